Source: an optimization exercise on an open RTL-to-GDS flow (aim: small area and a short achievable clock period). Production flows keep margins and buffers that such runs may drop. RTL that was checked went through simulation tests only; none was proved equivalent to the original. Order is by start time. A run may have started before the one above it ended, and the first run may already hold edits. The series may have gaps, and a smaller design here may also do less where the tests do not look. The RTL of runs 2 to 8, 16 to 20, 23 and 28 was laid out without a check of its function. The clock cells of runs 9 and 11 to 28 come from the design's own scripts or RTL, not from TritonCTS. The flow treats the clock pin as an ideal source. Dropping or thinning the clock tree relies on that and would not hold on a real chip. Power figures rest on the tool's default switching activity, not on a simulated workload.

<file path="design/flow/design.v">
`timescale 1ns/1ps
module fifo_sync #(
     parameter Depth = 64,
     parameter  Width = 8)
    (input clk,
     input  resetn,  
     input [Width-1:0] data_in,
     input wr_en, rd_en,
     output [Width-1:0] data_out,    
     output empty, full);
     reg [Width-1:0] memory [0: Depth-1];
     wire do_write = wr_en && !full;
     wire do_read = rd_en && !empty;
     localparam addr_width = $clog2(Depth);
     reg [addr_width:0] count; 
     reg [addr_width-1:0] rd_ptr,wr_ptr;
     always@(posedge clk)
        begin
            if(do_write) 
                    memory[wr_ptr] <= data_in;
        end            
      assign data_out = memory[rd_ptr];
      always@(posedge clk or negedge resetn)
        begin
            if(!resetn)
                begin
                    count <= 0;
                    rd_ptr <= 0;
                    wr_ptr <= 0;
                end  
            else if(do_read && do_write)
                begin
                    rd_ptr <= rd_ptr +1;
                    wr_ptr <= wr_ptr +1;
                end
             else if (do_write)
                begin
                    wr_ptr <= wr_ptr +1;
                    count <= count +1;
                end        
             else if(do_read)
                begin
                    rd_ptr <= rd_ptr +1;
                    count <= count -1;
                end
          end
       assign empty = (count == 0);
       assign full = (count == Depth);
     endmodule
</file>
<file path="design/flow/run.sh">
#!/bin/bash
# synth_recipe.tcl (not shown) runs the flow's synth.tcl, then flattens the netlist and writes it again
# the make line also repeats each setting of config.mk as NAME=value (left out here)
make -C /OpenROAD-flow-scripts/flow DESIGN_CONFIG=/design/flow/config.mk WORK_HOME=/design/flow/orfs CLKGATE_MAP_FILE= SYNTH_SCRIPT=/design/flow/synth_recipe.tcl finish
</file>
<file path="design/flow/config.mk">
export PLATFORM = sky130hd
export DESIGN_NAME = fifo_sync
export DESIGN_NICKNAME = fifo_sync
export VERILOG_FILES = /design/flow/design.v
export SDC_FILE = /design/flow/constraint.sdc
export NUM_CORES = 4
export LEC_CHECK = 0
export CAP_MARGIN = 20
export CORE_MARGIN = 2
export CORE_UTILIZATION = 40
export SLEW_MARGIN = 20
</file>
<file path="design/flow/constraint.sdc">
create_clock -name core_clock -period 4.0 [get_ports {clk}]
set_input_delay 0.8000 -clock core_clock [delete_from_list [all_inputs] [get_ports {clk}]]
set_output_delay 0.8000 -clock core_clock [all_outputs]
set_load 0.01 [all_outputs]
</file>
==> impl_results.md, run 1 <==
* Ports at 22
* Slew Viols, Final at 0
* Hpwl dp at 30.2 mm
* Layout area overhead at 18.9%
* # fillers at 4284
* CP Class: flop to primary output
* Largest stage delay, worst path at 0.54 ns
* FMAX at 254 MHz
* Skew final at 0.0147 ns
* Final setup violation count at 0
* Syn. warnings at 1
* Leakage Power at 8.37 nW
* Largest net degree at the start of global routing at 65
* CP max FO at 15
* First-pass GRT wire length at 73.7 mm
* VDD IR max at 0.000345 V
* Actual slew at the worst max-slew pin at 1.08 ns
* # H-tree levels at 2
* Placed Area at 22600 sq um
* Cell family with most CP delay: multiplexers
* Placer Congestion at 0.795
* CP Data Arrival Time at 3.14 ns
* Synth Flop Type: edfxtp_1
* Die Span X at 234 um
* Hold violation count in the final report at 0
* Vias/cell at 5.52
* Final core occ at 0.480
* Post-CTS Hold Fix Bufs at 0
* CTS tree: done
* Final period util at 0.985
* Clock transition at path regs at 0.06 ns
* Finished Cell Area at 25100 sq um
* # DRC at 0
* Row cnt at 84
* Clock root buffer: clkbuf_16
* Most frequent cells in the layout: edfxtp_1 (512), buf_4 (111), mux4_2 (91)
* Port Buffer Count at 21
* CP required at 3.20 ns
* Via total after detailed routing at 10700
* Drt wl/cell at 25.7 um
* Most common cell after layout, fill and taps aside: edfxtp_1
* Grt total ovfl at 0
* Drt pass-1 iters at 6
* Initial antenna violation count at 0
* Hold_ws at 0.166 ns
* Startpoint Class: flop
* Flops & latches, synth at 531
* Die H at 234 um
* GRT Util Overall at 0.187
* Num CTS Buffers at 55
* Layout Nets at 1224
* Synth Instances at 1059
* Sequential share of the synthesized area at 0.750
* Clock latency on the worst-skew pair at 0.59 ns
* Critical Path Sink Type: primary output
* Max-cap violations at 0
* Async SR Flop Fraction at 0.0358
* Min-Delay Path Class: primary input to async pin
* Avg Inst Size Synth at 20.0 sq um
* RSZ-0062 raised after global routing: no
* Outcome: timing/DRC/antenna clean
* Vias in the first global route at 11000
* Synth unique cells at 53
* EDFF count, synth at 512
* WL final at 49.8 mm
* Layout cells sized above 1 at 0.292
* Post-DRT Antenna Nets at 0
* Clock Sinks at 531
* WP buf/inv at 3
* Rel. slew slack at 0.282
* Starting Density at 0.404
* CORE AREA at 52300 sq um
* Tmin final at 3.94 ns
* Synthesized area at 21100 sq um
* PD cells at 709 nW/um^2
* Setup TNS Final at 0 ns
* Crit-path slowest cell: mux4_2
* Die ar. at 54700 sq um
* Worst-path cell chain: buf_4, bufbuf_16, mux4_2, mux2i_1, a22oi_2, o2111a_2, dlygate4sd2_1
* Drt first-iter violations at 1012
* Clk buf depth at 3
-- cell type report --
cell class	count	area (sq um)	share of cell area
Tap cell	688	861	0.0343
Sequential cell	531	15900	0.631
Multi-Input combinational cell	460	5090	0.203
Antenna cell	1	2.50	0.0000996
Inverter	9	33.8	0.00134
Timing Repair Buffer	145	1370	0.0544
Clock buffer	68	1510	0.0600
Clock inverter	34	410	0.0163
-- path summary, 6_finish.rpt --
path / slack (ns) / depth (start not counted) / start / end
max: 0.06 / 7 / rd_ptr[0]$_DFFE_PN0P_ / data_out[1]
min: 0.17 / 1 / resetn / count[4]$_DFFE_PN0P_
max reg2reg: 1.20 / 11 / count[5]$_DFFE_PN0P_ / count[6]$_DFFE_PN0P_
min reg2reg: 0.52 / 1 / count[6]$_DFFE_PN0P_ / count[6]$_DFFE_PN0P_
max in group asynchronous: 3.44 / 1 / resetn / rd_ptr[1]$_DFFE_PN0P_
min in group core_clock: 0.52 / 1 / count[6]$_DFFE_PN0P_ / count[6]$_DFFE_PN0P_
-- registers in the layout, indices dropped and copies added, names as in the netlist --
signal  flops
memory    512
count       7
rd_ptr      6
wr_ptr      6
-- cells in the mapped netlist, drive strengths merged (3+ instances only) --
cell type | instances | share of area
nand2 | 17 | 0.0030
nand3b | 7 | 0.0028
ha | 9 | 0.0053
xor2 | 5 | 0.0021
o22ai | 29 | 0.0086
mux2i | 89 | 0.042
xnor2 | 10 | 0.0041
edfxtp | 512 | 0.73
o2111a | 6 | 0.0032
or3b | 3 | 0.0012
a211oi | 32 | 0.012
nand3 | 5 | 0.0018
o21ai | 15 | 0.0036
clkbuf | 21 | 0.0038
buf | 38 | 0.015
nor2 | 79 | 0.014
nand2b | 5 | 0.0018
inv | 9 | 0.0016
dfrtp | 19 | 0.023
mux4 | 98 | 0.11
nor2b | 5 | 0.0015
a21oi | 7 | 0.0017
and3 | 3 | 0.00089
a22oi | 14 | 0.0050
-- layer usage --
metal / up-vias / routed length, um / global-route usage
li1: 4633 / - / -
met1: 5616 / 21700 / 0.261
met2: 351 / 23700 / 0.297
met3: 78 / 3040 / 0.0364
met4: 0 / 1430 / 0.0639
met5: - / 0 / 0
-- power by group --
group	switching, W	internal (W)	leakage [nW]
registers	0.000207	0.00638	4.83
clock network	0.00209	0.00330	0.939
logic	0.00316	0.00267	2.60
-- repair_timing --
item                                    4_1_cts  5_1_grt
pin swaps                                     8        1
setup buffers                                15        1
cloned                                        4        1
endpoints found under the setup margin        8        2
resized for setup                            58        8
-- per-stage QoR --
stage               instances  setup WS, ns  power (W)
finish                   1936        0.0587     0.0178
global route             1935       0.00749     0.0185
CTS                      1933      0.000554     0.0179
detailed placement       1812         0.153     0.0119
global placement         1812         0.119     0.0118
floorplan                1059          1.37     0.0100
-- cell families (layout without fill, tap and decap cells) --
kind of cell    count (synthesis)  in the layout  share of synthesized area
flops                         531            531                      0.750
simple gates                  134            134                     0.0303
buf+inv                        68            256                     0.0205
other cells                     0              1                          0
fa+ha+maj                      10             10                    0.00628
compound gates                113            113                     0.0380
mux                           188            188                      0.149
xor+xnor                       15             15                    0.00622
==> run 2: changes to the inputs <==
==> design/flow/design.v (replaced) <==
`timescale 1ns/1ps
module fifo_sync #(
     parameter Depth = 64,
     parameter Width = 8)
    (input clk,
     input  resetn,
     input [Width-1:0] data_in,
     input wr_en, rd_en,
     output [Width-1:0] data_out,
     output empty, full);
     localparam AW = $clog2(Depth);
     reg [AW:0] count;        
     reg        empty_r;      
     wire do_read  = rd_en & ~empty_r;
     wire do_write = wr_en & ~count[AW];
     always @(posedge clk or negedge resetn)
        if (!resetn) begin
           count   <= 0;
           empty_r <= 1'b1;
        end else if (do_write != do_read) begin
           count   <= do_write ? count + 1'b1 : count - 1'b1;
           empty_r <= do_read & (count == 1);
        end
     assign empty = empty_r;
     assign full  = count[AW];
     wire [Depth:0] valid;
     genvar i;
     generate
        for (i = 0; i < Depth; i = i + 1) begin : dec
           assign valid[i] = (count > i);
        end
     endgenerate
     assign valid[Depth] = 1'b0;
     reg  [Width-1:0] mem [0:Depth-1];
     generate
        for (i = 0; i < Depth; i = i + 1) begin : ent
           wire hold  = ~do_read & valid[i];
           wire shift =  do_read & valid[i+1];
           wire [Width-1:0] next = (i + 1 < Depth) ? mem[(i + 1) % Depth] : {Width{1'b0}};
           wire load  = ~(hold | shift);
           always @(posedge clk)
              mem[i] <= ({Width{hold}}  & mem[i])
                      | ({Width{shift}} & next)
                      | ({Width{load}}  & data_in);
        end
     endgenerate
     assign data_out = mem[0];
endmodule
==> run 2 against run 1 <==
Wire length up 35%. Via count up 71%. Critical path depth shrank 3. Die area up 5.4%. Hold slack improved by 0.31 ns. Sequential power rose by 48%. Final cell count increased by 48%. Non-clock buffer count decreased by 55. Critical path type is now flop to flop. Largest power group is now combinational cells. Highest routed layer is now met5.
==> impl_results.md, run 2 <==
* Avg Inst Size Synth at 10.6 sq um
* Final setup violation count at 0
* Hold_sp: mem[4][2]$_DFF_P_
* Final period util at 0.840
* Worst Setup SP: count[3]$_DFFE_PN0P_
* Synth Instances at 2109
* CTS resizes at 0
* Via total after detailed routing at 18200
* Finished Cell Area at 25000 sq um
* Critical Path Sink Type: flop
* # fillers at 5196
* GRT Util Overall at 0.231
* Clock Sinks at 520
* WP buf/inv at 0
* Most common cell in the synthesized netlist: dfxtp_1
* Largest register FFs at 504
* Vias/cell at 6.37
* Area of the multi-input gates at 10700 sq um
* Synthesized area at 22300 sq um
* Dpl ws at 0.185 ns
* Die H at 240 um
* Vias in the first global route at 17300
* Clock root buffer: clkbuf_16
* Drt first-iter violations at 1749
* # DRC at 0
* First-pass GRT wire length at 105 mm
* Biggest regs: mem x504, count x7, empty_r x1
* Hpwl dp at 41.3 mm
* Worst setup margin at 0.639 ns
* Min-Delay Path Class: flop to flop
* Drt pass-1 iters at 5
* Reg with most FFs: mem
* Most frequent cells in the layout: dfxtp_1 (504), a221o_1 (424), and3_1 (295)
* Hold violation count in the final report at 0
* Rel. slew slack at 0.258
* FMAX at 298 MHz
* Starting Density at 0.405
* Slew Viols, Final at 0
* Ports at 22
* CORE AREA at 55100 sq um
* # H-tree levels at 2
* Cell family with most CP delay: compound AO/OA/AOI/OAI gates
* Synth top area cells: dfxtp_1 (45%), a221o_1 (19%), and3_1 (8.3%)
* Clock latency on the worst-skew pair at 0.62 ns
* CP max FO at 21
* Startpoint Class: flop
* Async SR Flop Fraction at 0.0154
* Row cnt at 86
* Placed Area at 23000 sq um
* Post-synth top area cell: dfxtp_1
* CP Class: flop to flop
* CTS tree: done
* Synth Flop Type: dfxtp_1
* Final core occ at 0.453
* Drt wl/cell at 23.6 um
* Tmin final at 3.36 ns
* Grt total ovfl at 0
* Flops & latches, synth at 520
* Clk buf depth at 3
* Placer Congestion at 0.843
* Setup TNS Final at 0 ns
* Actual slew at the worst max-slew pin at 1.11 ns
* Sequential share of the synthesized area at 0.472
* CP Data Arrival Time at 3.86 ns
* VDD IR max at 0.000371 V
* Initial antenna violation count at 1
* Largest net degree at the start of global routing at 61
* Top-area cell type share of the netlist area at 0.453
* Register-to-register setup slack at 0.64 ns
* WL final at 67.3 mm
* Layout area overhead at 12.0%
* Register Area at 10500 sq um
* Crit-path slowest cell: dfrtp_1
* Layout cells sized above 1 at 0.132
* Outcome: timing/DRC/antenna clean
* EDFF count, synth at 8
* Die ar. at 57600 sq um
* Most common cell after layout, fill and taps aside: dfxtp_1
* Worst-path cell chain: nand2_1, o21ai_1, a211oi_2, a221o_1
* Post-CTS Setup Inserts at 0
* Synth unique cells at 97
* Die Span X at 240 um
* Largest stage delay, worst path at 1.02 ns
* PD cells at 1030 nW/um^2
* Port Buffer Count at 21
* Post-DRT Antenna Nets at 0
* Post-synth top cells: dfxtp_1 (504), a221o_1 (424), and3_1 (295)
* RR Startpoint: count[3]$_DFFE_PN0P_
* Max-cap violations at 0
* RSZ-0062 raised after global routing: no
* Syn. warnings at 2
* Clock transition at path regs at 0.06 ns
* Post-CTS Hold Fix Bufs at 0
* Num CTS Buffers at 55
* CP required at 4.50 ns
* Layout Nets at 2078
* Skew final at 0.0194 ns
* Leakage Power at 10.2 nW
* Hold_ws at 0.471 ns
==> run 2: cell count changes after synthesis, sizes merged, moves of 55 or more <==
cell	delta
and3	+292
mux2i	-88
dfxtp	+504
clkbuf	+79
mux4	-98
edfxtp	-504
and2	+57
buf	+57
a21oi	+55
a221o	+424
==> run 2: metrics by stage <==
stage | cells | total power (W)
final | 2857 | 0.0257
after global routing | 2856 | 0.0273
after CTS | 2856 | 0.0256
after detailed placement | 2752 | 0.0201
after global placement | 2752 | 0.0198
after floorplan | 2109 | 0.0173
==> run 2: final timing paths <==
path / endpoint / cells after the start
max in group asynchronous: count[6]$_DFFE_PN0P_ / 1
hold reg to reg: mem[3][2]$_DFF_P_ / 1
setup reg to reg: mem[26][4]$_DFF_P_ / 4
setup / recovery: mem[26][4]$_DFF_P_ / 4
min in group asynchronous: count[6]$_DFFE_PN0P_ / 1
hold / removal: mem[3][2]$_DFF_P_ / 1
==> run 2: final cells by class <==
class,instances,share of cell area
multi-input combinational,1363,0.430
sequential,520,0.422
clock buffer,68,0.0612
tap,748,0.0375
timing repair buffer,90,0.0281
clock inverter,36,0.0163
inverter,31,0.00466
antenna,1,0.000100
==> run 2: report_power, final <==
| part | internal, W | total [W] | switching (W) |
|---|---|---|---|
| Combinational | 0.00464 | 0.0106 | 0.00592 |
| Sequential | 0.00805 | 0.00975 | 0.00169 |
| Clock | 0.00323 | 0.00542 | 0.00218 |
| Total | 0.0159 | 0.0257 | 0.00980 |
==> run 2: cells by family (layout without fill, tap and decap cells) <==
family,after synthesis,count (layout),synth area share
buffers and inverters,226,225,0.0461
and+or+nand+nor,622,622,0.173
other,0,1,0
xor gates and xnor gates,5,5,0.00196
adders and majority gates,5,5,0.00281
AOI/OAI and AO/OA,730,730,0.304
muxes,1,1,0.000449
DFF,520,520,0.472
==> run 2: routing by layer <==
layer  global-route usage  up-vias  part of all wire
met1                0.337     8964              0.48
met3               0.0472      128             0.078
li1                     -     8465                 -
met5                    0        -           0.00019
met4               0.0809        2             0.029
met2                0.335      652              0.42
==> run 2: worst reg2reg max path: stages (launching register included) <==
cell and delay, ns:
dfrtp_1 1.02, nand2_1 0.60, o21ai_1 0.95, a211oi_2 0.33, a221o_1 0.36
==> run 3: changes to the inputs <==
==> design/flow/design.v (replaced) <==
`timescale 1ns/1ps
module fifo_sync #(
     parameter Depth = 64,
     parameter Width = 8)
    (input clk,
     input  resetn,
     input [Width-1:0] data_in,
     input wr_en, rd_en,
     output [Width-1:0] data_out,
     output empty, full);
     reg  [Depth-1:0] vld;
     wire [Depth:0]   valid = {1'b0, vld};
     wire do_read  = rd_en & vld[0];
     wire do_write = wr_en & ~vld[Depth-1];
     always @(posedge clk or negedge resetn)
        if (!resetn)
           vld <= 0;
        else if (do_write & ~do_read)
           vld <= {vld[Depth-2:0], 1'b1};
        else if (do_read & ~do_write)
           vld <= {1'b0, vld[Depth-1:1]};
     assign empty = ~vld[0];
     assign full  = vld[Depth-1];
     genvar i;
     reg  [Width-1:0] mem [0:Depth-1];
     generate
        for (i = 0; i < Depth; i = i + 1) begin : ent
           wire hold  = ~do_read & valid[i];
           wire shift =  do_read & valid[i+1];
           wire [Width-1:0] next = (i + 1 < Depth) ? mem[(i + 1) % Depth] : {Width{1'b0}};
           wire load  = ~(hold | shift);
           always @(posedge clk)
              mem[i] <= ({Width{hold}}  & mem[i])
                      | ({Width{shift}} & next)
                      | ({Width{load}}  & data_in);
        end
     endgenerate
     assign data_out = mem[0];
endmodule
==> run 3 against run 2 <==
Highest routed layer is now met4. Non-clock buffer count down 47. Combinational power decreased by 34%. Wire length decreased by 16%.
==> impl_results.md, run 3 <==
* GRT Util Overall at 0.180
* WP buf/inv at 2
* Tmin final at 2.73 ns
* FMAX at 367 MHz
* Final setup violation count at 0
* Flops & latches, synth at 576
* Setup TNS Final at 0 ns
* Num CTS Buffers at 60
* Leakage Power at 9.68 nW
* Outcome: timing/DRC/antenna clean
* First-pass GRT wire length at 94.1 mm
* Most frequent cells in the layout: dfxtp_1 (504), o221a_2 (423), nand2b_1 (243)
* Clock Sinks at 576
* Final Total Pwr at 0.0224 W
* Largest net degree at the start of global routing at 96
* Initial antenna violation count at 0
* CP Data Arrival Time at 1.93 ns
* Post-CTS Hold Fix Bufs at 0
* EDFF count, synth at 8
* Clock root buffer: clkbuf_16
* Biggest regs: mem x504, vld x64
* Via total after detailed routing at 16700
* Vias in the first global route at 16800
* CTS resizes at 0
* Placed Area at 24700 sq um
* Ports at 22
* Most common cell after layout, fill and taps aside: dfxtp_1
* Placer Congestion at 0.746
* Hpwl dp at 34.6 mm
* Post-CTS Setup Inserts at 0
* Slew Viols, Final at 0
* CORE AREA at 60400 sq um
* Post-synth top cells: dfxtp_1 (504), o221a_2 (423), nand2b_1 (243)
* Final core occ at 0.441
* CP required at 3.20 ns
* Vias/cell at 5.75
* CP max FO at 15
* Sequential share of the synthesized area at 0.489
* Die ar. at 62900 sq um
* Antenna Cells at 0
* Clock latency on the worst-skew pair at 0.63 ns
* Rel. slew slack at 0.387
* Most common cell in the synthesized netlist: dfxtp_1
* Starting Density at 0.404
* Worst Setup SP: vld[0]$_DFFE_PN0P_
* Drt pass-1 iters at 5
* # H-tree levels at 2
* Synthesized area at 24400 sq um
* Largest register FFs at 504
* Cell family with most CP delay: buffers and inverters
* Hold_ws at 0.310 ns
* Top-area cell type share of the netlist area at 0.414
* Hold violation count in the final report at 0
* Clock transition at path regs at 0.06 ns
* Max-cap violations at 0
* Post-DRT Antenna Nets at 0
* Finished Cell Area at 26600 sq um
* Layout area overhead at 9.25%
* CTS tree: done
* Row cnt at 90
* Final period util at 0.681
* Syn. warnings at 2
* Grt total ovfl at 0
* Actual slew at the worst max-slew pin at 0.919 ns
* Reg with most FFs: mem
* Die Span X at 251 um
* Worst-path cell chain: inv_1, clkdlybuf4s50_1
* Drt first-iter violations at 1111
* # DRC at 0
* Layout cells sized above 1 at 0.282
* VDD IR max at 0.000424 V
* Layout Nets at 2079
* Avg Inst Size Synth at 11.4 sq um
* CP Class: flop to primary output
* Async SR Flop Fraction at 0.111
* Post-synth top area cell: dfxtp_1
* Startpoint Class: flop
* Min-Delay Path Class: primary input to async pin
* RSZ-0062 raised after global routing: no
* Crit-path slowest cell: dfrtp_4
* Synth Instances at 2137
* Clk buf depth at 3
* PD cells at 840 nW/um^2
* Synth Flop Type: dfxtp_1
* Drt wl/cell at 19.6 um
* Largest stage delay, worst path at 0.58 ns
* Critical Path Sink Type: primary output
* Skew final at 0.0392 ns
* Synth unique cells at 43
* WL final at 56.8 mm
* Synth top area cells: dfxtp_1 (41%), o221a_2 (20%), or2b_1 (7.0%)
* Die H at 251 um
* RR Startpoint: vld[0]$_DFFE_PN0P_
* Port Buffer Count at 21
==> run 3: routing by layer <==
metal / part of all wire / GRT usage
met1: 0.50 / 0.255
met5: 0 / 0
met4: 0.021 / 0.0514
met2: 0.45 / 0.285
met3: 0.037 / 0.0250
==> run 3: kinds of logic after synthesis <==
| group | synth area share |
|---|---|
| muxes | 0.0214 |
| buffers and inverters | 0.0529 |
| DFF | 0.489 |
| xor gates and xnor gates | 0.00108 |
| AOI/OAI and AO/OA | 0.279 |
| and+or+nand+nor | 0.156 |
==> run 3: worst register-to-register path: stages (launching register included) <==
cell and delay [ns]:
dfrtp_4 0.58, buf_12 0.25, a21boi_1 0.71, nand2b_1 0.36, o221a_2 0.24
==> run 3: final timing paths <==
kind / to / slack, ns / cells past startpoint
worst max-delay path: empty / 1.27 / 2
worst min register to register: mem[62][5]$_DFF_P_ / 0.49 / 2
worst min-delay path: vld[55]$_DFFE_PN0P_ / 0.31 / 1
min in group core_clock: mem[62][5]$_DFF_P_ / 0.49 / 2
max in group asynchronous: vld[0]$_DFFE_PN0P_ / 3.02 / 1
worst max register to register: mem[46][3]$_DFF_P_ / 1.79 / 4
==> run 3: where the power goes <==
group | total (W) | switching, W | internal (W)
sequential | 0.00983 | 0.00161 | 0.00822
combinational | 0.00702 | 0.00337 | 0.00365
clock | 0.00553 | 0.00233 | 0.00319
total | 0.0224 | 0.00731 | 0.0151
==> run 3: final cells by class <==
type | instances | area, sq um
clock buffer | 94 | 1790
multi-input combinational | 1324 | 11200
timing repair buffer | 43 | 372
fill | 5581 | 33700
sequential | 576 | 11900
clock inverter | 15 | 160
tap | 782 | 978
inverter | 62 | 233
==> run 3: metrics by stage <==
step           setup WS (ns)  instances
3_3_place_gp            1.25       2787
5_1_grt                 1.20       2896
3_5_place_dp            1.19       2787
6_report                1.27       2896
4_1_cts                 1.23       2896
2_1_floorplan           2.02       2137
==> run 4: changes to the inputs <==
==> design/flow/design.v (replaced) <==
`timescale 1ns/1ps
module fifo_sync #(
     parameter Depth = 64,
     parameter Width = 8)
    (input clk,
     input  resetn,
     input [Width-1:0] data_in,
     input wr_en, rd_en,
     output [Width-1:0] data_out,
     output empty, full);
     reg  [7:0] ta;
     reg  [6:0] tb;
     reg        empty_r;
     wire do_read  = rd_en & ~empty_r;
     wire do_write = wr_en & ~ta[7];
     wire up   = do_write & ~do_read;
     wire down = do_read & ~do_write;
     always @(posedge clk or negedge resetn)
        if (!resetn) begin
           ta      <= 8'b0;
           tb      <= 7'b0;
           empty_r <= 1'b1;
        end else if (up) begin
           if (tb[6]) begin                  
              tb <= 7'b0;
              ta <= {ta[6:0], 1'b1};
           end else
              tb <= {tb[5:0], 1'b1};
           empty_r <= 1'b0;
        end else if (down) begin
           if (!tb[0]) begin                 
              tb <= 7'b1111111;
              ta <= {1'b0, ta[7:1]};
           end else
              tb <= {1'b0, tb[6:1]};
           empty_r <= ~ta[0] & ~tb[1];       
        end
     assign empty = empty_r;
     assign full  = ta[7];
     wire [Depth:0] valid;
     genvar i;
     generate
        for (i = 0; i < Depth; i = i + 1) begin : dec
           wire a_gt  = ta[i / 8];
           wire a_ge  = (i / 8 == 0) ? 1'b1 : ta[(i / 8 + 7) % 8];
           wire b_gt  = (i % 8 == 7) ? 1'b0 : tb[i % 8 % 7];
           assign valid[i] = a_gt | (a_ge & b_gt);
        end
     endgenerate
     assign valid[Depth] = 1'b0;
     reg  [Width-1:0] mem [0:Depth-1];
     generate
        for (i = 0; i < Depth; i = i + 1) begin : ent
           wire hold  = ~do_read & valid[i];
           wire shift =  do_read & valid[i+1];
           wire load  = ~(hold | shift);
           wire [Width-1:0] next = (i + 1 < Depth) ? mem[(i + 1) % Depth] : {Width{1'b0}};
           wire [Width-1:0] d;
           fifo_sel #(.Width(Width)) sel (
              .hold(hold), .shift(shift), .load(load),
              .cur(mem[i]), .nxt(next), .din(data_in), .d(d));
           always @(posedge clk)
              mem[i] <= d;
        end
     endgenerate
     assign data_out = mem[0];
endmodule
module fifo_sel #(
     parameter Width = 8)
    (input hold, shift, load,
     input [Width-1:0] cur, nxt, din,
     output [Width-1:0] d);
     assign d = ({Width{hold}}  & cur)
              | ({Width{shift}} & nxt)
              | ({Width{load}}  & din);
endmodule
--- a/design/flow/config.mk
+++ b/design/flow/config.mk
@@ -8,4 +8,7 @@
 export CAP_MARGIN = 20
 export CORE_MARGIN = 2
 export CORE_UTILIZATION = 40
+export SETUP_SLACK_MARGIN = 1.8
 export SLEW_MARGIN = 20
+export SYNTH_HIERARCHICAL = 1
+export SYNTH_MINIMUM_KEEP_SIZE = 0
==> run 4 against run 3 <==
Sequential share of layout area up 0.063 points. Non-clock buffer count increased by 47. Register-to-register slack gained 0.07 ns. Still clean on timing, DRC and antenna. Largest power group unchanged. Combinational power grew 26%.
==> impl_results.md, run 4 <==
* Most frequent cells in the layout: inv_1 (514), a222oi_1 (512), dfxtp_1 (512)
* Complex-gate fraction of the synthesized area at 0.290
* CP Data Arrival Time at 2.67 ns
* Worst setup margin at 1.82 ns
* Starting Density at 0.404
* Clock transition at path regs at 0.06 ns
* GRT Util Overall at 0.218
* Sequential share of the synthesized area at 0.527
* Reg with most FFs: mem
* Die Span X at 229 um
* FF-to-FF End: ta[7]$_DFFE_PN0P_
* Clock share of power at 0.213
* Clock latency on the worst-skew pair at 0.60 ns
* Avg Inst Size Synth at 9.78 sq um
* Clk buf depth at 3
* Sw frac at 0.378
* Post-synth top area cell: dfxtp_1
* Rel. slew slack at 0.334
* Skew final at 0.0195 ns
* CP required at 4.49 ns
* Register-to-register setup slack at 1.86 ns
* Xor/xnor share of the synthesized area at 0
* Final setup violation count at 0
* Synth top area cells: dfxtp_1 (51%), a222oi_1 (25%), inv_1 (9.6%)
* Largest stage delay, worst path at 0.57 ns
* Hold_sp: mem[44][6]$_DFF_P_
* FMAX at 458 MHz
* Syn. warnings at 9
* WL final at 59.2 mm
* Synth Area in Simple Gates at 0.0367
* Row cnt at 82
* Dpl ws at 0.527 ns
* VDD IR max at 0.000369 V
* Antenna Cells at 0
* Num CTS Buffers at 54
* Final Non-Filler Cells at 2747
* # DRC at 0
* PD cells at 998 nW/um^2
* Actual slew at the worst max-slew pin at 0.999 ns
* First-pass GRT wire length at 93.4 mm
* EDFF count, synth at 0
* Largest net degree at the start of global routing at 65
* Hold violation count in the final report at 0
* FF-to-FF path depth at 9
* Comb pwr share at 0.372
* CP Class: primary input to flop
* Synth unique cells at 33
* Layout cells sized above 1 at 0.137
* Synthesized area at 20200 sq um
* Min-Delay Path Class: flop to flop
* Hpwl dp at 35.1 mm
* Vias/cell at 6.26
* Via total after detailed routing at 17200
* Placer Congestion at 0.803
* RR Startpoint: empty_r$_DFFE_PN1P_
* Initial antenna violation count at 0
* Synth Flop Type: dfxtp_1
* RSZ-0062 raised after global routing: no
* Critical Path Sink Type: flop
* Tmin final at 2.18 ns
* Clock Sinks at 528
* Synth Instances at 2068
* Startpoint Class: primary input
* Clock root buffer: clkbuf_16
* Drt wl/cell at 21.6 um
* Layout area overhead at 17.5%
* Cell depth of the worst hold path at 2
* Max-cap violations at 0
* Hold path endpoint: mem[43][6]$_DFF_P_
* CORE AREA at 50100 sq um
* Die ar. at 52400 sq um
* Most common cell in the synthesized netlist: inv_1
* P_int at 0.0148 W
* # H-tree levels at 2
* Flop pwr share at 0.416
* P_sw at 0.00897 W
* Post-Synth Adder-Cell Area at 0.000619
* Post-DRT Antenna Nets at 0
* Setup TNS Final at 0 ns
* Outcome: timing/DRC/antenna clean
* Layout Nets at 2046
* Flops & latches, synth at 528
* Die H at 229 um
* Final period util at 0.546
* Drt first-iter violations at 3572
* Slew Viols, Final at 0
* Worst-path cell chain: clkdlybuf4s50_1, nand2b_4, clkinvlp_4, ha_4, clkinv_8, and3_4, mux2_4
* Drt pass-1 iters at 13
* Biggest regs: mem x512, ta x8, tb x7
* CTS tree: done
* Post-synth top cells: inv_1 (516), a222oi_1 (512), dfxtp_1 (512)
* Port Buffer Count at 21
* CP max FO at 13
* Async SR Flop Fraction at 0.0303
* Most common cell after layout, fill and taps aside: inv_1
* Crit-path slowest cell: clkdlybuf4s50_1
* Ports at 22
* Grt total ovfl at 0
* Final Total Pwr at 0.0237 W
* Placed Instances at 2606
* Leakage Power at 11.4 nW
* Largest family of logic cells by synthesized area: compound AO/OA/AOI/OAI gates
* Top-area cell type share of the netlist area at 0.507
* Mux share of post-synthesis cell area at 0.00408
* Vias in the first global route at 16400
* Largest register FFs at 512
==> run 4: metal layers <==
layer	vias up	GRT usage	share of wire
met5	-	0	0
met4	0	0.0694	0.023
met3	107	0.0373	0.087
met2	793	0.358	0.47
met1	8493	0.293	0.42
li1	7790	-	-
==> run 4: how the worst max path moves through the flow <==
stage	startpoint	slack, ns	to	cells after the start
final	wr_en	1.82	ta[7]$_DFFE_PN0P_	7
after global routing	empty_r$_DFFE_PN1P_	1.79	mem[35][5]$_DFF_P_	8
after CTS	rd_en	1.75	ta[7]$_DFFE_PN0P_	9
after detailed placement	rd_en	0.53	mem[22][6]$_DFF_P_	7
after global placement	rd_en	0.55	mem[62][6]$_DFF_P_	7
after floorplan	rd_en	1.54	ta[7]$_DFFE_PN0P_	11
==> run 4: worst max-delay path, delay by kind of cell <==
kind                       cells  cell delay [ns]
buffers and inverters          3             0.81
and+or+nand+nor                2             0.42
adders and majority gates      1             0.35
muxes                          1             0.29
==> run 4: stage by stage <==
stage / instance area [sq um] / hold WS, ns / utilization
after global routing: 23800 / 0.490 / 0.475
after CTS: 23300 / 0.469 / 0.465
final: 23800 / 0.467 / 0.475
after floorplan: 20300 / 0.435 / -
after global placement: 20600 / 0.444 / 0.412
after detailed placement: 20600 / 0.455 / 0.412
==> run 4: what timing repair did <==
item / 4_1_cts / 5_1_grt
pin swaps: 5 / 20
resized for setup: 143 / 63
endpoints found under the setup margin: 537 / 464
setup buffers: 21 / 15
endpoints found under the hold margin: 0 / 0
hold buffers: 0 / 0
cloned: 5 / 2
==> run 4: power groups by stage <==
stage / Combinational (W) / Sequential [W] / Clock (W)
floorplan: 0.00641 / 0.00897 / 0
global placement: 0.00722 / 0.00975 / 0
detailed placement: 0.00756 / 0.00980 / 0
CTS: 0.00827 / 0.00977 / 0.00514
global route: 0.00974 / 0.0101 / 0.00536
finish: 0.00882 / 0.00986 / 0.00504
==> run 4: cells by family (layout without fill, tap and decap cells) <==
| group | count (synthesis) | in the layout |
|---|---|---|
| simple gates | 170 | 170 |
| mux | 7 | 7 |
| fa+ha+maj | 1 | 1 |
| other cells | 1 | 9 |
| flops | 528 | 528 |
| buf+inv | 708 | 707 |
| compound gates | 653 | 653 |
==> run 4: area by class of cell <==
type                    count  area [sq um]
repair inverters            2          17.5
inverters                 517          1980
multi-input cells         840          7430
fillers                  4579         26300
clock buffers              89          1730
clock inverters             9          76.3
repair buffers             90          1030
flip-flops and latches    528         10700
well taps                 672           841
==> run 5: changes to the inputs <==
--- a/design/flow/config.mk
+++ b/design/flow/config.mk
@@ -8,7 +8,7 @@
 export CAP_MARGIN = 20
 export CORE_MARGIN = 2
 export CORE_UTILIZATION = 40
-export SETUP_SLACK_MARGIN = 1.8
+export SETUP_SLACK_MARGIN = 2.2
 export SLEW_MARGIN = 20
 export SYNTH_HIERARCHICAL = 1
 export SYNTH_MINIMUM_KEEP_SIZE = 0
==> run 5 against run 4 <==
Sequential power about the same. Worst setup slack worse by 0.028 ns. Critical path depth up 2. Largest cell class unchanged. Critical path type is now flop to flop. Largest power group unchanged. Highest routed layer unchanged. Final cell count up 2.4%.
==> impl_results.md, run 5 <==
* Leakage Power at 12.0 nW
* Clock Sinks at 528
* Met1 WL at 26.1 mm
* Die H at 229 um
* Synth unique cells at 33
* Vias/cell at 6.39
* Most common cell in the synthesized netlist: inv_1
* Clock root buffer: clkbuf_16
* Ports at 22
* Critical Path Sink Type: flop
* Antenna Cells at 0
* CP required at 4.47 ns
* WL final at 65.0 mm
* Routed wire length on met2 at 30.4 mm
* Most frequent cells in the layout: inv_1 (513), a222oi_1 (512), dfxtp_1 (504)
* CP Data Arrival Time at 2.69 ns
* Drt wl/cell at 23.1 um
* Clock transition at path regs at 0.07 ns
* Drt first-iter violations at 3966
* Actual slew at the worst max-slew pin at 1.14 ns
* Comb pwr share at 0.396
* Synthesized area at 20200 sq um
* Final setup violation count at 0
* RSZ-0062 raised after global routing: yes
* Sw frac at 0.386
* PD cells at 986 nW/um^2
* CTS tree: done
* Setup TNS Final at 0 ns
* Top Metal Used: met4
* # DRC at 0
* Startpoint Class: flop
* Flop pwr share at 0.398
* Synth Instances at 2068
* Drt pass-1 iters at 14
* EDFF count, synth at 0
* Post-DRT Antenna Nets at 0
* Die Span X at 229 um
* Largest register FFs at 512
* P_sw at 0.00977 W
* CP max FO at 8
* P_int at 0.0156 W
* Largest net degree at the start of global routing at 65
* Clock share of power at 0.206
* # H-tree levels at 2
* Vias in the first global route at 16700
* Outcome: timing/DRC/antenna clean
* Most common cell after layout, fill and taps aside: inv_1
* Placer Congestion at 0.782
* Hold violation count in the final report at 0
* Tmin final at 2.21 ns
* Port Buffer Count at 21
* Skew final at 0.0225 ns
* Sequential share of the synthesized area at 0.527
* Row cnt at 82
* Layout area overhead at 27.0%
* GRT Util Overall at 0.228
* Post-synth top area cell: dfxtp_1
* # fillers at 4334
* FMAX at 452 MHz
* Syn. warnings at 9
* Rel. slew slack at 0.241
* Clk buf depth at 3
* Layout cells sized above 1 at 0.231
* Min-Delay Path Class: flop to flop
* Synth top area cells: dfxtp_1 (51%), a222oi_1 (25%), inv_1 (9.6%)
* Final period util at 0.553
* WL met3 at 6.03 mm
* Avg Inst Size Synth at 9.78 sq um
* Die ar. at 52400 sq um
* Flops & latches, synth at 528
* Top-area cell type share of the netlist area at 0.507
* VDD IR max at 0.000440 V
* Hold_ws at 0.464 ns
* Grt total ovfl at 0
* Synth Flop Type: dfxtp_1
* Starting Density at 0.404
* Reg with most FFs: mem
* CP Class: flop to flop
* Slew Viols, Final at 0
* Max-cap violations at 0
* Async SR Flop Fraction at 0.0303
* Num CTS Buffers at 54
* Clock latency on the worst-skew pair at 0.61 ns
* First-pass GRT wire length at 96.3 mm
* Layout Nets at 2111
* Initial antenna violation count at 0
* Via total after detailed routing at 18000
* Biggest regs: mem x512, ta x8, tb x7
* CORE AREA at 50100 sq um
* Hpwl dp at 34.8 mm
* Post-synth top cells: inv_1 (516), a222oi_1 (512), dfxtp_1 (512)
==> run 5: cell counts after synthesis <==
Identical to the previous run, type by type.
==> run 5: cell type report <==
type                       instances  area (sq um)  area share
sequential                       528         10700       0.416
multi-input combinational        844          8230       0.321
timing repair buffer             148          2020      0.0786
inverter                         517          1980      0.0772
clock buffer                      80          1640      0.0640
tap                              672           841      0.0327
clock inverter                    20           213     0.00828
timing repair inverter             5          61.3     0.00239
==> run 5: cell families after synthesis <==
kind of cell               count (synthesis)  share of synthesized area
AOI/OAI and AO/OA                        653                      0.290
adders and majority gates                  1                   0.000619
buffers and inverters                    708                      0.142
DFF                                      528                      0.527
muxes                                      7                    0.00408
other                                      1                   0.000185
and+or+nand+nor                          170                     0.0367
==> run 5: worst max-delay path, cell delays in order, from the launching register on <==
cell and delay (ns):
dfstp_2 0.56, buf_6 0.13, nor2b_4 0.04, buf_12 0.16, buf_12 0.15, mux2_4 0.28, buf_12 0.16, a21oi_4 0.09
a222oi_1 0.38, inv_1 0.10
==> run 5: what timing repair did <==
action                                 4_1_cts  5_1_grt
resized for setup                          368      149
pin swaps                                  342      204
hold buffers                                 0        0
endpoints found under the hold margin        0        0
setup endpoints to repair                  538      538
buffers inserted                            60       31
gates cloned                                15        6
==> run 5: path summary, 6_finish.rpt <==
path                                     start                  to  slack [ns]  cells after the start
max                        empty_r$_DFFE_PN1P_  mem[32][4]$_DFF_P_        1.79                      9
min                         mem[42][6]$_DFF_P_  mem[41][6]$_DFF_P_        0.46                      2
min in group asynchronous               resetn   ta[0]$_DFFE_PN0P_        0.67                      1
min reg2reg                 mem[42][6]$_DFF_P_  mem[41][6]$_DFF_P_        0.46                      2
max in group asynchronous               resetn   ta[4]$_DFFE_PN0P_        2.70                      1
max reg2reg                empty_r$_DFFE_PN1P_  mem[32][4]$_DFF_P_        1.79                      9
==> run 5: per-stage QoR <==
step | power [W] | setup WS (ns) | instances | util | area, sq um
floorplan | 0.0154 | 1.54 | 2076 | - | 20300
global placement | 0.0170 | 0.602 | 2602 | 0.412 | 20600
detailed placement | 0.0173 | 0.569 | 2602 | 0.412 | 20600
CTS | 0.0244 | 1.87 | 2777 | 0.494 | 24700
global route | 0.0267 | 1.79 | 2814 | 0.513 | 25700
finish | 0.0253 | 1.79 | 2814 | 0.513 | 25700
==> run 5: layer usage <==
layer  track usage  vias to the layer above
li1              -                     7959
met1         0.304                     8858
met2         0.374                      987
met3        0.0362                      165
met4        0.0864                        0
met5             0                        -
==> run 5: power groups by stage <==
stage          combinational (W)  clock, W  sequential, W
3_5_place_dp             0.00742         0        0.00990
6_report                  0.0100   0.00522         0.0101
2_1_floorplan            0.00643         0        0.00897
4_1_cts                  0.00910   0.00528        0.00997
5_1_grt                   0.0109   0.00552         0.0103
3_3_place_gp             0.00713         0        0.00983
==> run 6: changes to the inputs <==
--- a/design/flow/design.v
+++ b/design/flow/design.v
@@ -10,8 +10,10 @@
      output empty, full);
      reg  [7:0] ta;
      reg  [6:0] tb;
-     reg        empty_r;
-     wire do_read  = rd_en & ~empty_r;
+     reg        nempty;       
+     reg        empty_r;      
+     reg        full_r;       
+     wire do_read  = rd_en & nempty;
      wire do_write = wr_en & ~ta[7];
      wire up   = do_write & ~do_read;
      wire down = do_read & ~do_write;
@@ -19,24 +21,30 @@
         if (!resetn) begin
            ta      <= 8'b0;
            tb      <= 7'b0;
+           nempty  <= 1'b0;
            empty_r <= 1'b1;
+           full_r  <= 1'b0;
         end else if (up) begin
            if (tb[6]) begin                  
               tb <= 7'b0;
               ta <= {ta[6:0], 1'b1};
            end else
               tb <= {tb[5:0], 1'b1};
+           nempty  <= 1'b1;
            empty_r <= 1'b0;
+           full_r  <= ta[6] & tb[6];         
         end else if (down) begin
            if (!tb[0]) begin                 
               tb <= 7'b1111111;
               ta <= {1'b0, ta[7:1]};
            end else
               tb <= {1'b0, tb[6:1]};
-           empty_r <= ~ta[0] & ~tb[1];       
+           nempty  <= ta[0] | tb[1];         
+           empty_r <= ~(ta[0] | tb[1]);
+           full_r  <= 1'b0;
         end
      assign empty = empty_r;
-     assign full  = ta[7];
+     assign full  = full_r;
      wire [Depth:0] valid;
      genvar i;
      generate
--- a/design/flow/config.mk
+++ b/design/flow/config.mk
@@ -8,6 +8,8 @@
 export CAP_MARGIN = 20
 export CORE_MARGIN = 2
 export CORE_UTILIZATION = 40
+export CTS_CLUSTER_DIAMETER = 100
+export CTS_CLUSTER_SIZE = 30
 export SETUP_SLACK_MARGIN = 2.2
 export SLEW_MARGIN = 20
 export SYNTH_HIERARCHICAL = 1
==> run 6 against run 5 <==
Still clean. Worst setup slack better by 0.12 ns. Fmax up 5.7%. Synthesized cell count up 0.19%. Power down 12%. Sequential power down 4%. Largest power group is now combinational cells.
==> impl_results.md, run 6 <==
* Clock latency on the worst-skew pair at 0.59 ns
* Layout area overhead at 17.9%
* Hold_sp: mem[26][6]$_DFF_P_
* Rel. slew slack at 0.329
* Synth Flop Type: dfxtp_1
* CP Class: flop to primary output
* Cell depth of the worst hold path at 2
* WL final at 58.9 mm
* Num CTS Buffers at 21
* Grt total ovfl at 0
* # fillers at 4421
* Avg Inst Size Synth at 9.80 sq um
* FF-to-FF path depth at 7
* Syn. warnings at 9
* Skew final at 0.0453 ns
* Outcome: timing/DRC/antenna clean
* RSZ-0062 raised after global routing: yes
* Synth unique cells at 35
* Startpoint Class: flop
* FMAX at 478 MHz
* Synth top area cells: dfxtp_1 (50%), a222oi_1 (25%), inv_1 (9.6%)
* Met1 WL at 24.8 mm
* Placed Instances at 2614
* Largest register FFs at 512
* Post-synth top cells: inv_1 (517), a222oi_1 (512), dfxtp_1 (512)
* Biggest regs: mem x512, ta x8, tb x7
* Post-synth top area cell: dfxtp_1
* Drt pass-1 iters at 11
* Setup TNS Final at 0 ns
* Actual slew at the worst max-slew pin at 1.01 ns
* Hold path endpoint: mem[25][6]$_DFF_P_
* Die ar. at 52600 sq um
* CP required at 3.20 ns
* Post-DRT Antenna Nets at 0
* Die Span X at 229 um
* Most common cell after layout, fill and taps aside: inv_1
* Vias in the first global route at 16000
* Die H at 229 um
* Tmin final at 2.09 ns
* Largest stage delay, worst path at 0.58 ns
* Top-area cell type share of the netlist area at 0.505
* Synth Instances at 2072
* EDFF count, synth at 0
* WL met3 at 4.52 mm
* Crit-path slowest cell: dfstp_2
* Slew Viols, Final at 0
* Critical Path Sink Type: primary output
* CORE AREA at 50200 sq um
* Final period util at 0.523
* Ports at 22
* Final Non-Filler Cells at 2741
* Placed Area at 20700 sq um
* Initial antenna violation count at 1
* First-pass GRT wire length at 89.2 mm
* FF-to-FF End: mem[20][6]$_DFF_P_
* Final setup violation count at 0
* CP max FO at 2
* Hold violation count in the final report at 0
* # H-tree levels at 1
* Via total after detailed routing at 17300
* Final Total Pwr at 0.0222 W
* Reg with most FFs: mem
* Row cnt at 82
* WP buf/inv at 1
* Starting Density at 0.405
* Max-cap violations at 0
* Drt wl/cell at 21.5 um
* Clock transition at path regs at 0.11 ns
* Clk buf depth at 3
* Flops & latches, synth at 530
* Clock Sinks at 530
* Register-to-register setup slack at 2.06 ns
* Placer Congestion at 0.780
* RR Startpoint: nempty$_DFFE_PN0P_
* Routed wire length on met2 at 27.9 mm
* Largest net degree at the start of global routing at 65
* Layout cells sized above 1 at 0.202
* Cell family with most CP delay: flip-flops
* VDD IR max at 0.000389 V
* # DRC at 0
* Antenna Cells at 0
* Synthesized area at 20300 sq um
* Most common cell in the synthesized netlist: inv_1
* Top Metal Used: met5
* Hpwl dp at 36.0 mm
* CP Data Arrival Time at 1.29 ns
* Vias/cell at 6.30
* Leakage Power at 11.2 nW
* Min-Delay Path Class: flop to flop
* Most frequent cells in the layout: inv_1 (516), a222oi_1 (512), dfxtp_1 (504)
* CTS tree: done
* Async SR Flop Fraction at 0.0340
* Sequential share of the synthesized area at 0.527
* GRT Util Overall at 0.205
* Port Buffer Count at 21
* Finished Cell Area at 23900 sq um
* Clock root buffer: clkbuf_16
* Layout Nets at 2076
* PD cells at 926 nW/um^2
* Drt first-iter violations at 3409
* Post-CTS Hold Fix Bufs at 0
* Worst-path cell chain: buf_6
## run 6: what timing repair did
| action | CTS | global route |
|---|---|---|
| setup buffers | 37 | 49 |
| pin swaps | 78 | 281 |
| endpoints found under the setup margin | 540 | 506 |
| resized for setup | 321 | 137 |
| cloned | 3 | 9 |
## run 6: area by class of cell
class                      count  area, sq um  share of cell area
tap                          672          841              0.0351
multi-input combinational    844         8090               0.338
inverter                     519         1970              0.0821
sequential                   530        10700               0.449
timing repair buffer         147         1720              0.0718
clock buffer                  26          544              0.0227
clock inverter                 3         46.3             0.00193
## run 6: how the worst max path moves through the flow
stage,from,endpoint,slack (ns),cells after the start
final,empty_r$_DFFE_PN1P_,empty,1.91,1
after global routing,empty_r$_DFFE_PN1P_,empty,1.89,1
after CTS,empty_r$_DFFE_PN1P_,empty,1.89,1
after detailed placement,rd_en,mem[7][6]$_DFF_P_,0.59,7
after global placement,rd_en,mem[7][6]$_DFF_P_,0.62,7
after floorplan,rd_en,ta[7]$_DFFE_PN0P_,1.45,12
## run 6: routing by layer
metal | vias up | track usage
li1 | 7847 | -
met1 | 8518 | 0.274
met2 | 781 | 0.344
met3 | 111 | 0.0300
met4 | 2 | 0.0578
met5 | - | 0
## run 6: report_power, final
| group | leakage [nW] | switching [W] | internal, W |
|---|---|---|---|
| sequential | 4.49 | 0.00176 | 0.00797 |
| combinational | 6.44 | 0.00553 | 0.00425 |
| clock | 0.284 | 0.00161 | 0.00105 |
## run 6: per-stage QoR
step	util	hold WS, ns	setup slack (ns)
global placement	0.413	0.446	0.617
floorplan	-	0.435	1.45
global route	0.477	0.482	1.89
finish	0.477	0.454	1.91
CTS	0.452	0.452	1.89
detailed placement	0.413	0.455	0.593
## run 6: cell families after synthesis
group,count (synthesis),share of synthesized area
compound gates,654,0.291
fa+ha+maj,1,0.000616
buf+inv,707,0.140
flops,530,0.527
mux,7,0.00456
other cells,1,0.000185
simple gates,172,0.0362
==> run 7: changes to the inputs <==
--- a/design/flow/config.mk
+++ b/design/flow/config.mk
@@ -7,7 +7,7 @@
 export LEC_CHECK = 0
 export CAP_MARGIN = 20
 export CORE_MARGIN = 2
-export CORE_UTILIZATION = 40
+export CORE_UTILIZATION = 55
 export CTS_CLUSTER_DIAMETER = 100
 export CTS_CLUSTER_SIZE = 30
 export SETUP_SLACK_MARGIN = 2.2
==> run 7 against run 6 <==
Die area is 27% lower. Sequential share of layout area increased by 1.8 points. Flip-flop and latch count did not move. Clock skew down 0.018 ns. First-iteration DRC count down 9.7%. Non-clock buffer count decreased by 37. Core utilization up 15 points. Largest cell class unchanged. Largest power group is now registers. Highest routed layer is now met4.
==> impl_results.md, run 7 <==
* Biggest regs: mem x512, ta x8, tb x7
* Reg with most FFs: mem
* Largest stage delay, worst path at 0.61 ns
* Port Buffer Count at 21
* Critical Path Sink Type: primary output
* # DRC at 0
* Drt pass-1 iters at 13
* Layout cells sized above 1 at 0.179
* Post-synth top cells: inv_1 (517), a222oi_1 (512), dfxtp_1 (512)
* Post-CTS Hold Fix Bufs at 0
* Skew final at 0.0268 ns
* Sequential share of the synthesized area at 0.527
* Die Span X at 196 um
* Clock transition at path regs at 0.12 ns
* Clock root buffer: clkbuf_16
* GR peak layer: met2
* Most common cell after layout, fill and taps aside: inv_1
* Syn. warnings at 9
* Ports at 22
* WP buf/inv at 1
* Setup TNS Final at 0 ns
* CTS tree: done
* Clk buf depth at 3
* CP Class: flop to primary output
* Async SR Flop Fraction at 0.0340
* Startpoint Class: flop
* Min-Delay Path Class: flop to flop
* Hpwl dp at 35.4 mm
* CORE AREA at 36500 sq um
* Tmin final at 2.09 ns
* Placed Area at 20500 sq um
* Largest net degree at the start of global routing at 42
* Antenna Cells at 0
* Sw frac at 0.400
* Comb pwr share at 0.436
* Layout area overhead at 13.2%
* P_sw at 0.00863 W
* Clock Sinks at 530
* Most common cell in the synthesized netlist: inv_1
* Placer Congestion at 0.804
* Synth unique cells at 35
* Drt wl/cell at 22.6 um
* Initial antenna violation count at 0
* GRT Util Overall at 0.281
* CP max FO at 2
* Leakage Power at 10.9 nW
* Flops & latches, synth at 530
* Grt total ovfl at 0
* WL final at 56.6 mm
* RSZ-0062 raised after global routing: yes
* P_int at 0.0129 W
* Rel. slew slack at 0.276
* Vias/cell at 6.78
* # fillers at 3016
* Row cnt at 70
* Final Total Pwr at 0.0216 W
* Actual slew at the worst max-slew pin at 1.09 ns
* Hold violation count in the final report at 0
* Clock share of power at 0.119
* Vias in the first global route at 15800
* Synth Instances at 2072
* Crit-path slowest cell: dfstp_2
* Avg Inst Size Synth at 9.80 sq um
* Outcome: timing/DRC/antenna clean
* PD cells at 938 nW/um^2
* Post-synth top area cell: dfxtp_1
* Die H at 196 um
* Worst-path cell chain: buf_6
* Most frequent cells in the layout: inv_1 (515), a222oi_1 (512), dfxtp_1 (504)
* EDFF count, synth at 0
* Slew Viols, Final at 0
* Clock latency on the worst-skew pair at 0.57 ns
* Largest register FFs at 512
* CP Data Arrival Time at 1.29 ns
* CP required at 3.20 ns
* Met3 Resource Use GR at 0.0296
* Grt met2 use at 0.470
* Via total after detailed routing at 16900
* # H-tree levels at 1
* Final setup violation count at 0
* Synth Flop Type: dfxtp_1
* Post-DRT Antenna Nets at 0
* FMAX at 478 MHz
* Finished Cell Area at 23000 sq um
* Layout Nets at 2043
* Synthesized area at 20300 sq um
* Worst setup margin at 1.91 ns
* First-pass GRT wire length at 88.5 mm
* Drt first-iter violations at 3080
* Final core occ at 0.630
* Synth top area cells: dfxtp_1 (50%), a222oi_1 (25%), inv_1 (9.6%)
* Grt met1 use at 0.389
* Max-cap violations at 0
* Cell family with most CP delay: flip-flops
* VDD IR max at 0.000539 V
* Flop pwr share at 0.445
* Num CTS Buffers at 21
* Starting Density at 0.556
* Final period util at 0.523
* Dpl ws at 0.384 ns
* Top-area cell type share of the netlist area at 0.505
* Die ar. at 38500 sq um
## run 7: cell types whose count changed in the layout (fill, tap and decap cells not counted), sizes merged
| cell | change |
|---|---|
| inv | +1 |
| clkbuf | -4 |
| bufinv | -1 |
| and2 | +2 |
| dlygate4sd2 | +1 |
| buf | -35 |
| clkdlybuf4s15 | -1 |
## run 7: logic make-up after synthesis
logic type / after synthesis / synth area share
muxes: 7 / 0.00456
adders and majority gates: 1 / 0.000616
AOI/OAI and AO/OA: 654 / 0.291
DFF: 530 / 0.527
and+or+nand+nor: 172 / 0.0362
buffers and inverters: 707 / 0.140
other: 1 / 0.000185
## run 7: final cells by class
| class | instances | area [sq um] | share of cell area |
|---|---|---|---|
| clock buffers | 24 | 537 | 0.0233 |
| clock inverters | 1 | 11.3 | 0.000490 |
| inverters | 519 | 1970 | 0.0857 |
| multi-input cells | 846 | 7890 | 0.343 |
| flip-flops and latches | 530 | 10700 | 0.467 |
| well taps | 468 | 586 | 0.0255 |
| repair buffers | 110 | 1250 | 0.0545 |
| repair inverters | 2 | 17.5 | 0.000762 |
## run 7: what timing repair did
action,4_1_cts,5_1_grt
endpoints found under the setup margin,540,508
gates cloned,4,6
gates resized for setup,252,138
buffers inserted,29,26
pin swaps,16,177
## run 7: power groups by stage
stage	Combinational, W	Clock, W	Sequential, W
after floorplan	0.00651	0	0.00898
after global placement	0.00729	0	0.00966
after detailed placement	0.00755	0	0.00970
after CTS	0.00863	0.00265	0.00957
after global routing	0.0103	0.00282	0.00985
final	0.00941	0.00256	0.00960
## run 7: final timing paths
| kind | startpoint | slack [ns] | depth (start not counted) | endpoint |
|---|---|---|---|---|
| max | empty_r$_DFFE_PN1P_ | 1.91 | 1 | empty |
| max in group asynchronous | resetn | 2.60 | 1 | tb[1]$_DFFE_PN0P_ |
| min | mem[43][6]$_DFF_P_ | 0.47 | 2 | mem[42][6]$_DFF_P_ |
| min reg2reg | mem[43][6]$_DFF_P_ | 0.47 | 2 | mem[42][6]$_DFF_P_ |
| min in group asynchronous | resetn | 0.73 | 1 | ta[7]$_DFFE_PN0P_ |
| max reg2reg | nempty$_DFFE_PN0P_ | 2.10 | 7 | mem[57][6]$_DFF_P_ |
## run 7: layer usage
metal	share of wire	vias up
li1	-	7786
met1	0.43	8291
met2	0.47	756
met3	0.074	107
met4	0.026	0
met5	0	-
## run 7: through the flow
stage	hold slack (ns)	instances
after floorplan	0.435	2080
after global placement	0.443	2410
after detailed placement	0.451	2410
after CTS	0.478	2468
after global routing	0.499	2500
final	0.467	2500
==> run 8: changes to the inputs <==
--- a/design/flow/design.v
+++ b/design/flow/design.v
@@ -11,7 +11,6 @@
      reg  [7:0] ta;
      reg  [6:0] tb;
      reg        nempty;       
-     reg        empty_r;      
      reg        full_r;       
      wire do_read  = rd_en & nempty;
      wire do_write = wr_en & ~ta[7];
@@ -22,7 +21,6 @@
            ta      <= 8'b0;
            tb      <= 7'b0;
            nempty  <= 1'b0;
-           empty_r <= 1'b1;
            full_r  <= 1'b0;
         end else if (up) begin
            if (tb[6]) begin                  
@@ -31,7 +29,6 @@
            end else
               tb <= {tb[5:0], 1'b1};
            nempty  <= 1'b1;
-           empty_r <= 1'b0;
            full_r  <= ta[6] & tb[6];         
         end else if (down) begin
            if (!tb[0]) begin                 
@@ -40,10 +37,9 @@
            end else
               tb <= {1'b0, tb[6:1]};
            nempty  <= ta[0] | tb[1];         
-           empty_r <= ~(ta[0] | tb[1]);
            full_r  <= 1'b0;
         end
-     assign empty = empty_r;
+     assign empty = ~nempty;
      assign full  = full_r;
      wire [Depth:0] valid;
      genvar i;
@@ -59,9 +55,9 @@
      reg  [Width-1:0] mem [0:Depth-1];
      generate
         for (i = 0; i < Depth; i = i + 1) begin : ent
-           wire hold  = ~do_read & valid[i];
-           wire shift =  do_read & valid[i+1];
-           wire load  = ~(hold | shift);
+           wire hold  = ~rd_en & valid[i];
+           wire shift =  rd_en & valid[i+1];
+           wire load  =  rd_en ? ~valid[i+1] : ~valid[i];
            wire [Width-1:0] next = (i + 1 < Depth) ? mem[(i + 1) % Depth] : {Width{1'b0}};
            wire [Width-1:0] d;
            fifo_sel #(.Width(Width)) sel (
--- a/design/flow/config.mk
+++ b/design/flow/config.mk
@@ -7,7 +7,7 @@
 export LEC_CHECK = 0
 export CAP_MARGIN = 20
 export CORE_MARGIN = 2
-export CORE_UTILIZATION = 55
+export CORE_UTILIZATION = 40
 export CTS_CLUSTER_DIAMETER = 100
 export CTS_CLUSTER_SIZE = 30
 export SETUP_SLACK_MARGIN = 2.2
==> run 8 against run 7 <==
Global-route usage is 9.3 points lower. Register-to-register slack gained 0.09 ns. Sequential power up 2%. Via count down 4.1%. Largest cell class unchanged. Still clean. Non-clock buffer count down 6. Combinational power shrank 23%.
==> impl_results.md, run 8 <==
* Largest stage delay, worst path at 0.41 ns
* Worst-path cell chain: inv_2, buf_6
* Port Buffer Count at 21
* Top-area cell type share of the netlist area at 0.509
* Post-DRT Antenna Nets at 0
* Synth unique cells at 29
* Min-Delay Path Class: flop to flop
* Synth top area cells: dfxtp_1 (51%), a222oi_1 (25%), inv_1 (9.6%)
* Clk buf depth at 3
* Starting Density at 0.404
* VDD IR max at 0.000344 V
* Slew Viols, Final at 0
* Clock share of power at 0.138
* Post-CTS Hold Fix Bufs at 0
* WL final at 52.3 mm
* Most common cell after layout, fill and taps aside: inv_1
* Clock transition at path regs at 0.12 ns
* Die Span X at 228 um
* Drt first-iter violations at 2933
* Grt total ovfl at 0
* Clock Sinks at 529
* Post-synth top area cell: dfxtp_1
* Reg with most FFs: mem
* CP Data Arrival Time at 1.15 ns
* Via total after detailed routing at 16200
* Comb pwr share at 0.366
* Placer Congestion at 0.781
* Largest net degree at the start of global routing at 65
* Num CTS Buffers at 21
* FMAX at 512 MHz
* Flops & latches, synth at 529
* Sequential share of the synthesized area at 0.530
* Avg Inst Size Synth at 9.92 sq um
* Synth Instances at 2029
* Register Area at 10700 sq um
* Final setup violation count at 0
* EDFF count, synth at 0
* Layout cells sized above 1 at 0.203
* # fillers at 4645
* Clock root buffer: clkbuf_16
* Leakage Power at 11.2 nW
* Layout area overhead at 15.9%
* Cell count along the critical path at 2
* Initial antenna violation count at 0
* Cell family with most CP delay: flip-flops
* Hpwl dp at 32.8 mm
* Area of the multi-input gates at 8190 sq um
* Die H at 228 um
* PD cells at 844 nW/um^2
* Layout Nets at 2013
* First-pass GRT wire length at 82.4 mm
* Sw frac at 0.386
* Actual slew at the worst max-slew pin at 1.04 ns
* Synth Flop Type: dfxtp_1
* Final Total Pwr at 0.0197 W
* FF-to-FF path depth at 7
* Row cnt at 82
* Crit-path slowest cell: dfrtp_1
* Setup TNS Final at 0 ns
* P_sw at 0.00760 W
* Startpoint Class: flop
* Most common cell in the synthesized netlist: inv_1
* Synthesized area at 20100 sq um
* CTS tree: done
* Tmin final at 1.95 ns
* Final period util at 0.488
* Cell depth of the worst hold path at 2
* P_int at 0.0121 W
* CORE AREA at 49900 sq um
* # DRC at 0
* Flop pwr share at 0.496
* Antenna Cells at 0
* Post-synth top cells: inv_1 (516), a222oi_1 (512), dfxtp_1 (512)
* CP max FO at 2
* Rel. slew slack at 0.308
* Clock latency on the worst-skew pair at 0.58 ns
* Outcome: timing/DRC/antenna clean
* Ports at 22
* Syn. warnings at 9
* Critical Path Sink Type: primary output
* Max-cap violations at 0
* Vias/cell at 6.07
* Largest register FFs at 512
* WP buf/inv at 2
* # H-tree levels at 1
* Vias in the first global route at 15200
* CP required at 3.20 ns
* RSZ-0062 raised after global routing: yes
* Async SR Flop Fraction at 0.0321
* Drt pass-1 iters at 14
* GRT Util Overall at 0.188
* Biggest regs: mem x512, ta x8, tb x7
* Drt wl/cell at 19.6 um
* Hold violation count in the final report at 0
* Die ar. at 52100 sq um
* CP Class: flop to primary output
* Skew final at 0.0284 ns
* Most frequent cells in the layout: inv_1 (515), a222oi_1 (512), dfxtp_1 (504)
run 8: layout make-up:
type,instances,share of cell area
Sequential cell,529,0.461
Multi-Input combinational cell,827,0.351
Inverter,516,0.0831
Timing Repair Buffer,104,0.0428
Tap cell,672,0.0361
Clock buffer,24,0.0230
Clock inverter,4,0.00317
run 8: final timing paths:
path                                    start                  to  slack [ns]
setup / recovery           nempty$_DFFE_PN0P_               empty        2.05
hold / removal             mem[15][6]$_DFF_P_  mem[14][6]$_DFF_P_        0.48
setup reg to reg            ta[2]$_DFFE_PN0P_  mem[15][2]$_DFF_P_        2.19
hold reg to reg            mem[15][6]$_DFF_P_  mem[14][6]$_DFF_P_        0.48
max in group asynchronous              resetn   tb[0]$_DFFE_PN0P_        2.79
min in group asynchronous              resetn  full_r$_DFFE_PN0P_        0.65
run 8: worst min-delay path, cell delays in order (launching register included):
cell,delay [ns]
dfxtp_1,0.35
a222oi_1,0.07
inv_1,0.05
run 8: per-stage QoR:
step | setup WS, ns | hold WS (ns) | std cells | instance area (sq um) | util
final | 2.05 | 0.476 | 2676 | 23300 | 0.468
after detailed placement | 0.935 | 0.455 | 2583 | 21000 | 0.422
after global routing | 2.00 | 0.503 | 2676 | 23300 | 0.468
after global placement | 0.982 | 0.447 | 2583 | 21000 | 0.422
after CTS | 2.02 | 0.483 | 2625 | 22300 | 0.447
after floorplan | 1.81 | 0.435 | 2037 | 21100 | -
run 8: cell families (layout without fill, tap and decap cells):
family | after synthesis | after routing | synth area share
flip-flops | 529 | 529 | 0.530
AND/OR/NAND/NOR | 222 | 225 | 0.0520
other | 1 | 9 | 0.000186
adder cells (fa/ha/maj) | 2 | 2 | 0.00124
AO/OA/AOI/OAI | 579 | 579 | 0.273
multiplexers | 12 | 12 | 0.00665
buffers and inverters | 684 | 648 | 0.136
run 8: metal layers:
metal,part of all wire,wire [um],track usage,vias up
met5,0,0,0,-
met4,0.015,771,0.0419,0
met3,0.061,3190,0.0216,45
met2,0.47,24800,0.314,550
met1,0.45,23500,0.261,8057
li1,-,-,-,7585
run 8: what timing repair did:
item,CTS,global route
setup endpoints to repair,539,461
cloned,1,3
pin swaps,0,7
buffers inserted,13,48
resized for setup,226,137
run 8: power by group through the flow:
stage               logic [W]  registers (W)  clock network (W)
finish                0.00720        0.00977            0.00271
detailed placement    0.00586        0.00978                  0
global placement      0.00559        0.00972                  0
CTS                   0.00628        0.00973            0.00280
global route          0.00801         0.0100            0.00297
floorplan             0.00549        0.00877                  0
==> run 9: changes to the inputs <==
--- a/design/flow/design.v
+++ b/design/flow/design.v
@@ -41,24 +41,33 @@
         end
      assign empty = ~nempty;
      assign full  = full_r;
-     wire [Depth:0] valid;
+     wire [Depth:0] vn;
      genvar i;
      generate
         for (i = 0; i < Depth; i = i + 1) begin : dec
            wire a_gt  = ta[i / 8];
            wire a_ge  = (i / 8 == 0) ? 1'b1 : ta[(i / 8 + 7) % 8];
            wire b_gt  = (i % 8 == 7) ? 1'b0 : tb[i % 8 % 7];
-           assign valid[i] = a_gt | (a_ge & b_gt);
+           assign vn[i] = ~(a_gt | (a_ge & b_gt));
         end
      endgenerate
-     assign valid[Depth] = 1'b0;
+     assign vn[Depth] = 1'b1;
+     wire rd_n = ~rd_en;
      reg  [Width-1:0] mem [0:Depth-1];
      generate
         for (i = 0; i < Depth; i = i + 1) begin : ent
-           wire hold  = ~rd_en & valid[i];
-           wire shift =  rd_en & valid[i+1];
-           wire load  =  rd_en ? ~valid[i+1] : ~valid[i];
-           wire [Width-1:0] next = (i + 1 < Depth) ? mem[(i + 1) % Depth] : {Width{1'b0}};
+           wire hold, shift, load;
+           wire [Width-1:0] next;
+           fifo_nor2 h (.a(rd_en), .b(vn[i]), .y(hold));
+           if (i + 1 < Depth) begin : mid
+              fifo_nor2 s (.a(rd_n), .b(vn[i+1]), .y(shift));
+              fifo_mux  l (.s(rd_en), .a(vn[i]), .b(vn[i+1]), .y(load));
+              assign next = mem[(i + 1) % Depth];
+           end else begin : last
+              assign shift = 1'b0;
+              assign load  = rd_en | vn[i];
+              assign next  = {Width{1'b0}};
+           end
            wire [Width-1:0] d;
            fifo_sel #(.Width(Width)) sel (
               .hold(hold), .shift(shift), .load(load),
@@ -78,3 +87,9 @@
               | ({Width{shift}} & nxt)
               | ({Width{load}}  & din);
 endmodule
+module fifo_nor2 (input a, b, output y);
+     assign y = ~(a | b);
+endmodule
+module fifo_mux (input s, a, b, output y);
+     assign y = s ? b : a;
+endmodule
==> design/flow/flow/run.sh (new file) <==
#!/bin/bash
# The standard ORFS flow (standard.sh), except that the clock tree is built by
# flow/cts_hook.tcl: a two-level tree of root buffers (up to 4 on the clock
# port) feeding leaf buffers at the centres of balanced groups of flip-flops.
set -euo pipefail
here=$(pwd)
export PRE_CTS_TCL=$here/flow/cts_hook.tcl
export MYCTS_LEAVES=${MYCTS_LEAVES:-21}
export MYCTS_ROOTS=${MYCTS_ROOTS:-4}
bash standard.sh finish > "$here/orfs_make.log" 2>&1 || { tail -n 50 "$here/orfs_make.log"; exit 1; }
tail -n 5 "$here/orfs_make.log"
==> design/flow/flow/cts_hook.tcl (new file) <==
# PRE_CTS_TCL hook: build the clock tree by hand (see mycts.tcl) and make
# the clock_tree_synthesis call that cts.tcl makes next do nothing, so the
# rest of cts.tcl (legalisation, timing repair) runs on this tree.
source [file join [file dirname [info script]] mycts.tcl]
mycts_build $::env(MYCTS_LEAVES) $::env(MYCTS_ROOTS) \
  sky130_fd_sc_hd__clkbuf_16 sky130_fd_sc_hd__clkbuf_16
rename clock_tree_synthesis orfs_clock_tree_synthesis
proc clock_tree_synthesis { args } {
  puts "clock tree built by flow/cts_hook.tcl; TritonCTS not run"
  set_propagated_clock [all_clocks]
}
==> design/flow/flow/mycts.tcl (new file) <==
# Two-level clock tree built by hand: root buffer(s) at the middle of the
# sinks, each driving leaf buffers placed at the centres of balanced groups of
# flip-flops (groups made by recursive bisection, so the leaves carry nearly
# equal loads and the registers' clock arrivals stay balanced).
proc mycts_split {pts k} {
  # pts: list of {x y item}; returns a list of k groups
  if {$k <= 1} { return [list $pts] }
  set xs {}; set ys {}
  foreach p $pts { lappend xs [lindex $p 0]; lappend ys [lindex $p 1] }
  set xs [lsort -integer $xs]; set ys [lsort -integer $ys]
  set w [expr {[lindex $xs end] - [lindex $xs 0]}]
  set h [expr {[lindex $ys end] - [lindex $ys 0]}]
  set axis [expr {$w >= $h ? 0 : 1}]
  set sorted [lsort -integer -index $axis $pts]
  set k1 [expr {$k / 2}]
  set n1 [expr {int(round(double([llength $pts]) * $k1 / $k))}]
  return [concat [mycts_split [lrange $sorted 0 [expr {$n1 - 1}]] $k1] \
                 [mycts_split [lrange $sorted $n1 end] [expr {$k - $k1}]]]
}
proc mycts_centre {pts} {
  set sx 0; set sy 0
  foreach p $pts { set sx [expr {$sx + [lindex $p 0]}]; set sy [expr {$sy + [lindex $p 1]}] }
  set n [llength $pts]
  return [list [expr {$sx / $n}] [expr {$sy / $n}]]
}
proc mycts_build {nleaf nroot leafcell rootcell} {
  set block [ord::get_db_block]
  set db [ord::get_db]
  set clknet [$block findNet clk]
  set leaf_m [$db findMaster $leafcell]
  set root_m [$db findMaster $rootcell]
  set pts {}
  foreach it [$clknet getITerms] {
    set bb [[$it getInst] getBBox]
    lappend pts [list [expr {([$bb xMin] + [$bb xMax]) / 2}] [expr {([$bb yMin] + [$bb yMax]) / 2}] $it]
  }
  puts "mycts: [llength $pts] sinks, $nleaf leaves, $nroot roots"
  set groups [mycts_split $pts $nleaf]
  set leaves {}
  set li 0
  foreach g $groups {
    lassign [mycts_centre $g] cx cy
    set inst [odb::dbInst_create $block $leaf_m "clkbuf_leaf_$li"]
    $inst setLocation [expr {$cx - [$leaf_m getWidth] / 2}] [expr {$cy - [$leaf_m getHeight] / 2}]
    $inst setPlacementStatus PLACED
    set net [odb::dbNet_create $block "clknet_leaf_$li"]
    $net setSigType CLOCK
    [$inst findITerm X] connect $net
    foreach p $g {
      set it [lindex $p 2]
      $it disconnect
      $it connect $net
    }
    lappend leaves [list $cx $cy $inst]
    incr li
  }
  set rgroups [mycts_split $leaves $nroot]
  set ri 0
  foreach g $rgroups {
    lassign [mycts_centre $g] cx cy
    set inst [odb::dbInst_create $block $root_m "clkbuf_root_$ri"]
    $inst setLocation [expr {$cx - [$root_m getWidth] / 2}] [expr {$cy - [$root_m getHeight] / 2}]
    $inst setPlacementStatus PLACED
    [$inst findITerm A] connect $clknet
    set net [odb::dbNet_create $block "clknet_root_$ri"]
    $net setSigType CLOCK
    [$inst findITerm X] connect $net
    foreach p $g { [[lindex $p 2] findITerm A] connect $net }
    incr ri
  }
  $clknet setSigType CLOCK
}
==> design/flow/standard.sh (new file) <==
#!/bin/bash
# synth_recipe.tcl (not shown) runs the flow's synth.tcl, then flattens the netlist and writes it again
# the make line also repeats each setting of config.mk as NAME=value (left out here)
make -C /OpenROAD-flow-scripts/flow DESIGN_CONFIG=/design/flow/config.mk WORK_HOME=/design/flow/orfs CLKGATE_MAP_FILE= SYNTH_SCRIPT=/design/flow/synth_recipe.tcl "${@:-finish}"
==> design/flow/config.mk (replaced) <==
export PLATFORM = sky130hd
export DESIGN_NAME = fifo_sync
export DESIGN_NICKNAME = fifo_sync
export VERILOG_FILES = /design/flow/design.v
export SDC_FILE = /design/flow/constraint.sdc
export NUM_CORES = 4
export LEC_CHECK = 0
export CAP_MARGIN = 20
export CORE_MARGIN = 2
export CORE_UTILIZATION = 55
export SETUP_SLACK_MARGIN = 2.4
export SLEW_MARGIN = 20
export SYNTH_HIERARCHICAL = 1
export SYNTH_MINIMUM_KEEP_SIZE = 0
removed: design/flow/run.sh
==> run 9 against run 8 <==
Combinational power rose by 44%. Via count increased by 7.0%. Synthesized cell count fell by 0.39%. Critical path type unchanged. Die area decreased by 25%. Register-to-register slack improved by 0.05 ns. Critical path depth is the same. Hold slack lost 0.0012 ns. Core utilization rose by 22 points. Critical endpoint unchanged. Power increased by 16%. Clock skew rose by 0.0025 ns. Sequential power barely moved. Sequential share of layout area fell by 3.9 points.
==> impl_results.md, run 9 <==
* WL final at 60.6 mm
* Ports at 22
* Drt pass-1 iters at 14
* EDFF count, synth at 0
* CP required at 3.20 ns
* Leakage Power at 12.2 nW
* Drt wl/cell at 23.5 um
* Final Total Pwr at 0.0228 W
* Drt first-iter violations at 3203
* Avg Inst Size Synth at 10.2 sq um
* Tmin final at 1.77 ns
* Max-cap violations at 0
* Vias in the first global route at 16300
* Outcome: timing/DRC/antenna clean
* Dpl ws at 1.37 ns
* Die Span X at 198 um
* GRT Util Overall at 0.299
* # fillers at 2741
* Via total after detailed routing at 17400
* Placer Congestion at 0.767
* Syn. warnings at 9
* Async SR Flop Fraction at 0.0321
* First-pass GRT wire length at 93.4 mm
* Reg with most FFs: mem
* Slew Viols, Final at 0
* Synth Flop Type: dfxtp_1
* Placed Area at 20800 sq um
* Crit-path slowest cell: dfrtp_1
* Placed Instances at 2380
* Post-DRT Antenna Nets at 0
* CP Class: flop to primary output
* Synth top area cells: dfxtp_1 (50%), a222oi_1 (25%), inv_1 (9.5%)
* Row cnt at 70
* Layout area overhead at 23.5%
* Finished Cell Area at 25400 sq um
* Critical Path Sink Type: primary output
* Synth Instances at 2021
* Worst setup margin at 2.23 ns
* Final Non-Filler Cells at 2579
* Hold violation count in the final report at 0
* Layout cells sized above 1 at 0.247
* Final setup violation count at 0
* Startpoint Class: flop
* Most common cell after layout, fill and taps aside: inv_1
* CP Data Arrival Time at 0.97 ns
* Clock latency on the worst-skew pair at 0.37 ns
* Biggest regs: mem x512, ta x8, tb x7
* Most frequent cells in the layout: inv_1 (516), a222oi_1 (512), dfxtp_1 (504)
* VDD IR max at 0.000556 V
* Synthesized area at 20600 sq um
* Antenna Cells at 0
* Largest register FFs at 512
* Skew final at 0.0309 ns
* Cell depth of the worst hold path at 2
* Rel. slew slack at 0.413
* Vias/cell at 6.74
* Hpwl dp at 33.3 mm
* # DRC at 0
* Min-Delay Path Class: flop to flop
* CP max FO at 2
* Flops & latches, synth at 529
* Grt total ovfl at 0
* Hold path endpoint: mem[35][6]$_DFF_P_
* Largest stage delay, worst path at 0.41 ns
* RR Startpoint: ta[2]$_DFFE_PN0P_
* Worst-path cell chain: inv_2, buf_6
* Clock transition at path regs at 0.10 ns
* Sequential share of the synthesized area at 0.518
* FF-to-FF End: mem[27][4]$_DFF_P_
* Hold_sp: mem[36][6]$_DFF_P_
* PD cells at 896 nW/um^2
* CORE AREA at 36800 sq um
* Register Area at 10700 sq um
* Most common cell in the synthesized netlist: inv_1
* Actual slew at the worst max-slew pin at 0.879 ns
* Starting Density at 0.560
* Post-synth top cells: inv_1 (523), a222oi_1 (512), dfxtp_1 (512)
* Final period util at 0.444
* Top-area cell type share of the netlist area at 0.498
* Area of the multi-input gates at 8790 sq um
* FMAX at 563 MHz
* FF-to-FF path depth at 6
* RSZ-0062 raised after global routing: yes
* Largest net degree at the start of global routing at 65
* Setup TNS Final at 0 ns
* Synth unique cells at 25
* Die ar. at 39000 sq um
* Port Buffer Count at 21
* Layout Nets at 2127
* Register-to-register setup slack at 2.24 ns
* Die H at 198 um
* Post-synth top area cell: dfxtp_1
* Initial antenna violation count at 1
==> run 9: repair_timing <==
action,in CTS,in global routing
hold buffers,0,0
buffers inserted,124,31
endpoints found under the setup margin,539,543
cloned,15,4
pin swaps,132,167
gates resized for setup,469,98
endpoints found under the hold margin,0,0
==> run 9: per-module statistics from Yosys (local to each module, per instance), excerpt <==
module | flops+latches | cells
fifo_sync | 529 | 679
fifo_mux | 0 | 1
fifo_nor2 | 0 | 1
==> run 9: final cells by class <==
cell class              instances  share of cell area
plain buffers                  25              0.0246
inverters                     523              0.0781
multi-input cells             824               0.345
flip-flops and latches        529               0.422
well taps                     468              0.0230
repair buffers                210               0.107
==> run 9: critical path, delay by kind of cell, from the launching register on <==
kind	cells	cell delay, ns
buf+inv	2	0.20
flops	1	0.41
==> run 9: worst max path at each step <==
stage	startpoint	to	slack, ns	cells after the start
global placement	rd_en	mem[26][6]$_DFF_P_	1.40	5
floorplan	rd_en	mem[63][6]$_DFF_P_	2.00	5
detailed placement	rd_en	mem[25][6]$_DFF_P_	1.37	5
CTS	nempty$_DFFE_PN0P_	empty	2.23	2
global route	rd_en	mem[34][0]$_DFF_P_	2.17	8
finish	nempty$_DFFE_PN0P_	empty	2.23	2
==> run 9: per-layer routing <==
metal / routed length (um) / GRT usage / part of all wire / up-vias
li1: - / - / - / 7882
met4: 1380 / 0.0724 / 0.023 / 2
met5: 7 / 0 / 0.00012 / -
met1: 25400 / 0.411 / 0.42 / 8655
met3: 5420 / 0.0463 / 0.090 / 87
met2: 28400 / 0.495 / 0.47 / 752
==> run 9: metrics by stage <==
stage	hold WS [ns]	util
after floorplan	0.435	-
after detailed placement	0.458	0.567
final	0.475	0.692
after global routing	0.499	0.692
after global placement	0.448	0.566
after CTS	0.464	0.669
==> run 9: cell families (layout without fill, tap and decap cells) <==
logic type / Yosys count / in the layout / share of synthesized area
simple gates: 159 / 159 / 0.0305
buf+inv: 676 / 758 / 0.131
other cells: 1 / 9 / 0.000182
fa+ha+maj: 2 / 2 / 0.00121
flops: 529 / 529 / 0.518
mux: 77 / 77 / 0.0527
compound gates: 577 / 577 / 0.266
==> run 9: report_power, final <==
group / internal (W) / switching [W] / leakage (nW)
clock network: 0.00113 / 0.00157 / 0.308
registers: 0.00794 / 0.00181 / 4.50
logic: 0.00484 / 0.00551 / 7.42
==> run 10: changes to the inputs <==
==> design/flow/run.sh (new file) <==
#!/bin/bash
# synth_recipe.tcl (not shown) runs the flow's synth.tcl, then flattens the netlist and writes it again
# the make line also repeats each setting of config.mk as NAME=value (left out here)
make -C /OpenROAD-flow-scripts/flow DESIGN_CONFIG=/design/flow/config.mk WORK_HOME=/design/flow/orfs CLKGATE_MAP_FILE= SYNTH_SCRIPT=/design/flow/synth_recipe.tcl finish
--- a/design/flow/config.mk
+++ b/design/flow/config.mk
@@ -8,7 +8,9 @@
 export CAP_MARGIN = 20
 export CORE_MARGIN = 2
 export CORE_UTILIZATION = 55
-export SETUP_SLACK_MARGIN = 2.4
+export CTS_CLUSTER_DIAMETER = 100
+export CTS_CLUSTER_SIZE = 25
+export SETUP_SLACK_MARGIN = 2.3
 export SLEW_MARGIN = 20
 export SYNTH_HIERARCHICAL = 1
 export SYNTH_MINIMUM_KEEP_SIZE = 0
removed: design/flow/flow/run.sh
removed: design/flow/flow/cts_hook.tcl
removed: design/flow/flow/mycts.tcl
removed: design/flow/standard.sh
==> run 10 against run 9 <==
Wire length fell by 8.0%. Power decreased by 5.5%. Still clean on timing, DRC and antenna. Global-route usage is 3.6 points lower. Critical path depth stayed put. Fmax is 9.8% lower. Largest power group is now registers. Worst setup slack got worse by 0.19 ns.
==> impl_results.md, run 10 <==
* Synth top area cells: dfxtp_1 (50%), a222oi_1 (25%), inv_1 (9.5%)
* Crit-path slowest cell: dfrtp_1
* VDD IR max at 0.000474 V
* Post-synth top cells: inv_1 (523), a222oi_1 (512), dfxtp_1 (512)
* Clock share of power at 0.130
* Sequential share of the synthesized area at 0.518
* RSZ-0062 raised after global routing: yes
* Synth Area in Simple Gates at 0.0305
* Largest stage delay, worst path at 0.40 ns
* Vias/cell at 6.70
* CP max FO at 2
* Comb pwr share at 0.423
* Leakage Power at 11.5 nW
* FF-to-FF path depth at 5
* FF-to-FF End: mem[40][4]$_DFF_P_
* CORE AREA at 36800 sq um
* Hold violation count in the final report at 0
* Layout cells sized above 1 at 0.204
* Placer Congestion at 0.768
* Slew Viols, Final at 0
* Port Buffer Count at 21
* Row cnt at 70
* PD cells at 917 nW/um^2
* Async SR Flop Fraction at 0.0321
* Syn. warnings at 9
* Drt first-iter violations at 2965
* Clock Sinks at 529
* Die Span X at 198 um
* Initial antenna violation count at 0
* CP Class: flop to primary output
* Mux share of post-synthesis cell area at 0.0527
* Hold_ws at 0.467 ns
* Synth unique cells at 25
* Largest register FFs at 512
* Most common cell after layout, fill and taps aside: inv_1
* EDFF count, synth at 0
* Post-DRT Antenna Nets at 0
* Die H at 198 um
* Clock root buffer: clkbuf_16
* Worst-path cell chain: inv_2, buf_6
* Most frequent cells in the layout: inv_1 (518), a222oi_1 (512), dfxtp_1 (504)
* Drt wl/cell at 22.3 um
* CTS tree: done
* WL final at 55.7 mm
* Flop pwr share at 0.447
* Die ar. at 39000 sq um
* Reg with most FFs: mem
* Layout Nets at 2038
* Most common cell in the synthesized netlist: inv_1
* Complex-gate fraction of the synthesized area at 0.266
* Hold_sp: mem[51][6]$_DFF_P_
* First-pass GRT wire length at 83.9 mm
* Synthesized area at 20600 sq um
* Largest family of logic cells by synthesized area: compound AO/OA/AOI/OAI gates
* Xor/xnor share of the synthesized area at 0
* Post-Synth Adder-Cell Area at 0.00121
* Starting Density at 0.560
* Skew final at 0.0270 ns
* FMAX at 508 MHz
* Grt total ovfl at 0
* Biggest regs: mem x512, ta x8, tb x7
* CP required at 3.20 ns
* Cell depth of the worst hold path at 2
* Ports at 22
* Hpwl dp at 33.8 mm
* Avg Inst Size Synth at 10.2 sq um
* Clock transition at path regs at 0.10 ns
* GRT Util Overall at 0.263
* Antenna Cells at 0
* Max-cap violations at 0
* Actual slew at the worst max-slew pin at 0.968 ns
* Synth Flop Type: dfxtp_1
* Post-CTS Hold Fix Bufs at 0
* Tmin final at 1.97 ns
* # H-tree levels at 1
* Flops & latches, synth at 529
* Worst Setup SP: nempty$_DFFE_PN0P_
* Synth Instances at 2021
* Via total after detailed routing at 16700
* Outcome: timing/DRC/antenna clean
* Register-to-register setup slack at 2.29 ns
* Vias in the first global route at 15400
* Clock latency on the worst-skew pair at 0.58 ns
* Startpoint Class: flop
* P_sw at 0.00836 W
* Final period util at 0.492
* RR Startpoint: ta[5]$_DFFE_PN0P_
* Drt pass-1 iters at 14
* Rel. slew slack at 0.355
* Largest net degree at the start of global routing at 65
* Critical Path Sink Type: primary output
* Hold path endpoint: mem[50][6]$_DFF_P_
* CP Data Arrival Time at 1.17 ns
* Layout area overhead at 14.0%
* Sw frac at 0.388
* P_int at 0.0132 W
* Min-Delay Path Class: flop to flop
* # DRC at 0
* Setup TNS Final at 0 ns
* Clk buf depth at 3
* Num CTS Buffers at 25
* Top-area cell type share of the netlist area at 0.498
* Post-synth top area cell: dfxtp_1
* Final setup violation count at 0
* Final Total Pwr at 0.0215 W
run 10: cell families after synthesis:
kind of cell,Yosys count
mux,77
fa+ha+maj,2
simple gates,159
buf+inv,676
flops,529
compound gates,577
other cells,1
run 10: modules after synthesis (local to each module, per instance), a selection:
module     flops+latches  cells inside
fifo_sync            529           679
fifo_mux               0             1
fifo_nor2              0             1
run 10: worst max-delay path by stage:
| stage | cells after the start | endpoint | slack (ns) |
|---|---|---|---|
| after floorplan | 5 | mem[63][6]$_DFF_P_ | 2.00 |
| after global placement | 6 | mem[5][2]$_DFF_P_ | 1.44 |
| after detailed placement | 6 | mem[50][5]$_DFF_P_ | 1.38 |
| after CTS | 2 | empty | 2.00 |
| after global routing | 2 | empty | 1.98 |
| final | 2 | empty | 2.03 |
run 10: repair_timing:
action	in CTS	in global routing
cloned	1	3
endpoints found under the setup margin	535	490
buffers inserted	9	71
resized for setup	171	168
pin swaps	2	51
run 10: power by group through the flow:
stage / clock [W] / sequential [W] / combinational [W]
6_report: 0.00279 / 0.00963 / 0.00912
5_1_grt: 0.00306 / 0.00988 / 0.0100
4_1_cts: 0.00287 / 0.0100 / 0.00710
3_5_place_dp: 0 / 0.00996 / 0.00680
3_3_place_gp: 0 / 0.00995 / 0.00654
2_1_floorplan: 0 / 0.00892 / 0.00614
run 10: per-layer routing:
metal	GRT usage	up-vias	routed length [um]
li1	-	7698	-
met1	0.365	8252	24300
met2	0.441	681	26200
met3	0.0307	71	4040
met4	0.0602	0	1140
met5	0	-	0
run 10: final cells by class:
| cell class | count | area [sq um] |
|---|---|---|
| fillers | 2967 | 13300 |
| flip-flops and latches | 529 | 10700 |
| multi-input cells | 824 | 8160 |
| inverters | 523 | 1980 |
| repair buffers | 121 | 1360 |
| clock buffers | 28 | 637 |
| well taps | 468 | 586 |
| clock inverters | 1 | 30.0 |
run 10: critical path, delay by kind of cell (launching register included):
family                 cells  cell delay, ns
flip-flops                 1            0.40
buffers and inverters      2            0.19
run 10: per-stage QoR:
stage | utilization | worst slack (ns) | cells | instance area (sq um)
after detailed placement | 0.567 | 1.38 | 2381 | 20900
after global placement | 0.567 | 1.44 | 2381 | 20900
final | 0.639 | 2.03 | 2494 | 23500
after floorplan | - | 2.00 | 2029 | 20700
after CTS | 0.598 | 2.00 | 2420 | 22000
after global routing | 0.639 | 1.98 | 2494 | 23500
==> run 11: changes to the inputs <==
==> design/flow/flow/run.sh (new file) <==
#!/bin/bash
# The standard ORFS flow (standard.sh), except that the clock tree is built by
# flow/cts_hook.tcl: a two-level tree of root buffers (up to 4 on the clock
# port) feeding leaf buffers at the centres of balanced groups of flip-flops.
set -euo pipefail
here=$(pwd)
export PRE_CTS_TCL=$here/flow/cts_hook.tcl
export MYCTS_LEAVES=${MYCTS_LEAVES:-21}
export MYCTS_ROOTS=${MYCTS_ROOTS:-4}
bash standard.sh finish > "$here/orfs_make.log" 2>&1 || { tail -n 50 "$here/orfs_make.log"; exit 1; }
tail -n 5 "$here/orfs_make.log"
==> design/flow/flow/cts_hook.tcl (new file) <==
# PRE_CTS_TCL hook: build the clock tree by hand (see mycts.tcl) and make
# the clock_tree_synthesis call that cts.tcl makes next do nothing, so the
# rest of cts.tcl (legalisation, timing repair) runs on this tree.
source [file join [file dirname [info script]] mycts.tcl]
mycts_build $::env(MYCTS_LEAVES) $::env(MYCTS_ROOTS) \
  sky130_fd_sc_hd__clkbuf_16 sky130_fd_sc_hd__clkbuf_16
rename clock_tree_synthesis orfs_clock_tree_synthesis
proc clock_tree_synthesis { args } {
  puts "clock tree built by flow/cts_hook.tcl; TritonCTS not run"
  set_propagated_clock [all_clocks]
}
==> design/flow/flow/mycts.tcl: back to that of run 9 <==
==> design/flow/standard.sh (new file) <==
#!/bin/bash
# synth_recipe.tcl (not shown) runs the flow's synth.tcl, then flattens the netlist and writes it again
# the make line also repeats each setting of config.mk as NAME=value (left out here)
make -C /OpenROAD-flow-scripts/flow DESIGN_CONFIG=/design/flow/config.mk WORK_HOME=/design/flow/orfs CLKGATE_MAP_FILE= SYNTH_SCRIPT=/design/flow/synth_recipe.tcl "${@:-finish}"
--- a/design/flow/config.mk
+++ b/design/flow/config.mk
@@ -8,9 +8,8 @@
 export CAP_MARGIN = 20
 export CORE_MARGIN = 2
 export CORE_UTILIZATION = 55
-export CTS_CLUSTER_DIAMETER = 100
-export CTS_CLUSTER_SIZE = 25
-export SETUP_SLACK_MARGIN = 2.3
+export SETUP_SLACK_MARGIN = 2.25
 export SLEW_MARGIN = 20
 export SYNTH_HIERARCHICAL = 1
 export SYNTH_MINIMUM_KEEP_SIZE = 0
+export TNS_END_PERCENT = 10
removed: design/flow/run.sh
==> run 11 against run 10 <==
Clock power decreased by 4%. Worst setup slack improved by 0.15 ns. Hold slack improved by 0.0051 ns. Clock skew increased by 0.0061 ns. Power decreased by 6.7%. Critical path depth increased by 3. Area after synthesis unchanged. Fmax increased by 8.4%. Sequential share of layout area increased by 2.3 points. Register-to-register slack got worse by 0.11 ns. Cell area decreased by 4.9%. Critical path type is now flop to flop.
==> impl_results.md, run 11 <==
* Leakage Power at 11.1 nW
* Vias/cell at 6.67
* # DRC at 0
* CP Data Arrival Time at 2.07 ns
* Max-cap violations at 0
* Vias in the first global route at 15000
* First-pass GRT wire length at 84.2 mm
* Worst setup margin at 2.18 ns
* Most frequent cells in the layout: inv_1 (521), a222oi_1 (512), dfxtp_1 (512)
* Layout area overhead at 8.47%
* Largest net degree at the start of global routing at 65
* Async SR Flop Fraction at 0.0321
* Post-synth top area cell: dfxtp_1
* Skew final at 0.0331 ns
* Crit-path slowest cell: dfrtp_4
* Die ar. at 39000 sq um
* Synth unique cells at 25
* Drt pass-1 iters at 11
* CP max FO at 8
* Post-synth top cells: inv_1 (523), a222oi_1 (512), dfxtp_1 (512)
* WL final at 54.3 mm
* CP required at 4.25 ns
* Clock latency on the worst-skew pair at 0.36 ns
* Syn. warnings at 9
* Min-Delay Path Class: flop to flop
* Hold violation count in the final report at 0
* Ports at 22
* Synth Area in Simple Gates at 0.0305
* Die Span X at 198 um
* Worst-path cell chain: buf_2, a21oi_1, nor2_1, a222oi_1, inv_1
* Top-area cell type share of the netlist area at 0.498
* EDFF count, synth at 0
* Outcome: timing/DRC/antenna clean
* Layout cells sized above 1 at 0.131
* Die H at 198 um
* Drt first-iter violations at 3042
* VDD IR max at 0.000474 V
* Final setup violation count at 0
* Post-CTS Hold Fix Bufs at 0
* RSZ-0062 raised after global routing: yes
* Starting Density at 0.560
* Tmin final at 1.82 ns
* Complex-gate fraction of the synthesized area at 0.266
* Actual slew at the worst max-slew pin at 0.972 ns
* Register-to-register setup slack at 2.18 ns
* Synthesized area at 20600 sq um
* Clock transition at path regs at 0.10 ns
* FMAX at 551 MHz
* Dpl ws at 1.05 ns
* Final period util at 0.454
* Grt total ovfl at 0
* Hpwl dp at 33.5 mm
* Startpoint Class: flop
* Most common cell in the synthesized netlist: inv_1
* Antenna Cells at 0
* Post-DRT Antenna Nets at 0
* Row cnt at 70
* Most common cell after layout, fill and taps aside: inv_1
* CORE AREA at 36800 sq um
* Initial antenna violation count at 0
* Xor/xnor share of the synthesized area at 0
* Via total after detailed routing at 16200
* Avg Inst Size Synth at 10.2 sq um
* Critical Path Sink Type: flop
* Biggest regs: mem x512, ta x8, tb x7
* CP Class: flop to flop
* Synth top area cells: dfxtp_1 (50%), a222oi_1 (25%), inv_1 (9.5%)
* Slew Viols, Final at 0
* Drt wl/cell at 22.3 um
* Layout Nets at 1985
* Largest family of logic cells by synthesized area: compound AO/OA/AOI/OAI gates
* Post-Synth Adder-Cell Area at 0.00121
* Port Buffer Count at 21
* Rel. slew slack at 0.352
* Synth Instances at 2021
* Sequential share of the synthesized area at 0.518
* Placer Congestion at 0.748
* Largest register FFs at 512
* Synth Flop Type: dfxtp_1
* Largest stage delay, worst path at 0.54 ns
* Setup TNS Final at 0 ns
* Flops & latches, synth at 529
* PD cells at 900 nW/um^2
* GRT Util Overall at 0.266
* Reg with most FFs: mem
* Mux share of post-synthesis cell area at 0.0527
[run 11: cell counts after synthesis]
No cell type changed its count.
[run 11: worst paths after layout]
kind	startpoint	end	cells past startpoint
min reg2reg	mem[28][6]$_DFF_P_	mem[27][6]$_DFF_P_	2
max	ta[6]$_DFFE_PN0P_	mem[50][2]$_DFF_P_	5
max in group asynchronous	resetn	tb[1]$_DFFE_PN0P_	1
max reg2reg	ta[6]$_DFFE_PN0P_	mem[50][2]$_DFF_P_	5
min	mem[28][6]$_DFF_P_	mem[27][6]$_DFF_P_	2
min in group asynchronous	resetn	full_r$_DFFE_PN0P_	1
[run 11: kinds of logic after synthesis]
logic type | Yosys count
buf+inv | 676
compound gates | 577
flops | 529
simple gates | 159
mux | 77
fa+ha+maj | 2
other cells | 1
[run 11: critical path: cells and delay by family, from the launching register on]
family,cells,cell delay [ns]
compound gates,2,0.67
flops,1,0.54
simple gates,1,0.23
buf+inv,2,0.26
[run 11: Yosys stat by module, one instance, submodules excluded, a selection]
module	times used	cells	flops+latches	area [sq um]
fifo_mux	63	1	0	15.0
fifo_nor2	127	1	0	3.75
fifo_sync	1	679	529	11500
[run 11: timing repair]
item / 4_1_cts / 5_1_grt
cloned: 4 / 2
hold endpoints to repair: 0 / 0
gates resized for setup: 95 / 79
setup buffers: 9 / 20
pin swaps: 3 / 5
endpoints found under the setup margin: 539 / 510
[run 11: where the power goes]
part           switching [W]  leakage, nW  internal [W]
registers            0.00203         4.50       0.00792
clock network        0.00154        0.308       0.00113
logic                0.00413         6.32       0.00334
[run 11: stage by stage]
stage               cells  instance area [sq um]  utilization  total power (W)  hold WS [ns]
finish               2437                  22300        0.608           0.0201         0.472
global route         2437                  22300        0.608           0.0215         0.496
CTS                  2415                  21800        0.593           0.0196         0.474
detailed placement   2377                  20800        0.565           0.0168         0.455
global placement     2377                  20800        0.565           0.0165         0.448
floorplan            2029                  20600            -           0.0150         0.435
[run 11: area by class of cell]
type,instances,area [sq um]
repair buffers,68,835
multi-input cells,824,7610
flip-flops and latches,529,10700
plain buffers,25,626
well taps,468,586
fillers,3167,14400
inverters,523,1970
[run 11: layer usage]
layer / up-vias / track usage / wire length (um)
li1: 7588 / - / -
met1: 7954 / 0.388 / 24300
met2: 658 / 0.433 / 25100
met3: 49 / 0.0208 / 4010
met4: 0 / 0.0551 / 931
met5: - / 0 / 0
==> run 12: changes to the inputs <==
--- a/design/flow/design.v
+++ b/design/flow/design.v
@@ -61,7 +61,7 @@
            fifo_nor2 h (.a(rd_en), .b(vn[i]), .y(hold));
            if (i + 1 < Depth) begin : mid
               fifo_nor2 s (.a(rd_n), .b(vn[i+1]), .y(shift));
-              fifo_mux  l (.s(rd_en), .a(vn[i]), .b(vn[i+1]), .y(load));
+              fifo_ao21 l (.a(rd_en), .b(vn[i+1]), .c(vn[i]), .y(load));
               assign next = mem[(i + 1) % Depth];
            end else begin : last
               assign shift = 1'b0;
@@ -90,6 +90,6 @@
 module fifo_nor2 (input a, b, output y);
      assign y = ~(a | b);
 endmodule
-module fifo_mux (input s, a, b, output y);
-     assign y = s ? b : a;
+module fifo_ao21 (input a, b, c, output y);
+     assign y = (a & b) | c;
 endmodule
--- a/design/flow/config.mk
+++ b/design/flow/config.mk
@@ -8,7 +8,7 @@
 export CAP_MARGIN = 20
 export CORE_MARGIN = 2
 export CORE_UTILIZATION = 55
-export SETUP_SLACK_MARGIN = 2.25
+export SETUP_SLACK_MARGIN = 2.2
 export SLEW_MARGIN = 20
 export SYNTH_HIERARCHICAL = 1
 export SYNTH_MINIMUM_KEEP_SIZE = 0
==> run 12 against run 11 <==
Final cell count fell by 0.62%. Die area fell by 2.3%. Sequential power fell by 3.5%. Area after synthesis fell by 2.3%. Highest routed layer unchanged.
==> impl_results.md, run 12 <==
* Synth Flop Type: dfxtp_1
* Vias in the first global route at 15100
* Actual slew at the worst max-slew pin at 0.903 ns
* Max-cap violations at 0
* Grt total ovfl at 0
* Leakage Power at 10.6 nW
* Tmin final at 2.02 ns
* Synthesized area at 20100 sq um
* Synth Instances at 2021
* Row cnt at 70
* Cell family with most CP delay: buffers and inverters
* Reg with most FFs: mem
* Hold violation count in the final report at 0
* Via total after detailed routing at 16000
* Largest family of logic cells by synthesized area: compound AO/OA/AOI/OAI gates
* Dpl ws at 1.20 ns
* Worst-path cell chain: clkdlybuf4s50_1
* FMAX at 495 MHz
* RSZ-0062 raised after global routing: yes
* Synth top area cells: dfxtp_1 (51%), a222oi_1 (25%), inv_1 (9.8%)
* Register Area at 10700 sq um
* Largest register FFs at 512
* Die ar. at 38100 sq um
* Hpwl dp at 32.5 mm
* Sequential share of the synthesized area at 0.530
* Startpoint Class: flop
* Synth Area in Simple Gates at 0.0313
* Skew final at 0.0303 ns
* WP buf/inv at 1
* Drt pass-1 iters at 13
* PD cells at 863 nW/um^2
* # DRC at 0
* Async SR Flop Fraction at 0.0321
* Final setup violation count at 0
* Post-DRT Antenna Nets at 0
* Min-Delay Path Class: flop to flop
* Die H at 195 um
* Rel. slew slack at 0.398
* Drt wl/cell at 20.9 um
* EDFF count, synth at 0
* Worst setup margin at 1.98 ns
* Mux share of post-synthesis cell area at 0.00696
* Most common cell in the synthesized netlist: inv_1
* CP Data Arrival Time at 1.22 ns
* Flops & latches, synth at 529
* CP max FO at 2
* Layout Nets at 1970
* GRT Util Overall at 0.251
* CP Class: flop to primary output
* Drt first-iter violations at 2928
* VDD IR max at 0.000517 V
* WL final at 50.7 mm
* Syn. warnings at 9
* Avg Inst Size Synth at 9.96 sq um
* CP required at 3.20 ns
* Post-CTS Hold Fix Bufs at 0
* Critical Path Sink Type: primary output
* Biggest regs: mem x512, ta x8, tb x7
* Initial antenna violation count at 0
* Vias/cell at 6.59
* Setup TNS Final at 0 ns
* Top-area cell type share of the netlist area at 0.509
* Clock latency on the worst-skew pair at 0.36 ns
* Clock transition at path regs at 0.09 ns
* Final period util at 0.505
* CORE AREA at 36300 sq um
* Post-Synth Adder-Cell Area at 0.00124
* Most common cell after layout, fill and taps aside: inv_1
* Complex-gate fraction of the synthesized area at 0.296
* Synth unique cells at 25
* Largest stage delay, worst path at 0.55 ns
* Xor/xnor share of the synthesized area at 0
* Placer Congestion at 0.794
* Port Buffer Count at 21
* Ports at 22
* Antenna Cells at 0
* Outcome: timing/DRC/antenna clean
* Layout cells sized above 1 at 0.0809
* Slew Viols, Final at 0
* Starting Density at 0.554
* Layout area overhead at 6.89%
* Post-synth top cells: inv_1 (523), a222oi_1 (512), dfxtp_1 (512)
* Largest net degree at the start of global routing at 65
* Crit-path slowest cell: clkdlybuf4s50_1
* Post-synth top area cell: dfxtp_1
* Area of the multi-input gates at 7080 sq um
* Most frequent cells in the layout: inv_1 (521), a222oi_1 (512), dfxtp_1 (512)
* Die Span X at 195 um
* First-pass GRT wire length at 80.2 mm
* # fillers at 3172
-- run 12: path summary, 6_finish.rpt --
path                               startpoint                 end  slack [ns]  cells past startpoint
setup / recovery            mem[0][5]$_DFF_P_         data_out[5]        1.98                      1
hold / removal             mem[11][6]$_DFF_P_  mem[10][6]$_DFF_P_        0.47                      2
setup reg to reg            tb[5]$_DFFE_PN0P_  mem[37][6]$_DFF_P_        2.16                      4
hold reg to reg            mem[11][6]$_DFF_P_  mem[10][6]$_DFF_P_        0.47                      2
max in group asynchronous              resetn   ta[6]$_DFFE_PN0P_        2.50                      1
min in group asynchronous              resetn   tb[1]$_DFFE_PN0P_        0.92                      1
-- run 12: report_power, final --
part,switching [W],leakage [nW],total [W],internal (W)
Combinational,0.00364,5.79,0.00631,0.00267
Sequential,0.00188,4.51,0.00961,0.00773
Clock,0.00152,0.308,0.00265,0.00113
-- run 12: cells by family after synthesis --
group | after synthesis
AOI/OAI and AO/OA | 640
muxes | 14
DFF | 529
adders and majority gates | 2
and+or+nand+nor | 159
other | 1
buffers and inverters | 676
-- run 12: tightest hold or removal path: stages, from the launching register on --
cell and delay, ns:
dfxtp_1 0.34, a222oi_1 0.06, inv_1 0.05
-- run 12: through the flow --
stage | utilization | power [W] | cells | hold slack [ns] | instance area [sq um]
6_report | 0.592 | 0.0186 | 2422 | 0.471 | 21500
5_1_grt | 0.592 | 0.0200 | 2422 | 0.498 | 21500
4_1_cts | 0.584 | 0.0185 | 2414 | 0.474 | 21200
3_5_place_dp | 0.558 | 0.0156 | 2380 | 0.453 | 20300
3_3_place_gp | 0.558 | 0.0154 | 2380 | 0.442 | 20300
2_1_floorplan | - | 0.0141 | 2029 | 0.435 | 20200
-- run 12: what timing repair did --
action / CTS / global route
gates cloned: 0 / 4
pin swaps: 3 / 7
resized for setup: 90 / 52
setup buffers: 9 / 4
endpoints found under the setup margin: 539 / 535
-- run 12: area by class of cell --
class | count | area share
Inverter | 523 | 0.0914
Multi-Input combinational cell | 824 | 0.329
Buffer | 25 | 0.0291
Tap cell | 468 | 0.0272
Sequential cell | 529 | 0.497
Timing Repair Buffer | 53 | 0.0258
-- run 12: metal layers --
metal,wire [um],global-route usage,vias to the layer above
met3,3350,0.0159,42
met5,0,0,-
met4,681,0.0362,0
met1,22400,0.352,7797
li1,-,-,7553
met2,24200,0.438,558
-- run 12: Yosys stat by module (local to each module, per instance), a selection --
| module | cells inside | flip-flops and latches |
|---|---|---|
| fifo_sync | 679 | 529 |
| fifo_ao21 | 1 | 0 |
| fifo_nor2 | 1 | 0 |
==> run 13: changes to the inputs <==
--- a/design/flow/flow/run.sh
+++ b/design/flow/flow/run.sh
@@ -7,5 +7,7 @@
 export PRE_CTS_TCL=$here/flow/cts_hook.tcl
 export MYCTS_LEAVES=${MYCTS_LEAVES:-21}
 export MYCTS_ROOTS=${MYCTS_ROOTS:-4}
+# port buffers: a plain buffer rather than the delay cell ORFS picks by area
+export BUFFER_PORTS_ARGS="-buffer_cell sky130_fd_sc_hd__buf_4"
 bash standard.sh finish > "$here/orfs_make.log" 2>&1 || { tail -n 50 "$here/orfs_make.log"; exit 1; }
 tail -n 5 "$here/orfs_make.log"
--- a/design/flow/config.mk
+++ b/design/flow/config.mk
@@ -8,8 +8,7 @@
 export CAP_MARGIN = 20
 export CORE_MARGIN = 2
 export CORE_UTILIZATION = 55
-export SETUP_SLACK_MARGIN = 2.2
+export SETUP_SLACK_MARGIN = 2.25
 export SLEW_MARGIN = 20
 export SYNTH_HIERARCHICAL = 1
 export SYNTH_MINIMUM_KEEP_SIZE = 0
-export TNS_END_PERCENT = 10
==> run 13 against run 12 <==
Hold slack worse by 0.18 ns. Via count increased by 2.2%. Sequential power barely moved. Flip-flop and latch count unchanged. Core utilization rose by 2.0 points. Synthesized cell count is the same. Die area stayed put. Clock skew up 0.0014 ns. Area after synthesis did not move. Worst setup slack gained 0.26 ns. Power rose by 5.1%.
==> impl_results.md, run 13 <==
* Post-synth top area cell: dfxtp_1
* Most frequent cells in the layout: inv_1 (520), a222oi_1 (512), dfxtp_1 (512)
* Drt first-iter violations at 2949
* CP Data Arrival Time at 2.03 ns
* CP Class: primary input to flop
* Drt wl/cell at 21.5 um
* Placed Area at 20200 sq um
* Layout cells sized above 1 at 0.144
* Final setup violation count at 0
* Most common cell in the synthesized netlist: inv_1
* Via total after detailed routing at 16300
* Startpoint Class: primary input
* Largest register FFs at 512
* Post-DRT Antenna Nets at 0
* Placed Instances at 2368
* EDFF count, synth at 0
* CP max FO at 7
* Final Total Pwr at 0.0195 W
* Synthesized area at 20100 sq um
* Clock transition at path regs at 0.10 ns
* Crit-path slowest cell: or2_4
* Die Span X at 195 um
* Critical Path Sink Type: flop
* First-pass GRT wire length at 81.3 mm
* Outcome: timing/DRC/antenna clean
* Flops & latches, synth at 529
* CORE AREA at 36300 sq um
* Sequential share of the synthesized area at 0.530
* Post-synth top cells: inv_1 (523), a222oi_1 (512), dfxtp_1 (512)
* Hold violation count in the final report at 0
* Grt total ovfl at 0
* Row cnt at 70
* Most common cell after layout, fill and taps aside: inv_1
* RSZ-0062 raised after global routing: yes
* Slew Viols, Final at 0
* Routed wire length on met2 at 24.4 mm
* Placer Congestion at 0.758
* Vias/cell at 6.65
* Drt pass-1 iters at 17
* Die H at 195 um
* Max-cap violations at 0
* RR Startpoint: ta[0]$_DFFE_PN0P_
* Layout area overhead at 10.6%
* Largest stage delay, worst path at 0.24 ns
* Syn. warnings at 9
* # DRC at 0
* Worst Setup SP: rd_en
* GRT Util Overall at 0.256
* WL final at 52.8 mm
* Clock latency on the worst-skew pair at 0.36 ns
* WL met3 at 4.19 mm
* Avg Inst Size Synth at 9.96 sq um
* Finished Cell Area at 22300 sq um
* Synth unique cells at 25
* Final core occ at 0.612
* Met1 WL at 23.5 mm
* Die ar. at 38100 sq um
* Async SR Flop Fraction at 0.0321
* Port Buffer Count at 21
* PD cells at 877 nW/um^2
* VDD IR max at 0.000561 V
* Min-Delay Path Class: primary input to async pin
* Biggest regs: mem x512, ta x8, tb x7
* Actual slew at the worst max-slew pin at 0.919 ns
* Top Metal Used: met4
* Final period util at 0.442
* Initial antenna violation count at 0
* Most common cell type on the critical path: buf_16
* Reg with most FFs: mem
* Rel. slew slack at 0.387
* Tmin final at 1.77 ns
* Setup TNS Final at 0 ns
* Vias in the first global route at 14800
* Worst-path cell chain: buf_16, buf_16, nand2_8, ha_4, or2_4, a21oi_4, buf_6, mux2i_1
* Largest net degree at the start of global routing at 75
* Top-area cell type share of the netlist area at 0.509
* Hpwl dp at 30.7 mm
* FMAX at 566 MHz
* Synth Instances at 2021
* CP required at 4.26 ns
* Synth Flop Type: dfxtp_1
* Ports at 22
* Leakage Power at 10.8 nW
* Final Non-Filler Cells at 2450
* Synth top area cells: dfxtp_1 (51%), a222oi_1 (25%), inv_1 (9.8%)
* Layout Nets at 1997
* Skew final at 0.0317 ns
* Starting Density at 0.554
## run 13: cell counts after synthesis
No cell type changed its count.
## run 13: power by group
group          leakage (nW)  switching (W)  internal (W)
sequential             4.51        0.00186       0.00776
clock                 0.308        0.00155       0.00113
combinational          6.02        0.00409       0.00314
## run 13: metal layers
metal / GRT usage / vias to the layer above
met5: 0 / -
met2: 0.422 / 647
met4: 0.0353 / 0
met1: 0.378 / 7991
met3: 0.0171 / 43
li1: - / 7623
## run 13: path summary, 6_finish.rpt
kind | slack, ns | end | depth (start not counted)
max reg2reg | 2.27 | mem[13][6]$_DFF_P_ | 5
max | 2.23 | ta[6]$_DFFE_PN0P_ | 8
min reg2reg | 0.45 | mem[33][6]$_DFF_P_ | 2
max in group asynchronous | 3.47 | ta[6]$_DFFE_PN0P_ | 1
min in group core_clock | 0.45 | mem[33][6]$_DFF_P_ | 2
min | 0.29 | full_r$_DFFE_PN0P_ | 1
## run 13: layout make-up
cell class	instances	area [sq um]
fillers	3080	14100
flip-flops and latches	529	10700
multi-input cells	824	7460
inverters	523	1970
repair buffers	79	880
plain buffers	25	626
well taps	468	586
repair inverters	1	7.51
diodes	1	2.50
## run 13: kinds of logic (layout without fill, tap and decap cells)
kind of cell | after synthesis | in the layout | synth area share
AND/OR/NAND/NOR | 159 | 159 | 0.0313
multiplexers | 14 | 14 | 0.00696
adder cells (fa/ha/maj) | 2 | 2 | 0.00124
AO/OA/AOI/OAI | 640 | 640 | 0.296
other | 1 | 10 | 0.000186
flip-flops | 529 | 529 | 0.530
buffers and inverters | 676 | 628 | 0.134
## run 13: per-stage QoR
stage	hold slack [ns]	worst slack (ns)
after floorplan	0.435	2.00
after CTS	0.286	2.22
after detailed placement	0.448	1.33
final	0.287	2.23
after global routing	0.289	2.15
after global placement	0.445	1.37
## run 13: worst max-delay path: cells and delay by family
family                     cells  cell delay, ns
and+or+nand+nor                2            0.30
adders and majority gates      1            0.17
buffers and inverters          3            0.42
muxes                          1            0.18
AOI/OAI and AO/OA              1            0.15
## run 13: repair_timing
action	4_1_cts	5_1_grt
hold buffers	0	0
resized for setup	113	121
setup buffers	9	43
pin swaps	1	19
gates cloned	3	1
setup endpoints to repair	530	423
## run 13: per-module statistics from Yosys, one instance, submodules excluded, excerpt
module | area [sq um] | flops+latches
fifo_sync | 11500 | 529
fifo_ao21 | 7.51 | 0
fifo_nor2 | 3.75 | 0
==> run 14: changes to the inputs <==
--- a/design/flow/config.mk
+++ b/design/flow/config.mk
@@ -7,7 +7,7 @@
 export LEC_CHECK = 0
 export CAP_MARGIN = 20
 export CORE_MARGIN = 2
-export CORE_UTILIZATION = 55
+export CORE_UTILIZATION = 65
 export SETUP_SLACK_MARGIN = 2.25
 export SLEW_MARGIN = 20
 export SYNTH_HIERARCHICAL = 1
==> run 14 against run 13 <==
Clock skew about the same. Critical path type unchanged. Final cell count decreased by 2.6%. Critical endpoint is now ta[4]$_DFFE_PN0P_. Sequential power increased by 0.4%. Largest power group unchanged. Worst setup slack got worse by 0.082 ns.
==> impl_results.md, run 14 <==
* Outcome: timing/DRC/antenna clean
* CP required at 4.26 ns
* Placed Area at 20100 sq um
* Final Total Pwr at 0.0199 W
* Final period util at 0.462
* Post-Synth Adder-Cell Area at 0.00124
* Drt wl/cell at 21.9 um
* Sequential share of the synthesized area at 0.530
* Most common cell in the synthesized netlist: inv_1
* Initial antenna violation count at 0
* Tmin final at 1.85 ns
* GRT Util Overall at 0.286
* Min-Delay Path Class: primary input to async pin
* CORE AREA at 30500 sq um
* Slew Viols, Final at 0
* Startpoint Class: primary input
* # DRC at 0
* Vias/cell at 6.99
* Syn. warnings at 9
* Die ar. at 32400 sq um
* Xor/xnor share of the synthesized area at 0
* Placer Congestion at 0.792
* Complex-gate fraction of the synthesized area at 0.296
* Synth unique cells at 25
* Vias in the first global route at 14800
* Sw frac at 0.389
* Synth Instances at 2021
* Die H at 180 um
* Via total after detailed routing at 16700
* Async SR Flop Fraction at 0.0321
* Largest family of logic cells by synthesized area: compound AO/OA/AOI/OAI gates
* Synth Flop Type: dfxtp_1
* VDD IR max at 0.000522 V
* Most frequent cells in the layout: inv_1 (518), a222oi_1 (512), dfxtp_1 (512)
* Top-area cell type share of the netlist area at 0.509
* CP max FO at 7
* Post-synth top cells: inv_1 (523), a222oi_1 (512), dfxtp_1 (512)
* Final setup violation count at 0
* Rel. slew slack at 0.366
* Comb pwr share at 0.380
* Reg with most FFs: mem
* CP Data Arrival Time at 2.11 ns
* Critical Path Sink Type: flop
* Skew final at 0.0319 ns
* Hpwl dp at 30.2 mm
* Final Non-Filler Cells at 2386
* Mux share of post-synthesis cell area at 0.00696
* Largest net degree at the start of global routing at 66
* Drt first-iter violations at 3546
* Die Span X at 180 um
* Post-DRT Antenna Nets at 0
* CP Class: primary input to flop
* Hold_ws at 0.298 ns
* Most common cell after layout, fill and taps aside: inv_1
* Layout area overhead at 12.1%
* Row cnt at 64
* WL final at 52.3 mm
* RSZ-0062 raised after global routing: yes
* Largest register FFs at 512
* Layout Nets at 2006
* FMAX at 541 MHz
* Avg Inst Size Synth at 9.96 sq um
* Leakage Power at 11.0 nW
* EDFF count, synth at 0
* Clock share of power at 0.134
* Finished Cell Area at 22600 sq um
* Hold violation count in the final report at 0
* Synth Area in Simple Gates at 0.0313
* Synthesized area at 20100 sq um
* Register-to-register setup slack at 2.20 ns
* Actual slew at the worst max-slew pin at 0.951 ns
* Grt total ovfl at 0
* P_int at 0.0121 W
* Synth top area cells: dfxtp_1 (51%), a222oi_1 (25%), inv_1 (9.8%)
* Flop pwr share at 0.486
* Post-synth top area cell: dfxtp_1
* Layout cells sized above 1 at 0.143
* Clock latency on the worst-skew pair at 0.36 ns
* Placed Instances at 2297
* Biggest regs: mem x512, ta x8, tb x7
* Flops & latches, synth at 529
* Drt pass-1 iters at 13
* Ports at 22
* PD cells at 882 nW/um^2
* Port Buffer Count at 21
* Max-cap violations at 0
* Antenna Cells at 0
* P_sw at 0.00774 W
* First-pass GRT wire length at 78.7 mm
* Post-CTS Hold Fix Bufs at 0
* Setup TNS Final at 0 ns
* Starting Density at 0.660
* Clock transition at path regs at 0.10 ns
run 14: metrics by stage:
step / worst slack [ns] / utilization
6_report: 2.15 / 0.739
5_1_grt: 2.11 / 0.739
4_1_cts: 2.20 / 0.692
3_5_place_dp: 1.49 / 0.660
3_3_place_gp: 1.60 / 0.660
2_1_floorplan: 2.00 / -
run 14: area by class of cell:
| cell class | instances | area (sq um) |
|---|---|---|
| Inverter | 523 | 1980 |
| Timing Repair Buffer | 88 | 992 |
| Tap cell | 396 | 495 |
| Sequential cell | 529 | 10700 |
| Multi-Input combinational cell | 824 | 7730 |
| Fill cell | 2146 | 7950 |
| Buffer | 25 | 626 |
| Timing Repair inverter | 1 | 7.51 |
run 14: cells by family (layout without fill, tap and decap cells):
logic type	after synthesis	count (layout)
AOI/OAI and AO/OA	640	640
DFF	529	529
and+or+nand+nor	159	159
buffers and inverters	676	637
muxes	14	14
adders and majority gates	2	2
other	1	9
run 14: modules after synthesis, one instance, submodules excluded, excerpt:
module | cells | cell area [sq um]
fifo_sync | 679 | 11500
fifo_nor2 | 1 | 3.75
fifo_ao21 | 1 | 7.51
run 14: power groups by stage:
| stage | Combinational (W) | Sequential (W) | Clock [W] |
|---|---|---|---|
| 6_report | 0.00756 | 0.00967 | 0.00266 |
| 5_1_grt | 0.00832 | 0.00987 | 0.00288 |
| 4_1_cts | 0.00617 | 0.00960 | 0.00269 |
| 3_5_place_dp | 0.00597 | 0.00965 | 0 |
| 3_3_place_gp | 0.00566 | 0.00958 | 0 |
| 2_1_floorplan | 0.00542 | 0.00871 | 0 |
run 14: critical path: stages:
cell	delay [ns]
buf_6	0.20
nand2_4	0.12
ha_4	0.20
or2_4	0.24
a21oi_4	0.16
buf_4	0.17
mux2i_1	0.20
run 14: worst paths after layout:
check                                   start            endpoint  depth (start not counted)
max in group asynchronous              resetn   ta[4]$_DFFE_PN0P_                          1
min                                    resetn  full_r$_DFFE_PN0P_                          1
max                                     rd_en   ta[4]$_DFFE_PN0P_                          7
max reg2reg                 tb[1]$_DFFE_PN0P_   mem[9][2]$_DFF_P_                          4
min in group core_clock    mem[22][6]$_DFF_P_  mem[21][6]$_DFF_P_                          2
min reg2reg                mem[22][6]$_DFF_P_  mem[21][6]$_DFF_P_                          2
run 14: per-layer routing:
metal | GRT usage | share of wire | routed length (um) | vias to the layer above
li1 | - | - | - | 7631
met1 | 0.420 | 0.43 | 22200 | 8108
met2 | 0.471 | 0.46 | 23900 | 871
met3 | 0.0255 | 0.099 | 5180 | 79
met4 | 0.0446 | 0.018 | 951 | 0
met5 | 0 | 0 | 0 | -
run 14: repair_timing:
item                                    CTS  global route
pin swaps                                 1            20
gates cloned                              1             6
endpoints found under the setup margin  526           506
resized for setup                       106           175
setup buffers                             4            53
==> run 15: changes to the inputs <==
--- a/design/flow/flow/run.sh
+++ b/design/flow/flow/run.sh
@@ -7,7 +7,5 @@
 export PRE_CTS_TCL=$here/flow/cts_hook.tcl
 export MYCTS_LEAVES=${MYCTS_LEAVES:-21}
 export MYCTS_ROOTS=${MYCTS_ROOTS:-4}
-# port buffers: a plain buffer rather than the delay cell ORFS picks by area
-export BUFFER_PORTS_ARGS="-buffer_cell sky130_fd_sc_hd__buf_4"
 bash standard.sh finish > "$here/orfs_make.log" 2>&1 || { tail -n 50 "$here/orfs_make.log"; exit 1; }
 tail -n 5 "$here/orfs_make.log"
--- a/design/flow/config.mk
+++ b/design/flow/config.mk
@@ -7,8 +7,9 @@
 export LEC_CHECK = 0
 export CAP_MARGIN = 20
 export CORE_MARGIN = 2
-export CORE_UTILIZATION = 65
-export SETUP_SLACK_MARGIN = 2.25
+export CORE_UTILIZATION = 55
+export SETUP_SLACK_MARGIN = 2.3
 export SLEW_MARGIN = 20
 export SYNTH_HIERARCHICAL = 1
 export SYNTH_MINIMUM_KEEP_SIZE = 0
+export TNS_END_PERCENT = 5
==> run 15 against run 14 <==
Synthesized cell count unchanged. Cell area down 2.1%. First-iteration DRC count down 19%. Sequential share of layout area up 1.0 points. Fmax up 2.3%. Combinational power down 8.2%. Flip-flop and latch count unchanged. Register-to-register slack better by 0.07 ns. Hold slack better by 0.17 ns.
==> impl_results.md, run 15 <==
* Die H at 195 um
* CP max FO at 14
* Layout cells sized above 1 at 0.129
* Leakage Power at 10.7 nW
* Vias/cell at 6.64
* Drt first-iter violations at 2862
* Drt wl/cell at 21.3 um
* Most common cell in the synthesized netlist: inv_1
* Synth unique cells at 25
* RR Startpoint: tb[0]$_DFFE_PN0P_
* CP Data Arrival Time at 2.07 ns
* PD cells at 872 nW/um^2
* Critical Path Sink Type: flop
* CP required at 4.26 ns
* Complex-gate fraction of the synthesized area at 0.296
* VDD IR max at 0.000580 V
* FF-to-FF path depth at 4
* Antenna Cells at 0
* Slew Viols, Final at 0
* Sequential share of the synthesized area at 0.530
* Largest stage delay, worst path at 0.25 ns
* Die ar. at 38100 sq um
* Worst-path cell chain: buf_16, nand2_4, ha_4, or2_4, a21oi_4, buf_12, mux2i_1
* Ports at 22
* Register Area at 10700 sq um
* Starting Density at 0.554
* Syn. warnings at 9
* Outcome: timing/DRC/antenna clean
* Placed Area at 20300 sq um
* Clock transition at path regs at 0.10 ns
* CORE AREA at 36300 sq um
* Max-cap violations at 0
* Finished Cell Area at 22100 sq um
* Xor/xnor share of the synthesized area at 0
* Top-area cell type share of the netlist area at 0.509
* Post-synth top cells: inv_1 (523), a222oi_1 (512), dfxtp_1 (512)
* Layout area overhead at 9.68%
* Post-DRT Antenna Nets at 0
* Worst Setup SP: rd_en
* Row cnt at 70
* Avg Inst Size Synth at 9.96 sq um
* Most frequent cells in the layout: inv_1 (522), a222oi_1 (512), dfxtp_1 (512)
* FF-to-FF End: mem[32][0]$_DFF_P_
* Post-synth top area cell: dfxtp_1
* Setup TNS Final at 0 ns
* Skew final at 0.0394 ns
* Clock latency on the worst-skew pair at 0.36 ns
* Layout Nets at 1988
* FMAX at 554 MHz
* Crit-path slowest cell: or2_4
* Final setup violation count at 0
* EDFF count, synth at 0
* Port Buffer Count at 21
* Synth top area cells: dfxtp_1 (51%), a222oi_1 (25%), inv_1 (9.8%)
* Drt pass-1 iters at 11
* Largest net degree at the start of global routing at 65
* Worst setup path end: ta[4]$_DFFE_PN0P_
* Largest register FFs at 512
* Mux share of post-synthesis cell area at 0.00696
* Post-Synth Adder-Cell Area at 0.00124
* Vias in the first global route at 15000
* Flops & latches, synth at 529
* Synth Instances at 2021
* Final core occ at 0.607
* Hold violation count in the final report at 0
* Area of the multi-input gates at 7410 sq um
* Via total after detailed routing at 16200
* Grt total ovfl at 0
* Worst setup margin at 2.19 ns
* Async SR Flop Fraction at 0.0321
* Reg with most FFs: mem
* Tmin final at 1.81 ns
* Synth Area in Simple Gates at 0.0313
* # DRC at 0
* GRT Util Overall at 0.252
* Synthesized area at 20100 sq um
* Final period util at 0.452
* Actual slew at the worst max-slew pin at 0.896 ns
* Min-Delay Path Class: flop to flop
* WL final at 51.9 mm
* CP Class: primary input to flop
* Dpl ws at 1.09 ns
* Largest family of logic cells by synthesized area: compound AO/OA/AOI/OAI gates
* Placer Congestion at 0.795
* First-pass GRT wire length at 80.7 mm
* Initial antenna violation count at 0
* Register-to-register setup slack at 2.27 ns
* Post-CTS Hold Fix Bufs at 0
* Most common cell after layout, fill and taps aside: inv_1
* Hold_ws at 0.470 ns
* Biggest regs: mem x512, ta x8, tb x7
* Hpwl dp at 32.4 mm
* Rel. slew slack at 0.403
* Die Span X at 195 um
* Synth Flop Type: dfxtp_1
* RSZ-0062 raised after global routing: yes
* # fillers at 3084
* Startpoint Class: primary input
[run 15: metrics by stage]
step	total power, W	instances
2_1_floorplan	0.0141	2029
3_3_place_gp	0.0154	2381
3_5_place_dp	0.0157	2381
4_1_cts	0.0185	2416
5_1_grt	0.0206	2440
6_report	0.0193	2440
[run 15: what timing repair did]
action | 4_1_cts | 5_1_grt
pin swaps | 2 | 9
setup buffers | 9 | 21
endpoints found under the setup margin | 539 | 532
hold endpoints to repair | 0 | 0
gates cloned | 1 | 3
gates resized for setup | 109 | 147
[run 15: per-module statistics from Yosys (local to each module, per instance), a selection]
module,times used,cells inside
fifo_nor2,127,1
fifo_sync,1,679
fifo_ao21,63,1
[run 15: area by class of cell]
| type | instances | area share |
|---|---|---|
| multi-input cells | 824 | 0.336 |
| inverters | 523 | 0.0891 |
| flip-flops and latches | 529 | 0.486 |
| repair buffers | 70 | 0.0341 |
| repair inverters | 1 | 0.000340 |
| plain buffers | 25 | 0.0283 |
| well taps | 468 | 0.0265 |
[run 15: kinds of logic (layout without fill, tap and decap cells)]
| group | count (synthesis) | after routing |
|---|---|---|
| muxes | 14 | 14 |
| buffers and inverters | 676 | 619 |
| and+or+nand+nor | 159 | 159 |
| AOI/OAI and AO/OA | 640 | 640 |
| other | 1 | 9 |
| DFF | 529 | 529 |
| adders and majority gates | 2 | 2 |
[run 15: how the worst min path moves through the flow]
stage	from	end	slack, ns	cells past startpoint
detailed placement	mem[24][6]$_DFF_P_	mem[23][6]$_DFF_P_	0.45	2
floorplan	mem[1][6]$_DFF_P_	mem[0][6]$_DFF_P_	0.44	2
finish	mem[41][6]$_DFF_P_	mem[40][6]$_DFF_P_	0.47	2
global route	mem[32][6]$_DFF_P_	mem[31][6]$_DFF_P_	0.50	2
global placement	mem[32][6]$_DFF_P_	mem[31][6]$_DFF_P_	0.45	2
CTS	mem[41][6]$_DFF_P_	mem[40][6]$_DFF_P_	0.47	2
[run 15: where the power goes]
part	internal (W)	switching, W	leakage (nW)	total, W
sequential	0.00776	0.00189	4.51	0.00965
combinational	0.00295	0.00399	5.93	0.00694
clock	0.00113	0.00153	0.308	0.00267
total	0.0118	0.00742	10.7	0.0193
[run 15: critical path: cells and delay by family]
kind / cells / cell delay [ns]
multiplexers: 1 / 0.22
adder cells (fa/ha/maj): 1 / 0.18
buffers and inverters: 2 / 0.30
AND/OR/NAND/NOR: 2 / 0.35
AO/OA/AOI/OAI: 1 / 0.19
[run 15: routing by layer]
| metal | routed length, um | GRT usage | share of wire | vias up |
|---|---|---|---|---|
| met1 | 23100 | 0.358 | 0.45 | 7984 |
| met4 | 891 | 0.0495 | 0.017 | 0 |
| met3 | 3300 | 0.0187 | 0.064 | 48 |
| li1 | - | - | - | 7586 |
| met5 | 0 | 0 | 0 | - |
| met2 | 24500 | 0.426 | 0.47 | 583 |
==> run 16: changes to the inputs <==
--- a/design/flow/design.v
+++ b/design/flow/design.v
@@ -12,32 +12,24 @@
      reg  [6:0] tb;
      reg        nempty;       
      reg        full_r;       
-     wire do_read  = rd_en & nempty;
-     wire do_write = wr_en & ~ta[7];
-     wire up   = do_write & ~do_read;
-     wire down = do_read & ~do_write;
+     wire [7:0] ta_n;
+     wire [6:0] tb_n;
+     wire       nempty_n, full_n;
+     fifo_cnt cnt (
+        .wr_en(wr_en), .rd_en(rd_en), .ta(ta), .tb(tb), .nempty(nempty),
+        .ta_n(ta_n), .tb_n(tb_n), .nempty_n(nempty_n), .full_n(full_n),
+        .full_r(full_r));
      always @(posedge clk or negedge resetn)
         if (!resetn) begin
            ta      <= 8'b0;
            tb      <= 7'b0;
            nempty  <= 1'b0;
            full_r  <= 1'b0;
-        end else if (up) begin
-           if (tb[6]) begin                  
-              tb <= 7'b0;
-              ta <= {ta[6:0], 1'b1};
-           end else
-              tb <= {tb[5:0], 1'b1};
-           nempty  <= 1'b1;
-           full_r  <= ta[6] & tb[6];         
-        end else if (down) begin
-           if (!tb[0]) begin                 
-              tb <= 7'b1111111;
-              ta <= {1'b0, ta[7:1]};
-           end else
-              tb <= {1'b0, tb[6:1]};
-           nempty  <= ta[0] | tb[1];         
-           full_r  <= 1'b0;
+        end else begin
+           ta      <= ta_n;
+           tb      <= tb_n;
+           nempty  <= nempty_n;
+           full_r  <= full_n;
         end
      assign empty = ~nempty;
      assign full  = full_r;
@@ -93,3 +85,24 @@
 module fifo_ao21 (input a, b, c, output y);
      assign y = (a & b) | c;
 endmodule
+module fifo_cnt (
+     input        wr_en, rd_en,
+     input  [7:0] ta,
+     input  [6:0] tb,
+     input        nempty, full_r,
+     output [7:0] ta_n,
+     output [6:0] tb_n,
+     output       nempty_n, full_n);
+     wire do_read  = rd_en & nempty;
+     wire do_write = wr_en & ~ta[7];
+     wire up   = do_write & ~do_read;
+     wire down = do_read & ~do_write;
+     wire [6:0] tb_inc = tb[6] ? 7'b0 : {tb[5:0], 1'b1};
+     wire [7:0] ta_inc = tb[6] ? {ta[6:0], 1'b1} : ta;
+     wire [6:0] tb_dec = tb[0] ? {1'b0, tb[6:1]} : 7'b1111111;
+     wire [7:0] ta_dec = tb[0] ? ta : {1'b0, ta[7:1]};
+     assign tb_n     = up ? tb_inc : down ? tb_dec : tb;
+     assign ta_n     = up ? ta_inc : down ? ta_dec : ta;
+     assign nempty_n = up | (down ? (ta[0] | tb[1]) : nempty);
+     assign full_n   = up ? (ta[6] & tb[6]) : (~down & full_r);
+endmodule
--- a/design/flow/flow/run.sh
+++ b/design/flow/flow/run.sh
@@ -7,5 +7,7 @@
 export PRE_CTS_TCL=$here/flow/cts_hook.tcl
 export MYCTS_LEAVES=${MYCTS_LEAVES:-21}
 export MYCTS_ROOTS=${MYCTS_ROOTS:-4}
+# port buffers: a plain buffer rather than the delay cell ORFS picks by area
+export BUFFER_PORTS_ARGS="-buffer_cell sky130_fd_sc_hd__buf_4"
 bash standard.sh finish > "$here/orfs_make.log" 2>&1 || { tail -n 50 "$here/orfs_make.log"; exit 1; }
 tail -n 5 "$here/orfs_make.log"
--- a/design/flow/config.mk
+++ b/design/flow/config.mk
@@ -8,8 +8,7 @@
 export CAP_MARGIN = 20
 export CORE_MARGIN = 2
 export CORE_UTILIZATION = 55
-export SETUP_SLACK_MARGIN = 2.3
+export SETUP_SLACK_MARGIN = 2.25
 export SLEW_MARGIN = 20
 export SYNTH_HIERARCHICAL = 1
 export SYNTH_MINIMUM_KEEP_SIZE = 0
-export TNS_END_PERCENT = 5
==> run 16 against run 15 <==
Clock power is essentially flat. Final cell count shrank 0.25%. Via count grew 0.28%. Sequential share of layout area shrank 0.43 points. Core utilization grew 0.39 points. Critical path depth is the same. Power grew 1.9%. Clock skew shrank 0.012 ns. Largest power group unchanged.
==> impl_results.md, run 16 <==
* Xor/xnor share of the synthesized area at 0.000803
* Critical Path Sink Type: flop
* WP buf/inv at 5
* Final core occ at 0.611
* Crit-path slowest cell: nor2_2
* Rel. slew slack at 0.394
* Max-cap violations at 0
* Die H at 196 um
* FF-to-FF path depth at 3
* Post-synth top area cell: dfxtp_1
* P_sw at 0.00719 W
* CP required at 4.29 ns
* Via total after detailed routing at 16200
* Reg with most FFs: mem
* Largest net degree at the start of global routing at 76
* Ports at 22
* Async SR Flop Fraction at 0.0321
* Vias/cell at 6.67
* Clock share of power at 0.135
* Hold violation count in the final report at 0
* Startpoint Class: primary input
* Flops & latches, synth at 529
* Layout area overhead at 9.98%
* RR Startpoint: ta[7]$_DFF_PN0_
* Hpwl dp at 30.3 mm
* EDFF count, synth at 0
* Final setup violation count at 0
* Most common cell type on the critical path: buf_12
* Min-Delay Path Class: primary input to async pin
* GRT Util Overall at 0.249
* Synth Instances at 2014
* PD cells at 881 nW/um^2
* Cell count along the critical path at 7
* CP Class: primary input to flop
* Die Span X at 196 um
* Sw frac at 0.366
* Most frequent cells in the layout: inv_1 (529), a222oi_1 (512), dfxtp_1 (512)
* Starting Density at 0.556
* Initial antenna violation count at 0
* Post-DRT Antenna Nets at 0
* CP max FO at 8
* Drt pass-1 iters at 13
* Hold_ws at 0.294 ns
* Syn. warnings at 9
* Synth Area in Simple Gates at 0.0313
* Area of the multi-input gates at 7560 sq um
* Register Area at 10700 sq um
* # DRC at 0
* Largest family of logic cells by synthesized area: compound AO/OA/AOI/OAI gates
* VDD IR max at 0.000628 V
* Drt first-iter violations at 2983
* Top-area cell type share of the netlist area at 0.506
* Cell family with most CP delay: buffers and inverters
* Outcome: timing/DRC/antenna clean
* RSZ-0062 raised after global routing: yes
* Die ar. at 38400 sq um
* Clock latency on the worst-skew pair at 0.35 ns
* Antenna Cells at 0
* Skew final at 0.0269 ns
* Flop pwr share at 0.509
* Avg Inst Size Synth at 10.1 sq um
* Complex-gate fraction of the synthesized area at 0.303
* Tmin final at 1.78 ns
* CORE AREA at 36400 sq um
* Clock transition at path regs at 0.10 ns
* Placed Instances at 2365
* Post-synth top cells: inv_1 (531), a222oi_1 (512), dfxtp_1 (512)
* Post-Synth Adder-Cell Area at 0
* Final Non-Filler Cells at 2434
* Grt total ovfl at 0
* Slew Viols, Final at 0
* Drt wl/cell at 21.2 um
* Port Buffer Count at 21
* Layout Nets at 1980
* Vias in the first global route at 15300
* Largest stage delay, worst path at 0.28 ns
* Synth Flop Type: dfxtp_1
* Largest register FFs at 512
* Worst Setup SP: rd_en
* Synth unique cells at 32
* Actual slew at the worst max-slew pin at 0.910 ns
* Comb pwr share at 0.356
* Synth top area cells: dfxtp_1 (51%), a222oi_1 (25%), inv_1 (9.8%)
* Post-CTS Hold Fix Bufs at 0
* Synthesized area at 20300 sq um
* Final period util at 0.446
* First-pass GRT wire length at 80.4 mm
* CP Data Arrival Time at 2.07 ns
* WL final at 51.6 mm
* # fillers at 3057
* Placer Congestion at 0.763
* Leakage Power at 11.0 nW
* Biggest regs: mem x512, ta x8, tb x7
* Most common cell in the synthesized netlist: inv_1
* Layout cells sized above 1 at 0.135
* Row cnt at 70
* Most common cell after layout, fill and taps aside: inv_1
* Setup TNS Final at 0 ns
* Worst-path cell chain: buf_12, clkinvlp_4, clkbuf_16, buf_12, nor2_2, a222oi_1, inv_1
* FMAX at 561 MHz
* P_int at 0.0124 W
* Mux share of post-synthesis cell area at 0.000494
* Sequential share of the synthesized area at 0.527
==> run 16: cell types whose count changed after synthesis, sizes merged, moves of 5 or more <==
cell,previous run,this run
nor2b,7,1
buf,3,15
o221a,0,6
a311oi,0,6
a211o,0,5
mux2i,14,1
nor4,1,12
o21ai,7,0
nand2,11,2
clkbuf,150,134
inv,523,531
==> run 16: area by class of cell <==
cell class / count / share of cell area
Inverter: 531 / 0.0897
Sequential cell: 529 / 0.482
Buffer: 25 / 0.0281
Multi-Input combinational cell: 813 / 0.339
Timing Repair inverter: 1 / 0.000337
Tap cell: 468 / 0.0263
Timing Repair Buffer: 67 / 0.0344
==> run 16: worst paths after layout <==
kind,end,slack (ns)
min in group core_clock,mem[47][6]$_DFF_P_,0.46
max in group asynchronous,ta[4]$_DFF_PN0_,3.47
worst min-delay path,ta[5]$_DFF_PN0_,0.29
worst max-delay path,mem[2][4]$_DFF_P_,2.22
worst min register to register,mem[47][6]$_DFF_P_,0.46
worst max register to register,tb[5]$_DFF_PN0_,2.24
==> run 16: repair_timing <==
action	in CTS	in global routing
endpoints found under the hold margin	0	0
pin swaps	0	10
endpoints found under the setup margin	530	509
resized for setup	88	150
setup buffers	5	36
gates cloned	1	2
==> run 16: cell families after synthesis <==
logic type,count (synthesis)
simple gates,156
other cells,1
flops,529
xor+xnor,1
mux,1
buf+inv,680
compound gates,646
==> run 16: layer usage <==
layer  wire, um  global-route usage  part of all wire  vias up
li1           -                   -                 -     7634
met1      22600               0.346              0.44     8009
met2      24800               0.431              0.48      542
met3       3230              0.0184             0.063       61
met4        976              0.0494             0.019        0
met5          0                   0                 0        -
==> run 16: stage by stage <==
| step | area [sq um] | setup slack (ns) | power, W |
|---|---|---|---|
| detailed placement | 20300 | 1.33 | 0.0161 |
| global route | 22300 | 2.15 | 0.0210 |
| global placement | 20300 | 1.38 | 0.0159 |
| CTS | 21200 | 2.15 | 0.0189 |
| finish | 22300 | 2.22 | 0.0196 |
| floorplan | 20300 | 2.03 | 0.0147 |
==> run 16: modules after synthesis (local to each module, per instance), excerpt <==
module     area [sq um]  flip-flops and latches
fifo_ao21          7.51                       0
fifo_cnt            455                       0
fifo_nor2          3.75                       0
fifo_sync         11200                     529
==> run 16: power by group through the flow <==
stage / clock network, W / registers [W] / logic, W
2_1_floorplan: 0 / 0.00910 / 0.00560
4_1_cts: 0.00274 / 0.00996 / 0.00620
6_report: 0.00266 / 0.00999 / 0.00698
5_1_grt: 0.00292 / 0.0102 / 0.00788
3_5_place_dp: 0 / 0.0100 / 0.00611
3_3_place_gp: 0 / 0.0100 / 0.00587
==> run 16: worst register-to-register path, stage by stage, from the launching register on <==
cell	delay, ns
dfrtp_2	0.62
nand2b_2	0.42
nand3_1	0.28
o221a_2	0.34
==> run 17: changes to the inputs <==
--- a/design/flow/config.mk
+++ b/design/flow/config.mk
@@ -8,7 +8,8 @@
 export CAP_MARGIN = 20
 export CORE_MARGIN = 2
 export CORE_UTILIZATION = 55
-export SETUP_SLACK_MARGIN = 2.25
+export SETUP_SLACK_MARGIN = 2.3
 export SLEW_MARGIN = 20
 export SYNTH_HIERARCHICAL = 1
 export SYNTH_MINIMUM_KEEP_SIZE = 0
+export TNS_END_PERCENT = 5
==> run 17 against run 16 <==
Combinational power increased by 2%. Register-to-register slack improved by 0.05 ns. Sequential power about the same. First-iteration DRC count increased by 11%. Worst setup slack got worse by 0.011 ns. Area after synthesis unchanged. Largest power group unchanged. Highest routed layer unchanged.
==> impl_results.md, run 17 <==
* Outcome: timing/DRC/antenna clean
* Finished Cell Area at 22500 sq um
* Drt first-iter violations at 3299
* FF-to-FF path depth at 4
* Rel. slew slack at 0.334
* Ports at 22
* VDD IR max at 0.000483 V
* Hold_ws at 0.295 ns
* Die H at 196 um
* Post-synth top area cell: dfxtp_1
* First-pass GRT wire length at 85.2 mm
* Actual slew at the worst max-slew pin at 0.999 ns
* WP buf/inv at 2
* # DRC at 0
* Synth top area cells: dfxtp_1 (51%), a222oi_1 (25%), inv_1 (9.8%)
* Die Span X at 196 um
* Post-CTS Hold Fix Bufs at 0
* Final Non-Filler Cells at 2428
* CP max FO at 4
* Min-Delay Path Class: primary input to async pin
* Clock transition at path regs at 0.10 ns
* GRT Util Overall at 0.271
* # fillers at 3047
* Synth unique cells at 32
* Final setup violation count at 0
* Avg Inst Size Synth at 10.1 sq um
* Worst-path cell chain: inv_2, buf_6
* FF-to-FF End: mem[32][1]$_DFF_P_
* Final Total Pwr at 0.0198 W
* Starting Density at 0.556
* Synth Flop Type: dfxtp_1
* Worst setup path end: empty
* Cell count along the critical path at 2
* Synth Instances at 2014
* Post-synth top cells: inv_1 (531), a222oi_1 (512), dfxtp_1 (512)
* Layout cells sized above 1 at 0.152
* Vias/cell at 6.88
* Reg with most FFs: mem
* FMAX at 557 MHz
* Grt total ovfl at 0
* Port Buffer Count at 21
* Hpwl dp at 31.2 mm
* Layout area overhead at 11.2%
* CP required at 3.20 ns
* Via total after detailed routing at 16700
* Syn. warnings at 9
* Flops & latches, synth at 529
* Synthesized area at 20300 sq um
* CP Class: flop to primary output
* Largest stage delay, worst path at 0.45 ns
* RR Startpoint: tb[0]$_DFF_PN0_
* Most common cell in the synthesized netlist: inv_1
* Post-DRT Antenna Nets at 0
* CORE AREA at 36400 sq um
* Initial antenna violation count at 1
* Worst Setup SP: nempty$_DFF_PN0_
* EDFF count, synth at 0
* Register-to-register setup slack at 2.29 ns
* Slew Viols, Final at 0
* Cell family with most CP delay: flip-flops
* Hold violation count in the final report at 0
* Leakage Power at 10.9 nW
* Tmin final at 1.79 ns
* Skew final at 0.0264 ns
* Max-cap violations at 0
* Crit-path slowest cell: dfrtp_2
* Drt pass-1 iters at 11
* Most common cell after layout, fill and taps aside: inv_1
* Vias in the first global route at 15300
* Biggest regs: mem x512, ta x8, tb x7
* RSZ-0062 raised after global routing: yes
* Die ar. at 38400 sq um
* PD cells at 881 nW/um^2
* Placed Area at 20300 sq um
* WL final at 56.4 mm
* Final period util at 0.448
* Placer Congestion at 0.782
* Largest register FFs at 512
* Drt wl/cell at 23.2 um
* Top-area cell type share of the netlist area at 0.506
* Largest net degree at the start of global routing at 65
* Layout Nets at 1973
* Startpoint Class: flop
* Sequential share of the synthesized area at 0.527
* Setup TNS Final at 0 ns
* Row cnt at 70
* Async SR Flop Fraction at 0.0321
* Most frequent cells in the layout: inv_1 (529), a222oi_1 (512), dfxtp_1 (512)
* Clock latency on the worst-skew pair at 0.36 ns
* CP Data Arrival Time at 0.99 ns
* Critical Path Sink Type: primary output
* Placed Instances at 2364
[run 17: cell counts after synthesis]
No cell type changed its count.
[run 17: cell type report]
class,count,area [sq um],share of cell area
multi-input cells,813,7680,0.341
inverters,531,2000,0.0887
repair buffers,60,883,0.0392
plain buffers,25,626,0.0278
diodes,1,2.50,0.000111
repair inverters,1,7.51,0.000333
flip-flops and latches,529,10700,0.477
well taps,468,586,0.0260
[run 17: cell families after synthesis]
group,after synthesis,synth area share
xor+xnor,1,0.000803
buf+inv,680,0.138
mux,1,0.000494
compound gates,646,0.303
other cells,1,0.000185
simple gates,156,0.0313
flops,529,0.527
[run 17: where the power goes]
group | switching [W] | total [W] | internal, W
Sequential | 0.00201 | 0.0100 | 0.00801
Clock | 0.00154 | 0.00267 | 0.00113
Combinational | 0.00377 | 0.00715 | 0.00338
[run 17: worst min path at each step]
stage / slack [ns] / cells after the start / from / to
2_1_floorplan: 0.44 / 2 / mem[1][6]$_DFF_P_ / mem[0][6]$_DFF_P_
3_3_place_gp: 0.45 / 2 / mem[38][6]$_DFF_P_ / mem[37][6]$_DFF_P_
3_5_place_dp: 0.46 / 2 / mem[13][6]$_DFF_P_ / mem[12][6]$_DFF_P_
4_1_cts: 0.28 / 1 / resetn / ta[6]$_DFF_PN0_
5_1_grt: 0.29 / 1 / resetn / ta[6]$_DFF_PN0_
6_report: 0.29 / 1 / resetn / ta[6]$_DFF_PN0_
[run 17: per-module statistics from Yosys, one instance, submodules excluded, excerpt]
module / cells inside / flops+latches / times used / cell area [sq um]
fifo_sync: 612 / 529 / 1 / 11200
fifo_ao21: 1 / 0 / 63 / 7.51
fifo_cnt: 60 / 0 / 1 / 455
fifo_nor2: 1 / 0 / 127 / 3.75
[run 17: timing repair]
item                       4_1_cts  5_1_grt
pin swaps                        7       31
gates cloned                     8        7
buffers inserted                 8       15
hold endpoints to repair         0        0
setup endpoints to repair      530      518
resized for setup              116      166
[run 17: metal layers]
layer	vias to the layer above	GRT usage	wire length (um)
met3	71	0.0193	3980
met4	0	0.0620	1170
met1	8350	0.384	25100
li1	7631	-	-
met5	-	0	0
met2	652	0.455	26200
[run 17: through the flow]
stage | utilization | setup slack, ns
global route | 0.618 | 2.20
global placement | 0.556 | 0.909
detailed placement | 0.556 | 0.860
floorplan | - | 2.03
CTS | 0.590 | 2.18
finish | 0.618 | 2.21
==> run 18: changes to the inputs <==
--- a/design/flow/config.mk
+++ b/design/flow/config.mk
@@ -8,8 +8,8 @@
 export CAP_MARGIN = 20
 export CORE_MARGIN = 2
 export CORE_UTILIZATION = 55
-export SETUP_SLACK_MARGIN = 2.3
+export PLACE_DENSITY = 0.72
+export SETUP_SLACK_MARGIN = 2.25
 export SLEW_MARGIN = 20
 export SYNTH_HIERARCHICAL = 1
 export SYNTH_MINIMUM_KEEP_SIZE = 0
-export TNS_END_PERCENT = 5
==> run 18 against run 17 <==
Critical path type is now primary input to flop. Hold slack lost 0.0081 ns. Worst setup slack lost 0.054 ns. Flip-flop and latch count is the same. Final cell count shrank 0.62%. Power shrank 2.3%. Global-route usage shrank 2.2 points. Via count shrank 1.6%. Sequential power is essentially flat. Synthesized cell count is the same. Cell area shrank 2.6%. Sequential share of layout area grew 1.2 points. Fmax shrank 2.9%.
==> impl_results.md, run 18 <==
* Clock transition at path regs at 0.09 ns
* Largest stage delay, worst path at 0.36 ns
* Skew final at 0.0287 ns
* Final core occ at 0.602
* CP max FO at 33
* Die ar. at 38400 sq um
* Final period util at 0.462
* GRT Util Overall at 0.249
* Post-DRT Antenna Nets at 0
* Vias in the first global route at 15800
* Post-synth top cells: inv_1 (531), a222oi_1 (512), dfxtp_1 (512)
* Via total after detailed routing at 16400
* Flops & latches, synth at 529
* Startpoint Class: primary input
* Async SR Flop Fraction at 0.0321
* Synth Instances at 2014
* Most common cell after layout, fill and taps aside: inv_1
* Crit-path slowest cell: a222oi_1
* Port Buffer Count at 21
* Layout Nets at 1958
* Slew Viols, Final at 0
* Placer Congestion at 0.780
* CP Class: primary input to flop
* Row cnt at 70
* Layout area overhead at 8.30%
* First-pass GRT wire length at 80.8 mm
* Actual slew at the worst max-slew pin at 0.917 ns
* Synth top area cells: dfxtp_1 (51%), a222oi_1 (25%), inv_1 (9.8%)
* CP required at 4.21 ns
* Drt wl/cell at 20.9 um
* Syn. warnings at 9
* Die H at 196 um
* Vias/cell at 6.81
* Ports at 22
* Tmin final at 1.85 ns
* PD cells at 884 nW/um^2
* Synth unique cells at 32
* Synthesized area at 20300 sq um
* # DRC at 0
* Biggest regs: mem x512, ta x8, tb x7
* RR Startpoint: tb[6]$_DFF_PN0_
* Register-to-register setup slack at 2.24 ns
* WL final at 50.5 mm
* Final Non-Filler Cells at 2413
* Outcome: timing/DRC/antenna clean
* Most frequent cells in the layout: inv_1 (529), a222oi_1 (512), dfxtp_1 (512)
* Leakage Power at 10.7 nW
* Largest net degree at the start of global routing at 65
* Setup TNS Final at 0 ns
* Max-cap violations at 0
* Die Span X at 196 um
* FF-to-FF path depth at 4
* Layout cells sized above 1 at 0.138
* Drt first-iter violations at 3458
* Post-synth top area cell: dfxtp_1
* Final setup violation count at 0
* Placed Instances at 2366
* Initial antenna violation count at 1
* Hpwl dp at 30.1 mm
* Drt pass-1 iters at 13
* FMAX at 541 MHz
* Reg with most FFs: mem
* Min-Delay Path Class: primary input to async pin
* Sequential share of the synthesized area at 0.527
* Register Area at 10700 sq um
* CORE AREA at 36400 sq um
* Critical Path Sink Type: flop
* Area of the multi-input gates at 7510 sq um
* Grt total ovfl at 0
* Avg Inst Size Synth at 10.1 sq um
* CP Data Arrival Time at 2.06 ns
* RSZ-0062 raised after global routing: yes
* Post-CTS Hold Fix Bufs at 0
* Most common cell in the synthesized netlist: inv_1
* Worst-path cell chain: buf_6, bufbuf_16, a21o_2, a222oi_1, inv_1
* Synth Flop Type: dfxtp_1
* Hold_ws at 0.287 ns
* VDD IR max at 0.000400 V
* EDFF count, synth at 0
* Rel. slew slack at 0.389
* Hold violation count in the final report at 0
* Final Total Pwr at 0.0194 W
* FF-to-FF End: mem[6][1]$_DFF_P_
* Top-area cell type share of the netlist area at 0.506
* Starting Density at 0.556
* Largest register FFs at 512
* # fillers at 3040
* Clock latency on the worst-skew pair at 0.35 ns
## run 18: changes by cell type in the layout (fill, tap and decap cells not counted), sizes merged
cell,change
buf,-12
clkinvlp,+1
clkbuf,-2
bufbuf,-3
or3,+1
## run 18: layout make-up
| class | instances | area share |
|---|---|---|
| repair buffers | 43 | 0.0215 |
| diodes | 1 | 0.000114 |
| inverters | 531 | 0.0911 |
| flip-flops and latches | 529 | 0.489 |
| well taps | 468 | 0.0267 |
| repair inverters | 2 | 0.000685 |
| plain buffers | 25 | 0.0285 |
| multi-input cells | 814 | 0.342 |
## run 18: power by group
group / internal (W) / total, W / switching, W
clock network: 0.00113 / 0.00264 / 0.00151
registers: 0.00800 / 0.0101 / 0.00210
logic: 0.00315 / 0.00665 / 0.00351
total: 0.0123 / 0.0194 / 0.00711
## run 18: how the worst max path moves through the flow
stage,from,cells past startpoint,slack (ns),to
5_1_grt,rd_en,5,2.09,mem[30][7]$_DFF_P_
3_3_place_gp,rd_en,6,1.22,mem[6][1]$_DFF_P_
6_report,rd_en,5,2.15,mem[30][7]$_DFF_P_
3_5_place_dp,rd_en,6,1.11,mem[1][0]$_DFF_P_
4_1_cts,rd_en,5,2.17,mem[36][6]$_DFF_P_
2_1_floorplan,rd_en,5,2.03,mem[12][0]$_DFF_P_
## run 18: per-module statistics from Yosys, one instance, submodules excluded, excerpt
| module | cells | copies in the design | area, sq um |
|---|---|---|---|
| fifo_ao21 | 1 | 63 | 7.51 |
| fifo_cnt | 60 | 1 | 455 |
| fifo_nor2 | 1 | 127 | 3.75 |
| fifo_sync | 612 | 1 | 11200 |
## run 18: critical path: cells and delay by family
family | cells | cell delay, ns
AO/OA/AOI/OAI | 2 | 0.65
buffers and inverters | 3 | 0.57
## run 18: timing repair
action                                  CTS  global route
endpoints found under the setup margin  529           500
cloned                                    3             3
resized for setup                       110           137
pin swaps                                 3            39
buffers inserted                         10             5
## run 18: logic make-up after synthesis
family	synth area share
buffers and inverters	0.138
AO/OA/AOI/OAI	0.303
flip-flops	0.527
AND/OR/NAND/NOR	0.0313
XOR/XNOR	0.000803
multiplexers	0.000494
other	0.000185
## run 18: routing by layer
metal | wire length, um | part of all wire | track usage
met1 | 20600 | 0.41 | 0.321
met4 | 1320 | 0.026 | 0.0564
met5 | 0 | 0 | 0
met3 | 3700 | 0.073 | 0.0215
met2 | 24900 | 0.49 | 0.453
## run 18: through the flow
stage | setup slack [ns] | cell area (sq um)
6_report | 2.15 | 21900
5_1_grt | 2.09 | 21900
4_1_cts | 2.17 | 21300
3_5_place_dp | 1.11 | 20300
3_3_place_gp | 1.22 | 20300
2_1_floorplan | 2.03 | 20300
==> run 19: changes to the inputs <==
--- a/design/flow/design.v
+++ b/design/flow/design.v
@@ -12,26 +12,29 @@
      reg  [6:0] tb;
      reg        nempty;       
      reg        full_r;       
+     reg        nempty_o;     
      wire [7:0] ta_n;
      wire [6:0] tb_n;
-     wire       nempty_n, full_n;
+     wire       nempty_n, nempty_o_n, full_n;
      fifo_cnt cnt (
         .wr_en(wr_en), .rd_en(rd_en), .ta(ta), .tb(tb), .nempty(nempty),
         .ta_n(ta_n), .tb_n(tb_n), .nempty_n(nempty_n), .full_n(full_n),
-        .full_r(full_r));
+        .full_r(full_r), .nempty_o(nempty_o), .nempty_o_n(nempty_o_n));
      always @(posedge clk or negedge resetn)
         if (!resetn) begin
            ta      <= 8'b0;
            tb      <= 7'b0;
            nempty  <= 1'b0;
+           nempty_o <= 1'b0;
            full_r  <= 1'b0;
         end else begin
            ta      <= ta_n;
            tb      <= tb_n;
            nempty  <= nempty_n;
+           nempty_o <= nempty_o_n;
            full_r  <= full_n;
         end
-     assign empty = ~nempty;
+     assign empty = ~nempty_o;
      assign full  = full_r;
      wire [Depth:0] vn;
      genvar i;
@@ -89,10 +92,10 @@
      input        wr_en, rd_en,
      input  [7:0] ta,
      input  [6:0] tb,
-     input        nempty, full_r,
+     input        nempty, full_r, nempty_o,
      output [7:0] ta_n,
      output [6:0] tb_n,
-     output       nempty_n, full_n);
+     output       nempty_n, full_n, nempty_o_n);
      wire do_read  = rd_en & nempty;
      wire do_write = wr_en & ~ta[7];
      wire up   = do_write & ~do_read;
@@ -104,5 +107,6 @@
      assign tb_n     = up ? tb_inc : down ? tb_dec : tb;
      assign ta_n     = up ? ta_inc : down ? ta_dec : ta;
      assign nempty_n = up | (down ? (ta[0] | tb[1]) : nempty);
+     assign nempty_o_n = up | (down ? (ta[0] | tb[1]) : nempty_o);
      assign full_n   = up ? (ta[6] & tb[6]) : (~down & full_r);
 endmodule
--- a/design/flow/config.mk
+++ b/design/flow/config.mk
@@ -8,7 +8,6 @@
 export CAP_MARGIN = 20
 export CORE_MARGIN = 2
 export CORE_UTILIZATION = 55
-export PLACE_DENSITY = 0.72
 export SETUP_SLACK_MARGIN = 2.25
 export SLEW_MARGIN = 20
 export SYNTH_HIERARCHICAL = 1
==> run 19 against run 18 <==
Area after synthesis increased by 0.14%. Critical path depth shrank 1. First-iteration DRC count shrank 10%.
==> impl_results.md, run 19 <==
* Outcome: timing/DRC/antenna clean
* Largest net degree at the start of global routing at 65
* Flops & latches, synth at 530
* CP required at 4.23 ns
* Post-DRT Antenna Nets at 0
* Routed wire length on met2 at 25.6 mm
* Register-to-register setup slack at 2.25 ns
* Post-synth top cells: inv_1 (530), a222oi_1 (512), dfxtp_1 (512)
* WP buf/inv at 1
* Crit-path slowest cell: dfrtp_4
* Drt first-iter violations at 3113
* Layout Nets at 1990
* Antenna Cells at 0
* Via total after detailed routing at 16400
* Hold violation count in the final report at 0
* Actual slew at the worst max-slew pin at 0.926 ns
* Syn. warnings at 9
* Placed Instances at 2372
* Most frequent cells in the layout: inv_1 (528), a222oi_1 (512), dfxtp_1 (512)
* Reg with most FFs: mem
* Largest stage delay, worst path at 0.65 ns
* Clock latency on the worst-skew pair at 0.37 ns
* Tmin final at 1.75 ns
* Async SR Flop Fraction at 0.0340
* Final period util at 0.438
* First-pass GRT wire length at 82.3 mm
* RSZ-0062 raised after global routing: yes
* Grt total ovfl at 0
* WL met3 at 3.48 mm
* Synthesized area at 20300 sq um
* Top Metal Used: met4
* EDFF count, synth at 0
* Skew final at 0.0338 ns
* Die H at 196 um
* Largest register FFs at 512
* # DRC at 0
* CORE AREA at 36400 sq um
* FMAX at 570 MHz
* Drt wl/cell at 21.9 um
* Vias/cell at 6.72
* Initial antenna violation count at 0
* Sequential share of the synthesized area at 0.528
* Synth Instances at 2023
* Die ar. at 38400 sq um
* Leakage Power at 11.1 nW
* CP max FO at 11
* Setup TNS Final at 0 ns
* Final setup violation count at 0
* Slew Viols, Final at 0
* Avg Inst Size Synth at 10.0 sq um
* Rel. slew slack at 0.383
* CP Data Arrival Time at 1.98 ns
* Worst-path cell chain: a21oi_2, nor2_2, a222oi_1, inv_1
* VDD IR max at 0.000555 V
* Ports at 22
* PD cells at 880 nW/um^2
* WL final at 53.4 mm
* Most common cell after layout, fill and taps aside: inv_1
* # fillers at 3015
* Synth top area cells: dfxtp_1 (51%), a222oi_1 (25%), inv_1 (9.8%)
* Die Span X at 196 um
* Port Buffer Count at 21
* FF-to-FF End: mem[10][7]$_DFF_P_
* Biggest regs: mem x512, ta x8, tb x7
* GRT Util Overall at 0.259
* Met1 WL at 23.4 mm
* Register Area at 10800 sq um
* Area of the multi-input gates at 7910 sq um
* Layout cells sized above 1 at 0.151
* Final Non-Filler Cells at 2444
* Starting Density at 0.557
* Min-Delay Path Class: primary input to async pin
* Cell family with most CP delay: compound AO/OA/AOI/OAI gates
* Post-synth top area cell: dfxtp_1
* Placer Congestion at 0.756
* Row cnt at 70
* Vias in the first global route at 15300
* RR Startpoint: tb[2]$_DFF_PN0_
* Top-area cell type share of the netlist area at 0.505
* Layout area overhead at 12.3%
* Hpwl dp at 30.7 mm
* Clock transition at path regs at 0.10 ns
* CP Class: flop to flop
* Cell count along the critical path at 4
* Synth unique cells at 34
* Most common cell in the synthesized netlist: inv_1
* Startpoint Class: flop
* Critical Path Sink Type: flop
* FF-to-FF path depth at 4
* Drt pass-1 iters at 12
* Synth Flop Type: dfxtp_1
* Max-cap violations at 0
* Post-CTS Hold Fix Bufs at 0
-- run 19: changes by cell type after synthesis, sizes merged --
cell    before  now
nor3         0    1
clkbuf     134  135
dfrtp       17   18
nand2b       2    1
o22ai        1    0
or2b         0    1
nand3        2    3
nand2        2    3
o21ai        0    2
and3         0    1
buf         15   16
a31oi        1    3
inv        531  530
-- run 19: report_power, final --
group	total [W]	internal [W]	switching (W)
Clock	0.00268	0.00113	0.00154
Combinational	0.00733	0.00345	0.00388
Sequential	0.0100	0.00802	0.00201
Total	0.0200	0.0126	0.00743
-- run 19: what timing repair did --
item	CTS	global route
endpoints found under the setup margin	532	500
pin swaps	0	25
resized for setup	168	156
cloned	5	4
setup buffers	2	36
-- run 19: metrics by stage --
stage          area (sq um)  utilization  setup slack [ns]  hold slack (ns)  power, W
2_1_floorplan         20300            -              2.03            0.435    0.0147
3_3_place_gp          20300        0.557              1.28            0.449    0.0159
4_1_cts               21600        0.593              2.22            0.291    0.0191
5_1_grt               22800        0.625              2.18            0.303    0.0214
6_report              22800        0.625              2.25            0.293    0.0200
3_5_place_dp          20300        0.557              1.23            0.454    0.0162
-- run 19: per-layer routing --
layer  global-route usage  vias to the layer above
li1                     -                     7666
met1                0.355                     8121
met2                0.448                      570
met3               0.0263                       70
met4               0.0516                        0
met5                    0                        -
-- run 19: worst max-delay path by stage --
stage,start,end,slack (ns)
2_1_floorplan,rd_en,mem[12][0]$_DFF_P_,2.03
3_3_place_gp,rd_en,mem[56][0]$_DFF_P_,1.28
6_report,tb[2]$_DFF_PN0_,mem[10][7]$_DFF_P_,2.25
3_5_place_dp,rd_en,mem[31][0]$_DFF_P_,1.23
5_1_grt,ta[0]$_DFF_PN0_,mem[10][7]$_DFF_P_,2.18
4_1_cts,ta[4]$_DFF_PN0_,mem[45][5]$_DFF_P_,2.22
-- run 19: layout make-up --
type                       instances  share of cell area
inverter                         530              0.0875
multi-input combinational        820               0.347
tap                              468              0.0257
sequential                       530               0.472
timing repair buffer              71              0.0397
buffer                            25              0.0275
-- run 19: logic make-up (layout without fill, tap and decap cells) --
| logic type | count (synthesis) | count (layout) | share of synthesized area |
|---|---|---|---|
| muxes | 1 | 1 | 0.000494 |
| buffers and inverters | 681 | 626 | 0.138 |
| DFF | 530 | 530 | 0.528 |
| other | 1 | 9 | 0.000185 |
| and+or+nand+nor | 160 | 160 | 0.0324 |
| xor gates and xnor gates | 1 | 1 | 0.000432 |
| AOI/OAI and AO/OA | 649 | 649 | 0.301 |
-- run 19: Yosys stat by module, one instance, submodules excluded, excerpt --
module	cells inside	times used	flip-flops and latches	area (sq um)
fifo_ao21	1	63	0	7.51
fifo_nor2	1	127	0	3.75
fifo_cnt	68	1	0	459
fifo_sync	613	1	530	11200
==> run 20: changes to the inputs <==
--- a/design/flow/design.v
+++ b/design/flow/design.v
@@ -96,17 +96,26 @@
      output [7:0] ta_n,
      output [6:0] tb_n,
      output       nempty_n, full_n, nempty_o_n);
-     wire do_read  = rd_en & nempty;
      wire do_write = wr_en & ~ta[7];
-     wire up   = do_write & ~do_read;
-     wire down = do_read & ~do_write;
      wire [6:0] tb_inc = tb[6] ? 7'b0 : {tb[5:0], 1'b1};
      wire [7:0] ta_inc = tb[6] ? {ta[6:0], 1'b1} : ta;
      wire [6:0] tb_dec = tb[0] ? {1'b0, tb[6:1]} : 7'b1111111;
      wire [7:0] ta_dec = tb[0] ? ta : {1'b0, ta[7:1]};
-     assign tb_n     = up ? tb_inc : down ? tb_dec : tb;
-     assign ta_n     = up ? ta_inc : down ? ta_dec : ta;
-     assign nempty_n = up | (down ? (ta[0] | tb[1]) : nempty);
-     assign nempty_o_n = up | (down ? (ta[0] | tb[1]) : nempty_o);
-     assign full_n   = up ? (ta[6] & tb[6]) : (~down & full_r);
+     wire [17:0] cur = {full_r, nempty_o, nempty, ta, tb};
+     wire [17:0] inc = {ta[6] & tb[6], 1'b1, 1'b1, ta_inc, tb_inc};
+     wire [17:0] dec = {1'b0, ta[0] | tb[1], ta[0] | tb[1], ta_dec, tb_dec};
+     wire [17:0] x0 = do_write ? inc : cur;
+     wire [17:0] x1r = do_write ? cur : dec;
+     wire [17:0] x1 = nempty ? x1r : x0;
+     wire [17:0] nx;
+     genvar k;
+     generate
+        for (k = 0; k < 18; k = k + 1) begin : m
+           fifo_mux2 u (.s(rd_en), .a(x0[k]), .b(x1[k]), .y(nx[k]));
+        end
+     endgenerate
+     assign {full_n, nempty_o_n, nempty_n, ta_n, tb_n} = nx;
 endmodule
+module fifo_mux2 (input s, a, b, output y);
+     assign y = s ? b : a;
+endmodule
==> run 20 against run 19 <==
Hold slack got worse by 0.0038 ns. Critical path depth rose by 1. Register-to-register slack got worse by 0.06 ns. Sequential share of layout area fell by 1.7 points. Final cell count rose by 5.1%. Area after synthesis rose by 2.2%. Clock skew rose by 0.010 ns. Flip-flop and latch count did not move.
==> impl_results.md, run 20 <==
* Finished Cell Area at 23600 sq um
* Placed Area at 20800 sq um
* Critical Path Sink Type: flop
* Vias/cell at 6.63
* WL final at 56.9 mm
* Hpwl dp at 31.1 mm
* Via total after detailed routing at 17000
* Post-synth top area cell: dfxtp_1
* RSZ-0062 raised after global routing: yes
* # fillers at 3009
* Post-synth top cells: inv_1 (526), a222oi_1 (512), dfxtp_1 (512)
* Mux share of post-synthesis cell area at 0.0163
* WP buf/inv at 1
* Reg with most FFs: mem
* Rel. slew slack at 0.361
* Synth Flop Type: dfxtp_1
* GRT Util Overall at 0.258
* Slew Viols, Final at 0
* Die H at 198 um
* CP required at 4.24 ns
* CP Class: flop to flop
* Actual slew at the worst max-slew pin at 0.959 ns
* Hold violation count in the final report at 0
* Antenna Cells at 0
* Biggest regs: mem x512, ta x8, tb x7
* Initial antenna violation count at 0
* Largest net degree at the start of global routing at 74
* Outcome: timing/DRC/antenna clean
* CORE AREA at 37400 sq um
* CP max FO at 6
* Xor/xnor share of the synthesized area at 0.000423
* Placer Congestion at 0.754
* Vias in the first global route at 15700
* Largest register FFs at 512
* Worst-path cell chain: buf_6, and4bb_4, a31oi_4, a221o_1, mux2_4
* Final period util at 0.454
* Clock transition at path regs at 0.10 ns
* Syn. warnings at 9
* Port Buffer Count at 21
* Complex-gate fraction of the synthesized area at 0.297
* Setup TNS Final at 0 ns
* Starting Density at 0.554
* Post-DRT Antenna Nets at 0
* CP Data Arrival Time at 2.05 ns
* Largest family of logic cells by synthesized area: compound AO/OA/AOI/OAI gates
* Drt first-iter violations at 3069
* Crit-path slowest cell: dfrtp_4
* Most common cell after layout, fill and taps aside: inv_1
* VDD IR max at 0.000476 V
* Async SR Flop Fraction at 0.0340
* Row cnt at 71
* Cell family with most CP delay: flip-flops
* EDFF count, synth at 0
* Largest stage delay, worst path at 0.52 ns
* Avg Inst Size Synth at 10.0 sq um
* First-pass GRT wire length at 84.1 mm
* FMAX at 551 MHz
* Layout cells sized above 1 at 0.167
* Top-area cell type share of the netlist area at 0.495
* Layout Nets at 2071
* Die ar. at 39200 sq um
* Tmin final at 1.81 ns
* Most frequent cells in the layout: inv_1 (524), a222oi_1 (512), dfxtp_1 (512)
* Synth unique cells at 41
* Leakage Power at 11.3 nW
* Sequential share of the synthesized area at 0.516
* Die Span X at 198 um
* Synthesized area at 20700 sq um
* Skew final at 0.0438 ns
* Flops & latches, synth at 530
* Grt total ovfl at 0
* Clock latency on the worst-skew pair at 0.37 ns
* Drt wl/cell at 22.2 um
* Synth Instances at 2067
* # DRC at 0
* Startpoint Class: flop
* Layout area overhead at 14.0%
* Worst Setup SP: ta[7]$_DFF_PN0_
* Ports at 22
* PD cells at 872 nW/um^2
* Min-Delay Path Class: primary input to async pin
* RR Startpoint: ta[7]$_DFF_PN0_
* Synth Area in Simple Gates at 0.0354
* Most common cell in the synthesized netlist: inv_1
* Post-Synth Adder-Cell Area at 0
* Max-cap violations at 0
* Synth top area cells: dfxtp_1 (49%), a222oi_1 (25%), inv_1 (9.5%)
* Drt pass-1 iters at 13
* Final setup violation count at 0
==> run 20: changes by cell type after synthesis, sizes merged, moves of 5 or more <==
cell / before / now
nor4: 12 / 0
a311oi: 6 / 0
nand2: 3 / 11
mux2: 0 / 24
a221o: 0 / 5
o21ai: 2 / 11
a211o: 5 / 0
o221a: 6 / 0
nand2b: 1 / 7
==> run 20: final cells by class <==
cell class,count,area [sq um],share of cell area
Sequential cell,530,10800,0.455
Multi-Input combinational cell,868,8300,0.351
Inverter,527,1980,0.0839
Timing Repair Buffer,106,1320,0.0560
Tap cell,511,639,0.0271
Buffer,25,626,0.0265
Timing Repair inverter,1,7.51,0.000318
==> run 20: routing by layer <==
layer  vias to the layer above  GRT usage  part of all wire
li1                       7890          -                 -
met1                      8520      0.349              0.43
met2                       564      0.455              0.49
met3                        62     0.0223             0.066
met4                         0     0.0418             0.015
met5                         -          0                 0
==> run 20: cells by family (layout without fill, tap and decap cells) <==
family / Yosys count / in the layout
buf+inv: 677 / 659
compound gates: 663 / 663
flops: 530 / 530
simple gates: 171 / 171
mux: 24 / 24
other cells: 1 / 9
xor+xnor: 1 / 1
==> run 20: timing repair <==
action	in CTS	in global routing
hold buffers	0	0
cloned	3	12
resized for setup	129	172
setup buffers	14	55
pin swaps	0	18
endpoints found under the setup margin	532	516
==> run 20: report_power, final <==
part           internal, W  total, W  switching [W]
registers          0.00786   0.00959        0.00174
clock network      0.00113   0.00270        0.00156
logic              0.00366   0.00831        0.00465
==> run 20: modules after synthesis, one instance, submodules excluded, a selection <==
module / cells / flops+latches
fifo_sync: 613 / 530
fifo_ao21: 1 / 0
fifo_nor2: 1 / 0
fifo_cnt: 94 / 0
fifo_mux2: 1 / 0
==> run 20: path summary, 6_finish.rpt <==
check | end | slack (ns) | cells past startpoint
worst max-delay path | ta[5]$_DFF_PN0_ | 2.19 | 5
worst min-delay path | ta[7]$_DFF_PN0_ | 0.29 | 1
worst max register to register | ta[5]$_DFF_PN0_ | 2.19 | 5
worst min register to register | mem[36][6]$_DFF_P_ | 0.47 | 2
max in group asynchronous | ta[0]$_DFF_PN0_ | 3.45 | 1
min in group core_clock | mem[36][6]$_DFF_P_ | 0.47 | 2
==> run 20: stage by stage <==
stage / util / power [W] / hold slack [ns] / setup WS, ns / std cells
2_1_floorplan: - / 0.0145 / 0.435 / 2.03 / 2075
5_1_grt: 0.632 / 0.0219 / 0.286 / 2.11 / 2568
3_3_place_gp: 0.557 / 0.0158 / 0.448 / 1.58 / 2459
4_1_cts: 0.589 / 0.0191 / 0.287 / 2.17 / 2501
3_5_place_dp: 0.557 / 0.0161 / 0.453 / 1.51 / 2459
6_report: 0.632 / 0.0206 / 0.289 / 2.19 / 2568
==> run 21: changes to the inputs <==
==> design/flow/design.v: back to that of run 12 <==
--- a/design/flow/config.mk
+++ b/design/flow/config.mk
@@ -5,10 +5,10 @@
 export SDC_FILE = /design/flow/constraint.sdc
 export NUM_CORES = 4
 export LEC_CHECK = 0
-export CAP_MARGIN = 20
+export CAP_MARGIN = 5
 export CORE_MARGIN = 2
 export CORE_UTILIZATION = 55
 export SETUP_SLACK_MARGIN = 2.25
-export SLEW_MARGIN = 20
+export SLEW_MARGIN = 5
 export SYNTH_HIERARCHICAL = 1
 export SYNTH_MINIMUM_KEEP_SIZE = 0
==> run 21 against run 20 <==
Highest routed layer unchanged. Register-to-register slack better by 0.08 ns. First-iteration DRC count shrank 3.9%. Flip-flop and latch count down 1. Power down 5.2%. Die area decreased by 2.8%. Largest power group unchanged.
==> impl_results.md, run 21 <==
* Register Area at 10700 sq um
* Via total after detailed routing at 16300
* Largest net degree at the start of global routing at 75
* Grt total ovfl at 0
* First-pass GRT wire length at 81.3 mm
* Drt wl/cell at 21.5 um
* Actual slew at the worst max-slew pin at 0.919 ns
* Starting Density at 0.554
* Area of the multi-input gates at 7460 sq um
* Largest stage delay, worst path at 0.24 ns
* Post-CTS Hold Fix Bufs at 0
* Tmin final at 1.77 ns
* CP max FO at 7
* Rel. slew slack at 0.387
* Clock latency on the worst-skew pair at 0.36 ns
* PD cells at 877 nW/um^2
* Initial antenna violation count at 0
* Syn. warnings at 9
* Most common cell in the synthesized netlist: inv_1
* CP Data Arrival Time at 2.03 ns
* Post-synth top cells: inv_1 (523), a222oi_1 (512), dfxtp_1 (512)
* Outcome: timing/DRC/antenna clean
* Biggest regs: mem x512, ta x8, tb x7
* Crit-path slowest cell: or2_4
* Die Span X at 195 um
* CORE AREA at 36300 sq um
* EDFF count, synth at 0
* Cell family with most CP delay: buffers and inverters
* Most common cell after layout, fill and taps aside: inv_1
* Post-DRT Antenna Nets at 0
* Synth Flop Type: dfxtp_1
* Hpwl dp at 30.7 mm
* Reg with most FFs: mem
* Row cnt at 70
* WP buf/inv at 3
* RR Startpoint: ta[0]$_DFFE_PN0P_
* Worst-path cell chain: buf_16, buf_16, nand2_8, ha_4, or2_4, a21oi_4, buf_6, mux2i_1
* Slew Viols, Final at 0
* RSZ-0062 raised after global routing: yes
* Die H at 195 um
* Ports at 22
* Port Buffer Count at 21
* Layout cells sized above 1 at 0.144
* Most common cell type on the critical path: buf_16
* FMAX at 566 MHz
* Flops & latches, synth at 529
* Worst Setup SP: rd_en
* Die ar. at 38100 sq um
* Top-area cell type share of the netlist area at 0.509
* Vias/cell at 6.65
* Critical Path Sink Type: flop
* Post-synth top area cell: dfxtp_1
* Sequential share of the synthesized area at 0.530
* Hold_ws at 0.287 ns
* Synthesized area at 20100 sq um
* Async SR Flop Fraction at 0.0321
* Synth Instances at 2021
* WL final at 52.8 mm
* Synth unique cells at 25
* CP required at 4.26 ns
* Clock transition at path regs at 0.10 ns
* Startpoint Class: primary input
* Layout area overhead at 10.6%
* Max-cap violations at 0
* Skew final at 0.0317 ns
* GRT Util Overall at 0.256
* Largest register FFs at 512
* Vias in the first global route at 14800
* Leakage Power at 10.8 nW
* Layout Nets at 1997
* Final period util at 0.442
* Placed Area at 20200 sq um
* Final setup violation count at 0
* Drt first-iter violations at 2949
* Placer Congestion at 0.758
* Min-Delay Path Class: primary input to async pin
* Hold violation count in the final report at 0
* CP Class: primary input to flop
* Synth top area cells: dfxtp_1 (51%), a222oi_1 (25%), inv_1 (9.8%)
* Setup TNS Final at 0 ns
* Avg Inst Size Synth at 9.96 sq um
* Finished Cell Area at 22300 sq um
* Final core occ at 0.612
* # DRC at 0
* Most frequent cells in the layout: inv_1 (520), a222oi_1 (512), dfxtp_1 (512)
* VDD IR max at 0.000561 V
* # fillers at 3080
* Drt pass-1 iters at 17
## run 21: cell types whose count changed after synthesis, sizes merged, moves of 5 or more
cell    before  now
mux2        24    0
clkbuf     131  150
buf         19    3
mux2i        0   14
nor2b        0    7
nand2b       7    1
a221o        5    0
a31oi        5    0
and2         5    0
## run 21: worst paths after layout
path	slack [ns]	to	depth (start not counted)
worst max register to register	2.27	mem[13][6]$_DFF_P_	5
min in group core_clock	0.45	mem[33][6]$_DFF_P_	2
worst max-delay path	2.23	ta[6]$_DFFE_PN0P_	8
worst min register to register	0.45	mem[33][6]$_DFF_P_	2
max in group asynchronous	3.47	ta[6]$_DFFE_PN0P_	1
worst min-delay path	0.29	full_r$_DFFE_PN0P_	1
## run 21: stage by stage
| step | power [W] | std cells | setup slack, ns |
|---|---|---|---|
| after floorplan | 0.0141 | 2029 | 2.00 |
| after global placement | 0.0154 | 2368 | 1.37 |
| after detailed placement | 0.0156 | 2368 | 1.33 |
| after CTS | 0.0186 | 2405 | 2.22 |
| after global routing | 0.0208 | 2449 | 2.15 |
| final | 0.0195 | 2450 | 2.23 |
## run 21: worst reg2reg max path, delay by kind of cell, from the launching register on
kind / cells / cell delay [ns]
buf+inv: 2 / 0.27
flops: 1 / 0.61
compound gates: 2 / 0.60
simple gates: 1 / 0.15
## run 21: layout make-up
class / instances / share of cell area
inverters: 523 / 0.0885
plain buffers: 25 / 0.0281
flip-flops and latches: 529 / 0.482
repair inverters: 1 / 0.000337
multi-input cells: 824 / 0.335
well taps: 468 / 0.0263
diodes: 1 / 0.000112
repair buffers: 79 / 0.0395
## run 21: logic make-up (layout without fill, tap and decap cells)
family / after synthesis / in the layout / synth area share
buffers and inverters: 676 / 628 / 0.134
muxes: 14 / 14 / 0.00696
and+or+nand+nor: 159 / 159 / 0.0313
adders and majority gates: 2 / 2 / 0.00124
AOI/OAI and AO/OA: 640 / 640 / 0.296
DFF: 529 / 529 / 0.530
other: 1 / 10 / 0.000186
## run 21: what timing repair did
| item | 4_1_cts | 5_1_grt |
|---|---|---|
| setup endpoints to repair | 530 | 423 |
| buffers inserted | 9 | 43 |
| resized for setup | 113 | 121 |
| gates cloned | 3 | 1 |
| pin swaps | 1 | 19 |
## run 21: modules after synthesis (local to each module, per instance), a selection
module     cells  flip-flops and latches  area (sq um)
fifo_ao21      1                       0          7.51
fifo_nor2      1                       0          3.75
fifo_sync    679                     529         11500
## run 21: power by group
group	switching, W	internal [W]
logic	0.00409	0.00314
registers	0.00186	0.00776
clock network	0.00155	0.00113
## run 21: metal layers
layer	track usage	vias to the layer above	wire length [um]
met5	0	-	0
met4	0.0353	0	711
met3	0.0171	43	4190
met2	0.422	647	24400
met1	0.378	7991	23500
li1	-	7623	-
==> run 22: changes to the inputs <==
==> design/flow/config.mk (replaced) <==
export PLATFORM = sky130hd
export DESIGN_NAME = fifo_sync
export DESIGN_NICKNAME = fifo_sync
export VERILOG_FILES = /design/flow/design.v
export SDC_FILE = /design/flow/constraint.sdc
export NUM_CORES = 4
export LEC_CHECK = 0
export CAP_MARGIN = 20
export CORE_MARGIN = 2
export CORE_UTILIZATION = 45
export SETUP_SLACK_MARGIN = 2.25
export SLEW_MARGIN = 20
export SYNTH_HIERARCHICAL = 1
export SYNTH_MINIMUM_KEEP_SIZE = 0
==> run 22 against run 21 <==
Fmax fell by 2.3%. Sequential power rose by 1%. Clock power about the same. Core utilization shrank 11 points. Global-route usage decreased by 4.4 points. Via count is 0.43% higher. Hold slack got worse by 0.00088 ns. Register-to-register slack lost 0.08 ns. First-iteration DRC count increased by 15%. Power fell by 0.88%. Area after synthesis did not move. Final cell count grew 4.3%. Critical path type is now flop to flop. Largest cell class unchanged.
==> impl_results.md, run 22 <==
* Top-area cell type share of the netlist area at 0.509
* Rel. slew slack at 0.358
* Sw frac at 0.385
* Grt total ovfl at 0
* Critical Path Sink Type: flop
* FMAX at 553 MHz
* Initial antenna violation count at 0
* Worst setup margin at 2.19 ns
* Via total after detailed routing at 16400
* Final Non-Filler Cells at 2555
* Syn. warnings at 9
* Most frequent cells in the layout: inv_1 (520), a222oi_1 (512), dfxtp_1 (512)
* Synth Instances at 2021
* Final core occ at 0.502
* Layout area overhead at 10.4%
* Skew final at 0.0324 ns
* CP Data Arrival Time at 2.06 ns
* CORE AREA at 44200 sq um
* Register-to-register setup slack at 2.19 ns
* Sequential share of the synthesized area at 0.530
* Hold_ws at 0.286 ns
* Largest register FFs at 512
* Port Buffer Count at 21
* Synthesized area at 20100 sq um
* Hold violation count in the final report at 0
* Post-CTS Hold Fix Bufs at 0
* Outcome: timing/DRC/antenna clean
* Hpwl dp at 31.3 mm
* Drt first-iter violations at 3379
* Die Span X at 216 um
* Startpoint Class: flop
* Final setup violation count at 0
* CP Class: flop to flop
* Layout Nets at 1979
* Clock latency on the worst-skew pair at 0.36 ns
* Comb pwr share at 0.360
* Crit-path slowest cell: dfrtp_4
* First-pass GRT wire length at 82.8 mm
* Reg with most FFs: mem
* Synth unique cells at 25
* Area of the multi-input gates at 7460 sq um
* Die H at 216 um
* Row cnt at 77
* Dpl ws at 1.15 ns
* Biggest regs: mem x512, ta x8, tb x7
* Actual slew at the worst max-slew pin at 0.963 ns
* Post-synth top area cell: dfxtp_1
* Layout cells sized above 1 at 0.136
* P_sw at 0.00746 W
* Synth top area cells: dfxtp_1 (51%), a222oi_1 (25%), inv_1 (9.8%)
* Clock share of power at 0.138
* FF-to-FF End: mem[55][6]$_DFF_P_
* Antenna Cells at 0
* Async SR Flop Fraction at 0.0321
* Die ar. at 46400 sq um
* Placed Instances at 2493
* Post-synth top cells: inv_1 (523), a222oi_1 (512), dfxtp_1 (512)
* Synth Flop Type: dfxtp_1
* Most common cell in the synthesized netlist: inv_1
* Largest net degree at the start of global routing at 65
* EDFF count, synth at 0
* Vias/cell at 6.41
* CP max FO at 9
* Slew Viols, Final at 0
* RR Startpoint: ta[6]$_DFFE_PN0P_
* CP required at 4.25 ns
* Largest stage delay, worst path at 0.55 ns
* Post-DRT Antenna Nets at 0
* Leakage Power at 10.7 nW
* VDD IR max at 0.000348 V
* P_int at 0.0119 W
* Most common cell after layout, fill and taps aside: inv_1
* # fillers at 4036
* # DRC at 0
* Min-Delay Path Class: primary input to async pin
* Clock transition at path regs at 0.10 ns
* FF-to-FF path depth at 5
* Flops & latches, synth at 529
* Ports at 22
* Drt pass-1 iters at 13
* Final period util at 0.452
* Max-cap violations at 0
* Vias in the first global route at 15500
* Tmin final at 1.81 ns
* Flop pwr share at 0.503
* Placer Congestion at 0.769
* Setup TNS Final at 0 ns
* PD cells at 871 nW/um^2
* Starting Density at 0.455
* Register Area at 10700 sq um
* RSZ-0062 raised after global routing: yes
* Worst-path cell chain: clkbuf_8, clkinvlp_4, a21o_1, a222oi_1, inv_1
* Avg Inst Size Synth at 9.96 sq um
* WL final at 52.6 mm
* Drt wl/cell at 20.6 um
* GRT Util Overall at 0.212
run 22: cell count changes in the layout (fill, tap and decap cells not counted), sizes merged:
cell and change:
buf -17, clkbuf -1, diode -1
run 22: power groups by stage:
stage | Sequential, W | Combinational, W | Clock (W)
CTS | 0.00959 | 0.00622 | 0.00276
detailed placement | 0.00967 | 0.00600 | 0
floorplan | 0.00871 | 0.00542 | 0
finish | 0.00973 | 0.00696 | 0.00267
global route | 0.00997 | 0.00780 | 0.00293
global placement | 0.00964 | 0.00574 | 0
run 22: final cells by class:
type                       instances  share of cell area
sequential                       529               0.483
multi-input combinational        824               0.336
inverter                         523              0.0887
tap                              592              0.0333
timing repair buffer              61              0.0304
buffer                            25              0.0282
timing repair inverter             1            0.000338
run 22: how the worst max path moves through the flow:
stage | endpoint | cells past startpoint | from
after floorplan | mem[63][6]$_DFF_P_ | 5 | rd_en
after global placement | mem[27][3]$_DFF_P_ | 6 | rd_en
after detailed placement | mem[30][5]$_DFF_P_ | 6 | rd_en
after CTS | mem[29][7]$_DFF_P_ | 4 | tb[5]$_DFFE_PN0P_
after global routing | mem[54][6]$_DFF_P_ | 5 | ta[6]$_DFFE_PN0P_
final | mem[55][6]$_DFF_P_ | 5 | ta[6]$_DFFE_PN0P_
run 22: through the flow:
stage,power (W),cell area (sq um)
after floorplan,0.0141,20200
after global placement,0.0154,20400
after detailed placement,0.0157,20400
after CTS,0.0186,21400
after global routing,0.0207,22200
final,0.0194,22200
run 22: kinds of logic after synthesis:
family / after synthesis / synth area share
AO/OA/AOI/OAI: 640 / 0.296
adder cells (fa/ha/maj): 2 / 0.00124
buffers and inverters: 676 / 0.134
flip-flops: 529 / 0.530
multiplexers: 14 / 0.00696
other: 1 / 0.000186
AND/OR/NAND/NOR: 159 / 0.0313
run 22: per-layer routing:
| layer | part of all wire | GRT usage | vias up |
|---|---|---|---|
| met5 | 0 | 0 | - |
| met4 | 0.021 | 0.0510 | 0 |
| met3 | 0.071 | 0.0221 | 68 |
| met2 | 0.48 | 0.363 | 605 |
| met1 | 0.43 | 0.287 | 8123 |
| li1 | - | - | 7578 |
run 22: worst max-delay path: cells and delay by family (launching register included):
family	cells	cell delay (ns)
compound gates	2	0.60
flops	1	0.55
buf+inv	3	0.53
run 22: per-module statistics from Yosys, one instance, submodules excluded, a selection:
| module | cells inside | times used | area, sq um |
|---|---|---|---|
| fifo_nor2 | 1 | 127 | 3.75 |
| fifo_sync | 679 | 1 | 11500 |
| fifo_ao21 | 1 | 63 | 7.51 |
run 22: timing repair:
action,CTS,global route
cloned,3,0
resized for setup,104,136
hold endpoints to repair,0,0
pin swaps,2,16
endpoints found under the setup margin,531,462
buffers inserted,9,25
==> run 23: changes to the inputs <==
==> design/flow/design.v: back to that of run 19 <==
--- a/design/flow/config.mk
+++ b/design/flow/config.mk
@@ -7,7 +7,7 @@
 export LEC_CHECK = 0
 export CAP_MARGIN = 20
 export CORE_MARGIN = 2
-export CORE_UTILIZATION = 45
+export CORE_UTILIZATION = 50
 export SETUP_SLACK_MARGIN = 2.25
 export SLEW_MARGIN = 20
 export SYNTH_HIERARCHICAL = 1
==> run 23 against run 22 <==
Still clean on timing, DRC and antenna. Worst setup slack gained 0.050 ns. Register-to-register slack improved by 0.06 ns. Via count increased by 2.0%. Critical path depth shrank 3. Area after synthesis up 0.75%. Fmax increased by 2.8%. First-iteration DRC count down 10%. Cell area rose by 1.7%. Sequential share of layout area shrank 0.67 points. Final cell count fell by 1.9%. Critical endpoint is now empty. Largest cell class unchanged.
==> impl_results.md, run 23 <==
* Outcome: timing/DRC/antenna clean
* Vias in the first global route at 15400
* Crit-path slowest cell: dfrtp_2
* WL final at 55.8 mm
* Sequential share of the synthesized area at 0.528
* Final period util at 0.439
* Vias/cell at 6.66
* Layout cells sized above 1 at 0.153
* Post-synth top cells: inv_1 (530), a222oi_1 (512), dfxtp_1 (512)
* # fillers at 3454
* Max-cap violations at 0
* Ports at 22
* CP required at 3.20 ns
* Drt pass-1 iters at 17
* First-pass GRT wire length at 83.4 mm
* Die Span X at 205 um
* Reg with most FFs: mem
* CP Data Arrival Time at 0.96 ns
* CORE AREA at 39900 sq um
* Most frequent cells in the layout: inv_1 (528), a222oi_1 (512), dfxtp_1 (510)
* Most common cell in the synthesized netlist: inv_1
* Antenna Cells at 0
* PD cells at 885 nW/um^2
* Async SR Flop Fraction at 0.0340
* Slew Viols, Final at 0
* Top-area cell type share of the netlist area at 0.505
* Critical Path Sink Type: primary output
* Tmin final at 1.76 ns
* Biggest regs: mem x512, ta x8, tb x7
* Via total after detailed routing at 16700
* Setup TNS Final at 0 ns
* Skew final at 0.0372 ns
* Layout area overhead at 11.4%
* Die H at 205 um
* CP max FO at 2
* Worst-path cell chain: inv_2, buf_6
* Synth Instances at 2023
* Startpoint Class: flop
* Starting Density at 0.508
* Row cnt at 73
* Synth Flop Type: dfxtp_1
* Initial antenna violation count at 0
* Drt wl/cell at 22.2 um
* VDD IR max at 0.000565 V
* FMAX at 569 MHz
* Largest register FFs at 512
* CP Class: flop to primary output
* Synth unique cells at 34
* Most common cell after layout, fill and taps aside: inv_1
* Leakage Power at 11.0 nW
* Hpwl dp at 31.8 mm
* Rel. slew slack at 0.328
* Final setup violation count at 0
* Post-synth top area cell: dfxtp_1
* Synth top area cells: dfxtp_1 (51%), a222oi_1 (25%), inv_1 (9.8%)
* Layout Nets at 1996
* EDFF count, synth at 0
* Synthesized area at 20300 sq um
* Largest net degree at the start of global routing at 65
* Largest stage delay, worst path at 0.47 ns
* Flops & latches, synth at 530
* Port Buffer Count at 21
* Syn. warnings at 9
* Clock transition at path regs at 0.10 ns
* Placer Congestion at 0.766
* Final Total Pwr at 0.0200 W
* GRT Util Overall at 0.241
* Actual slew at the worst max-slew pin at 1.01 ns
* Clock latency on the worst-skew pair at 0.36 ns
* Die ar. at 42200 sq um
* Grt total ovfl at 0
* Avg Inst Size Synth at 10.0 sq um
* Post-DRT Antenna Nets at 0
* Min-Delay Path Class: primary input to async pin
* RSZ-0062 raised after global routing: yes
* Hold violation count in the final report at 0
* Drt first-iter violations at 3033
* # DRC at 0
-- run 23: through the flow --
stage | std cells | area (sq um) | worst slack (ns) | util | hold slack, ns
floorplan | 2031 | 20300 | 2.03 | - | 0.435
global placement | 2430 | 20400 | 1.53 | 0.510 | 0.453
detailed placement | 2430 | 20400 | 1.46 | 0.510 | 0.457
CTS | 2457 | 21400 | 2.16 | 0.535 | 0.290
global route | 2507 | 22600 | 2.16 | 0.566 | 0.295
finish | 2507 | 22600 | 2.24 | 0.566 | 0.290
-- run 23: where the power goes --
part           leakage (nW)  total [W]  switching, W  internal (W)
registers              4.48     0.0101       0.00205       0.00803
logic                  6.24    0.00723       0.00382       0.00341
clock network         0.308    0.00267       0.00154       0.00113
total                  11.0     0.0200       0.00741        0.0126
-- run 23: cell type report --
cell class,count,area (sq um),area share
multi-input combinational,820,7630,0.338
timing repair buffer,77,921,0.0408
sequential,530,10800,0.476
buffer,25,626,0.0277
tap,525,657,0.0291
inverter,530,1990,0.0883
-- run 23: cells by family (layout without fill, tap and decap cells) --
kind of cell | Yosys count | after routing | share of synthesized area
mux | 1 | 1 | 0.000494
other cells | 1 | 9 | 0.000185
buf+inv | 681 | 632 | 0.138
compound gates | 649 | 649 | 0.301
flops | 530 | 530 | 0.528
xor+xnor | 1 | 1 | 0.000432
simple gates | 160 | 160 | 0.0324
-- run 23: path summary, 6_finish.rpt --
kind	start	end	slack (ns)	depth (start not counted)
max in group asynchronous	resetn	ta[7]$_DFF_PN0_	3.46	1
min in group core_clock	mem[63][6]$_DFF_P_	mem[62][6]$_DFF_P_	0.48	2
hold / removal	resetn	tb[1]$_DFF_PN0_	0.29	1
setup reg to reg	ta[2]$_DFF_PN0_	mem[24][1]$_DFF_P_	2.25	5
hold reg to reg	mem[63][6]$_DFF_P_	mem[62][6]$_DFF_P_	0.48	2
setup / recovery	nempty_o$_DFF_PN0_	empty	2.24	2
-- run 23: critical path: cells and delay by family (launching register included) --
family   cells  cell delay (ns)
buf+inv      2             0.16
flops        1             0.47
-- run 23: per-layer routing --
layer,GRT usage,share of wire
met2,0.410,0.47
met1,0.331,0.43
met3,0.0228,0.081
met5,0,0
met4,0.0565,0.021
-- run 23: what timing repair did --
action / 4_1_cts / 5_1_grt
gates cloned: 1 / 8
setup endpoints to repair: 529 / 515
gates resized for setup: 118 / 153
pin swaps: 0 / 21
setup buffers: 1 / 42
hold buffers: 0 / 0
-- run 23: per-module statistics from Yosys (local to each module, per instance), a selection --
module / flip-flops and latches / copies in the design / cell area (sq um) / cells
fifo_ao21: 0 / 63 / 7.51 / 1
fifo_cnt: 0 / 1 / 459 / 68
fifo_nor2: 0 / 127 / 3.75 / 1
fifo_sync: 530 / 1 / 11200 / 613
==> run 24: changes to the inputs <==
==> design/flow/design.v: back to that of run 12 <==
==> run 24 against run 23 <==
Clock skew shrank 0.0098 ns. Global-route usage about the same. Synthesized cell count is essentially flat. Wire length is 3.5% lower.
==> impl_results.md, run 24 <==
* VDD IR max at 0.000433 V
* # DRC at 0
* Hold violation count in the final report at 0
* Critical Path Sink Type: flop
* RSZ-0062 raised after global routing: yes
* Actual slew at the worst max-slew pin at 0.967 ns
* Synth Instances at 2021
* # fillers at 3501
* Row cnt at 73
* Final Non-Filler Cells at 2492
* Skew final at 0.0274 ns
* Setup TNS Final at 0 ns
* Layout Nets at 1983
* GR peak layer: met2
* Reg with most FFs: mem
* Grt met2 use at 0.407
* Layout area overhead at 10.2%
* FMAX at 568 MHz
* Die ar. at 41900 sq um
* P_sw at 0.00752 W
* Biggest regs: mem x512, ta x8, tb x7
* EDFF count, synth at 0
* Post-CTS Hold Fix Bufs at 0
* Placer Congestion at 0.772
* Register Area at 10700 sq um
* CP max FO at 18
* P_int at 0.0119 W
* Sequential share of the synthesized area at 0.530
* Tmin final at 1.76 ns
* Outcome: timing/DRC/antenna clean
* Post-synth top cells: inv_1 (523), a222oi_1 (512), dfxtp_1 (512)
* Ports at 22
* FF-to-FF path depth at 4
* First-pass GRT wire length at 83.4 mm
* Hpwl dp at 31.6 mm
* Synthesized area at 20100 sq um
* Synth unique cells at 25
* Startpoint Class: flop
* Largest net degree at the start of global routing at 70
* Clock share of power at 0.137
* Most frequent cells in the layout: inv_1 (521), a222oi_1 (512), dfxtp_1 (512)
* WL final at 53.8 mm
* Final period util at 0.440
* Initial antenna violation count at 0
* Vias/cell at 6.56
* Final setup violation count at 0
* Port Buffer Count at 21
* Met3 Resource Use GR at 0.0129
* PD cells at 876 nW/um^2
* RR Startpoint: ta[6]$_DFFE_PN0P_
* Drt pass-1 iters at 14
* Most common cell in the synthesized netlist: inv_1
* Largest register FFs at 512
* Final Total Pwr at 0.0194 W
* Comb pwr share at 0.361
* Antenna Cells at 0
* Grt met1 use at 0.343
* CP Class: flop to flop
* Drt first-iter violations at 3278
* CP required at 4.23 ns
* Clock latency on the worst-skew pair at 0.36 ns
* Syn. warnings at 9
* Layout cells sized above 1 at 0.130
* CORE AREA at 39700 sq um
* Leakage Power at 10.8 nW
* Die H at 205 um
* FF-to-FF End: mem[54][6]$_DFF_P_
* Register-to-register setup slack at 2.24 ns
* Hold_ws at 0.295 ns
* CP Data Arrival Time at 1.98 ns
* GRT Util Overall at 0.240
* Clock transition at path regs at 0.10 ns
* Vias in the first global route at 15300
* Die Span X at 205 um
* Top-area cell type share of the netlist area at 0.509
* Starting Density at 0.507
* Final core occ at 0.558
* Async SR Flop Fraction at 0.0321
* Sw frac at 0.387
* Slew Viols, Final at 0
* Post-synth top area cell: dfxtp_1
* Post-DRT Antenna Nets at 0
* Synth Flop Type: dfxtp_1
* Min-Delay Path Class: primary input to async pin
* Area of the multi-input gates at 7440 sq um
* Drt wl/cell at 21.6 um
* Avg Inst Size Synth at 9.96 sq um
* Synth top area cells: dfxtp_1 (51%), a222oi_1 (25%), inv_1 (9.8%)
* Placed Instances at 2426
* Grt total ovfl at 0
* Flops & latches, synth at 529
* Most common cell after layout, fill and taps aside: inv_1
* Rel. slew slack at 0.356
* Via total after detailed routing at 16300
* Max-cap violations at 0
* Flop pwr share at 0.501
-- run 24: routing by layer --
| metal | routed length (um) | vias to the layer above | part of all wire |
|---|---|---|---|
| li1 | - | 7587 | - |
| met1 | 23800 | 8053 | 0.44 |
| met2 | 25300 | 645 | 0.47 |
| met3 | 3860 | 56 | 0.072 |
| met4 | 874 | 0 | 0.016 |
| met5 | 0 | - | 0 |
-- run 24: Yosys stat by module (local to each module, per instance), excerpt --
module | copies in the design | cells | cell area (sq um)
fifo_ao21 | 63 | 1 | 7.51
fifo_nor2 | 127 | 1 | 3.75
fifo_sync | 1 | 679 | 11500
-- run 24: timing repair --
action / CTS / global route
gates resized for setup: 134 / 92
gates cloned: 1 / 4
buffers inserted: 6 / 30
pin swaps: 1 / 8
endpoints found under the setup margin: 526 / 500
-- run 24: cell type report --
class	count	area share
Sequential cell	529	0.484
Multi-Input combinational cell	824	0.336
Inverter	523	0.0887
Timing Repair Buffer	65	0.0335
Tap cell	525	0.0296
Buffer	25	0.0282
Timing Repair inverter	1	0.000339
-- run 24: kinds of logic after synthesis --
| family | count (synthesis) | synth area share |
|---|---|---|
| mux | 14 | 0.00696 |
| compound gates | 640 | 0.296 |
| flops | 529 | 0.530 |
| fa+ha+maj | 2 | 0.00124 |
| buf+inv | 676 | 0.134 |
| other cells | 1 | 0.000186 |
| simple gates | 159 | 0.0313 |
-- run 24: power groups by stage --
stage               clock (W)  sequential [W]  combinational [W]
floorplan                   0         0.00871            0.00542
global placement            0         0.00972            0.00573
detailed placement          0         0.00975            0.00597
CTS                   0.00274         0.00975            0.00621
global route          0.00291         0.00997            0.00787
finish                0.00267         0.00973            0.00702
-- run 24: worst max path at each step --
stage / startpoint / to / slack (ns)
CTS: tb[6]$_DFFE_PN0P_ / mem[14][6]$_DFF_P_ / 2.17
detailed placement: rd_en / mem[41][5]$_DFF_P_ / 1.32
global route: ta[2]$_DFFE_PN0P_ / mem[18][6]$_DFF_P_ / 2.14
finish: ta[6]$_DFFE_PN0P_ / mem[54][6]$_DFF_P_ / 2.24
floorplan: rd_en / mem[63][6]$_DFF_P_ / 2.00
global placement: rd_en / mem[41][1]$_DFF_P_ / 1.40
-- run 24: per-stage QoR --
step | cell area (sq um) | setup slack [ns]
final | 22200 | 2.24
after global routing | 22200 | 2.14
after CTS | 21400 | 2.17
after detailed placement | 20300 | 1.32
after global placement | 20300 | 1.40
after floorplan | 20200 | 2.00
-- run 24: critical path, cell delays in order, from the launching register on --
cell	delay, ns
dfrtp_4	0.68
inv_1	0.24
a21o_1	0.31
a222oi_1	0.34
inv_1	0.07
==> run 25: changes to the inputs <==
--- a/design/flow/flow/run.sh
+++ b/design/flow/flow/run.sh
@@ -6,7 +6,7 @@
 here=$(pwd)
 export PRE_CTS_TCL=$here/flow/cts_hook.tcl
 export MYCTS_LEAVES=${MYCTS_LEAVES:-21}
-export MYCTS_ROOTS=${MYCTS_ROOTS:-4}
+export MYCTS_ROOTS=${MYCTS_ROOTS:-3}
 # port buffers: a plain buffer rather than the delay cell ORFS picks by area
 export BUFFER_PORTS_ARGS="-buffer_cell sky130_fd_sc_hd__buf_4"
 bash standard.sh finish > "$here/orfs_make.log" 2>&1 || { tail -n 50 "$here/orfs_make.log"; exit 1; }
==> run 25 against run 24 <==
Clock skew decreased by 0.012 ns. Clock power fell by 2%. Wire length rose by 0.13%. Synthesized cell count is the same. Worst setup slack got worse by 0.0065 ns. Critical endpoint is now mem[56][4]$_DFF_P_.
==> impl_results.md, run 25 <==
* Outcome: timing/DRC/antenna clean
* Largest register FFs at 512
* Largest net degree at the start of global routing at 65
* Post-synth top cells: inv_1 (523), a222oi_1 (512), dfxtp_1 (512)
* Synthesized area at 20100 sq um
* Synth Area in Simple Gates at 0.0313
* Hold_ws at 0.271 ns
* Xor/xnor share of the synthesized area at 0
* Vias in the first global route at 15500
* Synth Flop Type: dfxtp_1
* Vias/cell at 6.57
* Mux share of post-synthesis cell area at 0.00696
* Post-DRT Antenna Nets at 0
* RSZ-0062 raised after global routing: yes
* Row cnt at 73
* Setup TNS Final at 0 ns
* Startpoint Class: flop
* Layout Nets at 1988
* FF-to-FF End: mem[56][4]$_DFF_P_
* Port Buffer Count at 21
* Via total after detailed routing at 16400
* Drt wl/cell at 21.6 um
* Post-CTS Hold Fix Bufs at 0
* Actual slew at the worst max-slew pin at 0.972 ns
* RR Startpoint: tb[0]$_DFFE_PN0P_
* Rel. slew slack at 0.352
* Starting Density at 0.507
* WL final at 53.9 mm
* EDFF count, synth at 0
* Die H at 205 um
* Ports at 22
* Final Total Pwr at 0.0198 W
* Post-synth top area cell: dfxtp_1
* Leakage Power at 10.8 nW
* Complex-gate fraction of the synthesized area at 0.296
* Die ar. at 41900 sq um
* Worst Setup SP: tb[0]$_DFFE_PN0P_
* Clock transition at path regs at 0.10 ns
* Clock latency on the worst-skew pair at 0.38 ns
* Flops & latches, synth at 529
* Register Area at 10700 sq um
* Layout area overhead at 12.3%
* CP required at 4.26 ns
* Met3 Resource Use GR at 0.0173
* CP max FO at 8
* Grt total ovfl at 0
* Worst setup path end: mem[56][4]$_DFF_P_
* # DRC at 0
* CORE AREA at 39700 sq um
* Drt first-iter violations at 3158
* Slew Viols, Final at 0
* Most common cell after layout, fill and taps aside: inv_1
* Initial antenna violation count at 0
* Largest family of logic cells by synthesized area: compound AO/OA/AOI/OAI gates
* Synth Instances at 2021
* First-pass GRT wire length at 84.7 mm
* GR peak layer: met2
* Register-to-register setup slack at 2.23 ns
* Die Span X at 205 um
* # fillers at 3448
* Post-Synth Adder-Cell Area at 0.00124
* Most frequent cells in the layout: inv_1 (521), a222oi_1 (512), dfxtp_1 (512)
* Most common cell in the synthesized netlist: inv_1
* Biggest regs: mem x512, ta x8, tb x7
* Min-Delay Path Class: primary input to async pin
* Grt met2 use at 0.411
* CP Data Arrival Time at 2.02 ns
* Top-area cell type share of the netlist area at 0.509
* CP Class: flop to flop
* Reg with most FFs: mem
* Critical Path Sink Type: flop
* GRT Util Overall at 0.244
* Async SR Flop Fraction at 0.0321
* Hold violation count in the final report at 0
* VDD IR max at 0.000436 V
* Sequential share of the synthesized area at 0.530
* Skew final at 0.0156 ns
* Synth unique cells at 25
* FF-to-FF path depth at 5
* PD cells at 875 nW/um^2
* Layout cells sized above 1 at 0.145
* Avg Inst Size Synth at 9.96 sq um
* Tmin final at 1.77 ns
* Drt pass-1 iters at 14
* Placer Congestion at 0.772
* Area of the multi-input gates at 7840 sq um
* Grt met1 use at 0.345
* FMAX at 566 MHz
* Max-cap violations at 0
* Final setup violation count at 0
* Final period util at 0.442
* Hpwl dp at 31.6 mm
* Syn. warnings at 9
* Antenna Cells at 0
* Synth top area cells: dfxtp_1 (51%), a222oi_1 (25%), inv_1 (9.8%)
run 25: cell count changes in the layout (fill, tap and decap cells not counted), moves of 3 or more:
cell	delta
a21oi_4	+17
a21oi_2	-17
a21o_2	+9
buf_4	+7
a21o_4	+10
nor2_2	-28
nor2_4	+33
nor2_1	-5
a21o_1	-19
clkbuf_16	-3
run 25: cell families (layout without fill, tap and decap cells):
logic type / after synthesis / in the layout
AND/OR/NAND/NOR: 159 / 159
multiplexers: 14 / 14
flip-flops: 529 / 529
other: 1 / 9
adder cells (fa/ha/maj): 2 / 2
AO/OA/AOI/OAI: 640 / 640
buffers and inverters: 676 / 619
run 25: per-module statistics from Yosys, one instance, submodules excluded, excerpt:
module,cells,copies in the design,flip-flops and latches,area [sq um]
fifo_sync,679,1,529,11500
fifo_ao21,1,63,0,7.51
fifo_nor2,1,127,0,3.75
run 25: per-layer routing:
metal,routed length (um),vias up,share of wire
met2,25700,601,0.48
met3,3830,49,0.071
met1,23600,8147,0.44
met4,740,0,0.014
li1,-,7601,-
met5,0,-,0
run 25: worst min path at each step:
stage / startpoint / endpoint / slack (ns) / depth (start not counted)
after floorplan: mem[1][6]$_DFF_P_ / mem[0][6]$_DFF_P_ / 0.44 / 2
after global placement: mem[1][6]$_DFF_P_ / mem[0][6]$_DFF_P_ / 0.45 / 2
after detailed placement: mem[16][6]$_DFF_P_ / mem[15][6]$_DFF_P_ / 0.46 / 2
after CTS: resetn / tb[1]$_DFFE_PN0P_ / 0.27 / 1
after global routing: resetn / tb[1]$_DFFE_PN0P_ / 0.28 / 1
final: resetn / tb[1]$_DFFE_PN0P_ / 0.27 / 1
run 25: layout make-up:
class / count / share of cell area
Timing Repair Buffer: 71 / 0.0354
Inverter: 523 / 0.0870
Buffer: 24 / 0.0266
Multi-Input combinational cell: 824 / 0.347
Tap cell: 525 / 0.0291
Timing Repair inverter: 1 / 0.000332
Sequential cell: 529 / 0.475
run 25: through the flow:
stage | setup slack, ns | instance area, sq um | cells | utilization
floorplan | 2.00 | 20200 | 2029 | -
global placement | 1.40 | 20300 | 2426 | 0.511
detailed placement | 1.32 | 20300 | 2426 | 0.511
CTS | 2.19 | 21600 | 2460 | 0.545
global route | 2.16 | 22600 | 2497 | 0.569
finish | 2.23 | 22600 | 2497 | 0.569
run 25: worst max-delay path, stage by stage, from the launching register on:
cell,delay [ns]
dfrtp_4,0.60
buf_6,0.20
a21oi_4,0.24
nor2_2,0.13
a222oi_1,0.40
inv_1,0.07
run 25: repair_timing:
item                       4_1_cts  5_1_grt
pin swaps                        1       31
resized for setup              185      126
cloned                           2        2
setup buffers                    8       35
setup endpoints to repair      527      463
run 25: power breakdown:
part	total, W	internal [W]	leakage, nW	switching [W]
clock network	0.00261	0.00109	0.296	0.00153
logic	0.00737	0.00321	6.04	0.00416
registers	0.00979	0.00776	4.51	0.00203
==> run 26: changes to the inputs <==
--- a/design/flow/flow/run.sh
+++ b/design/flow/flow/run.sh
@@ -6,7 +6,7 @@
 here=$(pwd)
 export PRE_CTS_TCL=$here/flow/cts_hook.tcl
 export MYCTS_LEAVES=${MYCTS_LEAVES:-21}
-export MYCTS_ROOTS=${MYCTS_ROOTS:-3}
+export MYCTS_ROOTS=${MYCTS_ROOTS:-4}
 # port buffers: a plain buffer rather than the delay cell ORFS picks by area
 export BUFFER_PORTS_ARGS="-buffer_cell sky130_fd_sc_hd__buf_4"
 bash standard.sh finish > "$here/orfs_make.log" 2>&1 || { tail -n 50 "$here/orfs_make.log"; exit 1; }
--- a/design/flow/config.mk
+++ b/design/flow/config.mk
@@ -8,7 +8,8 @@
 export CAP_MARGIN = 20
 export CORE_MARGIN = 2
 export CORE_UTILIZATION = 50
-export SETUP_SLACK_MARGIN = 2.25
+export SETUP_SLACK_MARGIN = 2.3
 export SLEW_MARGIN = 20
 export SYNTH_HIERARCHICAL = 1
 export SYNTH_MINIMUM_KEEP_SIZE = 0
+export TNS_END_PERCENT = 5
==> run 26 against run 25 <==
Hold slack improved by 0.024 ns. Sequential share of layout area up 1.7 points. Cell area is 3.6% lower. Highest routed layer unchanged. Area after synthesis stayed put. Flip-flop and latch count is the same. Still clean. Sequential power fell by 1%. Largest power group unchanged. Critical endpoint is now empty. Worst setup slack lost 0.0085 ns. Power is 4.3% lower. Clock power is 2% higher.
==> impl_results.md, run 26 <==
* Outcome: timing/DRC/antenna clean
* P_int at 0.0117 W
* Clock share of power at 0.141
* Die ar. at 41900 sq um
* Hold violation count in the final report at 0
* CP required at 3.20 ns
* Final core occ at 0.548
* Ports at 22
* Async SR Flop Fraction at 0.0321
* Syn. warnings at 9
* Final period util at 0.444
* Finished Cell Area at 21800 sq um
* Synth Instances at 2021
* Largest stage delay, worst path at 0.40 ns
* Flops & latches, synth at 529
* Row cnt at 73
* Starting Density at 0.507
* # fillers at 3495
* Tmin final at 1.77 ns
* Biggest regs: mem x512, ta x8, tb x7
* VDD IR max at 0.000393 V
* CORE AREA at 39700 sq um
* Port Buffer Count at 21
* Layout Nets at 1966
* Most frequent cells in the layout: inv_1 (520), a222oi_1 (512), dfxtp_1 (512)
* Synth Flop Type: dfxtp_1
* Clock transition at path regs at 0.10 ns
* FF-to-FF End: mem[62][6]$_DFF_P_
* Sw frac at 0.382
* P_sw at 0.00723 W
* Actual slew at the worst max-slew pin at 0.932 ns
* Drt wl/cell at 20.5 um
* Min-Delay Path Class: primary input to async pin
* RR Startpoint: ta[7]$_DFFE_PN0P_
* Most common cell in the synthesized netlist: inv_1
* Post-synth top area cell: dfxtp_1
* Reg with most FFs: mem
* CP Data Arrival Time at 0.97 ns
* Via total after detailed routing at 16200
* Max-cap violations at 0
* Cell family with most CP delay: flip-flops
* Die H at 205 um
* First-pass GRT wire length at 80.1 mm
* Vias in the first global route at 15300
* Critical Path Sink Type: primary output
* # DRC at 0
* Layout cells sized above 1 at 0.114
* GRT Util Overall at 0.230
* Post-DRT Antenna Nets at 0
* RSZ-0062 raised after global routing: yes
* Avg Inst Size Synth at 9.96 sq um
* Synth unique cells at 25
* Area of the multi-input gates at 7250 sq um
* FF-to-FF path depth at 4
* Skew final at 0.0233 ns
* Comb pwr share at 0.349
* Largest net degree at the start of global routing at 72
* WP buf/inv at 2
* Largest register FFs at 512
* Initial antenna violation count at 1
* Vias/cell at 6.53
* Top-area cell type share of the netlist area at 0.509
* Grt total ovfl at 0
* Post-CTS Hold Fix Bufs at 0
* WL final at 50.8 mm
* FMAX at 564 MHz
* Synth top area cells: dfxtp_1 (51%), a222oi_1 (25%), inv_1 (9.8%)
* EDFF count, synth at 0
* CP Class: flop to primary output
* Crit-path slowest cell: dfrtp_1
* Placed Area at 20300 sq um
* Setup TNS Final at 0 ns
* Rel. slew slack at 0.379
* Flop pwr share at 0.511
* Placer Congestion at 0.761
* Register Area at 10700 sq um
* Worst-path cell chain: inv_2, buf_4
* Final Non-Filler Cells at 2476
* Hold_ws at 0.295 ns
* Drt pass-1 iters at 13
* Placed Instances at 2426
* Drt first-iter violations at 3062
* Clock latency on the worst-skew pair at 0.36 ns
* Post-synth top cells: inv_1 (523), a222oi_1 (512), dfxtp_1 (512)
* Register-to-register setup slack at 2.24 ns
* CP max FO at 2
* Startpoint Class: flop
* Hpwl dp at 30.6 mm
* Final setup violation count at 0
* PD cells at 869 nW/um^2
* Leakage Power at 10.6 nW
* Layout area overhead at 8.24%
* Most common cell after layout, fill and taps aside: inv_1
* Synthesized area at 20100 sq um
* Sequential share of the synthesized area at 0.530
* Die Span X at 205 um
* Slew Viols, Final at 0
-- run 26: cell counts after synthesis --
No cell type changed its count.
-- run 26: power by group through the flow --
stage	registers [W]	clock network (W)	logic [W]
6_report	0.00967	0.00266	0.00660
5_1_grt	0.00992	0.00294	0.00740
4_1_cts	0.00955	0.00274	0.00620
3_5_place_dp	0.00964	0	0.00599
3_3_place_gp	0.00960	0	0.00576
2_1_floorplan	0.00869	0	0.00543
-- run 26: modules after synthesis (local to each module, per instance), a selection --
module,flip-flops and latches,cells inside,copies in the design
fifo_ao21,0,1,63
fifo_nor2,0,1,127
fifo_sync,529,679,1
-- run 26: cells by family (layout without fill, tap and decap cells) --
kind of cell             count (synthesis)  in the layout  synth area share
other                                    1             10          0.000186
adder cells (fa/ha/maj)                  2              2           0.00124
AND/OR/NAND/NOR                        159            159            0.0313
flip-flops                             529            529             0.530
AO/OA/AOI/OAI                          640            640             0.296
buffers and inverters                  676            597             0.134
multiplexers                            14             14           0.00696
-- run 26: routing by layer --
layer  GRT usage  wire length, um  part of all wire  vias up
met5           0                0                 0        -
met2       0.403            24300              0.48      584
met1       0.310            22000              0.43     7959
met3      0.0175             3410             0.067       78
li1            -                -                 -     7540
met4      0.0518             1100             0.022        0
-- run 26: what timing repair did --
| action | CTS | global route |
|---|---|---|
| pin swaps | 2 | 5 |
| setup endpoints to repair | 531 | 520 |
| setup buffers | 11 | 10 |
| cloned | 3 | 0 |
| resized for setup | 88 | 99 |
-- run 26: layout make-up --
cell class	count	share of cell area
flip-flops and latches	529	0.492
multi-input cells	824	0.333
inverters	523	0.0904
well taps	525	0.0301
plain buffers	25	0.0287
repair buffers	48	0.0251
repair inverters	1	0.000345
diodes	1	0.000115
-- run 26: worst max path at each step --
stage,startpoint,to,slack [ns],cells past startpoint
global route,rd_en,mem[30][4]$_DFF_P_,2.17,5
global placement,rd_en,ta[1]$_DFFE_PN0P_,1.19,6
finish,nempty$_DFFE_PN0P_,empty,2.23,2
CTS,tb[0]$_DFFE_PN0P_,mem[40][6]$_DFF_P_,2.22,4
detailed placement,rd_en,ta[3]$_DFFE_PN0P_,1.14,6
floorplan,rd_en,mem[63][6]$_DFF_P_,2.00,5
-- run 26: worst register-to-register path: stages (launching register included) --
cell      delay [ns]
dfrtp_2         0.62
inv_1           0.27
a21o_1          0.31
a222oi_1        0.38
inv_1           0.08
-- run 26: metrics by stage --
step / setup WS [ns] / total power [W]
after floorplan: 2.00 / 0.0141
after global placement: 1.19 / 0.0154
after detailed placement: 1.14 / 0.0156
after CTS: 2.22 / 0.0185
after global routing: 2.17 / 0.0203
final: 2.23 / 0.0189
==> run 27: changes to the inputs <==
--- a/design/flow/config.mk
+++ b/design/flow/config.mk
@@ -8,8 +8,8 @@
 export CAP_MARGIN = 20
 export CORE_MARGIN = 2
 export CORE_UTILIZATION = 50
-export SETUP_SLACK_MARGIN = 2.3
+export SETUP_SLACK_MARGIN = 2.35
 export SLEW_MARGIN = 20
 export SYNTH_HIERARCHICAL = 1
 export SYNTH_MINIMUM_KEEP_SIZE = 0
-export TNS_END_PERCENT = 5
+export TNS_END_PERCENT = 2
==> run 27 against run 26 <==
Critical path depth up 2. Largest power group unchanged. Via count about the same. Highest routed layer unchanged. Power up 2.3%. Register-to-register slack about the same. Synthesized cell count unchanged. Sequential share of layout area down 0.70 points. Global-route usage up 0.61 points. Area after synthesis unchanged. Clock power about the same. Worst setup slack better by 0.0069 ns. Still clean on timing, DRC and antenna. First-iteration DRC count down 6.2%. Combinational power up 5.9%.
==> impl_results.md, run 27 <==
* Min-Delay Path Class: primary input to async pin
* Tmin final at 1.77 ns
* Vias/cell at 6.52
* Die Span X at 205 um
* Hold_ws at 0.289 ns
* Largest register FFs at 512
* Worst-path cell chain: inv_1, a21o_4, a222oi_1, inv_1
* Hold violation count in the final report at 0
* Antenna Cells at 0
* Most common cell in the synthesized netlist: inv_1
* Synth top area cells: dfxtp_1 (51%), a222oi_1 (25%), inv_1 (9.8%)
* CP max FO at 17
* Critical Path Sink Type: flop
* Rel. slew slack at 0.398
* RSZ-0062 raised after global routing: yes
* PD cells at 875 nW/um^2
* Clock transition at path regs at 0.09 ns
* Most common cell type on the critical path: inv_1
* Skew final at 0.0186 ns
* # DRC at 0
* Final period util at 0.442
* GRT Util Overall at 0.236
* Largest net degree at the start of global routing at 65
* Die H at 205 um
* EDFF count, synth at 0
* Hpwl dp at 30.1 mm
* Async SR Flop Fraction at 0.0321
* Slew Viols, Final at 0
* CP Data Arrival Time at 2.00 ns
* First-pass GRT wire length at 81.9 mm
* CORE AREA at 39700 sq um
* Post-synth top cells: inv_1 (523), a222oi_1 (512), dfxtp_1 (512)
* WL final at 52.2 mm
* Die ar. at 41900 sq um
* Synthesized area at 20100 sq um
* Startpoint Class: flop
* Synth Instances at 2021
* Clock latency on the worst-skew pair at 0.35 ns
* Crit-path slowest cell: dfrtp_4
* Syn. warnings at 9
* Layout cells sized above 1 at 0.138
* Final core occ at 0.557
* # fillers at 3557
* Biggest regs: mem x512, ta x8, tb x7
* Synth unique cells at 25
* Synth Flop Type: dfxtp_1
* Avg Inst Size Synth at 9.96 sq um
* Drt wl/cell at 21.1 um
* RR Startpoint: ta[4]$_DFFE_PN0P_
* Setup TNS Final at 0 ns
* Most frequent cells in the layout: inv_1 (521), a222oi_1 (512), dfxtp_1 (512)
* Top-area cell type share of the netlist area at 0.509
* Post-synth top area cell: dfxtp_1
* Post-DRT Antenna Nets at 0
* Layout area overhead at 9.86%
* Sequential share of the synthesized area at 0.530
* Leakage Power at 10.7 nW
* Grt total ovfl at 0
* Port Buffer Count at 21
* Actual slew at the worst max-slew pin at 0.902 ns
* Largest stage delay, worst path at 0.68 ns
* VDD IR max at 0.000407 V
* Drt first-iter violations at 2871
* Drt pass-1 iters at 12
* Dpl ws at 1.17 ns
* Worst setup margin at 2.23 ns
* Reg with most FFs: mem
* Flops & latches, synth at 529
* Initial antenna violation count at 0
* Starting Density at 0.507
* CP required at 4.23 ns
* Final setup violation count at 0
* Placer Congestion at 0.765
* Worst Setup SP: ta[4]$_DFFE_PN0P_
* Layout Nets at 1969
* Via total after detailed routing at 16200
* Outcome: timing/DRC/antenna clean
* Ports at 22
* CP Class: flop to flop
* Max-cap violations at 0
* Vias in the first global route at 15300
* Row cnt at 73
* Most common cell after layout, fill and taps aside: inv_1
* FMAX at 566 MHz
run 27: cell count changes in the layout (fill, tap and decap cells not counted), sizes merged:
cell / change
buf: +2
clkbuf: +1
clkinvlp: -1
diode: -1
inv: +1
run 27: path summary, 6_finish.rpt:
| kind | endpoint | slack [ns] | cells past startpoint |
|---|---|---|---|
| max in group asynchronous | tb[1]$_DFFE_PN0P_ | 3.49 | 1 |
| setup reg to reg | mem[38][6]$_DFF_P_ | 2.23 | 4 |
| hold / removal | ta[0]$_DFFE_PN0P_ | 0.29 | 1 |
| hold reg to reg | mem[51][0]$_DFF_P_ | 0.48 | 2 |
| min in group core_clock | mem[51][0]$_DFF_P_ | 0.48 | 2 |
| setup / recovery | mem[38][6]$_DFF_P_ | 2.23 | 4 |
run 27: repair_timing:
item	CTS	global route
resized for setup	134	110
setup endpoints to repair	532	531
cloned	4	0
hold buffers	0	0
setup buffers	8	16
pin swaps	2	8
run 27: worst max-delay path: cells and delay by family (launching register included):
family	cells	cell delay, ns
buffers and inverters	2	0.36
AO/OA/AOI/OAI	2	0.61
flip-flops	1	0.68
run 27: cells by family after synthesis:
kind of cell | count (synthesis) | share of synthesized area
buffers and inverters | 676 | 0.134
AOI/OAI and AO/OA | 640 | 0.296
DFF | 529 | 0.530
and+or+nand+nor | 159 | 0.0313
muxes | 14 | 0.00696
adders and majority gates | 2 | 0.00124
other | 1 | 0.000186
run 27: Yosys stat by module, one instance, submodules excluded, excerpt:
| module | cells inside | cell area [sq um] | copies in the design | flops+latches |
|---|---|---|---|---|
| fifo_nor2 | 1 | 3.75 | 127 | 0 |
| fifo_ao21 | 1 | 7.51 | 63 | 0 |
| fifo_sync | 679 | 11500 | 1 | 529 |
run 27: area by class of cell:
type | count | area, sq um | share of cell area
buffer | 25 | 626 | 0.0283
inverter | 523 | 1970 | 0.0889
multi-input combinational | 824 | 7490 | 0.339
sequential | 529 | 10700 | 0.485
tap | 525 | 657 | 0.0297
timing repair buffer | 51 | 633 | 0.0286
timing repair inverter | 1 | 7.51 | 0.000339
run 27: metrics by stage:
stage / cells / instance area [sq um] / total power [W]
2_1_floorplan: 2029 / 20200 / 0.0141
3_3_place_gp: 2425 / 20300 / 0.0153
3_5_place_dp: 2425 / 20300 / 0.0156
4_1_cts: 2462 / 21500 / 0.0187
5_1_grt: 2478 / 22100 / 0.0207
6_report: 2478 / 22100 / 0.0194
run 27: power breakdown:
part / internal (W) / leakage [nW] / switching (W) / total, W
sequential: 0.00776 / 4.51 / 0.00193 / 0.00969
clock: 0.00113 / 0.308 / 0.00154 / 0.00267
combinational: 0.00302 / 5.86 / 0.00397 / 0.00699
run 27: layer usage:
metal  wire length (um)  GRT usage
met4                755     0.0546
met5                  0          0
met2              25500      0.413
met3               3480     0.0223
met1              22500      0.316
==> run 28: changes to the inputs <==
==> design/flow/design.v: back to that of run 19 <==
--- a/design/flow/config.mk
+++ b/design/flow/config.mk
@@ -8,8 +8,8 @@
 export CAP_MARGIN = 20
 export CORE_MARGIN = 2
 export CORE_UTILIZATION = 50
-export SETUP_SLACK_MARGIN = 2.35
+export SETUP_SLACK_MARGIN = 2.3
 export SLEW_MARGIN = 20
 export SYNTH_HIERARCHICAL = 1
 export SYNTH_MINIMUM_KEEP_SIZE = 0
-export TNS_END_PERCENT = 2
+export TNS_END_PERCENT = 5
==> run 28 against run 27 <==
Core utilization rose by 2.6 points. Die area rose by 0.73%. Combinational power rose by 11%. First-iteration DRC count rose by 7.0%. Register-to-register slack improved by 0.03 ns. Global-route usage fell by 0.088 points. Via count rose by 2.2%.
==> impl_results.md, run 28 <==
* Final period util at 0.438
* Largest net degree at the start of global routing at 65
* Starting Density at 0.508
* CORE AREA at 39900 sq um
* FF-to-FF End: mem[10][0]$_DFF_P_
* Hpwl dp at 30.6 mm
* Largest register FFs at 512
* Final Non-Filler Cells at 2515
* Ports at 22
* Biggest regs: mem x512, ta x8, tb x7
* Layout Nets at 2004
* Flop pwr share at 0.485
* Leakage Power at 11.2 nW
* Layout area overhead at 14.6%
* # DRC at 0
* Clock share of power at 0.133
* Reg with most FFs: mem
* Comb pwr share at 0.382
* Area of the multi-input gates at 8120 sq um
* Layout cells sized above 1 at 0.159
* Vias/cell at 6.57
* CP Data Arrival Time at 0.95 ns
* Skew final at 0.0324 ns
* First-pass GRT wire length at 82.6 mm
* Initial antenna violation count at 0
* Via total after detailed routing at 16500
* Placer Congestion at 0.747
* Die ar. at 42200 sq um
* CP Class: flop to primary output
* Synth Instances at 2023
* FF-to-FF path depth at 5
* Startpoint Class: flop
* CP max FO at 2
* Min-Delay Path Class: primary input to async pin
* P_sw at 0.00750 W
* P_int at 0.0128 W
* Sequential share of the synthesized area at 0.528
* CP required at 3.20 ns
* Post-synth top area cell: dfxtp_1
* Vias in the first global route at 15600
* Synthesized area at 20300 sq um
* Hold_ws at 0.295 ns
* Synth unique cells at 34
* Tmin final at 1.75 ns
* Drt pass-1 iters at 11
* Post-synth top cells: inv_1 (530), a222oi_1 (512), dfxtp_1 (512)
* Grt met1 use at 0.308
* Most common cell in the synthesized netlist: inv_1
* Sw frac at 0.370
* Synth top area cells: dfxtp_1 (51%), a222oi_1 (25%), inv_1 (9.8%)
* Post-DRT Antenna Nets at 0
* Async SR Flop Fraction at 0.0340
* Port Buffer Count at 21
* Actual slew at the worst max-slew pin at 0.904 ns
* Placed Instances at 2431
* Slew Viols, Final at 0
* Die H at 205 um
* Worst setup path end: empty
* Worst Setup SP: nempty_o$_DFF_PN0_
* Avg Inst Size Synth at 10.0 sq um
* Placed Area at 20400 sq um
* Hold violation count in the final report at 0
* Clock transition at path regs at 0.10 ns
* Final core occ at 0.582
* Drt first-iter violations at 3071
* Row cnt at 73
* # fillers at 3334
* Register Area at 10800 sq um
* Flops & latches, synth at 530
* Grt met2 use at 0.427
* Most frequent cells in the layout: inv_1 (528), a222oi_1 (512), dfxtp_1 (512)
* Die Span X at 205 um
* Register-to-register setup slack at 2.26 ns
* Max-cap violations at 0
* Syn. warnings at 9
* Top-area cell type share of the netlist area at 0.505
* EDFF count, synth at 0
* Antenna Cells at 0
* Clock latency on the worst-skew pair at 0.36 ns
* Synth Flop Type: dfxtp_1
* Drt wl/cell at 21.2 um
* Most common cell after layout, fill and taps aside: inv_1
* Grt total ovfl at 0
* Setup TNS Final at 0 ns
* GRT Util Overall at 0.236
* Critical Path Sink Type: primary output
* Post-CTS Hold Fix Bufs at 0
* Met3 Resource Use GR at 0.0158
* Rel. slew slack at 0.397
* RSZ-0062 raised after global routing: yes
* VDD IR max at 0.000456 V
* GR peak layer: met2
* RR Startpoint: ta[0]$_DFF_PN0_
* WL final at 53.3 mm
* Outcome: timing/DRC/antenna clean
* FMAX at 570 MHz
* Finished Cell Area at 23200 sq um
* PD cells at 873 nW/um^2
* Final setup violation count at 0
run 28: cell types whose count changed in the layout (fill, tap and decap cells not counted), moves of 7 or more:
cell / delta
a21oi_2: -31
nor2_2: -70
a21o_4: +10
buf_4: +21
nor2_4: +68
nor4_1: +11
inv_1: +7
a21oi_4: +30
a21o_1: -12
mux2i_1: -12
nand2_1: -7
run 28: how the worst min path moves through the flow:
stage | slack (ns) | cells after the start | from | endpoint
floorplan | 0.44 | 2 | mem[1][6]$_DFF_P_ | mem[0][6]$_DFF_P_
global placement | 0.45 | 2 | mem[29][6]$_DFF_P_ | mem[28][6]$_DFF_P_
detailed placement | 0.45 | 2 | mem[54][6]$_DFF_P_ | mem[53][6]$_DFF_P_
CTS | 0.29 | 1 | resetn | ta[0]$_DFF_PN0_
global route | 0.30 | 1 | resetn | ta[0]$_DFF_PN0_
finish | 0.29 | 1 | resetn | ta[0]$_DFF_PN0_
run 28: metal layers:
| metal | wire length [um] | share of wire |
|---|---|---|
| met5 | 0 | 0 |
| met3 | 2780 | 0.052 |
| met4 | 1200 | 0.022 |
| met1 | 23000 | 0.43 |
| met2 | 26400 | 0.49 |
run 28: layout make-up:
type | count | area share
Multi-Input combinational cell | 820 | 0.349
Inverter | 530 | 0.0857
Buffer | 25 | 0.0269
Timing Repair Buffer | 85 | 0.0476
Sequential cell | 530 | 0.462
Tap cell | 525 | 0.0283
run 28: per-stage QoR:
step,power [W],setup WS (ns)
3_5_place_dp,0.0161,1.15
2_1_floorplan,0.0147,2.03
3_3_place_gp,0.0158,1.18
5_1_grt,0.0217,2.19
4_1_cts,0.0194,2.22
6_report,0.0203,2.25
run 28: per-module statistics from Yosys, one instance, submodules excluded, a selection:
module	area (sq um)	flip-flops and latches	cells inside
fifo_cnt	459	0	68
fifo_sync	11200	530	613
fifo_nor2	3.75	0	1
fifo_ao21	7.51	0	1
run 28: power groups by stage:
stage | Sequential, W | Combinational, W | Clock [W]
final | 0.00984 | 0.00776 | 0.00269
after global routing | 0.0101 | 0.00861 | 0.00294
after detailed placement | 0.00998 | 0.00616 | 0
after CTS | 0.00995 | 0.00673 | 0.00276
after floorplan | 0.00910 | 0.00558 | 0
after global placement | 0.00994 | 0.00588 | 0
run 28: kinds of logic (layout without fill, tap and decap cells):
family          after synthesis  count (layout)  synth area share
compound gates              649             649             0.301
simple gates                160             160            0.0324
mux                           1               1          0.000494
other cells                   1               9          0.000185
buf+inv                     681             640             0.138
flops                       530             530             0.528
xor+xnor                      1               1          0.000432
run 28: repair_timing:
| item | 4_1_cts | 5_1_grt |
|---|---|---|
| resized for setup | 250 | 97 |
| endpoints found under the setup margin | 532 | 517 |
| cloned | 6 | 3 |
| hold endpoints to repair | 0 | 0 |
| pin swaps | 7 | 34 |
| buffers inserted | 9 | 41 |
run 28: worst max-delay path, stage by stage, from the launching register on:
cell and delay [ns]:
dfrtp_1 0.41, inv_2 0.08, buf_4 0.12

re-timing with driven ports:
No port has a modelled driver above. Below, the same layouts with a new extraction and two added sets of constraints. Step 1, drivers: a clkbuf_16 drives clk and a buf_2 each remaining input, both assumed. Step 2 also shifts input and output timing later by t, the mid clock arrival at the registers, as if the neighbouring blocks saw the same clock. Slacks: ideal ports / drivers / drivers and shift; pairs: ideal ports / drivers.
| run | t (ns) | setup slack, ns | worst hold slack (ns) | worst setup path at the end | latest minus earliest clock arrival (ns) |
|---|---|---|---|---|---|
| run 1 | 0.639 | 0.059 / 0.007 / 0.645 | 0.166 / 0.135 / 0.516 | register to output | 0.015 / 0.015 |
| run 2 | 0.661 | 0.639 / 0.639 / 0.043 | 0.471 / 0.471 / 0.471 | input to register | 0.023 / 0.022 |
| run 3 | 0.681 | 1.275 / 1.212 / 1.120 | 0.310 / 0.306 / 0.491 | input to register | 0.044 / 0.044 |
| run 4 | 0.647 | 1.817 / 1.819 / 1.201 | 0.467 / 0.467 / 0.467 | input to register | 0.024 / 0.024 |
| run 5 | 0.657 | 1.788 / 1.759 / 1.326 | 0.464 / 0.464 / 0.464 | input to register | 0.023 / 0.023 |
| run 6 | 0.631 | 1.908 / 1.849 / 1.531 | 0.454 / 0.454 / 0.454 | input to register | 0.050 / 0.050 |
| run 7 | 0.615 | 1.908 / 1.852 / 1.581 | 0.467 / 0.467 / 0.467 | input to register | 0.027 / 0.027 |
| run 8 | 0.627 | 2.046 / 1.986 / 1.502 | 0.476 / 0.476 / 0.476 | input to register | 0.028 / 0.028 |
| run 9 | 0.472 | 2.225 / 1.980 / 1.509 | 0.475 / 0.465 / 0.475 | input to register | 0.031 / 0.031 |
| run 10 | 0.622 | 2.033 / 1.978 / 1.515 | 0.467 / 0.467 / 0.467 | input to register | 0.028 / 0.028 |
| run 11 | 0.473 | 2.185 / 2.101 / 1.637 | 0.472 / 0.472 / 0.472 | input to register | 0.039 / 0.038 |
| run 12 | 0.461 | 1.978 / 1.861 / 1.659 | 0.471 / 0.471 / 0.471 | input to register | 0.035 / 0.035 |
| run 13 | 0.462 | 2.233 / 2.119 / 1.768 | 0.287 / 0.289 / 0.451 | input to register | 0.032 / 0.032 |
| run 14 | 0.464 | 2.152 / 2.146 / 1.744 | 0.298 / 0.240 / 0.475 | input to register | 0.034 / 0.034 |
| run 15 | 0.456 | 2.194 / 2.107 / 1.660 | 0.470 / 0.470 / 0.470 | input to register | 0.039 / 0.040 |
| run 16 | 0.456 | 2.217 / 2.141 / 1.782 | 0.294 / 0.244 / 0.462 | input to register | 0.031 / 0.030 |
| run 17 | 0.469 | 2.206 / 2.084 / 1.696 | 0.295 / 0.258 / 0.469 | input to register | 0.032 / 0.031 |
| run 18 | 0.455 | 2.152 / 2.106 / 1.779 | 0.287 / 0.272 / 0.463 | input to register | 0.034 / 0.033 |
| run 19 | 0.470 | 2.246 / 2.124 / 1.654 | 0.293 / 0.246 / 0.471 | input to register | 0.038 / 0.038 |
| run 20 | 0.471 | 2.186 / 2.134 / 1.814 | 0.289 / 0.241 / 0.468 | input to register | 0.047 / 0.046 |
| run 21 | 0.462 | 2.233 / 2.119 / 1.768 | 0.287 / 0.289 / 0.451 | input to register | 0.032 / 0.032 |
| run 22 | 0.466 | 2.192 / 2.139 / 1.765 | 0.286 / 0.268 / 0.472 | input to register | 0.036 / 0.035 |
| run 23 | 0.458 | 2.242 / 2.129 / 1.694 | 0.290 / 0.249 / 0.479 | input to register | 0.038 / 0.039 |
| run 24 | 0.466 | 2.241 / 2.141 / 1.853 | 0.295 / 0.265 / 0.469 | input to register | 0.030 / 0.030 |
| run 25 | 0.463 | 2.234 / 2.142 / 1.820 | 0.271 / 0.263 / 0.480 | input to register | 0.017 / 0.016 |
| run 26 | 0.461 | 2.226 / 2.116 / 1.818 | 0.295 / 0.310 / 0.473 | input to register | 0.031 / 0.030 |
| run 27 | 0.468 | 2.232 / 2.124 / 1.830 | 0.289 / 0.219 / 0.480 | input to register | 0.024 / 0.024 |
| run 28 | 0.464 | 2.247 / 2.130 / 1.769 | 0.295 / 0.270 / 0.476 | input to register | 0.037 / 0.037 |
After both steps every run listed still meets setup and hold. For run 9, which loses most, drivers alone change the setup slack by -0.245 ns; drivers and shift together by -0.716 ns.
